What follows belongs to an exercise in optimizing a design on an open flow for small area; a production flow would make more cautious choices.
Where RTL was checked, it was by simulation tests only, not by an equivalence proof against the original.
Order is by start time. A run may have started before the one above it ended, and the first run may already hold edits.
The series may have gaps, and a smaller design here may also do less where the tests do not look.
For run 8, only the layout was checked, not whether the RTL still works.
The clock cells of runs 8 to 18 come from the design's own scripts or RTL, not from TritonCTS.
The clock input has no modelled driver; a real chip could not lean on it and would need a root buffer or a full tree.
Power and IR drop assume default switching activity.

==> run.sh <==
#!/bin/bash
# synth_recipe.tcl (not shown) runs the flow's synth.tcl, then flattens the netlist and writes it again
# the make line also repeats each setting of config.mk as NAME=value (left out here)
make -C /OpenROAD-flow-scripts/flow DESIGN_CONFIG=/design/flow/config.mk WORK_HOME=/design/flow/orfs CLKGATE_MAP_FILE= SYNTH_SCRIPT=/design/flow/synth_recipe.tcl finish
==> config.mk <==
export PLATFORM = sky130hd
export DESIGN_NAME = stopwatch
export DESIGN_NICKNAME = stopwatch
export VERILOG_FILES = /design/flow/design.v
export SDC_FILE = /design/flow/constraint.sdc
export NUM_CORES = 4
export LEC_CHECK = 0
export CAP_MARGIN = 20
export CORE_MARGIN = 2
export CORE_UTILIZATION = 40
export SLEW_MARGIN = 20
==> constraint.sdc <==
create_clock -name core_clock -period 10.0 [get_ports {clk}]
set_input_delay 2.0000 -clock core_clock [delete_from_list [all_inputs] [get_ports {clk}]]
set_output_delay 2.0000 -clock core_clock [all_outputs]
set_load 0.01 [all_outputs]
==> design.v <==
`timescale 1ns / 1ps
module clock_div(
    input clk,
    input rst,
    output reg two_hz_clk,
    output reg one_hz_clk,
    output reg four_hundred_hz_clk,
    output reg four_hz_clk
);
integer two_hz_cnt, one_hz_cnt, four_hundred_hz_cnt, four_hz_cnt;
always @ (posedge clk) begin
    if (rst) begin
        two_hz_cnt  <= 0;
        one_hz_cnt  <= 0;
        four_hundred_hz_cnt <= 0;
        four_hz_cnt <= 0;
        two_hz_clk <= 0;
        one_hz_clk <= 0;
        four_hundred_hz_clk <= 0;
        four_hz_clk <= 0;
    end
    else begin
        two_hz_cnt <= two_hz_cnt + 1;
        one_hz_cnt <= one_hz_cnt + 1;
        four_hundred_hz_cnt <= four_hundred_hz_cnt + 1;
        four_hz_cnt <= four_hz_cnt + 1;   
        if (two_hz_cnt == 50000 - 1) begin
            two_hz_clk <= 1;
            two_hz_cnt <= 0;
        end
        else begin
            two_hz_clk <= 0;
        end
        if (one_hz_cnt == 100000 - 1) begin
            one_hz_clk <= 1;
            one_hz_cnt <= 0;
        end
        else begin
            one_hz_clk <= 0;
        end
        if (four_hundred_hz_cnt == 250 - 1) begin
            four_hundred_hz_clk <= 1;
            four_hundred_hz_cnt <= 0;
        end
        else begin
            four_hundred_hz_clk <= 0;
        end
        if (four_hz_cnt == 25000 - 1) begin
            four_hz_clk <= 1;
            four_hz_cnt <= 0;
        end
        else begin
            four_hz_clk <= 0;
        end
    end
 end
endmodule
`timescale 1ns / 1ps
module dec_counter(
    input wire       clk,
    input wire       rst,
    input wire       en,
    output reg [3:0] count,
    output wire      c_out
);
    assign c_out = en && (count == 4'b 1001);
    always @(posedge clk) begin
        if (rst) begin
            count <= 4'b0000;
        end
        else if (en) begin
            if (count == 4'b 1001) begin
                count <= 4'b 0000;
            end
            else begin
                count <= count + 1;
            end
        end
    end
endmodule
`timescale 1ns / 1ps
module counter(
    input clk,
    input rst,
    input en,
    output wire [3:0] count_ones,
    output wire [3:0] count_tens,
    output wire c_out
);
    wire c_out_ones;
    wire rst_tens;
    dec_counter ones_place (
        .clk(clk),
        .rst(rst),
        .en(en),
        .count(count_ones),
        .c_out(c_out_ones)
    );
    dec_counter tens_place (
        .clk(clk),
        .rst(rst_tens),
        .en(c_out_ones),
        .count(count_tens),
        .c_out()
    );
    assign c_out = en && count_tens == 5 && count_ones == 9;
    assign rst_tens = rst || c_out;
endmodule
`timescale 1ns / 1ps
module debouncer(
    input wire clk,
    input wire rst,
    input wire en,
    input wire btn_in,
    output reg btn_state
);
    reg [2:0] hist;
    always @(posedge clk) begin
        if (rst) begin
            hist <= 3'b000;
            btn_state <= 0;
        end
        else if (en) begin
            hist <= {hist[1:0], btn_in};
            if (hist == 3'b110)
                btn_state <= ~btn_state;
        end
    end
endmodule
`timescale 1ns / 1ps
module ssd_converter(
    input  wire [3:0] n,
    output reg  [7:0] ssd
);
    always @(n) begin
        case (n)           
            4'h0: ssd = ~8'b00111111;  
            4'h1: ssd = ~8'b00000110;  
            4'h2: ssd = ~8'b01011011;  
            4'h3: ssd = ~8'b01001111;  
            4'h4: ssd = ~8'b01100110;  
            4'h5: ssd = ~8'b01101101;  
            4'h6: ssd = ~8'b01111101;  
            4'h7: ssd = ~8'b00000111;  
            4'h8: ssd = ~8'b01111111;  
            4'h9: ssd = ~8'b01101111;  
            default: ssd = ~8'b00000000;  
        endcase
    end
endmodule
`timescale 1ns / 1ps
module blink(
    input wire clk,
    input wire rst,
    input wire en,
    input wire enable,
    input wire [7:0] digit1,
    input wire [7:0] digit2,
    output reg [7:0] digit1_out,
    output reg [7:0] digit2_out
);
    reg show;
    always @(posedge clk) begin
        if (rst) begin
            show <= 0;
            digit1_out <= ~8'b00000000;
            digit2_out <= ~8'b00000000;
        end
        else if (en) begin
            show <= ~show;
            if (enable && !show) begin
                digit1_out <= ~8'b00000000;
                digit2_out <= ~8'b00000000;
            end
            else begin
                digit1_out <= digit1;
                digit2_out <= digit2;
            end
        end
     end
endmodule
`timescale 1ns / 1ps
module ssd_driver(
    input wire clk,
    input wire rst,
    input wire en,
    input wire [7:0] digit1,  
    input wire [7:0] digit2,
    input wire [7:0] digit3,
    input wire [7:0] digit4,
    output reg [7:0] cathode,
    output reg [3:0] anode
);
    integer i;
    integer i_last;
    always @(posedge clk) begin
        if (rst) begin
            anode <= 4'b1111;
            cathode <= ~8'b00000000;
            i <= 0;
            i_last <= 3;
        end
        else if (en) begin
            anode[i_last] <= 1;
            anode[i] <= 0;
            case (i)
                'd 0: cathode <= digit1;
                'd 1: cathode <= digit2;
                'd 2: cathode <= digit3;
                'd 3: cathode <= digit4;
            endcase
            i_last <= i;
            i <= (i + 1) % 4;
        end
    end
endmodule
`timescale 1ns / 1ps
module stopwatch(
    input           clk,
    input   [1:0]   sw,      
    input           btnS,    
    input           btnR,    
    output  [7:0]   seg,     
    output  [3:0]   an       
    );
    wire one_hz, two_hz, four_hz, four_hundred_hz;
    wire rst, pause;
    assign rst = btnR;
    wire adj = sw[0];
    wire sel = sw[1];
    clock_div cdiv(
        .clk(clk),
        .rst(rst),
        .one_hz_clk(one_hz),
        .two_hz_clk(two_hz),
        .four_hz_clk(four_hz),
        .four_hundred_hz_clk(four_hundred_hz)
    );
    debouncer pause_db(
        .clk(clk),
        .rst(rst),
        .en(four_hundred_hz),
        .btn_in(btnS),
        .btn_state(pause)
    );
    wire [3:0] ones_sec, tens_sec, ones_min, tens_min;
    wire counter_en, seconds_en, minutes_en, sec_overflow;
    assign counter_en = (adj) ? two_hz : (pause ? 1'b0 : one_hz);
    assign seconds_en = (adj && !sel) ? 1'b0 : counter_en;
    assign minutes_en = (adj && !sel) ? counter_en : (adj ? 1'b0 : sec_overflow);
    counter seconds(
        .clk(clk),
        .rst(rst),
        .en(seconds_en),
        .count_ones(ones_sec),
        .count_tens(tens_sec),
        .c_out(sec_overflow)
    );
    counter minutes(
        .clk(clk),
        .rst(rst),
        .en(minutes_en),
        .count_ones(ones_min),
        .count_tens(tens_min),
        .c_out()
    );
    wire [7:0] digit1, digit2, digit3, digit4;
    ssd_converter sec_ones_convert(
        .n(ones_sec),
        .ssd(digit1)
    );
    ssd_converter sec_tens_convert(
        .n(tens_sec),
        .ssd(digit2)
    );
    ssd_converter min_ones_convert(
        .n(ones_min),
        .ssd(digit3)
    );
    ssd_converter min_tens_convert(
        .n(tens_min),
        .ssd(digit4)
    );
    wire [7:0] digit1_blink, digit2_blink, digit3_blink, digit4_blink;
    blink secBlink(
        .clk(clk),
        .rst(rst),
        .en(four_hz),
        .enable(adj && sel),
        .digit1(digit1),
        .digit2(digit2),
        .digit1_out(digit1_blink),
        .digit2_out(digit2_blink)
    );
    blink minBlink(
        .clk(clk),
        .rst(rst),
        .en(four_hz),
        .enable(adj && !sel),
        .digit1(digit3),
        .digit2(digit4),
        .digit1_out(digit3_blink),
        .digit2_out(digit4_blink)
    );
    ssd_driver driver(
        .clk(clk),
        .rst(rst),
        .en(four_hundred_hz),
        .digit1(digit1_blink),
        .digit2(digit2_blink),
        .digit3(digit3_blink),
        .digit4(digit4_blink),
        .cathode(seg),
        .anode(an)
    );
endmodule
==> metrics.cfg, run 1 <==
[placement]
dp_hpwl_mm = 13.9
placed_area_mm2 = 0.0109
pre_cts_ws_ns = 4.74
gp_congestion = 0.807
portBuffers = 15

[synthesis]
synth_nets = 1263
synthTopCellsByArea = dfxtp_1, nor2_1, xor2_1
synth_cells = 1221
synth-edff-count = 0
async_flop_share_pct = 0
ys_warn_count = 6
seq_area_frac_synth_pct = 43.3
synth_area_mm2 = 0.0105
yosysUniqueCellTypes = 75
yosysTopAreaCell = dfxtp_1
ys.flop_type = dfxtp_1
ys_ff_latch = 227
syn_avg_cell_area_um2 = 8.59
synth_top_area_share_pct = 43.3

[timing]
setup_viol = 0
fin_worst_skew_ns = 0.0149
drv_slew = 0
finalHoldViolations = 0
relSlewSlack_pct = 44.1
fmaxAchievable_ghz = 0.210
period_share_pct = 47.6
final.setup.tns_ns = 0
rsz0062_at_grt = false
fin_ws_ns = 5.24
period_needed_ns = 4.76
worstMarginPinSlew_ns = 0.835
whs_ns = 0.444

[critical_path]
r2r_slack_ns = 6.87
cp_max_fo = 13
reg2reg_from = seconds.tens_place.count[1]$_SDFFE_PP0P_
critPathLaunch = sw[0]
reg2reg_to = minBlink.digit2[4]$_DFF_P_
required_ns = 10.44
arrival_ns = 5.19
crit_end = minBlink.digit2[4]$_DFF_P_
reg2reg_depth = 11
startpoint_type = input pin
end_kind = flop
worstSetupPathType = in -> reg

[cts]
cts_resized = 0
clk_latency_ns = 0.52
clockBufferDepth = 3
clkTransAtPathRegs_ns = 0.06
cts_sinks = 227
cts_tree = built
cts_setup_buffers = 0
cts-hold-fix-buffers = 0
cts_buffers = 25
cts_max_level = 1
cts-root-buf = clkbuf_16

[run]
drv_cap = 0

[final_layout]
utilization_pct = 45.1
nFillCells = 2524
stdcell_area_mm2 = 0.0117
syn2layout_area_growth_pct = 11.5
drive_gt1_share_pct = 6.65
nets = 1259
antenna_cells = 0

[power]
irDropWorstVdd_mv = 0.147
p_leak_nw = 4.22
power_density_mw_per_mm2 = 158

[routing]
firstDrtPassIters = 4
wl_per_cell_um = 13.1
vias = 8080
final_antenna_net_count = 0
drtIter0Drc = 476
routed_wl_mm = 20.5
drcViolationCount = 0
vias_per_cell = 5.15

[global_route]
grt_overflow_total = 0
grt_max_degree = 55
grt_antenna_before_repair = 0
grt_pass1_wl_mm = 36.1
first_global_vias = 7529
grt_usage_pct = 14.9

[die]
die_w_um = 166
rows = 59
io_pins = 17
die_h_um = 166
start_util_pct = 40.5
fp.dieArea_mm2 = 0.0275
core_area_mm2 = 0.0259

[outcome]
outcome = timing/DRC/antenna clean

[worst_hold_path]
min_path_type = reg -> reg

-- critical path: stages --
cell and delay (ns):
clkdlybuf4s50_1 0.55, nor3b_2 0.48, o2111ai_4 0.25, a21o_1 0.40
nor3_1 0.23, a21oi_1 0.09, or2_2 0.34, ha_1 0.25
o21ai_0 0.16, a221o_1 0.16, o21ai_0 0.07, o32ai_1 0.21
-- state kept, by name, summed over array words and instances (netlist names), 32 cells and up --
register and flops:
cdiv.four_hz_cnt 32, cdiv.one_hz_cnt 32, cdiv.two_hz_cnt 32, cdiv.four_hundred_hz_cnt 32
-- final cells by class --
type	instances	area, µm²	area share (%)
clock buffers	33	696	5.95
clock inverters	10	111	0.952
repair buffers	22	198	1.69
multi-input cells	894	5550	47.5
flip-flops and latches	227	4540	38.9
inverters	47	176	1.51
well taps	335	419	3.58
-- cell families after synthesis --
| logic type | after synthesis | synth area share, % |
|---|---|---|
| AOI/OAI and AO/OA | 182 | 11.7 |
| xor gates and xnor gates | 123 | 10.3 |
| adders and majority gates | 37 | 4.42 |
| buffers and inverters | 100 | 3.76 |
| DFF | 227 | 43.3 |
| muxes | 14 | 1.35 |
| other | 1 | 0.0358 |
| and+or+nand+nor | 537 | 25.1 |
-- layer usage --
metal  up-vias  track usage, %  wire length (µm)
li1       4217               -                 -
met1      3741            21.5             10600
met2        87            23.0              8820
met3        35            2.26               609
met4         0            4.50               535
met5         -               0                 0
-- through the flow --
stage,cells,power (mW)
finish,1568,1.85
global route,1568,1.92
CTS,1568,1.88
detailed placement,1525,0.970
global placement,1525,0.970
floorplan,1221,0.960
-- where the power goes --
| part | leakage, nW | switching [mW] | internal (mW) |
|---|---|---|---|
| sequential | 1.83 | 0.00507 | 0.911 |
| combinational | 2.00 | 0.0236 | 0.0101 |
| clock | 0.390 | 0.360 | 0.538 |
| total | 4.22 | 0.389 | 1.46 |
-- how the worst min path moves through the flow --
stage | start | endpoint | depth (start not counted)
6_report | cdiv.one_hz_cnt[0]$_SDFF_PP0_ | cdiv.one_hz_cnt[0]$_SDFF_PP0_ | 1
5_1_grt | cdiv.one_hz_cnt[0]$_SDFF_PP0_ | cdiv.one_hz_cnt[0]$_SDFF_PP0_ | 1
4_1_cts | cdiv.one_hz_cnt[0]$_SDFF_PP0_ | cdiv.one_hz_cnt[0]$_SDFF_PP0_ | 1
3_5_place_dp | cdiv.one_hz_cnt[0]$_SDFF_PP0_ | cdiv.one_hz_cnt[0]$_SDFF_PP0_ | 1
3_3_place_gp | cdiv.one_hz_cnt[0]$_SDFF_PP0_ | cdiv.one_hz_cnt[0]$_SDFF_PP0_ | 1
2_1_floorplan | cdiv.one_hz_cnt[0]$_SDFF_PP0_ | cdiv.one_hz_cnt[0]$_SDFF_PP0_ | 1
-- cells in the final DEF (no fill, tap or decap), types with 28 or more instances in the layout --
master / count
nor2_1: 178
o21ai_0: 31
inv_1: 44
o22ai_1: 32
xnor2_1: 52
nand2_1: 120
nand3_1: 45
nor4_1: 28
a21oi_1: 43
ha_1: 37
nand4_1: 30
xor2_1: 71
dfxtp_1: 227
-- synth_stat cells (6+ instances only) --
cell      instances
nand4_1          30
nor4b_1           6
nor4_1           28
and3_1           26
nand2_1         120
or2_2             8
o21ai_0          31
nand2b_1          9
a22oi_1           7
or3_1            13
a21oi_1          43
o211ai_1         13
o21ai_1           7
a31oi_1           7
xnor2_1          52
mux2i_1          13
inv_1            45
dfxtp_1         227
and4_1           13
clkbuf_1         44
nor2b_1          10
nor2_1          178
nor3_1           21
and2_1           10
ha_1             37
o22ai_1          32
xor2_1           71
nand3_1          45
==> inputs of run 2 (changes only) <==
==> design.v (replaced) <==
`timescale 1ns / 1ps
module stopwatch(
    input           clk,
    input   [1:0]   sw,      
    input           btnS,    
    input           btnR,    
    output  [7:0]   seg,     
    output  [3:0]   an       
    );
    wire rst = btnR;
    wire adj = sw[0];
    wire sel = sw[1];
    reg [7:0] c1;
    reg [6:0] c2;
    reg [1:0] c3;
    wire [16:0] inc = {c3, c2, c1} + 17'd1;
    wire t400 = &c1;
    wire t4   = t400 & (&c2);
    always @(posedge clk) begin
        if (rst) begin
            c1 <= 8'd5;
            c2 <= 7'd28;
            c3 <= 2'd0;
        end
        else begin
            c1 <= inc[7:0] | {5'b0, t400, t400, 1'b0};
            c2 <= inc[14:8] | {2'b0, t4, t4, t4, 2'b0};
            c3 <= inc[16:15];
        end
    end
    reg [2:0] hist;
    reg pause;
    always @(posedge clk) begin
        if (t400)
            hist[2] <= hist[1];
        if (rst) begin
            hist[1:0] <= 2'b00;
            pause <= 1'b0;
        end
        else if (t400) begin
            hist[1:0] <= {hist[0], btnS};
            if (hist == 3'b110)
                pause <= ~pause;
        end
    end
    reg [3:0] so, mo;
    reg [2:0] st, mt;
    reg ps, pm, bs, bm;
    wire so9 = so == 4'd9;
    wire mo9 = mo == 4'd9;
    wire [3:0] so_n = ps ? (so9 ? 4'd0 : so + 4'd1) : so;
    wire [2:0] st_n = (ps & so9) ? ((st == 3'd5) ? 3'd0 : st + 3'd1) : st;
    wire [3:0] mo_n = pm ? (mo9 ? 4'd0 : mo + 4'd1) : mo;
    wire [2:0] mt_n = (pm & mo9) ? ((mt == 3'd5) ? 3'd0 : mt + 3'd1) : mt;
    wire hz1 = &c3;
    wire hz2 = c3[0];
    wire sec_en = adj ? (sel & hz2) : (~pause & hz1);
    wire min_en = adj ? (~sel & hz2) : (sec_en & so_n == 4'd9 & st_n == 3'd5);
    wire noshow = ~c3[0];
    always @(posedge clk) begin
        if (rst) begin
            so <= 4'd0; st <= 3'd0; mo <= 4'd0; mt <= 3'd0;
            ps <= 1'b0; pm <= 1'b0;
            bs <= 1'b1; bm <= 1'b1;
        end
        else if (t4) begin
            so <= so_n; st <= st_n; mo <= mo_n; mt <= mt_n;
            ps <= sec_en;
            pm <= min_en;
            bs <= adj & sel & noshow;
            bm <= adj & ~sel & noshow;
        end
    end
    reg [3:0] code;
    reg started;
    wire [1:0] pos = c2[1:0] - 2'd1;
    always @(posedge clk) begin
        if (rst) begin
            code <= 4'hf;
            started <= 1'b0;
        end
        else if (t400) begin
            started <= 1'b1;
            case (c2[1:0])
                2'd0: code <= bs ? 4'hf : so;
                2'd1: code <= bs ? 4'hf : {1'b0, st};
                2'd2: code <= bm ? 4'hf : mo;
                2'd3: code <= bm ? 4'hf : {1'b0, mt};
            endcase
        end
    end
    assign an[0] = ~(started & pos == 2'd0);
    assign an[1] = ~(started & pos == 2'd1);
    assign an[2] = ~(started & pos == 2'd2);
    assign an[3] = ~(started & pos == 2'd3);
    wire [6:0] seg_l =          
        (code == 4'h0) ? ~7'b0111111 :
        (code == 4'h1) ? ~7'b0000110 :
        (code == 4'h2) ? ~7'b1011011 :
        (code == 4'h3) ? ~7'b1001111 :
        (code == 4'h4) ? ~7'b1100110 :
        (code == 4'h5) ? ~7'b1101101 :
        (code == 4'h6) ? ~7'b1111101 :
        (code == 4'h7) ? ~7'b0000111 :
        (code == 4'h8) ? ~7'b1111111 :
        (code == 4'h9) ? ~7'b1101111 :
                         ~7'b0000000;
    assign seg = {1'b1, seg_l};
endmodule
==> run 2 against run 1 <==
Net effect:
- still clean
- die area is 77% lower
- setup slack improved by 0.80 ns
- total power decreased by 82%
- critical endpoint is now seg[3]
- largest cell class unchanged
==> metrics.cfg, run 2 <==
[critical_path]
critical_path.cell_chain = or3_1 -> and3_1 -> o21ai_0 -> clkdlybuf4s50_1
cp_max_fo = 11
critical_path_buf_inv_count = 1
critical-path-top-delay-family = simple AND/OR/NAND/NOR gates
arrival_ns = 1.96
end_kind = output pin
max_stage_delay_ns = 0.55
startpoint_type = flop
worstSetupPathType = reg -> out
crit_path_top_delay_cell = clkdlybuf4s50_1
required_ns = 8.00
r2r_slack_ns = 7.46

[cts]
clockBufferDepth = 2
cts-root-buf = clkbuf_8
clkTransAtPathRegs_ns = 0.09
cts_sinks = 44
cts_setup_buffers = 0
clk_latency_ns = 0.30
cts_max_level = 2
cts_resized = 0
cts_buffers = 5
cts-hold-fix-buffers = 0
cts_tree = built

[global_route]
grt_pass1_wl_mm = 7.96
grt_max_degree = 42
grt_usage_pct = 15.9
grt_antenna_before_repair = 0
first_global_vias = 1704
grt_overflow_total = 0

[routing]
vias = 1829
final_antenna_net_count = 0
wl_per_cell_um = 13.1
drtIter0Drc = 102
vias_per_cell = 5.27
drcViolationCount = 0
routed_wl_mm = 4.54
firstDrtPassIters = 4

[die]
fp.dieArea_mm2 = 0.00621
rows = 27
die_w_um = 78.8
die_h_um = 78.8
io_pins = 17
core_area_mm2 = 0.00544
start_util_pct = 41.2

[synthesis]
synth_area_mm2 = 0.00224
synth_nets = 273
yosysUniqueCellTypes = 49
ys_warn_count = 1
async_flop_share_pct = 0
yosysTopAreaCell = dfxtp_1
synth_cells = 267
post-synth-top-count-cell = dfxtp_1
synth_top_area_share_pct = 38.5
netlist_top_cells_count = dfxtp_1, nor2_1, nand2_1
syn_avg_cell_area_um2 = 8.38
seq_area_frac_synth_pct = 39.8
synth-edff-count = 1
ys.flop_type = dfxtp_1
synthTopCellsByArea = dfxtp_1, a21oi_1, nor2_1
ys_ff_latch = 44

[power]
p_clk_share_pct = 41.1
irDropWorstVdd_mv = 0.0703
power.internal_mw = 0.257
p_leak_nw = 0.813
power_density_mw_per_mm2 = 130
power_frac_seq_pct = 55.4
swShare_pct = 21.3
p_switching_mw = 0.0698
comb_power_share_pct = 3.5

[final_layout]
largest_register = c1
nFillCells = 548
utilization_pct = 46.4
largest_reg_flops = 8
reg.largest.list = c1 x8, c2 x7
syn2layout_area_growth_pct = 12.6
nets = 280
final_common_cell = dfxtp_1
mostFrequentLayoutCells = dfxtp_1, nor2_1, nand2_1
drive_gt1_share_pct = 5.82
antenna_cells = 0

[timing]
period_needed_ns = 3.96
setup_viol = 0
drv_slew = 0
period_share_pct = 39.6
fmaxAchievable_ghz = 0.253
finalHoldViolations = 0
relSlewSlack_pct = 54.7
rsz0062_at_grt = false
fin_worst_skew_ns = 0.0134
worstMarginPinSlew_ns = 0.679
final.setup.tns_ns = 0

[worst_hold_path]
min_path_type = reg -> reg

[placement]
gp_congestion = 0.772
portBuffers = 15
dp_hpwl_mm = 3.09

[run]
drv_cap = 0

[outcome]
outcome = timing/DRC/antenna clean

==> run 2: routing by layer <==
layer  vias up  share of wire [%]  wire, µm  track usage [%]
met3         5                2.8       128             3.86
met4         0               0.97        44             4.91
li1        977                  -         -                -
met1       826                 52      2380             21.1
met5         -                  0         0                0
met2        21                 44      1990             25.6
==> run 2: metrics by stage <==
stage               power (mW)  area [µm²]  hold WS, ns  setup slack [ns]  std cells
global placement         0.197        2410        0.432              6.33        339
finish                   0.327        2520        0.451              6.04        347
CTS                      0.332        2520        0.455              6.03        347
global route             0.341        2520        0.472              5.94        347
floorplan                0.193        2240        0.408              6.85        267
detailed placement       0.197        2410        0.433              6.26        339
==> run 2: worst reg2reg max path: stages (launching register included) <==
cell and delay (ns):
dfxtp_1 0.77, nand4_1 0.29, or4_4 0.71, or4b_1 0.55
a21oi_1 0.16
==> run 2: power by group through the flow <==
stage          clock network (mW)  logic, mW  registers, mW
3_3_place_gp                    0     0.0116          0.185
2_1_floorplan                   0    0.00833          0.185
3_5_place_dp                    0     0.0116          0.185
6_report                    0.134     0.0116          0.181
4_1_cts                     0.139     0.0117          0.181
5_1_grt                     0.146     0.0133          0.182
==> run 2: cell type report <==
cell class | count | area, µm² | area share [%]
timing repair buffer | 17 | 165 | 6.55
sequential | 44 | 891 | 35.3
clock inverter | 2 | 35.0 | 1.39
clock buffer | 6 | 72.6 | 2.88
multi-input combinational | 197 | 1230 | 48.9
inverter | 9 | 33.8 | 1.34
tap | 72 | 90.1 | 3.57
==> run 2: cell families (layout without fill, tap and decap cells) <==
| family | Yosys count | count (layout) | synth area share [%] |
|---|---|---|---|
| compound gates | 56 | 56 | 15.9 |
| xor+xnor | 16 | 16 | 6.26 |
| fa+ha+maj | 1 | 1 | 0.559 |
| buf+inv | 26 | 34 | 5.09 |
| flops | 44 | 44 | 39.8 |
| mux | 8 | 8 | 3.58 |
| other cells | 1 | 1 | 0.168 |
| simple gates | 115 | 115 | 28.6 |
==> run 2: worst paths after layout <==
path	start	endpoint	depth (start not counted)
worst min-delay path	c1[0]$_SDFF_PP1_	c1[0]$_SDFF_PP1_	1
worst max-delay path	code[1]$_SDFFE_PP1P_	seg[3]	4
worst max register to register	c2[0]$_SDFF_PP0_	mt[0]$_SDFFE_PP0P_	4
worst min register to register	c1[0]$_SDFF_PP1_	c1[0]$_SDFF_PP1_	1
==> inputs of run 3 (changes only) <==
==> flow/run.sh (new file) <==
#!/bin/bash
# Standard ORFS layout (standard.sh) with two changes:
#  - port buffers are buf_1 instead of the default choice,
#  - CTS inserts no dummy load cells and uses small clock buffers.
set -euo pipefail
export BUFFER_PORTS_ARGS="-buffer_cell sky130_fd_sc_hd__buf_1"
export CTS_ARGS="-sink_clustering_enable -repair_clock_nets -dont_use_dummy_load -buf_list sky130_fd_sc_hd__clkbuf_4"
bash standard.sh > standard_make.log 2>&1
==> standard.sh (new file) <==
#!/bin/bash
# synth_recipe.tcl (not shown) runs the flow's synth.tcl, then flattens the netlist and writes it again
# the make line also repeats each setting of config.mk as NAME=value (left out here)
make -C /OpenROAD-flow-scripts/flow DESIGN_CONFIG=/design/flow/config.mk WORK_HOME=/design/flow/orfs CLKGATE_MAP_FILE= SYNTH_SCRIPT=/design/flow/synth_recipe.tcl "${@:-finish}"
removed: run.sh
==> run 3 against run 2 <==
Net effect:
- wire length down 3.4%
- cell count is 0.86% lower
- sequential power barely moved
- count of clock-buffer cells in the layout is 1 lower
- synthesized cell count is the same
- area after synthesis did not move
- critical path depth did not move
- still clean on timing, DRC and antenna
- register-to-register slack about the same
- maximum frequency grew 8.6%
- sequential share of layout area increased by 2.5 points
==> metrics.cfg, run 3 <==
[critical_path]
required_ns = 8.00
startpoint_type = flop
arrival_ns = 1.64
end_kind = output pin
worstSetupPathType = reg -> out
r2r_slack_ns = 7.47
cp_max_fo = 11

[power]
power_mw = 0.269
p_switching_mw = 0.0633
p_clk_share_pct = 28.7
power_frac_seq_pct = 67.3
power.internal_mw = 0.206
power_density_mw_per_mm2 = 114
swShare_pct = 23.5
irDropWorstVdd_mv = 0.0892
p_leak_nw = 0.734
comb_power_share_pct = 3.9

[timing]
relSlewSlack_pct = 54.0
final.setup.tns_ns = 0
rsz0062_at_grt = false
fmaxAchievable_ghz = 0.275
fin_worst_skew_ns = 0.00657
drv_slew = 0
setup_viol = 0
period_needed_ns = 3.64
finalHoldViolations = 0
worstMarginPinSlew_ns = 0.689
period_share_pct = 36.4
fin_ws_ns = 6.36

[global_route]
grt_overflow_total = 0
first_global_vias = 1661
grt_usage_pct = 15.3
grt_pass1_wl_mm = 7.57
grt_antenna_before_repair = 0
grt_max_degree = 42

[die]
die_w_um = 78.8
core_area_mm2 = 0.00544
rows = 27
start_util_pct = 41.2
fp.dieArea_mm2 = 0.00621
die_h_um = 78.8
io_pins = 17

[synthesis]
synth-edff-count = 1
syn_avg_cell_area_um2 = 8.38
ys_ff_latch = 44
synth_nets = 273
post-synth-top-count-cell = dfxtp_1
synth_cells = 267
synth_area_mm2 = 0.00224
async_flop_share_pct = 0
yosysUniqueCellTypes = 49
synth_top_area_share_pct = 38.5
netlist_top_cells_count = dfxtp_1, nor2_1, nand2_1
seq_area_frac_synth_pct = 39.8
synthTopCellsByArea = dfxtp_1, a21oi_1, nor2_1
yosysTopAreaCell = dfxtp_1
ys.flop_type = dfxtp_1
ys_warn_count = 1

[worst_hold_path]
min_path_type = reg -> reg

[run]
drv_cap = 0

[routing]
firstDrtPassIters = 4
vias = 1878
final_antenna_net_count = 0
drcViolationCount = 0
drtIter0Drc = 150
vias_per_cell = 5.46
routed_wl_mm = 4.39
wl_per_cell_um = 12.8

[cts]
cts_resized = 0
clockBufferDepth = 2
cts_sinks = 44
cts-root-buf = clkbuf_4
cts_max_level = 2
cts_setup_buffers = 0
cts-hold-fix-buffers = 0
clk_latency_ns = 0.35
cts_buffers = 5
cts_tree = built
clkTransAtPathRegs_ns = 0.12

[final_layout]
drive_gt1_share_pct = 5.15
largest_reg_flops = 8
syn2layout_area_growth_pct = 5.31
mostFrequentLayoutCells = dfxtp_1, nor2_1, nand2_1
reg.largest.list = c1 x8, c2 x7
nets = 280
final_common_cell = dfxtp_1
largest_register = c1
stdcell_area_mm2 = 0.00236
fin_cells = 344
antenna_cells = 0

[placement]
placed_area_mm2 = 0.00232
pre_cts_ws_ns = 6.63
portBuffers = 15
gp_congestion = 0.786
dp_hpwl_mm = 3.00
dp.cells = 339

[outcome]
outcome = timing/DRC/antenna clean

## run 3: cell counts after synthesis
No cell type changed its count.
## run 3: cell families (layout without fill, tap and decap cells)
logic type	Yosys count	after routing	synth area share, %
AOI/OAI and AO/OA	56	56	15.9
adders and majority gates	1	1	0.559
buffers and inverters	26	31	5.09
and+or+nand+nor	115	115	28.6
DFF	44	44	39.8
other	1	1	0.168
xor gates and xnor gates	16	16	6.26
muxes	8	8	3.58
## run 3: power by group through the flow
stage                     sequential (mW)  clock (mW)  combinational [mW]
after floorplan                     0.185           0             0.00833
after global placement              0.185           0              0.0105
after detailed placement            0.185           0              0.0105
after CTS                           0.181      0.0813              0.0106
after global routing                0.182      0.0869              0.0124
final                               0.181      0.0774              0.0105
## run 3: final timing paths
check,start,end,cells after the start
max,code[1]$_SDFFE_PP1P_,seg[3],4
min,c1[0]$_SDFF_PP1_,c1[0]$_SDFF_PP1_,1
max reg2reg,c2[0]$_SDFF_PP0_,mo[3]$_SDFFE_PP0P_,4
min reg2reg,c1[0]$_SDFF_PP1_,c1[0]$_SDFF_PP1_,1
## run 3: layout make-up
cell class	count	area [µm²]
sequential	44	891
fill	566	3080
multi-input combinational	197	1230
tap	72	90.1
clock buffer	5	37.5
inverter	9	33.8
timing repair buffer	17	71.3
## run 3: critical path, cell delays in order (launching register included)
cell     delay [ns]
dfxtp_1        0.43
or3_1          0.40
and3_1         0.17
o21ai_0        0.14
buf_1          0.16
## run 3: through the flow
stage               hold slack, ns  utilization (%)
floorplan                    0.408                -
global placement             0.432             42.7
detailed placement           0.437             42.7
CTS                          0.467             43.3
global route                 0.494             43.3
finish                       0.461             43.3
## run 3: per-layer routing
layer / vias up / GRT usage, % / share of wire (%)
li1: 973 / - / -
met1: 881 / 20.6 / 52
met2: 19 / 24.0 / 44
met3: 5 / 3.18 / 2.9
met4: 0 / 5.79 / 1.1
met5: - / 0 / 0
==> inputs of run 4 (changes only) <==
--- a/design.v
+++ b/design.v
@@ -47,4 +47,5 @@
     reg [2:0] st, mt;
     reg ps, pm, bs, bm;
+    reg mtp, bmp;    
     wire so9 = so == 4'd9;
     wire mo9 = mo == 4'd9;
@@ -52,5 +53,4 @@
     wire [2:0] st_n = (ps & so9) ? ((st == 3'd5) ? 3'd0 : st + 3'd1) : st;
     wire [3:0] mo_n = pm ? (mo9 ? 4'd0 : mo + 4'd1) : mo;
-    wire [2:0] mt_n = (pm & mo9) ? ((mt == 3'd5) ? 3'd0 : mt + 3'd1) : mt;
     wire hz1 = &c3;
     wire hz2 = c3[0];
@@ -60,34 +60,41 @@
     always @(posedge clk) begin
         if (rst) begin
-            so <= 4'd0; st <= 3'd0; mo <= 4'd0; mt <= 3'd0;
+            so <= 4'd0; st <= 3'd0; mo <= 4'd0;
             ps <= 1'b0; pm <= 1'b0;
-            bs <= 1'b1; bm <= 1'b1;
+            bs <= 1'b1; bmp <= 1'b1;
         end
         else if (t4) begin
-            so <= so_n; st <= st_n; mo <= mo_n; mt <= mt_n;
+            so <= so_n; st <= st_n; mo <= mo_n;
             ps <= sec_en;
             pm <= min_en;
             bs <= adj & sel & noshow;
-            bm <= adj & ~sel & noshow;
+            bmp <= adj & ~sel & noshow;
         end
     end
-    reg [3:0] code;
-    reg started;
-    wire [1:0] pos = c2[1:0] - 2'd1;
     always @(posedge clk) begin
         if (rst) begin
-            code <= 4'hf;
-            started <= 1'b0;
+            mt <= 3'd0;
+            mtp <= 1'b0;
+            bm <= 1'b1;
         end
         else if (t400) begin
-            started <= 1'b1;
-            case (c2[1:0])
-                2'd0: code <= bs ? 4'hf : so;
-                2'd1: code <= bs ? 4'hf : {1'b0, st};
-                2'd2: code <= bm ? 4'hf : mo;
-                2'd3: code <= bm ? 4'hf : {1'b0, mt};
-            endcase
+            if (mtp)
+                mt <= (mt == 3'd5) ? 3'd0 : mt + 3'd1;
+            mtp <= t4 & pm & mo9;
+            bm <= bmp;
         end
     end
+    reg started;
+    always @(posedge clk) begin
+        if (rst)
+            started <= 1'b0;
+        else if (t400)
+            started <= 1'b1;
+    end
+    wire [1:0] pos = c2[1:0] - 2'd1;
+    wire [3:0] code = (pos == 2'd0) ? (bs ? 4'hf : so) :
+                      (pos == 2'd1) ? (bs ? 4'hf : {1'b0, st}) :
+                      (pos == 2'd2) ? (bm ? 4'hf : mo) :
+                                      (bm ? 4'hf : {1'b0, mt});
     assign an[0] = ~(started & pos == 2'd0);
     assign an[1] = ~(started & pos == 2'd1);
==> flow/run.sh (replaced) <==
#!/bin/bash
# Layout flow: the standard ORFS flow (standard.sh) with three changes.
#  1. Synthesis is the standard one, but ABC maps the logic with the
#     area-oriented script flow/abc_area.script (registers are mapped before
#     ABC runs, so they are the standard synthesis's, with the same names).
#  2. Port buffers are buf_1 (buffer_ports -buffer_cell).
#  3. CTS inserts no dummy loads and uses the buffers given in flow/cts_args.
# Each step's output goes to a log file of its own in this folder.
set -euo pipefail
W=$(pwd)
rm -rf "$W/scripts_area"
cp -r "$FLOW_HOME/scripts" "$W/scripts_area"
cp "$W/flow/abc_area.script" "$W/scripts_area/abc_area.script"
SCRIPTS_DIR="$W/scripts_area" ABC_AREA=1 bash standard.sh synth > "$W/synth.log" 2>&1
export BUFFER_PORTS_ARGS="-buffer_cell sky130_fd_sc_hd__buf_1"
export CTS_ARGS="$(cat "$W/flow/cts_args")"
bash standard.sh > "$W/layout.log" 2>&1
==> flow/abc_area.script (new file) <==
strash
dc2
dch -f
amap
strash
dc2
dch -f
amap
topo
==> flow/cts_args (new file) <==
-sink_clustering_enable -repair_clock_nets -dont_use_dummy_load -buf_list {sky130_fd_sc_hd__clkbuf_2 sky130_fd_sc_hd__clkbuf_4 sky130_fd_sc_hd__clkbuf_8}
==> run 4 against run 3 <==
Net effect:
- clock skew rose by 0.0096 ns
- setup slack worse by 1.0 ns
- die area is 15% lower
- cell count is 6.1% lower
- utilization grew 1.7 points
- flip-flop and latch count shrank 2
- critical endpoint is now seg[6]
- count of clock-buffer cells in the layout unchanged
==> metrics.cfg, run 4 <==
[die]
die_h_um = 72.8
fp.dieArea_mm2 = 0.00529
core_area_mm2 = 0.00463
rows = 25
start_util_pct = 40.8
io_pins = 17
die_w_um = 72.8

[routing]
drcViolationCount = 0
met3_length_um = 137
vias_per_cell = 5.24
vias = 1692
wl_per_cell_um = 12.1
drtIter0Drc = 104
final_antenna_net_count = 0
wl_met1_mm = 2.01
routed_wl_mm = 3.90
top_layer_used = met4
firstDrtPassIters = 4
wl_met2_mm = 1.65

[timing]
period_needed_ns = 4.66
fmaxAchievable_ghz = 0.214
final.setup.tns_ns = 0
period_share_pct = 46.6
drv_slew = 0
setup_viol = 0
fin_worst_skew_ns = 0.0161
finalHoldViolations = 0
rsz0062_at_grt = false

[global_route]
grt_overflow_total = 0
grt_max_degree = 28
grt_usage_pct = 16.0
first_global_vias = 1449
grt_pass1_wl_mm = 6.52
grt_antenna_before_repair = 0

[critical_path]
worstSetupPathType = reg -> out
required_ns = 8.00
startpoint_type = flop
end_kind = output pin
arrival_ns = 2.66
cp_max_fo = 6

[final_layout]
drive_gt1_share_pct = 2.23
syn2layout_area_growth_pct = 10.2
nets = 277
antenna_cells = 0
final_common_cell = nor2_1
stdcell_area_mm2 = 0.00208
mostFrequentLayoutCells = nor2_1, dfxtp_1, clkinv_1
largest_register = c1
reg.largest.list = c1 x8, c2 x7
largest_reg_flops = 8

[power]
swShare_pct = 21.2
power_frac_seq_pct = 61.8
p_switching_mw = 0.0585
p_leak_nw = 0.686
power_density_mw_per_mm2 = 133
comb_power_share_pct = 3.4
irDropWorstVdd_mv = 0.0535
power_mw = 0.276
p_clk_share_pct = 34.9
power.internal_mw = 0.218

[synthesis]
netlist_top_cells_count = nor2_1, dfxtp_1, clkinv_1
synth_area_mm2 = 0.00189
seq_area_frac_synth_pct = 45.0
ys_warn_count = 1
synth_top_area_share_pct = 43.4
synth_nets = 255
syn_avg_cell_area_um2 = 7.59
synthTopCellsByArea = dfxtp_1, nor2_1, clkinv_1
yosysUniqueCellTypes = 32
synth-edff-count = 1
ys.flop_type = dfxtp_1
ys_ff_latch = 42
post-synth-top-count-cell = nor2_1
synth_cells = 249
async_flop_share_pct = 0
yosysTopAreaCell = dfxtp_1

[placement]
portBuffers = 15
gp_congestion = 0.852
placed_area_mm2 = 0.00201
dp_hpwl_mm = 2.86

[cts]
clkTransAtPathRegs_ns = 0.08
cts_buffers = 5
clockBufferDepth = 2
cts_tree = built
cts_max_level = 2
cts-root-buf = clkbuf_8
cts_sinks = 42
clk_latency_ns = 0.30
cts-hold-fix-buffers = 0
cts_resized = 0
cts_setup_buffers = 0

[worst_hold_path]
min_path_type = reg -> reg

[outcome]
outcome = timing/DRC/antenna clean

[run]
drv_cap = 0

## run 4: power groups by stage
stage | combinational [mW] | sequential [mW] | clock, mW
floorplan | 0.00575 | 0.174 | 0
CTS | 0.00953 | 0.171 | 0.101
detailed placement | 0.00942 | 0.174 | 0
global route | 0.0108 | 0.171 | 0.108
finish | 0.00935 | 0.171 | 0.0963
global placement | 0.00949 | 0.174 | 0
## run 4: cell families (layout without fill, tap and decap cells)
kind of cell	count (synthesis)	in the layout	share of synthesized area (%)
compound gates	70	70	24.1
fa+ha+maj	1	1	0.662
flops	42	42	45.0
simple gates	104	104	23.7
buf+inv	31	51	6.35
other cells	1	1	0.198
## run 4: worst max-delay path, stage by stage (launching register included)
cell,delay [ns]
dfxtp_1,0.40
clkinv_1,0.14
nor2_1,0.36
nand2_1,0.17
o22ai_1,0.28
clkinv_1,0.19
nor2_1,0.23
nor2_1,0.10
nor2_1,0.14
o221a_1,0.20
buf_1,0.15
## run 4: final timing paths
path                         to             start  slack [ns]  depth (start not counted)
max                      seg[6]  c2[0]$_SDFF_PP0_        5.34                         10
min            c1[0]$_SDFF_PP1_  c1[0]$_SDFF_PP1_        0.41                          1
max reg2reg  mo[3]$_SDFFE_PP0P_  c1[0]$_SDFF_PP1_        6.26                         15
min reg2reg    c1[0]$_SDFF_PP1_  c1[0]$_SDFF_PP1_        0.41                          1
## run 4: cell type report
type / count / area [µm²]
Fill cell: 484 / 2550
Timing Repair Buffer: 16 / 63.8
Tap cell: 54 / 67.6
Clock buffer: 5 / 68.8
Multi-Input combinational cell: 176 / 920
Sequential cell: 42 / 851
Inverter: 30 / 113
## run 4: per-stage QoR
stage / utilization (%) / hold WS, ns / setup WS [ns] / instances
final: 45.0 / 0.406 / 5.34 / 323
after global placement: 43.5 / 0.388 / 5.70 / 318
after floorplan: - / 0.376 / 6.01 / 249
after CTS: 45.0 / 0.411 / 5.32 / 323
after global routing: 45.0 / 0.442 / 4.95 / 323
after detailed placement: 43.5 / 0.391 / 5.67 / 318
## run 4: routing by layer
metal / vias up / global-route usage, %
li1: 924 / -
met1: 731 / 21.3
met2: 26 / 24.1
met3: 11 / 3.87
met4: 0 / 7.82
met5: - / 0
==> inputs of run 5 (changes only) <==
==> flow/cts_args (replaced) <==
-sink_clustering_enable -repair_clock_nets -dont_use_dummy_load -buf_list sky130_fd_sc_hd__clkbuf_8 -sink_clustering_size 50 -sink_clustering_max_diameter 200
==> run 5 against run 4 <==
Net effect:
- wire length is the same
- critical path type unchanged
- area after synthesis is the same
- clock power is essentially flat
- global-route usage is the same
- register-to-register slack is essentially flat
- worst hold slack is the same
- first-iteration DRC count is the same
- largest cell class unchanged
- highest routed layer unchanged
- utilization is the same
- design area is the same
- setup slack is the same
- die area is the same
- synthesized cell count is the same
- still clean
==> metrics.cfg, run 5 <==
[cts]
clockBufferDepth = 2
clk_latency_ns = 0.30
cts-root-buf = clkbuf_8
clkTransAtPathRegs_ns = 0.08
cts_resized = 0
cts_max_level = 2
cts-hold-fix-buffers = 0
cts_buffers = 5
cts_setup_buffers = 0
cts_tree = built
cts_sinks = 42

[worst_hold_path]
min_path_type = reg -> reg
hold_depth = 1

[die]
start_util_pct = 40.8
die_h_um = 72.8
core_area_mm2 = 0.00463
io_pins = 17
die_w_um = 72.8
fp.dieArea_mm2 = 0.00529
rows = 25

[final_layout]
utilization_pct = 45.0
antenna_cells = 0
mostFrequentLayoutCells = nor2_1, dfxtp_1, clkinv_1
syn2layout_area_growth_pct = 10.2
stdcell_area_mm2 = 0.00208
nFillCells = 484
largest_reg_flops = 8
drive_gt1_share_pct = 2.23
multi_input_area_um2 = 920
reg.largest.list = c1 x8, c2 x7
seqCellArea_um2 = 851
final_common_cell = nor2_1
largest_register = c1
nets = 277

[synthesis]
post-synth-top-count-cell = nor2_1
syn_avg_cell_area_um2 = 7.59
synthTopCellsByArea = dfxtp_1, nor2_1, clkinv_1
yosysUniqueCellTypes = 32
netlist_top_cells_count = nor2_1, dfxtp_1, clkinv_1
ys.flop_type = dfxtp_1
yosysTopAreaCell = dfxtp_1
synth_nets = 255
seq_area_frac_synth_pct = 45.0
synth-edff-count = 1
async_flop_share_pct = 0
synth_area_mm2 = 0.00189
synth_cells = 249
ys_warn_count = 1
synth_top_area_share_pct = 43.4
ys_ff_latch = 42

[critical_path]
cp_max_fo = 6
worstSetupPathType = reg -> out
startpoint_type = flop
required_ns = 8.00
end_kind = output pin
reg2reg_depth = 15
arrival_ns = 2.66

[routing]
routed_wl_mm = 3.90
final_antenna_net_count = 0
drtIter0Drc = 104
vias_per_cell = 5.24
drcViolationCount = 0
vias = 1692
firstDrtPassIters = 4
wl_per_cell_um = 12.1

[placement]
dp_hpwl_mm = 2.86
portBuffers = 15
gp_congestion = 0.852
placed_area_mm2 = 0.00201

[global_route]
grt_usage_pct = 16.0
met3_usage_pct = 3.87
grt_pass1_wl_mm = 6.52
grt-busiest-layer = met2
grt_antenna_before_repair = 0
grt_use_met1_pct = 21.3
grt_max_degree = 28
first_global_vias = 1449
grt_overflow_total = 0
use_met2_pct = 24.1

[outcome]
outcome = timing/DRC/antenna clean

[power]
power_mw = 0.276
irDropWorstVdd_mv = 0.0535
p_leak_nw = 0.686
power_density_mw_per_mm2 = 133

[timing]
fmaxAchievable_ghz = 0.214
final.setup.tns_ns = 0
drv_slew = 0
fin_worst_skew_ns = 0.0161
whs_ns = 0.406
rsz0062_at_grt = false
period_needed_ns = 4.66
period_share_pct = 46.6
setup_viol = 0
finalHoldViolations = 0

[run]
drv_cap = 0

-- run 5: cell counts after synthesis --
No cell type changed its count.
-- run 5: final timing paths --
check,endpoint,slack [ns],start
min,c1[0]$_SDFF_PP1_,0.41,c1[0]$_SDFF_PP1_
max reg2reg,mo[3]$_SDFFE_PP0P_,6.26,c1[0]$_SDFF_PP1_
min reg2reg,c1[0]$_SDFF_PP1_,0.41,c1[0]$_SDFF_PP1_
max,seg[6],5.34,c2[0]$_SDFF_PP0_
-- run 5: cells by family after synthesis --
family | count (synthesis) | share of synthesized area [%]
AO/OA/AOI/OAI | 70 | 24.1
adder cells (fa/ha/maj) | 1 | 0.662
buffers and inverters | 31 | 6.35
flip-flops | 42 | 45.0
other | 1 | 0.198
AND/OR/NAND/NOR | 104 | 23.7
-- run 5: metrics by stage --
step / std cells / worst slack, ns
2_1_floorplan: 249 / 6.01
3_3_place_gp: 318 / 5.70
3_5_place_dp: 318 / 5.67
4_1_cts: 323 / 5.32
5_1_grt: 323 / 4.95
6_report: 323 / 5.34
-- run 5: final cells by class --
type	count	share of cell area, %
Tap cell	54	3.24
Multi-Input combinational cell	176	44.1
Sequential cell	42	40.8
Inverter	30	5.41
Clock buffer	5	3.30
Timing Repair Buffer	16	3.06
-- run 5: critical path, stage by stage, from the launching register on --
cell      delay [ns]
dfxtp_1         0.40
clkinv_1        0.14
nor2_1          0.36
nand2_1         0.17
o22ai_1         0.28
clkinv_1        0.19
nor2_1          0.23
nor2_1          0.10
nor2_1          0.14
o221a_1         0.20
buf_1           0.15
-- run 5: report_power, final --
group	total, mW	switching, mW	internal (mW)
Clock	0.0963	0.0513	0.0450
Combinational	0.00935	0.00617	0.00318
Sequential	0.171	0.00101	0.170
Total	0.276	0.0585	0.218
-- run 5: routing by layer --
layer | wire [µm] | vias up
met4 | 107 | 0
li1 | - | 924
met5 | 0 | -
met1 | 2010 | 731
met3 | 137 | 11
met2 | 1650 | 26
==> inputs of run 6 (changes only) <==
==> flow/cts_args (replaced) <==
-sink_clustering_enable -repair_clock_nets -dont_use_dummy_load -buf_list sky130_fd_sc_hd__clkbuf_8
==> run 6 against run 5 <==
Net effect:
- sequential power hardly changed
- sequential share of layout area stayed put
- combinational power hardly changed
- die area stayed put
- wire length stayed put
- register-to-register slack hardly changed
- worst hold slack stayed put
- clock power hardly changed
- utilization stayed put
- total power stayed put
- flip-flop and latch count stayed put
- clock skew stayed put
- critical path type unchanged
- largest cell class unchanged
==> metrics.cfg, run 6 <==
[final_layout]
largest_register = c1
drive_gt1_share_pct = 2.23
multi_input_area_um2 = 920
largest_reg_flops = 8
nFillCells = 484
reg.largest.list = c1 x8, c2 x7
antenna_cells = 0
syn2layout_area_growth_pct = 10.2
utilization_pct = 45.0
stdcell_area_mm2 = 0.00208
nets = 277
mostFrequentLayoutCells = nor2_1, dfxtp_1, clkinv_1
final_common_cell = nor2_1
seqCellArea_um2 = 851

[die]
rows = 25
core_area_mm2 = 0.00463
io_pins = 17
die_h_um = 72.8
start_util_pct = 40.8
die_w_um = 72.8
fp.dieArea_mm2 = 0.00529

[synthesis]
synth_xor_area_share_pct = 0
yosysTopAreaCell = dfxtp_1
ys.flop_type = dfxtp_1
synth_nets = 255
synth_area_mm2 = 0.00189
synth_top_area_share_pct = 43.4
synthTopCellsByArea = dfxtp_1, nor2_1, clkinv_1
synth-simple-area-share_pct = 23.7
syn_avg_cell_area_um2 = 7.59
synth_cells = 249
ys_ff_latch = 42
synth-adder-area-share_pct = 0.662
async_flop_share_pct = 0
synth_compound_area_share_pct = 24.1
ys_warn_count = 1
synthMuxAreaShare_pct = 0
synth_top_family_by_area = compound AO/OA/AOI/OAI gates
netlist_top_cells_count = nor2_1, dfxtp_1, clkinv_1
seq_area_frac_synth_pct = 45.0
yosysUniqueCellTypes = 32
post-synth-top-count-cell = nor2_1
synth-edff-count = 1

[routing]
vias_per_cell = 5.24
vias = 1692
final_antenna_net_count = 0
firstDrtPassIters = 4
drcViolationCount = 0
routed_wl_mm = 3.90
wl_per_cell_um = 12.1
drtIter0Drc = 104

[critical_path]
end_kind = output pin
arrival_ns = 2.66
required_ns = 8.00
cp_max_fo = 6
startpoint_type = flop
worstSetupPathType = reg -> out

[placement]
dp_hpwl_mm = 2.86
portBuffers = 15
placed_area_mm2 = 0.00201
gp_congestion = 0.852

[cts]
cts_tree = built
clk_latency_ns = 0.30
cts_sinks = 42
clkTransAtPathRegs_ns = 0.08
cts_buffers = 5
cts-hold-fix-buffers = 0
cts-root-buf = clkbuf_8
cts_max_level = 2
clockBufferDepth = 2
cts_resized = 0
cts_setup_buffers = 0

[timing]
fin_worst_skew_ns = 0.0161
period_needed_ns = 4.66
drv_slew = 0
period_share_pct = 46.6
whs_ns = 0.406
rsz0062_at_grt = false
fmaxAchievable_ghz = 0.214
setup_viol = 0
final.setup.tns_ns = 0
finalHoldViolations = 0

[power]
comb_power_share_pct = 3.4
power_frac_seq_pct = 61.8
p_leak_nw = 0.686
power.internal_mw = 0.218
power_mw = 0.276
irDropWorstVdd_mv = 0.0535
p_clk_share_pct = 34.9
power_density_mw_per_mm2 = 133
swShare_pct = 21.2
p_switching_mw = 0.0585

[global_route]
grt_antenna_before_repair = 0
first_global_vias = 1449
grt_usage_pct = 16.0
grt_pass1_wl_mm = 6.52
grt_overflow_total = 0
grt_max_degree = 28

[outcome]
outcome = timing/DRC/antenna clean

[worst_hold_path]
min_path_type = reg -> reg

[run]
drv_cap = 0

==> run 6: cell counts after synthesis <==
Identical to the previous run, type by type.
==> run 6: critical path: stages (launching register included) <==
cell and delay (ns):
dfxtp_1 0.40, clkinv_1 0.14, nor2_1 0.36, nand2_1 0.17, o22ai_1 0.28, clkinv_1 0.19
nor2_1 0.23, nor2_1 0.10, nor2_1 0.14, o221a_1 0.20, buf_1 0.15
==> run 6: logic make-up after synthesis <==
family | after synthesis
compound gates | 70
fa+ha+maj | 1
buf+inv | 31
flops | 42
other cells | 1
simple gates | 104
==> run 6: path summary, 6_finish.rpt <==
path	from	end	slack (ns)	cells after the start
setup / recovery	c2[0]$_SDFF_PP0_	seg[6]	5.34	10
setup reg to reg	c1[0]$_SDFF_PP1_	mo[3]$_SDFFE_PP0P_	6.26	15
hold / removal	c1[0]$_SDFF_PP1_	c1[0]$_SDFF_PP1_	0.41	1
hold reg to reg	c1[0]$_SDFF_PP1_	c1[0]$_SDFF_PP1_	0.41	1
==> run 6: final cells by class <==
class | count | area share [%]
clock buffer | 5 | 3.30
sequential | 42 | 40.8
timing repair buffer | 16 | 3.06
inverter | 30 | 5.41
multi-input combinational | 176 | 44.1
tap | 54 | 3.24
==> run 6: per-stage QoR <==
step	worst slack [ns]	std cells
CTS	5.32	323
global route	4.95	323
finish	5.34	323
floorplan	6.01	249
global placement	5.70	318
detailed placement	5.67	318
==> run 6: metal layers <==
metal	wire [µm]	vias up	GRT usage (%)
li1	-	924	-
met1	2010	731	21.3
met2	1650	26	24.1
met3	137	11	3.87
met4	107	0	7.82
met5	0	-	0
==> run 6: power by group through the flow <==
stage,sequential [mW],clock (mW),combinational [mW]
6_report,0.171,0.0963,0.00935
5_1_grt,0.171,0.108,0.0108
4_1_cts,0.171,0.101,0.00953
3_5_place_dp,0.174,0,0.00942
3_3_place_gp,0.174,0,0.00949
2_1_floorplan,0.174,0,0.00575
==> inputs of run 7 (changes only) <==
--- a/design.v
+++ b/design.v
@@ -85,11 +85,5 @@
         end
     end
-    reg started;
-    always @(posedge clk) begin
-        if (rst)
-            started <= 1'b0;
-        else if (t400)
-            started <= 1'b1;
-    end
+    wire started = ~((c2 == 7'd28) & bs & bmp);
     wire [1:0] pos = c2[1:0] - 2'd1;
     wire [3:0] code = (pos == 2'd0) ? (bs ? 4'hf : so) :
==> flow/abc_area.script (replaced) <==
strash
&get -n
&deepsyn -T 30
&put
dch -f
amap
topo
==> run 7 against run 6 <==
Net effect:
- still clean
- via count fell by 7.0%
- utilization rose by 0.54 points
- count of clock-buffer cells in the layout did not move
- sequential power barely moved
- sequential share of layout area rose by 1.3 points
- flip-flop and latch count fell by 1
- critical path type unchanged
- critical endpoint is now seg[1]
- largest cell class is now sequential cells
- largest power group unchanged
==> metrics.cfg, run 7 <==
[outcome]
outcome = timing/DRC/antenna clean

[synthesis]
ys_warn_count = 1
synth-edff-count = 1
async_flop_share_pct = 0
synthTopCellsByArea = dfxtp_1, nor2_1, clkinv_1
syn_avg_cell_area_um2 = 7.57
yosysTopAreaCell = dfxtp_1
synth_top_area_share_pct = 44.8
seq_area_frac_synth_pct = 46.5
synth_cells = 236
ys_ff_latch = 41
post-synth-top-count-cell = nor2_1
yosysUniqueCellTypes = 31
netlist_top_cells_count = nor2_1, dfxtp_1, clkinv_1
synth_area_mm2 = 0.00179
synth_nets = 242
ys.flop_type = dfxtp_1

[cts]
cts_tree = built
cts_buffers = 5
clkTransAtPathRegs_ns = 0.09
cts_resized = 0
cts_setup_buffers = 0
cts_max_level = 2
cts-root-buf = clkbuf_8
cts-hold-fix-buffers = 0
cts_sinks = 41
clk_latency_ns = 0.30
clockBufferDepth = 2

[die]
core_area_mm2 = 0.00432
io_pins = 17
start_util_pct = 41.3
die_w_um = 70.8
rows = 24
fp.dieArea_mm2 = 0.00502
die_h_um = 70.8

[timing]
worstMarginPinSlew_ns = 0.900
fmaxAchievable_ghz = 0.215
drv_slew = 0
relSlewSlack_pct = 40.0
final.setup.tns_ns = 0
period_needed_ns = 4.64
whs_ns = 0.404
finalHoldViolations = 0
fin_worst_skew_ns = 0.0231
rsz0062_at_grt = false
setup_viol = 0
period_share_pct = 46.4

[power]
p_switching_mw = 0.0606
power_density_mw_per_mm2 = 140
p_leak_nw = 0.656
power.internal_mw = 0.215
swShare_pct = 22.0
p_clk_share_pct = 35.2
irDropWorstVdd_mv = 0.0695
comb_power_share_pct = 3.9
power_frac_seq_pct = 60.8

[placement]
dp_hpwl_mm = 2.76
gp_congestion = 0.874
portBuffers = 15

[global_route]
first_global_vias = 1406
grt_max_degree = 20
grt_overflow_total = 0
grt_antenna_before_repair = 0
grt_pass1_wl_mm = 6.21
grt_usage_pct = 15.7

[critical_path]
reg2reg_depth = 14
worstSetupPathType = reg -> out
cp_max_fo = 7
startpoint_type = flop
required_ns = 8.00
arrival_ns = 2.64
end_kind = output pin

[final_layout]
mostFrequentLayoutCells = nor2_1, dfxtp_1, clkinv_1
nets = 263
antenna_cells = 0
largest_reg_flops = 8
drive_gt1_share_pct = 1.96
syn2layout_area_growth_pct = 10.2
reg.largest.list = c1 x8, c2 x7
utilization_pct = 45.5
final_common_cell = nor2_1
largest_register = c1

[routing]
wl_per_cell_um = 12.0
vias_per_cell = 5.13
drtIter0Drc = 101
vias = 1574
final_antenna_net_count = 0
routed_wl_mm = 3.67
firstDrtPassIters = 4
drcViolationCount = 0

[worst_hold_path]
min_path_type = reg -> reg
hold_depth = 1

[run]
drv_cap = 0

[run 7: cell count changes in the layout (fill, tap and decap cells not counted), sizes merged, moves of 4 or more]
cell and delta:
o21ai +6, clkinv +7, a22oi -4, a21oi -6
nor2 -6, a221oi -5
[run 7: final timing paths]
check	to	slack [ns]	start
min reg2reg	c1[0]$_SDFF_PP1_	0.40	c1[0]$_SDFF_PP1_
max reg2reg	mtp$_SDFFE_PP0P_	6.46	c1[0]$_SDFF_PP1_
max	seg[1]	5.36	c2[0]$_SDFF_PP0_
min	c1[0]$_SDFF_PP1_	0.40	c1[0]$_SDFF_PP1_
[run 7: layout make-up]
class                      count  area (µm²)
fill                         467        2350
sequential                    41         831
multi-input combinational    157         810
inverter                      37         139
clock buffer                   5        68.8
tap                           52        65.1
timing repair buffer          15        56.3
[run 7: routing by layer]
layer  GRT usage [%]  vias up  share of wire (%)
li1                -      843                  -
met2            24.6       32                 44
met3            4.42        6                5.2
met4            5.03        0                1.5
met1            21.0      693                 50
met5               0        -                  0
[run 7: cell families (layout without fill, tap and decap cells)]
kind of cell	count (synthesis)	count (layout)	share of synthesized area (%)
adder cells (fa/ha/maj)	1	1	0.700
flip-flops	41	41	46.5
buffers and inverters	38	57	8.19
other	1	1	0.210
AO/OA/AOI/OAI	62	62	22.0
AND/OR/NAND/NOR	93	93	22.4
[run 7: per-stage QoR]
stage                     setup slack (ns)  power [mW]  instances  cell area, µm²
after floorplan                       5.78       0.179        236            1790
after detailed placement              5.71       0.182        302            1900
final                                 5.36       0.275        307            1970
after CTS                             5.37       0.279        307            1970
after global routing                  4.98       0.286        307            1970
after global placement                5.80       0.182        302            1900
[run 7: critical path: stages (launching register included)]
cell	delay [ns]
dfxtp_1	0.45
nand2_1	0.19
o22a_1	0.20
o221ai_1	0.34
nand2_1	0.14
nand2_1	0.11
o21ai_0	0.10
o21ai_0	0.12
o31ai_1	0.14
or2_0	0.25
o21ai_0	0.14
buf_1	0.17
[run 7: power by group through the flow]
stage	Sequential [mW]	Combinational, mW	Clock, mW
after floorplan	0.171	0.00759	0
after global placement	0.171	0.0109	0
after detailed placement	0.171	0.0108	0
after CTS	0.168	0.0109	0.100
after global routing	0.168	0.0126	0.106
final	0.168	0.0109	0.0970
==> inputs of run 8 (changes only) <==
--- a/design.v
+++ b/design.v
@@ -51,10 +51,10 @@
     wire mo9 = mo == 4'd9;
     wire [3:0] so_n = ps ? (so9 ? 4'd0 : so + 4'd1) : so;
-    wire [2:0] st_n = (ps & so9) ? ((st == 3'd5) ? 3'd0 : st + 3'd1) : st;
+    wire [2:0] st_n = (ps & so9) ? {st[1:0], ~st[2]} : st;
     wire [3:0] mo_n = pm ? (mo9 ? 4'd0 : mo + 4'd1) : mo;
     wire hz1 = &c3;
     wire hz2 = c3[0];
     wire sec_en = adj ? (sel & hz2) : (~pause & hz1);
-    wire min_en = adj ? (~sel & hz2) : (sec_en & so_n == 4'd9 & st_n == 3'd5);
+    wire min_en = adj ? (~sel & hz2) : (sec_en & so_n == 4'd9 & st_n[2] & ~st_n[1]);
     wire noshow = ~c3[0];
     always @(posedge clk) begin
@@ -80,5 +80,5 @@
         else if (t400) begin
             if (mtp)
-                mt <= (mt == 3'd5) ? 3'd0 : mt + 3'd1;
+                mt <= {mt[1:0], ~mt[2]};
             mtp <= t4 & pm & mo9;
             bm <= bmp;
@@ -87,8 +87,10 @@
     wire started = ~((c2 == 7'd28) & bs & bmp);
     wire [1:0] pos = c2[1:0] - 2'd1;
+    wire [2:0] stb = {st[2] & ~st[0], st[1] & st[0], st[0] & ~st[1] | st[2] & st[0] | st[2] & ~st[1]};
+    wire [2:0] mtb = {mt[2] & ~mt[0], mt[1] & mt[0], mt[0] & ~mt[1] | mt[2] & mt[0] | mt[2] & ~mt[1]};
     wire [3:0] code = (pos == 2'd0) ? (bs ? 4'hf : so) :
-                      (pos == 2'd1) ? (bs ? 4'hf : {1'b0, st}) :
+                      (pos == 2'd1) ? (bs ? 4'hf : {1'b0, stb}) :
                       (pos == 2'd2) ? (bm ? 4'hf : mo) :
-                                      (bm ? 4'hf : {1'b0, mt});
+                                      (bm ? 4'hf : {1'b0, mtb});
     assign an[0] = ~(started & pos == 2'd0);
     assign an[1] = ~(started & pos == 2'd1);
==> flow/run.sh (replaced) <==
#!/bin/bash
# Layout flow: the standard ORFS flow (standard.sh) with these changes.
#  1. Synthesis is the standard one, but ABC maps the logic with the
#     area-oriented script flow/abc_area.script (registers are mapped before
#     ABC runs, so they are the standard synthesis's, with the same names).
#  2. Port buffers are buf_1 (buffer_ports -buffer_cell).
#  3. Clock distribution: instead of clock_tree_synthesis, the clock port
#     drives four clkbuf_8 leaf buffers, one per region of the die
#     (flow/leafcts.tcl); the rest of the CTS step (timing repair, detailed
#     placement) is unchanged.
# The ORFS scripts are copied to scripts_area/ and only those two points are
# changed there. Each step's output goes to a log file in this folder.
set -euo pipefail
W=$(pwd)
rm -rf "$W/scripts_area"
cp -r "$FLOW_HOME/scripts" "$W/scripts_area"
cp "$W/flow/abc_area.script" "$W/scripts_area/abc_area.script"
sed -i "s|^log_cmd clock_tree_synthesis {\*}\$cts_args\$|source $W/flow/leafcts.tcl; my_cts|" "$W/scripts_area/cts.tcl"
grep -q "my_cts" "$W/scripts_area/cts.tcl"
export SCRIPTS_DIR="$W/scripts_area"
ABC_AREA=1 bash standard.sh synth > "$W/synth.log" 2>&1
export BUFFER_PORTS_ARGS="-buffer_cell sky130_fd_sc_hd__buf_1"
bash standard.sh > "$W/layout.log" 2>&1
==> flow/leafcts.tcl (new file) <==
# Clock distribution: the clock port drives N leaf buffers directly, each
# feeding the flip-flops of one region of the die (regions split at the
# median x, then at the median y of each half).
proc my_leaf_cts { buf n } {
  set block [ord::get_db_block]
  set sinks {}
  foreach p [get_pins -hierarchical */CLK] {
    set inst [sta::sta_to_db_inst [get_cells -of_objects $p]]
    set bb [$inst getBBox]
    lappend sinks [list $p [expr {([$bb xMin] + [$bb xMax]) / 2}] [expr {([$bb yMin] + [$bb yMax]) / 2}]]
  }
  set groups [list $sinks]
  while { [llength $groups] < $n } {
    # split the largest group along its longer side
    set gi 0; set best -1
    for {set i 0} {$i < [llength $groups]} {incr i} {
      if { [llength [lindex $groups $i]] > $best } { set best [llength [lindex $groups $i]]; set gi $i }
    }
    set g [lindex $groups $gi]
    set xs [lmap s $g {lindex $s 1}]; set ys [lmap s $g {lindex $s 2}]
    set dx [expr {[tcl::mathfunc::max {*}$xs] - [tcl::mathfunc::min {*}$xs]}]
    set dy [expr {[tcl::mathfunc::max {*}$ys] - [tcl::mathfunc::min {*}$ys]}]
    set k [expr {$dx >= $dy ? 1 : 2}]
    set g [lsort -integer -index $k $g]
    set h [expr {[llength $g] / 2}]
    set groups [lreplace $groups $gi $gi [lrange $g 0 [expr {$h - 1}]] [lrange $g $h end]]
  }
  set i 0
  foreach g $groups {
    set pins [lmap s $g {lindex $s 0}]
    set cx 0; set cy 0
    foreach s $g { set cx [expr {$cx + [lindex $s 1]}]; set cy [expr {$cy + [lindex $s 2]}] }
    set cx [expr {$cx / [llength $g] / 1000.0}]; set cy [expr {$cy / [llength $g] / 1000.0}]
    insert_buffer -buffer_cell $buf -net clk -load_pins $pins -location [list $cx $cy] -buffer_name clkbuf_leaf_$i -net_name clk_leaf_$i
    incr i
  }
}

# Used in place of clock_tree_synthesis in cts.tcl (see run.sh).
proc my_cts { } {
  my_leaf_cts sky130_fd_sc_hd__clkbuf_8 4
  global_connect
  set_propagated_clock [all_clocks]
}
removed: flow/cts_args
==> run 8 against run 7 <==
Net effect:
- largest power group unchanged
- first-iteration DRC count decreased by 53%
- highest routed layer unchanged
- total power fell by 5.3%
- clock skew down 0.014 ns
- via count rose by 2.1%
- sequential share of layout area is 0.49 points higher
- synthesized cell count decreased by 1.7%
- design area shrank 1.1%
- maximum frequency up 5.9%
- critical path depth decreased by 1
- global-route usage fell by 0.69 points
==> metrics.cfg, run 8 <==
[power]
power_density_mw_per_mm2 = 134
p_leak_nw = 0.676
irDropWorstVdd_mv = 0.0785

[routing]
final_antenna_net_count = 0
routed_wl_mm = 3.69
drcViolationCount = 0
vias = 1607
wl_per_cell_um = 12.2
drtIter0Drc = 47
firstDrtPassIters = 4
vias_per_cell = 5.30

[synthesis]
ys.flop_type = dfxtp_1
synth-edff-count = 1
ys_ff_latch = 41
yosysTopAreaCell = dfxtp_1
ys_warn_count = 1
synth_area_mm2 = 0.00177
seq_area_frac_synth_pct = 46.9
post-synth-top-count-cell = dfxtp_1
syn_avg_cell_area_um2 = 7.63
async_flop_share_pct = 0
yosysUniqueCellTypes = 32
synthTopCellsByArea = dfxtp_1, clkinv_1, nor2_1
netlist_top_cells_count = dfxtp_1, clkinv_1, nor2_1
synth_top_area_share_pct = 45.2
synth_cells = 232
synth_nets = 238

[final_layout]
largest_reg_flops = 8
mostFrequentLayoutCells = dfxtp_1, clkinv_1, nor2_1
reg.largest.list = c1 x8, c2 x7
final_common_cell = dfxtp_1
drive_gt1_share_pct = 1.99
largest_register = c1
antenna_cells = 0
nets = 259
syn2layout_area_growth_pct = 9.96

[timing]
setup_viol = 0
finalHoldViolations = 0
period_needed_ns = 4.38
worstMarginPinSlew_ns = 0.566
fmaxAchievable_ghz = 0.228
period_share_pct = 43.8
drv_slew = 0
rsz0062_at_grt = false
relSlewSlack_pct = 62.1
fin_ws_ns = 5.62
fin_worst_skew_ns = 0.00909
final.setup.tns_ns = 0

[critical_path]
startpoint_type = flop
arrival_ns = 2.38
critical-path-top-delay-family = compound AO/OA/AOI/OAI gates
critical_path.cell_chain = clkinv_1 -> nand2_1 -> o22ai_1 -> a211oi_1 -> nand2_1 -> o221ai_1 -> nand2_1 -> o31ai_1 -> nor2b_1 -> buf_1
reg2reg_from = c1[0]$_SDFF_PP1_
reg2reg_to = mo[3]$_SDFFE_PP0P_
cp_max_fo = 8
cpMostUsedCell = nand2_1
reg2reg_depth = 16
end_kind = output pin
crit_path_top_delay_cell = a211oi_1
max_stage_delay_ns = 0.47
required_ns = 8.00
worstSetupPathType = reg -> out
r2r_slack_ns = 6.64
critical_path_buf_inv_count = 2

[cts]
cts_setup_buffers = 0
clk_latency_ns = 0.14
clkTransAtPathRegs_ns = 0.08
cts_resized = 0
cts-hold-fix-buffers = 0

[global_route]
grt_pass1_wl_mm = 6.40
grt_antenna_before_repair = 0
grt_usage_pct = 15.0
grt_overflow_total = 0
grt_max_degree = 19
first_global_vias = 1443

[die]
die_w_um = 70.5
fp.dieArea_mm2 = 0.00497
io_pins = 17
rows = 24
core_area_mm2 = 0.00429
start_util_pct = 41.2
die_h_um = 70.5

[placement]
portBuffers = 15
dp_hpwl_mm = 2.78
gp_congestion = 0.785
pre_cts_ws_ns = 5.77

[worst_hold_path]
min_to = c1[0]$_SDFF_PP1_
hold_depth = 1
min_path_type = reg -> reg
hp-start = c1[0]$_SDFF_PP1_

[run]
drv_cap = 0

[outcome]
outcome = timing/DRC/antenna clean

==> run 8: per-stage QoR <==
stage / utilization, % / std cells / total power, mW / hold WS (ns) / instance area, µm²
detailed placement: 44.1 / 299 / 0.187 / 0.396 / 1890
global route: 45.3 / 303 / 0.270 / 0.421 / 1950
floorplan: - / 232 / 0.181 / 0.376 / 1770
CTS: 45.3 / 303 / 0.263 / 0.412 / 1950
finish: 45.3 / 303 / 0.261 / 0.409 / 1950
global placement: 44.1 / 299 / 0.186 / 0.388 / 1890
==> run 8: layout make-up, without the clock buffers <==
cell class | count | area [µm²]
flip-flops and latches | 41 | 831
fillers | 448 | 2350
inverters | 38 | 143
well taps | 52 | 65.1
multi-input cells | 152 | 790
repair buffers | 16 | 63.8
==> run 8: worst max-delay path by stage <==
stage | to | slack (ns) | startpoint | cells after the start
2_1_floorplan | seg[0] | 5.88 | c2[1]$_SDFF_PP0_ | 11
3_3_place_gp | seg[0] | 5.83 | c2[0]$_SDFF_PP0_ | 10
3_5_place_dp | seg[0] | 5.77 | c2[0]$_SDFF_PP0_ | 10
4_1_cts | seg[0] | 5.61 | c2[0]$_SDFF_PP0_ | 10
5_1_grt | seg[0] | 5.25 | c2[1]$_SDFF_PP0_ | 12
6_report | seg[0] | 5.62 | c2[0]$_SDFF_PP0_ | 10
==> run 8: routing by layer <==
| layer | share of wire, % | GRT usage [%] |
|---|---|---|
| met1 | 49 | 21.4 |
| met2 | 46 | 25.8 |
| met3 | 3.2 | 1.85 |
| met4 | 0.98 | 1.05 |
| met5 | 0 | 0 |
==> run 8: cells by family (layout without fill, tap and decap cells) <==
| logic type | count (synthesis) | count (layout) | synth area share [%] |
|---|---|---|---|
| AND/OR/NAND/NOR | 81 | 81 | 19.3 |
| buffers and inverters | 39 | 58 | 8.48 |
| other | 1 | 1 | 0.212 |
| AO/OA/AOI/OAI | 69 | 69 | 24.4 |
| flip-flops | 41 | 41 | 46.9 |
| adder cells (fa/ha/maj) | 1 | 1 | 0.707 |
==> run 8: power breakdown <==
part	total [mW]	switching [mW]	internal, mW
combinational	0.0150	0.00994	0.00509
sequential	0.168	0.00183	0.166
clock	0.0781	0.0416	0.0365
==> inputs of run 9 (changes only) <==
--- a/design.v
+++ b/design.v
@@ -29,26 +29,43 @@
         end
     end
-    reg [2:0] hist;
-    reg pause;
+    reg [2:0] hist_i;    
+    wire [2:0] hist = ~hist_i;
+    reg pause_i;    
+    wire pause = ~pause_i;
     always @(posedge clk) begin
         if (t400)
-            hist[2] <= hist[1];
+            hist_i[2] <= ~(hist[1]);
         if (rst) begin
-            hist[1:0] <= 2'b00;
-            pause <= 1'b0;
+            hist_i[1:0] <= ~(2'b00);
+            pause_i <= ~(1'b0);
         end
         else if (t400) begin
-            hist[1:0] <= {hist[0], btnS};
+            hist_i[1:0] <= ~({hist[0], btnS});
             if (hist == 3'b110)
-                pause <= ~pause;
+                pause_i <= ~(~pause);
         end
     end
-    reg [3:0] so, mo;
-    reg [2:0] st, mt;
-    reg ps, pm, bs, bm;
-    reg mtp, bmp;    
-    wire so9 = so == 4'd9;
-    wire mo9 = mo == 4'd9;
-    wire [3:0] so_n = ps ? (so9 ? 4'd0 : so + 4'd1) : so;
+    reg [3:0] so;
+    reg [3:0] mo;
+    reg [2:0] st;
+    reg [2:0] mt;
+    reg bm;
+    reg x;
+    reg y;
+    reg z;
+    wire ps  = x & ~z;
+    wire pm  = y & ~z;
+    wire bs  = x & z;
+    wire bmp = y & z;
+    reg mtp;    
+    wire so9 = so[3] & so[0];
+    wire mo9 = mo[3] & mo[0];
+    function [3:0] bcd_inc(input [3:0] d);
+        bcd_inc = {(d[3] & ~d[0]) | (d[2] & d[1] & d[0]),
+                   d[2] ^ (d[1] & d[0]),
+                   d[1] ^ (d[0] & ~d[3]),
+                   ~d[0]};
+    endfunction
+    wire [3:0] so_n = ps ? bcd_inc(so) : so;
     wire [2:0] st_n = (ps & so9) ? {st[1:0], ~st[2]} : st;
     wire [3:0] mo_n = pm ? (mo9 ? 4'd0 : mo + 4'd1) : mo;
@@ -56,18 +73,22 @@
     wire hz2 = c3[0];
     wire sec_en = adj ? (sel & hz2) : (~pause & hz1);
-    wire min_en = adj ? (~sel & hz2) : (sec_en & so_n == 4'd9 & st_n[2] & ~st_n[1]);
+    wire min_en = adj ? (~sel & hz2) : (sec_en & so_n[3] & so_n[0] & st_n[2] & ~st_n[1]);
     wire noshow = ~c3[0];
     always @(posedge clk) begin
         if (rst) begin
-            so <= 4'd0; st <= 3'd0; mo <= 4'd0;
-            ps <= 1'b0; pm <= 1'b0;
-            bs <= 1'b1; bmp <= 1'b1;
+            so <= 4'd0;
+            st <= 3'd0;
+            mo <= 4'd0;
+            x <= 1'b1;
+            y <= 1'b1;
+            z <= 1'b1;
         end
         else if (t4) begin
-            so <= so_n; st <= st_n; mo <= mo_n;
-            ps <= sec_en;
-            pm <= min_en;
-            bs <= adj & sel & noshow;
-            bmp <= adj & ~sel & noshow;
+            so <= so_n;
+            st <= st_n;
+            mo <= mo_n;
+            x <= sec_en | (adj & sel & noshow);
+            y <= min_en | (adj & ~sel & noshow);
+            z <= noshow;
         end
     end
@@ -85,5 +106,5 @@
         end
     end
-    wire started = ~((c2 == 7'd28) & bs & bmp);
+    wire started = ~(~c2[6] & ~c2[5] & ~c2[1] & ~c2[0] & x & y & z);
     wire [1:0] pos = c2[1:0] - 2'd1;
     wire [2:0] stb = {st[2] & ~st[0], st[1] & st[0], st[0] & ~st[1] | st[2] & st[0] | st[2] & ~st[1]};
==> run 9 against run 8 <==
Net effect:
- clock skew fell by 0.0050 ns
- combinational power fell by 13%
- worst hold slack got worse by 0.0041 ns
- global-route usage fell by 0.58 points
- die area fell by 1.5%
- setup slack got worse by 0.29 ns
- area after synthesis fell by 1.6%
- highest routed layer unchanged
- utilization fell by 0.50 points
- critical path type unchanged
- sequential share of layout area fell by 0.26 points
- still clean on timing, DRC and antenna
==> metrics.cfg, run 9 <==
[global_route]
use_met2_pct = 24.4
first_global_vias = 1382
grt_usage_pct = 14.4
grt_antenna_before_repair = 0
met3_usage_pct = 1.59
grt_pass1_wl_mm = 6.02
grt_use_met1_pct = 20.8
grt-busiest-layer = met2
grt_max_degree = 18
grt_overflow_total = 0

[synthesis]
yosysUniqueCellTypes = 28
synthTopCellsByArea = dfxtp_1, nor2_1, clkinv_1
ys_warn_count = 1
synth_top_area_share_pct = 44.8
ys_ff_latch = 40
async_flop_share_pct = 0
netlist_top_cells_count = dfxtp_1, nor2_1, clkinv_1
seq_area_frac_synth_pct = 46.5
synth_cells = 229
synth_area_mm2 = 0.00174
ys.flop_type = dfxtp_1
post-synth-top-count-cell = dfxtp_1
yosysTopAreaCell = dfxtp_1
syn_avg_cell_area_um2 = 7.61
synth_nets = 236
synth-edff-count = 1

[cts]
cts_setup_buffers = 0
cts-hold-fix-buffers = 0
cts_resized = 0
clkTransAtPathRegs_ns = 0.07
clk_latency_ns = 0.13

[critical_path]
r2r_slack_ns = 6.33
required_ns = 8.00
startpoint_type = flop
cp_max_fo = 7
reg2reg_from = c1[0]$_SDFF_PP1_
arrival_ns = 2.67
reg2reg_depth = 12
worstSetupPathType = reg -> out
end_kind = output pin
reg2reg_to = mo[2]$_SDFFE_PP0P_

[routing]
drtIter0Drc = 74
routed_wl_mm = 3.59
vias = 1556
final_antenna_net_count = 0
firstDrtPassIters = 4
drcViolationCount = 0
wl_per_cell_um = 12.0
vias_per_cell = 5.20

[final_layout]
largest_register = c1
drive_gt1_share_pct = 1.62
syn2layout_area_growth_pct = 9.69
reg.largest.list = c1 x8, c2 x7
largest_reg_flops = 8
mostFrequentLayoutCells = dfxtp_1, nor2_1, clkinv_1
fin_cells = 299
final_common_cell = dfxtp_1
nets = 256
antenna_cells = 0

[die]
fp.dieArea_mm2 = 0.00490
io_pins = 17
core_area_mm2 = 0.00426
die_w_um = 70.0
start_util_pct = 40.9
rows = 24
die_h_um = 70.0

[timing]
period_share_pct = 46.7
finalHoldViolations = 0
setup_viol = 0
fmaxAchievable_ghz = 0.214
worstMarginPinSlew_ns = 0.851
period_needed_ns = 4.67
relSlewSlack_pct = 43.3
rsz0062_at_grt = false
fin_ws_ns = 5.33
final.setup.tns_ns = 0
fin_worst_skew_ns = 0.00409
whs_ns = 0.405
drv_slew = 0

[power]
p_leak_nw = 0.667
power_mw = 0.253
irDropWorstVdd_mv = 0.0990
power_density_mw_per_mm2 = 132

[placement]
pre_cts_ws_ns = 5.50
gp_congestion = 0.819
dp_hpwl_mm = 2.75
portBuffers = 15
dp.cells = 295

[worst_hold_path]
hp-start = c1[0]$_SDFF_PP1_
hold_depth = 1
min_path_type = reg -> reg
min_to = c1[0]$_SDFF_PP1_

[run]
drv_cap = 0

[outcome]
outcome = timing/DRC/antenna clean

-- run 9: cell count changes after synthesis, sizes merged, moves of 3 or more --
cell	before	now
nand2	23	15
nor3	8	12
o22ai	9	13
a21oi	16	19
-- run 9: final cells by class, without the clock buffers --
class	instances	area, µm²
inverters	36	135
fillers	467	2350
repair buffers	15	56.3
well taps	52	65.1
flip-flops and latches	40	811
multi-input cells	152	790
-- run 9: through the flow --
stage,area [µm²],utilization (%)
floorplan,1740,-
global placement,1860,43.5
detailed placement,1860,43.5
CTS,1910,44.8
global route,1910,44.8
finish,1910,44.8
-- run 9: how the worst max path moves through the flow --
stage,startpoint,endpoint,slack (ns),cells past startpoint
after floorplan,c2[0]$_SDFF_PP0_,seg[0],5.36,11
after global placement,c2[0]$_SDFF_PP0_,seg[1],5.58,13
after detailed placement,c2[0]$_SDFF_PP0_,seg[1],5.50,13
after CTS,c2[0]$_SDFF_PP0_,seg[1],5.34,13
after global routing,c2[0]$_SDFF_PP0_,seg[1],5.05,13
final,c2[0]$_SDFF_PP0_,seg[1],5.33,13
-- run 9: cell families (layout without fill, tap and decap cells) --
family | Yosys count | in the layout | synth area share, %
flip-flops | 40 | 40 | 46.5
AND/OR/NAND/NOR | 82 | 82 | 20.6
buffers and inverters | 37 | 55 | 8.18
adder cells (fa/ha/maj) | 2 | 2 | 1.44
other | 1 | 1 | 0.215
AO/OA/AOI/OAI | 67 | 67 | 23.0
-- run 9: per-layer routing --
| layer | wire length (µm) | part of all wire [%] |
|---|---|---|
| met2 | 1530 | 43 |
| met4 | 25 | 0.70 |
| met1 | 1930 | 54 |
| met3 | 102 | 2.8 |
| met5 | 0 | 0 |
-- run 9: power by group --
| group | internal [mW] | total (mW) | switching [mW] |
|---|---|---|---|
| clock | 0.0364 | 0.0765 | 0.0401 |
| sequential | 0.162 | 0.164 | 0.00162 |
| combinational | 0.00427 | 0.0130 | 0.00871 |
| total | 0.203 | 0.253 | 0.0504 |
-- run 9: worst max-delay path, cell delays in order (launching register included) --
cell	delay (ns)
dfxtp_1	0.43
clkinv_1	0.11
or2_0	0.30
o21a_1	0.19
o22a_1	0.25
nor2_1	0.16
a21oi_1	0.08
o31ai_1	0.29
clkinv_1	0.11
o22ai_1	0.18
o21ai_0	0.16
nor2_1	0.11
nor2_1	0.04
buf_1	0.12
==> inputs of run 10 (changes only) <==
--- a/design.v
+++ b/design.v
@@ -11,8 +11,16 @@
     wire adj = sw[0];
     wire sel = sw[1];
+    reg x;
+    reg y;
+    reg z;
+    wire ps  = x & ~z;
+    wire pm  = y & ~z;
+    wire bs  = x & z;
+    wire bmp = y & z;
     reg [7:0] c1;
     reg [6:0] c2;
-    reg [1:0] c3;
-    wire [16:0] inc = {c3, c2, c1} + 17'd1;
+    reg c3h;
+    wire c3l = z & ~(x & y);
+    wire [14:0] inc = {c2, c1} + 15'd1;
     wire t400 = &c1;
     wire t4   = t400 & (&c2);
@@ -21,10 +29,11 @@
             c1 <= 8'd5;
             c2 <= 7'd28;
-            c3 <= 2'd0;
+            c3h <= 1'b0;
         end
         else begin
             c1 <= inc[7:0] | {5'b0, t400, t400, 1'b0};
             c2 <= inc[14:8] | {2'b0, t4, t4, t4, 2'b0};
-            c3 <= inc[16:15];
+            if (t4 & c3l)
+                c3h <= ~c3h;
         end
     end
@@ -51,11 +60,4 @@
     reg [2:0] mt;
     reg bm;
-    reg x;
-    reg y;
-    reg z;
-    wire ps  = x & ~z;
-    wire pm  = y & ~z;
-    wire bs  = x & z;
-    wire bmp = y & z;
     reg mtp;    
     wire so9 = so[3] & so[0];
@@ -70,9 +72,9 @@
     wire [2:0] st_n = (ps & so9) ? {st[1:0], ~st[2]} : st;
     wire [3:0] mo_n = pm ? (mo9 ? 4'd0 : mo + 4'd1) : mo;
-    wire hz1 = &c3;
-    wire hz2 = c3[0];
+    wire hz1 = c3h & c3l;
+    wire hz2 = c3l;
     wire sec_en = adj ? (sel & hz2) : (~pause & hz1);
     wire min_en = adj ? (~sel & hz2) : (sec_en & so_n[3] & so_n[0] & st_n[2] & ~st_n[1]);
-    wire noshow = ~c3[0];
+    wire noshow = ~c3l;
     always @(posedge clk) begin
         if (rst) begin
==> run 10 against run 9 <==
Net effect:
- still clean
- first-iteration DRC count increased by 39%
- die area decreased by 2.2%
- register-to-register slack improved by 0.45 ns
- clock power about the same
- area after synthesis decreased by 2.4%
- critical path depth decreased by 1
- largest power group unchanged
- sequential power decreased by 3%
- clock skew increased by 0.0042 ns
- cell count decreased by 5.4%
- worst hold slack got worse by 0.0011 ns
- critical path type unchanged
- highest routed layer unchanged
==> metrics.cfg, run 10 <==
[outcome]
outcome = timing/DRC/antenna clean

[die]
fp.dieArea_mm2 = 0.00479
start_util_pct = 41.9
rows = 23
die_w_um = 69.2
io_pins = 17
core_area_mm2 = 0.00406
die_h_um = 69.2

[timing]
period_needed_ns = 4.93
setup_viol = 0
relSlewSlack_pct = 47.5
final.setup.tns_ns = 0
finalHoldViolations = 0
fmaxAchievable_ghz = 0.203
rsz0062_at_grt = false
fin_worst_skew_ns = 0.00833
period_share_pct = 49.3
drv_slew = 0
worstMarginPinSlew_ns = 0.787

[global_route]
grt_overflow_total = 0
grt_antenna_before_repair = 0
first_global_vias = 1369
grt_pass1_wl_mm = 6.28
grt_usage_pct = 15.1
grt_max_degree = 17

[critical_path]
worstSetupPathType = reg -> out
required_ns = 8.00
end_kind = output pin
arrival_ns = 2.93
cp_max_fo = 6
startpoint_type = flop

[cts]
cts_resized = 0
cts-hold-fix-buffers = 0
clk_latency_ns = 0.13
clkTransAtPathRegs_ns = 0.07
cts_setup_buffers = 0

[power]
power_density_mw_per_mm2 = 130
comb_power_share_pct = 3.5
power_mw = 0.244
p_switching_mw = 0.0468
swShare_pct = 19.2
irDropWorstVdd_mv = 0.0434
power.internal_mw = 0.197
power_frac_seq_pct = 65.2
p_clk_share_pct = 31.4
p_leak_nw = 0.648

[synthesis]
async_flop_share_pct = 0
synthMuxAreaShare_pct = 0
synth_nets = 222
synth-edff-count = 1
synthTopCellsByArea = dfxtp_1, clkinv_1, nor2_1
synth-adder-area-share_pct = 1.47
ys_warn_count = 1
synth_top_family_by_area = compound AO/OA/AOI/OAI gates
synth-simple-area-share_pct = 20.1
netlist_top_cells_count = dfxtp_1, clkinv_1, nor2_1
seq_area_frac_synth_pct = 46.5
ys_ff_latch = 39
synth_compound_area_share_pct = 24.6
synth_cells = 215
yosysTopAreaCell = dfxtp_1
post-synth-top-count-cell = dfxtp_1
yosysUniqueCellTypes = 34
synth_area_mm2 = 0.00170
synth_xor_area_share_pct = 0
synth_top_area_share_pct = 44.7
syn_avg_cell_area_um2 = 7.91
ys.flop_type = dfxtp_1

[routing]
vias_per_cell = 5.30
vias = 1499
routed_wl_mm = 3.63
final_antenna_net_count = 0
firstDrtPassIters = 4
drcViolationCount = 0
wl_per_cell_um = 12.8
drtIter0Drc = 103

[final_layout]
reg.largest.list = c1 x8, c2 x7
drive_gt1_share_pct = 1.72
antenna_cells = 0
seqCellArea_um2 = 791
nFillCells = 421
syn2layout_area_growth_pct = 9.78
fin_cells = 283
nets = 242
multi_input_area_um2 = 791
largest_reg_flops = 8
mostFrequentLayoutCells = dfxtp_1, clkinv_1, nor2_1
final_common_cell = dfxtp_1
largest_register = c1

[run]
drv_cap = 0

[placement]
dp_hpwl_mm = 2.70
portBuffers = 15
gp_congestion = 0.823
dp.cells = 279

[worst_hold_path]
min_path_type = reg -> reg

-- run 10: cell count changes in the layout (fill, tap and decap cells not counted), moves of 2 or more --
| cell | before | now |
|---|---|---|
| nor2_1 | 38 | 29 |
| clkinv_1 | 36 | 30 |
| o22ai_1 | 13 | 8 |
| a21oi_1 | 19 | 15 |
| a211oi_1 | 8 | 5 |
| nand2b_1 | 0 | 3 |
| nor3_1 | 12 | 9 |
| o32ai_1 | 0 | 3 |
| a22oi_1 | 1 | 3 |
| nand2_1 | 15 | 17 |
| o22a_1 | 2 | 4 |
-- run 10: through the flow --
step / utilization (%) / hold slack [ns] / setup slack, ns / instance area, µm²
4_1_cts: 46.0 / 0.405 / 5.11 / 1870
5_1_grt: 46.0 / 0.429 / 4.76 / 1870
6_report: 46.0 / 0.404 / 5.07 / 1870
3_5_place_dp: 44.7 / 0.389 / 5.30 / 1810
2_1_floorplan: - / 0.376 / 5.46 / 1700
3_3_place_gp: 44.7 / 0.390 / 5.40 / 1810
-- run 10: cell type report, without the clock buffers --
| cell class | instances | area share [%] |
|---|---|---|
| multi-input cells | 145 | 42.3 |
| flip-flops and latches | 39 | 42.3 |
| inverters | 30 | 6.03 |
| well taps | 50 | 3.35 |
| repair buffers | 15 | 3.01 |
-- run 10: worst paths after layout --
path	startpoint	end	slack, ns	cells after the start
max	c2[0]$_SDFF_PP0_	seg[1]	5.07	12
min	c1[0]$_SDFF_PP1_	c1[0]$_SDFF_PP1_	0.40	1
max reg2reg	c1[0]$_SDFF_PP1_	mo[2]$_SDFFE_PP0P_	6.78	13
min reg2reg	c1[0]$_SDFF_PP1_	c1[0]$_SDFF_PP1_	0.40	1
-- run 10: critical path, cell delays in order, from the launching register on --
cell and delay (ns):
dfxtp_1 0.43, clkinv_1 0.20, nor2_1 0.22, clkinv_1 0.17, o22a_1 0.18, o21ai_0 0.41, nand2b_1 0.16, nand2_1 0.11
o21ai_0 0.09, nor2b_1 0.15, or3_1 0.36, o21ai_0 0.15, buf_1 0.17
-- run 10: kinds of logic after synthesis --
logic type               after synthesis
AND/OR/NAND/NOR                       76
AO/OA/AOI/OAI                         66
flip-flops                            39
buffers and inverters                 31
adder cells (fa/ha/maj)                2
other                                  1
-- run 10: layer usage --
| layer | vias to the layer above | track usage (%) | part of all wire (%) |
|---|---|---|---|
| met3 | 6 | 2.03 | 4.9 |
| met2 | 28 | 22.9 | 41 |
| met4 | 0 | 2.61 | 1.6 |
| met1 | 671 | 23.2 | 52 |
| li1 | 794 | - | - |
| met5 | - | 0 | 0 |
-- run 10: power groups by stage --
stage | logic (mW) | registers [mW] | clock network [mW]
detailed placement | 0.00843 | 0.162 | 0
CTS | 0.00844 | 0.159 | 0.0773
global route | 0.00979 | 0.159 | 0.0850
floorplan | 0.00564 | 0.162 | 0
finish | 0.00845 | 0.159 | 0.0764
global placement | 0.00831 | 0.162 | 0
==> inputs of run 11 (changes only) <==
--- a/flow/run.sh
+++ b/flow/run.sh
@@ -6,5 +6,5 @@
 #  2. Port buffers are buf_1 (buffer_ports -buffer_cell).
 #  3. Clock distribution: instead of clock_tree_synthesis, the clock port
-#     drives four clkbuf_8 leaf buffers, one per region of the die
+#     drives three buf_6 leaf buffers, one per strip of the die
 #     (flow/leafcts.tcl); the rest of the CTS step (timing repair, detailed
 #     placement) is unchanged.
==> flow/leafcts.tcl (replaced) <==
# Clock distribution: the clock port drives n leaf buffers directly, each
# feeding the flip-flops of one strip of the die: the flip-flops are sorted
# along the longer side of their bounding box and cut into n groups of equal
# size; each buffer sits at the centroid of its group.
proc my_leaf_cts { buf n } {
  set block [ord::get_db_block]
  set sinks {}
  foreach p [get_pins -hierarchical */CLK] {
    set inst [sta::sta_to_db_inst [get_cells -of_objects $p]]
    set bb [$inst getBBox]
    lappend sinks [list $p [expr {([$bb xMin] + [$bb xMax]) / 2}] [expr {([$bb yMin] + [$bb yMax]) / 2}]]
  }
  # cut the sinks into n strips of equal count along the longer side
  set xs [lmap s $sinks {lindex $s 1}]; set ys [lmap s $sinks {lindex $s 2}]
  set dx [expr {[tcl::mathfunc::max {*}$xs] - [tcl::mathfunc::min {*}$xs]}]
  set dy [expr {[tcl::mathfunc::max {*}$ys] - [tcl::mathfunc::min {*}$ys]}]
  set k [expr {$dx >= $dy ? 1 : 2}]
  set sorted [lsort -integer -index $k $sinks]
  set groups {}
  set m [llength $sorted]
  for {set j 0} {$j < $n} {incr j} {
    lappend groups [lrange $sorted [expr {$j * $m / $n}] [expr {($j + 1) * $m / $n - 1}]]
  }
  set i 0
  foreach g $groups {
    set pins [lmap s $g {lindex $s 0}]
    set cx 0; set cy 0
    foreach s $g { set cx [expr {$cx + [lindex $s 1]}]; set cy [expr {$cy + [lindex $s 2]}] }
    set cx [expr {$cx / [llength $g] / 1000.0}]; set cy [expr {$cy / [llength $g] / 1000.0}]
    insert_buffer -buffer_cell $buf -net clk -load_pins $pins -location [list $cx $cy] -buffer_name clkbuf_leaf_$i -net_name clk_leaf_$i
    incr i
  }
}

# Used in place of clock_tree_synthesis in cts.tcl (see run.sh).
proc my_cts { } {
  my_leaf_cts sky130_fd_sc_hd__buf_6 3
  global_connect
  set_propagated_clock [all_clocks]
}
==> run 11 against run 10 <==
Net effect:
- total power down 5.8%
- die area is the same
- worst hold slack improved by 0.0052 ns
- critical endpoint unchanged
==> metrics.cfg, run 11 <==
[global_route]
first_global_vias = 1350
grt_max_degree = 17
grt_usage_pct = 14.9
grt_antenna_before_repair = 0
grt_overflow_total = 0
grt_pass1_wl_mm = 6.20

[routing]
vias = 1510
routed_wl_mm = 3.58
drtIter0Drc = 94
firstDrtPassIters = 4
vias_per_cell = 5.35
final_antenna_net_count = 0
wl_per_cell_um = 12.7
drcViolationCount = 0

[final_layout]
reg.largest.list = c1 x8, c2 x7
syn2layout_area_growth_pct = 8.53
stdcell_area_mm2 = 0.00185
largest_reg_flops = 8
nets = 241
mostFrequentLayoutCells = dfxtp_1, clkinv_1, nor2_1
drive_gt1_share_pct = 1.29
final_common_cell = dfxtp_1
utilization_pct = 45.5
fin_cells = 282
antenna_cells = 0
largest_register = c1

[timing]
relSlewSlack_pct = 47.0
rsz0062_at_grt = false
whs_ns = 0.409
finalHoldViolations = 0
fmaxAchievable_ghz = 0.205
worstMarginPinSlew_ns = 0.794
period_share_pct = 48.8
final.setup.tns_ns = 0
setup_viol = 0
period_needed_ns = 4.88
drv_slew = 0
fin_ws_ns = 5.12
fin_worst_skew_ns = 0.00182

[critical_path]
arrival_ns = 2.88
cpMostUsedCell = o21ai_0
startpoint_type = flop
worstSetupPathType = reg -> out
critical_path.cell_chain = clkinv_1 -> nor2_1 -> clkinv_1 -> o22a_1 -> o21ai_0 -> nand2b_1 -> nand2_1 -> o21ai_0 -> nor2b_1 -> or3_1 -> o21ai_0 -> buf_1
critical-path-top-delay-family = simple AND/OR/NAND/NOR gates
critical_path_buf_inv_count = 3
reg2reg_to = mo[2]$_SDFFE_PP0P_
cp_max_fo = 6
reg2reg_depth = 13
max_stage_delay_ns = 0.43
r2r_slack_ns = 6.76
crit_path_top_delay_cell = dfxtp_1
end_kind = output pin
crit_cells = 12
reg2reg_from = c1[0]$_SDFF_PP1_
required_ns = 8.00

[power]
comb_power_share_pct = 3.7
irDropWorstVdd_mv = 0.0486
p_clk_share_pct = 27.1
power_frac_seq_pct = 69.2
power.internal_mw = 0.184
power_mw = 0.229
p_switching_mw = 0.0449
swShare_pct = 19.6
p_leak_nw = 0.637
power_density_mw_per_mm2 = 124

[outcome]
outcome = timing/DRC/antenna clean

[synthesis]
netlist_top_cells_count = dfxtp_1, clkinv_1, nor2_1
yosysUniqueCellTypes = 34
synth_nets = 222
ys_warn_count = 1
yosysTopAreaCell = dfxtp_1
synth-edff-count = 1
synth_area_mm2 = 0.00170
syn_avg_cell_area_um2 = 7.91
post-synth-top-count-cell = dfxtp_1
synth_cells = 215
ys.flop_type = dfxtp_1
synthTopCellsByArea = dfxtp_1, clkinv_1, nor2_1
seq_area_frac_synth_pct = 46.5
ys_ff_latch = 39
async_flop_share_pct = 0
synth_top_area_share_pct = 44.7

[die]
core_area_mm2 = 0.00406
start_util_pct = 41.9
die_w_um = 69.2
die_h_um = 69.2
fp.dieArea_mm2 = 0.00479
rows = 23
io_pins = 17

[cts]
clk_latency_ns = 0.12
clkTransAtPathRegs_ns = 0.09
cts_resized = 0
cts_setup_buffers = 0
cts-hold-fix-buffers = 0

[placement]
dp_hpwl_mm = 2.70
placed_area_mm2 = 0.00181
gp_congestion = 0.823
dp.cells = 279
pre_cts_ws_ns = 5.30
portBuffers = 15

[worst_hold_path]
min_to = c1[0]$_SDFF_PP1_
min_path_type = reg -> reg
hp-start = c1[0]$_SDFF_PP1_
hold_depth = 1

[run]
drv_cap = 0

==> run 11: cell counts after synthesis <==
No cell type changed its count.
==> run 11: cells by family after synthesis <==
family	count (synthesis)	synth area share (%)
AOI/OAI and AO/OA	66	24.6
buffers and inverters	31	7.06
other	1	0.220
adders and majority gates	2	1.47
DFF	39	46.5
and+or+nand+nor	76	20.1
==> run 11: how the worst max path moves through the flow <==
stage | from | to | slack, ns
floorplan | c2[0]$_SDFF_PP0_ | seg[1] | 5.46
global placement | c2[0]$_SDFF_PP0_ | seg[1] | 5.40
detailed placement | c2[0]$_SDFF_PP0_ | seg[1] | 5.30
CTS | c2[0]$_SDFF_PP0_ | seg[1] | 5.13
global route | c2[0]$_SDFF_PP0_ | seg[1] | 4.76
finish | c2[0]$_SDFF_PP0_ | seg[1] | 5.12
==> run 11: final cells by class, without the clock buffers <==
class	count	area (µm²)
inverter	30	113
sequential	39	791
fill	423	2210
timing repair buffer	15	56.3
tap	50	62.6
multi-input combinational	145	791
==> run 11: power groups by stage <==
stage          logic, mW  clock network [mW]  registers (mW)
2_1_floorplan    0.00564                   0           0.162
5_1_grt          0.00977              0.0714           0.159
6_report         0.00840              0.0622           0.159
3_5_place_dp     0.00843                   0           0.162
4_1_cts          0.00845              0.0640           0.159
3_3_place_gp     0.00831                   0           0.162
==> run 11: worst reg2reg max path: cells and delay by family, from the launching register on <==
kind                       cells  cell delay [ns]
AOI/OAI and AO/OA              1             0.41
adders and majority gates      1             0.19
buffers and inverters          2             0.15
DFF                            1             0.36
and+or+nand+nor                9             2.03
==> run 11: layer usage <==
| layer | vias to the layer above | track usage [%] | share of wire [%] |
|---|---|---|---|
| met5 | - | 0 | 0 |
| met4 | 0 | 1.96 | 1.8 |
| met3 | 5 | 1.31 | 3.9 |
| met2 | 27 | 22.5 | 41 |
| met1 | 684 | 23.4 | 53 |
| li1 | 794 | - | - |
==> inputs of run 12 (changes only) <==
==> flow/abc_area.script (replaced) <==
strash
&get -n
&deepsyn -T 30
&put
dch -f
amap -A 20 -F 4 -C 2000
mfs3 -aez -H 6
mfs3 -ae -H 6
mfs3 -aer -H 6
topo
==> run 12 against run 11 <==
Net effect:
- via count is 4.2% lower
- largest cell class is now multi-input combinational cells
- sequential power hardly changed
- critical path depth is the same
- setup slack better by 0.23 ns
- still clean on timing, DRC and antenna
- sequential share of layout area grew 0.38 points
- first-iteration DRC count fell by 27%
- flip-flop and latch count unchanged
- worst hold slack improved by 0.0035 ns
==> metrics.cfg, run 12 <==
[routing]
final_antenna_net_count = 0
vias = 1447
drtIter0Drc = 69
firstDrtPassIters = 4
drcViolationCount = 0
vias_per_cell = 5.21
wl_per_cell_um = 12.1
routed_wl_mm = 3.37

[synthesis]
synth_area_mm2 = 0.00168
yosysTopAreaCell = dfxtp_1
ys_warn_count = 1
synth_cells = 210
yosysUniqueCellTypes = 32
async_flop_share_pct = 0
ys.flop_type = dfxtp_1
synth-edff-count = 1
synth_nets = 217
syn_avg_cell_area_um2 = 7.99
ys_ff_latch = 39
netlist_top_cells_count = dfxtp_1, nor2_1, clkinv_1
synthTopCellsByArea = dfxtp_1, nor2_1, o21ai_0
post-synth-top-count-cell = dfxtp_1
synth_top_area_share_pct = 45.3
seq_area_frac_synth_pct = 47.1

[timing]
fin_worst_skew_ns = 0.00364
rsz0062_at_grt = false
worstMarginPinSlew_ns = 0.572
period_share_pct = 46.5
drv_slew = 0
relSlewSlack_pct = 61.8
finalHoldViolations = 0
period_needed_ns = 4.65
final.setup.tns_ns = 0
setup_viol = 0
fin_ws_ns = 5.35
fmaxAchievable_ghz = 0.215

[cts]
cts-hold-fix-buffers = 0
cts_resized = 0
clk_latency_ns = 0.12
clkTransAtPathRegs_ns = 0.09
cts_setup_buffers = 0

[critical_path]
r2r_slack_ns = 6.72
required_ns = 8.00
end_kind = output pin
cp_max_fo = 6
reg2reg_depth = 17
reg2reg_to = st[0]$_SDFFE_PP0P_
startpoint_type = flop
reg2reg_from = c1[0]$_SDFF_PP1_
worstSetupPathType = reg -> out
arrival_ns = 2.65

[placement]
pre_cts_ws_ns = 5.50
dp_hpwl_mm = 2.60
gp_congestion = 0.861
portBuffers = 15

[final_layout]
antenna_cells = 0
largest_reg_flops = 8
final_common_cell = dfxtp_1
drive_gt1_share_pct = 1.75
mostFrequentLayoutCells = dfxtp_1, nor2_1, clkinv_1
reg.largest.list = c1 x8, c2 x7
syn2layout_area_growth_pct = 9.10
largest_register = c1
nets = 237
nFillCells = 432

[worst_hold_path]
hp-start = c1[0]$_SDFF_PP1_
min_to = c1[0]$_SDFF_PP1_
min_path_type = reg -> reg
hold_depth = 1

[power]
power_mw = 0.231
power_density_mw_per_mm2 = 126
p_leak_nw = 0.662
irDropWorstVdd_mv = 0.0754

[global_route]
grt_antenna_before_repair = 0
grt_overflow_total = 0
grt_max_degree = 19
first_global_vias = 1352
grt_usage_pct = 15.2
grt_pass1_wl_mm = 5.67

[die]
fp.dieArea_mm2 = 0.00473
die_h_um = 68.8
io_pins = 17
rows = 23
die_w_um = 68.8
start_util_pct = 41.6
core_area_mm2 = 0.00403

[run]
drv_cap = 0

[outcome]
outcome = timing/DRC/antenna clean

==> run 12: changes by cell type after synthesis, moves of 3 or more <==
cell,change
a21oi_1,+3
o21bai_1,+4
and2_0,+3
a211oi_1,-3
clkinv_1,-7
nor3_1,-3
nor2_1,+4
==> run 12: stage by stage <==
stage | utilization [%] | hold slack (ns) | cell area (µm²) | std cells
6_report | 45.4 | 0.413 | 1830 | 278
5_1_grt | 45.4 | 0.440 | 1830 | 278
4_1_cts | 45.4 | 0.417 | 1830 | 278
3_5_place_dp | 44.6 | 0.396 | 1800 | 275
3_3_place_gp | 44.6 | 0.390 | 1800 | 275
2_1_floorplan | - | 0.376 | 1680 | 210
==> run 12: worst max path at each step <==
stage                                 from     end
final                     c2[0]$_SDFF_PP0_  seg[1]
after global placement    c2[0]$_SDFF_PP0_  seg[1]
after floorplan           c2[0]$_SDFF_PP0_  seg[1]
after global routing      c2[0]$_SDFF_PP0_  seg[1]
after detailed placement  c2[0]$_SDFF_PP0_  seg[1]
after CTS                 c2[0]$_SDFF_PP0_  seg[1]
==> run 12: kinds of logic (layout without fill, tap and decap cells) <==
group | Yosys count | after routing | synth area share [%]
xor gates and xnor gates | 3 | 3 | 1.57
buffers and inverters | 24 | 42 | 5.59
adders and majority gates | 2 | 2 | 1.49
DFF | 39 | 39 | 47.1
other | 1 | 1 | 0.223
and+or+nand+nor | 73 | 73 | 19.2
AOI/OAI and AO/OA | 68 | 68 | 24.8
==> run 12: cell type report, without the clock buffers <==
type	instances	area, µm²	share of cell area (%)
Tap cell	50	62.6	3.42
Sequential cell	39	791	43.2
Timing Repair Buffer	16	63.8	3.49
Inverter	23	86.3	4.72
Multi-Input combinational cell	147	793	43.3
==> run 12: report_power, final <==
| part | leakage [nW] | internal (mW) | switching (mW) |
|---|---|---|---|
| registers | 0.319 | 0.158 | 0.00120 |
| logic | 0.325 | 0.00324 | 0.00577 |
| clock network | 0.0182 | 0.0241 | 0.0393 |
| total | 0.662 | 0.185 | 0.0462 |
==> run 12: critical path, stage by stage, from the launching register on <==
cell	delay, ns
dfxtp_1	0.38
clkinv_1	0.14
nor2_1	0.18
clkinv_1	0.15
o22a_1	0.18
o221ai_1	0.38
nor2b_1	0.22
nor2_1	0.10
a21oi_1	0.19
o21bai_1	0.11
o21bai_1	0.17
o21bai_1	0.14
buf_1	0.16
==> run 12: per-layer routing <==
layer	share of wire, %	global-route usage, %
met1	52	20.5
met2	42	27.0
met3	3.6	0.812
met4	2.2	2.70
met5	0	0
==> inputs of run 13 (changes only) <==
--- a/design.v
+++ b/design.v
@@ -22,16 +22,17 @@
     reg c3h;
     wire c3l = z & ~(x & y);
-    wire [14:0] inc = {c2, c1} + 15'd1;
-    wire t400 = &c1;
+    wire t400 = c1 == 8'h28;
     wire t4   = t400 & (&c2);
+    wire fb = c1[7] ^ c1[4] ^ c1[2] ^ c1[0];
+    wire [6:0] c2_inc = c2 + {6'd0, t400};
     always @(posedge clk) begin
         if (rst) begin
-            c1 <= 8'd5;
+            c1 <= 8'h08;
             c2 <= 7'd28;
             c3h <= 1'b0;
         end
         else begin
-            c1 <= inc[7:0] | {5'b0, t400, t400, 1'b0};
-            c2 <= inc[14:8] | {2'b0, t4, t4, t4, 2'b0};
+            c1 <= {c1[6], c1[5] & ~t400, c1[4:0], fb};
+            c2 <= c2_inc | {2'b0, t4, t4, t4, 2'b0};
             if (t4 & c3l)
                 c3h <= ~c3h;
==> run 13 against run 12 <==
Net effect:
- still clean
- via count fell by 1.8%
- flip-flop and latch count unchanged
- design area fell by 1.2%
- global-route usage increased by 0.73 points
- sequential share of layout area grew 0.51 points
- largest power group unchanged
==> metrics.cfg, run 13 <==
[global_route]
first_global_vias = 1295
grt_antenna_before_repair = 0
met3_usage_pct = 1.62
use_met2_pct = 26.0
grt_usage_pct = 15.9
grt_pass1_wl_mm = 5.91
grt_use_met1_pct = 23.2
grt_max_degree = 20
grt-busiest-layer = met2
grt_overflow_total = 0

[cts]
clk_latency_ns = 0.12
clkTransAtPathRegs_ns = 0.09
cts-hold-fix-buffers = 0
cts_setup_buffers = 0
cts_resized = 0

[timing]
period_share_pct = 45.5
drv_slew = 0
worstMarginPinSlew_ns = 0.826
relSlewSlack_pct = 44.9
rsz0062_at_grt = false
period_needed_ns = 4.55
final.setup.tns_ns = 0
setup_viol = 0
finalHoldViolations = 0
fin_worst_skew_ns = 0.00594
fmaxAchievable_ghz = 0.220

[routing]
wl_per_cell_um = 12.4
drcViolationCount = 0
final_antenna_net_count = 0
routed_wl_mm = 3.37
vias = 1421
drtIter0Drc = 64
firstDrtPassIters = 4
vias_per_cell = 5.22

[synthesis]
synth_top_area_share_pct = 45.7
synth_nets = 213
synth-edff-count = 1
async_flop_share_pct = 0
ys_warn_count = 1
synth_area_mm2 = 0.00166
post-synth-top-count-cell = dfxtp_1
yosysTopAreaCell = dfxtp_1
yosysUniqueCellTypes = 34
ys_ff_latch = 39
netlist_top_cells_count = dfxtp_1, clkinv_1, nor2_1
ys.flop_type = dfxtp_1
synth_cells = 205
syn_avg_cell_area_um2 = 8.12
seq_area_frac_synth_pct = 47.5
synthTopCellsByArea = dfxtp_1, clkinv_1, nor2_1

[die]
die_h_um = 68.5
core_area_mm2 = 0.00400
rows = 23
fp.dieArea_mm2 = 0.00469
die_w_um = 68.5
start_util_pct = 41.6
io_pins = 17

[final_layout]
antenna_cells = 0
stdcell_area_mm2 = 0.00181
final_common_cell = dfxtp_1
largest_register = c1
nets = 232
syn2layout_area_growth_pct = 8.72
mostFrequentLayoutCells = dfxtp_1, clkinv_1, nor2_1
drive_gt1_share_pct = 1.35
largest_reg_flops = 8
reg.largest.list = c1 x8, c2 x7

[placement]
placed_area_mm2 = 0.00178
portBuffers = 15
gp_congestion = 0.795
dp_hpwl_mm = 2.60

[worst_hold_path]
hold_depth = 2
min_to = c1[2]$_SDFF_PP0_
min_path_type = reg -> reg
hp-start = c1[1]$_SDFF_PP0_

[critical_path]
reg2reg_depth = 9
r2r_slack_ns = 6.81
worstSetupPathType = reg -> out
cp_max_fo = 8
required_ns = 8.00
end_kind = output pin
arrival_ns = 2.55
reg2reg_from = c1[6]$_SDFF_PP0_
reg2reg_to = mo[1]$_SDFFE_PP0P_
startpoint_type = flop

[power]
irDropWorstVdd_mv = 0.0688
power_mw = 0.233
p_leak_nw = 0.626
power_density_mw_per_mm2 = 129

[outcome]
outcome = timing/DRC/antenna clean

[run]
drv_cap = 0

run 13: final cells by class, without the clock buffers:
cell class              count  area [µm²]
fillers                   409        2190
inverters                  27         101
multi-input cells         138         764
flip-flops and latches     39         791
well taps                  50        62.6
repair buffers             15        56.3
run 13: report_power, final:
group | leakage, nW | switching (mW) | total [mW] | internal, mW
combinational | 0.290 | 0.00613 | 0.00911 | 0.00298
clock | 0.0182 | 0.0404 | 0.0645 | 0.0241
sequential | 0.317 | 0.00120 | 0.159 | 0.158
total | 0.626 | 0.0478 | 0.233 | 0.185
run 13: through the flow:
step | hold WS [ns] | util (%) | std cells | worst slack, ns
6_report | 0.425 | 45.2 | 272 | 5.45
5_1_grt | 0.467 | 45.2 | 272 | 5.11
4_1_cts | 0.429 | 45.2 | 272 | 5.46
3_5_place_dp | 0.416 | 44.4 | 269 | 5.63
3_3_place_gp | 0.419 | 44.4 | 269 | 5.74
2_1_floorplan | 0.401 | - | 205 | 5.61
run 13: layer usage:
layer / wire (µm) / up-vias
li1: - / 753
met1: 1690 / 653
met2: 1560 / 12
met3: 82 / 3
met4: 41 / 0
met5: 0 / -
run 13: worst max path at each step:
stage	from	end	cells past startpoint
final	c2[1]$_SDFF_PP0_	seg[0]	12
after global routing	c2[1]$_SDFF_PP0_	seg[0]	12
after CTS	c2[1]$_SDFF_PP0_	seg[0]	12
after detailed placement	c2[1]$_SDFF_PP0_	seg[0]	12
after global placement	c2[1]$_SDFF_PP0_	seg[0]	12
after floorplan	c2[1]$_SDFF_PP0_	seg[0]	11
run 13: cell families after synthesis:
family,count (synthesis),share of synthesized area [%]
flops,39,47.5
compound gates,63,23.2
fa+ha+maj,3,2.26
other cells,1,0.225
buf+inv,28,6.54
xor+xnor,3,1.58
simple gates,68,18.7
run 13: critical path: stages (launching register included):
cell and delay, ns:
dfxtp_1 0.45, nor2b_1 0.25, clkinv_1 0.13, a21oi_1 0.13, a21oi_1 0.06, o22ai_1 0.32, nand2_1 0.17, o31a_1 0.14
o21ai_0 0.22, a21oi_1 0.10, nor2_1 0.15, o21a_1 0.14, buf_1 0.15
==> inputs of run 14 (changes only) <==
--- a/design.v
+++ b/design.v
@@ -39,19 +39,17 @@
         end
     end
-    reg [2:0] hist_i;    
-    wire [2:0] hist = ~hist_i;
-    reg pause_i;    
-    wire pause = ~pause_i;
+    reg [2:0] hist;
+    reg pause;
     always @(posedge clk) begin
         if (t400)
-            hist_i[2] <= ~(hist[1]);
+            hist[2] <= hist[1];
         if (rst) begin
-            hist_i[1:0] <= ~(2'b00);
-            pause_i <= ~(1'b0);
+            hist[1:0] <= 2'b00;
+            pause <= 1'b0;
         end
         else if (t400) begin
-            hist_i[1:0] <= ~({hist[0], btnS});
+            hist[1:0] <= {hist[0], btnS};
             if (hist == 3'b110)
-                pause_i <= ~(~pause);
+                pause <= ~pause;
         end
     end
--- a/flow/run.sh
+++ b/flow/run.sh
@@ -1,7 +1,9 @@
 #!/bin/bash
 # Layout flow: the standard ORFS flow (standard.sh) with these changes.
-#  1. Synthesis is the standard one, but ABC maps the logic with the
-#     area-oriented script flow/abc_area.script (registers are mapped before
-#     ABC runs, so they are the standard synthesis's, with the same names).
+#  1. Synthesis is the standard one, except that Yosys does not extract
+#     half/full adders into adder cells (ADDER_MAP_FILE empty), and ABC maps
+#     the logic with the area-oriented script flow/abc_area.script.
+#     Registers are mapped before ABC runs, so they are the standard
+#     synthesis's, with the same names and cell types.
 #  2. Port buffers are buf_1 (buffer_ports -buffer_cell).
 #  3. Clock distribution: instead of clock_tree_synthesis, the clock port
@@ -19,5 +21,5 @@
 grep -q "my_cts" "$W/scripts_area/cts.tcl"
 export SCRIPTS_DIR="$W/scripts_area"
-ABC_AREA=1 bash standard.sh synth > "$W/synth.log" 2>&1
+ADDER_MAP_FILE= ABC_AREA=1 bash standard.sh synth > "$W/synth.log" 2>&1
 export BUFFER_PORTS_ARGS="-buffer_cell sky130_fd_sc_hd__buf_1"
 bash standard.sh > "$W/layout.log" 2>&1
==> run 14 against run 13 <==
Net effect:
- critical path type unchanged
- synthesized cell count is 0.49% higher
- sequential share of layout area is 1.2 points higher
- setup slack better by 0.31 ns
- flip-flop and latch count stayed put
- design area is 2.7% lower
- sequential power hardly changed
- register-to-register slack worse by 0.10 ns
- largest power group unchanged
- clock skew is 0.00081 ns higher
- utilization is 0.58 points lower
- area after synthesis is 3.4% lower
- still clean
- first-iteration DRC count is 84% higher
- global-route usage is 1.4 points lower
==> metrics.cfg, run 14 <==
[outcome]
outcome = timing/DRC/antenna clean

[timing]
final.setup.tns_ns = 0
rsz0062_at_grt = false
fmaxAchievable_ghz = 0.236
fin_ws_ns = 5.76
finalHoldViolations = 0
drv_slew = 0
setup_viol = 0
whs_ns = 0.420
period_needed_ns = 4.24
worstMarginPinSlew_ns = 0.559
relSlewSlack_pct = 62.4
period_share_pct = 42.4
fin_worst_skew_ns = 0.00675

[power]
power_density_mw_per_mm2 = 132
irDropWorstVdd_mv = 0.0794
p_leak_nw = 0.597

[global_route]
grt_overflow_total = 0
grt_antenna_before_repair = 0
grt_pass1_wl_mm = 5.22
first_global_vias = 1206
grt_max_degree = 17
grt_usage_pct = 14.5

[worst_hold_path]
min_path_type = reg -> reg
hold_depth = 2
hp-start = c1[1]$_SDFF_PP0_
min_to = c1[2]$_SDFF_PP0_

[synthesis]
seq_area_frac_synth_pct = 49.2
ys.flop_type = dfxtp_1
syn_avg_cell_area_um2 = 7.80
ys_ff_latch = 39
async_flop_share_pct = 0
synth_area_mm2 = 0.00161
synth-edff-count = 1
synthTopCellsByArea = dfxtp_1, clkinv_1, nor2_1
ys_warn_count = 1
yosysUniqueCellTypes = 32
post-synth-top-count-cell = clkinv_1
netlist_top_cells_count = clkinv_1, dfxtp_1, nor2_1
synth_cells = 206
synth_nets = 211
synth_top_area_share_pct = 47.3
yosysTopAreaCell = dfxtp_1

[cts]
clkTransAtPathRegs_ns = 0.09
clk_latency_ns = 0.12
cts-hold-fix-buffers = 0
cts_resized = 0
cts_setup_buffers = 0

[placement]
gp_congestion = 0.788
pre_cts_ws_ns = 5.93
dp_hpwl_mm = 2.42
portBuffers = 15

[critical_path]
worstSetupPathType = reg -> out
reg2reg_to = st[1]$_SDFFE_PP0P_
reg2reg_from = c1[0]$_SDFF_PP0_
required_ns = 8.00
critPathLaunch = c2[1]$_SDFF_PP0_
r2r_slack_ns = 6.71
cp_max_fo = 4
arrival_ns = 2.24
reg2reg_depth = 14
end_kind = output pin
startpoint_type = flop

[routing]
drcViolationCount = 0
firstDrtPassIters = 4
vias_per_cell = 5.06
drtIter0Drc = 118
final_antenna_net_count = 0
routed_wl_mm = 3.13
vias = 1386
wl_per_cell_um = 11.4

[final_layout]
syn2layout_area_growth_pct = 9.49
reg.largest.list = c1 x8, c2 x7
nets = 231
largest_reg_flops = 8
largest_register = c1
mostFrequentLayoutCells = clkinv_1, dfxtp_1, nor2_1
drive_gt1_share_pct = 1.79
antenna_cells = 0
utilization_pct = 44.7
final_common_cell = clkinv_1

[die]
die_w_um = 67.4
start_util_pct = 40.8
die_h_um = 67.4
io_pins = 17
rows = 23
core_area_mm2 = 0.00394
fp.dieArea_mm2 = 0.00454

[run]
drv_cap = 0

run 14: cell types whose count changed after synthesis, sizes merged, moves of 2 or more:
cell    change
nor4        -2
a221oi      -2
o22ai       +2
ha          -3
clkinv     +12
a21oi       -2
o21ai       +3
nor2b       -7
run 14: through the flow:
| step | area (µm²) | std cells | total power, mW |
|---|---|---|---|
| final | 1760 | 274 | 0.232 |
| after global routing | 1760 | 274 | 0.241 |
| after CTS | 1760 | 274 | 0.234 |
| after detailed placement | 1730 | 271 | 0.172 |
| after global placement | 1730 | 271 | 0.172 |
| after floorplan | 1610 | 206 | 0.168 |
run 14: how the worst max path moves through the flow:
| stage | end | cells after the start |
|---|---|---|
| global placement | seg[2] | 12 |
| global route | seg[2] | 13 |
| floorplan | seg[2] | 11 |
| CTS | seg[2] | 13 |
| detailed placement | seg[2] | 13 |
| finish | seg[2] | 13 |
run 14: critical path: stages (launching register included):
cell	delay [ns]
dfxtp_1	0.36
clkinv_1	0.10
nor2_1	0.14
clkinv_1	0.15
a21oi_1	0.14
a21oi_1	0.06
o22a_1	0.25
nor2_1	0.15
clkinv_1	0.09
nand2_1	0.10
o211ai_1	0.10
o21ai_0	0.23
o21ai_0	0.10
buf_1	0.14
run 14: metal layers:
metal | track usage, % | up-vias | part of all wire [%]
li1 | - | 743 | -
met1 | 20.4 | 627 | 51
met2 | 25.2 | 13 | 44
met3 | 1.17 | 3 | 3.0
met4 | 1.53 | 0 | 1.2
met5 | 0 | - | 0
run 14: logic make-up (layout without fill, tap and decap cells):
group / after synthesis / count (layout) / synth area share [%]
AOI/OAI and AO/OA: 64 / 64 / 24.0
and+or+nand+nor: 61 / 61 / 16.5
buffers and inverters: 40 / 58 / 9.57
DFF: 39 / 39 / 49.2
other: 1 / 1 / 0.233
xor gates and xnor gates: 1 / 1 / 0.545
run 14: final cells by class, without the clock buffers:
cell class	count	area, µm²
fill	399	2180
sequential	39	791
multi-input combinational	127	663
inverter	39	146
timing repair buffer	16	63.8
tap	50	62.6
run 14: where the power goes:
| part | switching, mW | internal (mW) |
|---|---|---|
| sequential | 0.00102 | 0.158 |
| combinational | 0.00655 | 0.00292 |
| clock | 0.0394 | 0.0241 |
| total | 0.0469 | 0.185 |
==> inputs of run 15 (changes only) <==
--- a/design.v
+++ b/design.v
@@ -11,5 +11,6 @@
     wire adj = sw[0];
     wire sel = sw[1];
-    reg x;
+    reg x_i;    
+    wire x = ~x_i;
     reg y;
     reg z;
@@ -18,6 +19,8 @@
     wire bs  = x & z;
     wire bmp = y & z;
-    reg [7:0] c1;
-    reg [6:0] c2;
+    reg [7:0] c1_s;    
+    wire [7:0] c1 = c1_s ^ 8'hc3;
+    reg [6:0] c2_s;    
+    wire [6:0] c2 = c2_s ^ 7'h20;
     reg c3h;
     wire c3l = z & ~(x & y);
@@ -28,11 +31,11 @@
     always @(posedge clk) begin
         if (rst) begin
-            c1 <= 8'h08;
-            c2 <= 7'd28;
+            c1_s <= 8'h08 ^ 8'hc3;
+            c2_s <= 7'd28 ^ 7'h20;
             c3h <= 1'b0;
         end
         else begin
-            c1 <= {c1[6], c1[5] & ~t400, c1[4:0], fb};
-            c2 <= c2_inc | {2'b0, t4, t4, t4, 2'b0};
+            c1_s <= {c1[6], c1[5] & ~t400, c1[4:0], fb} ^ 8'hc3;
+            c2_s <= (c2_inc | {2'b0, t4, t4, t4, 2'b0}) ^ 7'h20;
             if (t4 & c3l)
                 c3h <= ~c3h;
@@ -81,5 +84,5 @@
             st <= 3'd0;
             mo <= 4'd0;
-            x <= 1'b1;
+            x_i <= 1'b0;
             y <= 1'b1;
             z <= 1'b1;
@@ -89,5 +92,5 @@
             st <= st_n;
             mo <= mo_n;
-            x <= sec_en | (adj & sel & noshow);
+            x_i <= ~(sec_en | (adj & sel & noshow));
             y <= min_en | (adj & ~sel & noshow);
             z <= noshow;
==> run 15 against run 14 <==
Net effect:
- still clean
- sequential share of layout area is 0.29 points higher
- design area is 0.64% lower
- area after synthesis is 0.54% lower
- first-iteration DRC count is 30% lower
- wire length is 1.8% lower
- maximum frequency is 8.4% lower
- synthesized cell count is 0.97% lower
- critical path type unchanged
- largest cell class unchanged
==> metrics.cfg, run 15 <==
[critical_path]
r2r_slack_ns = 6.10
end_kind = output pin
startpoint_type = flop
required_ns = 8.00
reg2reg_from = c1_s[4]$_SDFF_PP0_
arrival_ns = 2.63
cp_max_fo = 5
reg2reg_depth = 18
worstSetupPathType = reg -> out
reg2reg_to = mo[3]$_SDFFE_PP0P_

[cts]
cts-hold-fix-buffers = 0
cts_setup_buffers = 0
clk_latency_ns = 0.12
clkTransAtPathRegs_ns = 0.09
cts_resized = 0

[synthesis]
ys_ff_latch = 39
synth_top_area_share_pct = 47.6
synth_area_mm2 = 0.00160
ys_warn_count = 1
yosysTopAreaCell = dfxtp_1
seq_area_frac_synth_pct = 49.5
post-synth-top-count-cell = dfxtp_1
netlist_top_cells_count = dfxtp_1, nor2_1, clkinv_1
syn_avg_cell_area_um2 = 7.84
async_flop_share_pct = 0
synthTopCellsByArea = dfxtp_1, nor2_1, o21ai_0
synth_nets = 209
ys.flop_type = dfxtp_1
synth-edff-count = 1
yosysUniqueCellTypes = 27
synth_cells = 204

[final_layout]
antenna_cells = 0
syn2layout_area_growth_pct = 9.39
utilization_pct = 46.7
nets = 229
final_common_cell = dfxtp_1
drive_gt1_share_pct = 1.80
reg.largest.list = c1_s x8, c2_s x7
largest_register = c1_s
mostFrequentLayoutCells = dfxtp_1, nor2_1, clkinv_1
largest_reg_flops = 8
stdcell_area_mm2 = 0.00175

[routing]
final_antenna_net_count = 0
drcViolationCount = 0
vias_per_cell = 5.04
drtIter0Drc = 83
routed_wl_mm = 3.08
firstDrtPassIters = 4
wl_per_cell_um = 11.4
vias = 1360

[worst_hold_path]
hp-start = c1_s[5]$_SDFF_PP0_
min_to = c1_s[6]$_SDFF_PP1_
hold_depth = 1
min_path_type = reg -> reg

[timing]
rsz0062_at_grt = false
period_share_pct = 46.3
period_needed_ns = 4.63
whs_ns = 0.416
drv_slew = 0
fmaxAchievable_ghz = 0.216
worstMarginPinSlew_ns = 0.802
fin_worst_skew_ns = 0.0110
finalHoldViolations = 0
setup_viol = 0
relSlewSlack_pct = 45.1
final.setup.tns_ns = 0

[die]
io_pins = 17
rows = 22
die_w_um = 67.2
start_util_pct = 42.7
core_area_mm2 = 0.00374
die_h_um = 67.2
fp.dieArea_mm2 = 0.00452

[global_route]
grt_usage_pct = 14.1
grt_pass1_wl_mm = 5.13
first_global_vias = 1162
grt_antenna_before_repair = 0
grt_overflow_total = 0
grt_max_degree = 20

[run]
drv_cap = 0

[power]
power_density_mw_per_mm2 = 134
irDropWorstVdd_mv = 0.0760
p_leak_nw = 0.594

[placement]
placed_area_mm2 = 0.00172
portBuffers = 15
gp_congestion = 0.790
dp_hpwl_mm = 2.36

[outcome]
outcome = timing/DRC/antenna clean

-- run 15: layer usage --
layer | routed length [µm] | up-vias | part of all wire, % | global-route usage (%)
met2 | 1340 | 22 | 44 | 24.3
li1 | - | 733 | - | -
met1 | 1550 | 600 | 50 | 19.6
met5 | 0 | - | 0 | 0
met4 | 36 | 0 | 1.2 | 1.53
met3 | 149 | 5 | 4.8 | 1.50
-- run 15: layout make-up, without the clock buffers --
cell class	count	area, µm²
fillers	406	1990
inverters	23	86.3
multi-input cells	141	714
flip-flops and latches	39	791
well taps	48	60.1
repair buffers	16	63.8
-- run 15: kinds of logic (layout without fill, tap and decap cells) --
kind of cell / Yosys count / count (layout) / synth area share [%]
buf+inv: 24 / 42 / 5.87
simple gates: 80 / 80 / 22.3
other cells: 1 / 1 / 0.235
flops: 39 / 39 / 49.5
compound gates: 60 / 60 / 22.1
-- run 15: worst max path at each step --
stage | startpoint | to | slack [ns]
floorplan | c2_s[0]$_SDFF_PP0_ | seg[1] | 5.68
global placement | c2_s[0]$_SDFF_PP0_ | seg[1] | 5.62
detailed placement | c2_s[0]$_SDFF_PP0_ | seg[1] | 5.56
CTS | c2_s[0]$_SDFF_PP0_ | seg[1] | 5.41
global route | c2_s[0]$_SDFF_PP0_ | seg[1] | 5.13
finish | c2_s[0]$_SDFF_PP0_ | seg[1] | 5.37
-- run 15: worst max-delay path: stages, from the launching register on --
cell,delay (ns)
dfxtp_1,0.37
nand2b_1,0.21
nor3_1,0.07
a2111oi_0,0.68
and2_0,0.25
nor2_1,0.07
o21bai_1,0.20
o21ai_0,0.24
clkinv_1,0.12
o21bai_1,0.13
buf_1,0.16
-- run 15: power breakdown --
group | total (mW) | leakage, nW | switching (mW) | internal (mW)
Combinational | 0.0106 | 0.257 | 0.00687 | 0.00375
Sequential | 0.160 | 0.319 | 0.00143 | 0.159
Clock | 0.0631 | 0.0182 | 0.0391 | 0.0241
Total | 0.234 | 0.594 | 0.0474 | 0.186
-- run 15: metrics by stage --
step                      cells  power (mW)  setup WS [ns]
after floorplan             204       0.170           5.68
after global placement      267       0.174           5.62
after detailed placement    267       0.174           5.56
after CTS                   270       0.236           5.41
after global routing        270       0.243           5.13
final                       270       0.234           5.37
==> inputs of run 16 (changes only) <==
--- a/design.v
+++ b/design.v
@@ -11,6 +11,5 @@
     wire adj = sw[0];
     wire sel = sw[1];
-    reg x_i;    
-    wire x = ~x_i;
+    reg x;
     reg y;
     reg z;
@@ -19,8 +18,6 @@
     wire bs  = x & z;
     wire bmp = y & z;
-    reg [7:0] c1_s;    
-    wire [7:0] c1 = c1_s ^ 8'hc3;
-    reg [6:0] c2_s;    
-    wire [6:0] c2 = c2_s ^ 7'h20;
+    reg [7:0] c1;
+    reg [6:0] c2;
     reg c3h;
     wire c3l = z & ~(x & y);
@@ -31,11 +28,11 @@
     always @(posedge clk) begin
         if (rst) begin
-            c1_s <= 8'h08 ^ 8'hc3;
-            c2_s <= 7'd28 ^ 7'h20;
+            c1 <= 8'h08;
+            c2 <= 7'd28;
             c3h <= 1'b0;
         end
         else begin
-            c1_s <= {c1[6], c1[5] & ~t400, c1[4:0], fb} ^ 8'hc3;
-            c2_s <= (c2_inc | {2'b0, t4, t4, t4, 2'b0}) ^ 7'h20;
+            c1 <= {c1[6], c1[5] & ~t400, c1[4:0], fb};
+            c2 <= c2_inc | {2'b0, t4, t4, t4, 2'b0};
             if (t4 & c3l)
                 c3h <= ~c3h;
@@ -84,5 +81,5 @@
             st <= 3'd0;
             mo <= 4'd0;
-            x_i <= 1'b0;
+            x <= 1'b1;
             y <= 1'b1;
             z <= 1'b1;
@@ -92,5 +89,5 @@
             st <= st_n;
             mo <= mo_n;
-            x_i <= ~(sec_en | (adj & sel & noshow));
+            x <= sec_en | (adj & sel & noshow);
             y <= min_en | (adj & ~sel & noshow);
             z <= noshow;
--- a/config.mk
+++ b/config.mk
@@ -6,6 +6,6 @@
 export NUM_CORES = 4
 export LEC_CHECK = 0
-export CAP_MARGIN = 20
+export CAP_MARGIN = 0
 export CORE_MARGIN = 2
 export CORE_UTILIZATION = 40
-export SLEW_MARGIN = 20
+export SLEW_MARGIN = 0
==> run 16 against run 15 <==
Net effect:
- largest cell class unchanged
- worst hold slack improved by 0.0040 ns
- critical endpoint is now seg[2]
- critical path depth increased by 3
- largest power group unchanged
- die area rose by 0.52%
- global-route usage increased by 0.46 points
- sequential power hardly changed
- utilization decreased by 2.1 points
- synthesized cell count is 0.98% higher
- cell count increased by 1.5%
- first-iteration DRC count increased by 42%
- still clean
- setup slack better by 0.39 ns
- wire length is 1.8% higher
==> metrics.cfg, run 16 <==
[outcome]
outcome = timing/DRC/antenna clean

[critical_path]
critPathLaunch = c2[1]$_SDFF_PP0_
reg2reg_from = c1[0]$_SDFF_PP0_
crit_path_top_delay_cell = dfxtp_1
arrival_ns = 2.24
cp_max_fo = 4
critical-path-top-delay-family = compound AO/OA/AOI/OAI gates
r2r_slack_ns = 6.71
end_kind = output pin
critical_path_buf_inv_count = 4
worstSetupPathType = reg -> out
critical_path.cell_chain = clkinv_1 -> nor2_1 -> clkinv_1 -> a21oi_1 -> a21oi_1 -> o22a_1 -> nor2_1 -> clkinv_1 -> nand2_1 -> o211ai_1 -> o21ai_0 -> o21ai_0 -> buf_1
cpMostUsedCell = clkinv_1
max_stage_delay_ns = 0.36
required_ns = 8.00
startpoint_type = flop

[synthesis]
ys.flop_type = dfxtp_1
ys_warn_count = 1
syn_avg_cell_area_um2 = 7.80
yosysTopAreaCell = dfxtp_1
yosysUniqueCellTypes = 32
ys_ff_latch = 39
netlist_top_cells_count = clkinv_1, dfxtp_1, nor2_1
seq_area_frac_synth_pct = 49.2
async_flop_share_pct = 0
synthTopCellsByArea = dfxtp_1, clkinv_1, nor2_1
synth_area_mm2 = 0.00161
synth_cells = 206
synth_top_area_share_pct = 47.3
synth_nets = 211
post-synth-top-count-cell = clkinv_1
synth-edff-count = 1

[routing]
drtIter0Drc = 118
drcViolationCount = 0
final_antenna_net_count = 0
vias = 1386
vias_per_cell = 5.06
firstDrtPassIters = 4
wl_per_cell_um = 11.4
routed_wl_mm = 3.13

[die]
core_area_mm2 = 0.00394
fp.dieArea_mm2 = 0.00454
die_h_um = 67.4
rows = 23
start_util_pct = 40.8
io_pins = 17
die_w_um = 67.4

[final_layout]
largest_register = c1
seqCellArea_um2 = 791
stdcell_area_mm2 = 0.00176
drive_gt1_share_pct = 1.79
largest_reg_flops = 8
mostFrequentLayoutCells = clkinv_1, dfxtp_1, nor2_1
final_common_cell = clkinv_1
fin_cells = 274
nets = 231
multi_input_area_um2 = 663
reg.largest.list = c1 x8, c2 x7
syn2layout_area_growth_pct = 9.49
antenna_cells = 0
nFillCells = 399

[worst_hold_path]
min_path_type = reg -> reg
hp-start = c1[1]$_SDFF_PP0_

[timing]
period_needed_ns = 4.24
fin_ws_ns = 5.76
fin_worst_skew_ns = 0.00675
drv_slew = 0
period_share_pct = 42.4
final.setup.tns_ns = 0
relSlewSlack_pct = 62.4
setup_viol = 0
rsz0062_at_grt = false
whs_ns = 0.420
finalHoldViolations = 0
fmaxAchievable_ghz = 0.236
worstMarginPinSlew_ns = 0.559

[power]
power_density_mw_per_mm2 = 132
irDropWorstVdd_mv = 0.0794
p_leak_nw = 0.597

[run]
drv_cap = 0

[cts]
cts_setup_buffers = 0
clk_latency_ns = 0.12
clkTransAtPathRegs_ns = 0.09
cts_resized = 0
cts-hold-fix-buffers = 0

[placement]
gp_congestion = 0.788
dp.cells = 271
placed_area_mm2 = 0.00173
dp_hpwl_mm = 2.42
pre_cts_ws_ns = 5.93
portBuffers = 15

[global_route]
grt_usage_pct = 14.5
grt_pass1_wl_mm = 5.22
grt_max_degree = 17
grt_antenna_before_repair = 0
first_global_vias = 1206
grt_overflow_total = 0

run 16: cell count changes in the layout (fill, tap and decap cells not counted), moves of 2 or more:
cell,delta
nor2_1,-8
o21bai_1,-2
nand2_1,-2
nor2b_1,-3
and2_0,-3
clkinv_1,+16
a222oi_1,+2
nor3_1,-5
and3_1,+2
run 16: logic make-up after synthesis:
family	Yosys count	share of synthesized area, %
AOI/OAI and AO/OA	64	24.0
xor gates and xnor gates	1	0.545
buffers and inverters	40	9.57
DFF	39	49.2
other	1	0.233
and+or+nand+nor	61	16.5
run 16: through the flow:
step	utilization (%)	power, mW
2_1_floorplan	-	0.168
3_3_place_gp	43.8	0.172
3_5_place_dp	43.8	0.172
4_1_cts	44.7	0.234
5_1_grt	44.7	0.241
6_report	44.7	0.232
run 16: worst paths after layout:
check,to,cells past startpoint
hold reg to reg,c1[2]$_SDFF_PP0_,2
setup reg to reg,st[1]$_SDFFE_PP0P_,14
setup / recovery,seg[2],13
hold / removal,c1[2]$_SDFF_PP0_,2
run 16: final cells by class, without the clock buffers:
cell class,instances,share of cell area [%]
multi-input combinational,127,37.7
tap,50,3.55
sequential,39,44.9
inverter,39,8.32
timing repair buffer,16,3.62
run 16: per-layer routing:
layer / up-vias / wire (µm) / GRT usage [%]
met3: 3 / 93 / 1.17
li1: 743 / - / -
met5: - / 0 / 0
met4: 0 / 37 / 1.53
met1: 627 / 1610 / 20.4
met2: 13 / 1390 / 25.2
run 16: where the power goes:
part	total, mW	leakage (nW)	internal, mW	switching (mW)
logic	0.00947	0.261	0.00292	0.00655
clock network	0.0634	0.0182	0.0241	0.0394
registers	0.159	0.319	0.158	0.00102
run 16: worst reg2reg max path, delay by kind of cell (launching register included):
family                 cells  cell delay [ns]
AND/OR/NAND/NOR           11             2.44
flip-flops                 1             0.31
buffers and inverters      2             0.34
AO/OA/AOI/OAI              1             0.10
==> inputs of run 17 (changes only) <==
--- a/design.v
+++ b/design.v
@@ -11,5 +11,6 @@
     wire adj = sw[0];
     wire sel = sw[1];
-    reg x;
+    reg x_i;    
+    wire x = ~x_i;
     reg y;
     reg z;
@@ -18,6 +19,8 @@
     wire bs  = x & z;
     wire bmp = y & z;
-    reg [7:0] c1;
-    reg [6:0] c2;
+    reg [7:0] c1_s;    
+    wire [7:0] c1 = c1_s ^ 8'hc3;
+    reg [6:0] c2_s;    
+    wire [6:0] c2 = c2_s ^ 7'h20;
     reg c3h;
     wire c3l = z & ~(x & y);
@@ -28,11 +31,11 @@
     always @(posedge clk) begin
         if (rst) begin
-            c1 <= 8'h08;
-            c2 <= 7'd28;
+            c1_s <= 8'h08 ^ 8'hc3;
+            c2_s <= 7'd28 ^ 7'h20;
             c3h <= 1'b0;
         end
         else begin
-            c1 <= {c1[6], c1[5] & ~t400, c1[4:0], fb};
-            c2 <= c2_inc | {2'b0, t4, t4, t4, 2'b0};
+            c1_s <= {c1[6], c1[5] & ~t400, c1[4:0], fb} ^ 8'hc3;
+            c2_s <= (c2_inc | {2'b0, t4, t4, t4, 2'b0}) ^ 7'h20;
             if (t4 & c3l)
                 c3h <= ~c3h;
@@ -81,5 +84,5 @@
             st <= 3'd0;
             mo <= 4'd0;
-            x <= 1'b1;
+            x_i <= 1'b0;
             y <= 1'b1;
             z <= 1'b1;
@@ -89,5 +92,5 @@
             st <= st_n;
             mo <= mo_n;
-            x <= sec_en | (adj & sel & noshow);
+            x_i <= ~(sec_en | (adj & sel & noshow));
             y <= min_en | (adj & ~sel & noshow);
             z <= noshow;
--- a/flow/run.sh
+++ b/flow/run.sh
@@ -21,5 +21,5 @@
 grep -q "my_cts" "$W/scripts_area/cts.tcl"
 export SCRIPTS_DIR="$W/scripts_area"
-ADDER_MAP_FILE= ABC_AREA=1 bash standard.sh synth > "$W/synth.log" 2>&1
+SYNTH_INSBUF=0 ADDER_MAP_FILE= ABC_AREA=1 bash standard.sh synth > "$W/synth.log" 2>&1
 export BUFFER_PORTS_ARGS="-buffer_cell sky130_fd_sc_hd__buf_1"
 bash standard.sh > "$W/layout.log" 2>&1
--- a/config.mk
+++ b/config.mk
@@ -9,3 +9,4 @@
 export CORE_MARGIN = 2
 export CORE_UTILIZATION = 40
+export GPL_TIMING_DRIVEN = 0
 export SLEW_MARGIN = 0
==> run 17 against run 16 <==
Net effect:
- maximum frequency is 8.3% lower
- setup slack worse by 0.38 ns
- area after synthesis is 1.0% lower
- register-to-register slack worse by 0.70 ns
- sequential share of layout area is 0.48 points higher
- first-iteration DRC count is 65% lower
- combinational power is 8% higher
- total power is 0.47% higher
- cell count is 1.8% lower
- die area is 0.96% lower
- via count is 4.3% lower
- critical endpoint is now seg[1]
- largest power group unchanged
- highest routed layer unchanged
==> metrics.cfg, run 17 <==
[placement]
portBuffers = 15
dp_hpwl_mm = 2.30
gp_congestion = 0.734

[worst_hold_path]
min_path_type = reg -> reg

[power]
irDropWorstVdd_mv = 0.0539
p_leak_nw = 0.590
power_density_mw_per_mm2 = 134

[critical_path]
max_stage_delay_ns = 0.72
cp_max_fo = 5
required_ns = 8.00
end_kind = output pin
arrival_ns = 2.62
critical-path-top-delay-family = compound AO/OA/AOI/OAI gates
critical_path.cell_chain = nand2b_1 -> nor3_1 -> a2111oi_0 -> and2_0 -> nor2_1 -> o21bai_1 -> o21ai_0 -> clkinv_1 -> o21bai_1 -> buf_1
critical_path_buf_inv_count = 2
worstSetupPathType = reg -> out
startpoint_type = flop
crit_path_top_delay_cell = a2111oi_0
cpMostUsedCell = o21bai_1

[final_layout]
largest_reg_flops = 8
seqCellArea_um2 = 791
final_common_cell = dfxtp_1
antenna_cells = 0
syn2layout_area_growth_pct = 9.43
nFillCells = 396
largest_register = c1_s
mostFrequentLayoutCells = dfxtp_1, nor2_1, clkinv_1
drive_gt1_share_pct = 1.36
reg.largest.list = c1_s x8, c2_s x7
nets = 228
multi_input_area_um2 = 714
utilization_pct = 46.5

[timing]
fin_worst_skew_ns = 0.00631
rsz0062_at_grt = false
worstMarginPinSlew_ns = 0.848
finalHoldViolations = 0
period_share_pct = 46.2
relSlewSlack_pct = 42.0
setup_viol = 0
period_needed_ns = 4.62
drv_slew = 0
whs_ns = 0.412
fmaxAchievable_ghz = 0.217
final.setup.tns_ns = 0

[synthesis]
netlist_top_cells_count = dfxtp_1, nor2_1, clkinv_1
ys_ff_latch = 39
synth_area_mm2 = 0.00159
yosysTopAreaCell = dfxtp_1
synth-edff-count = 1
synth_nets = 208
syn_avg_cell_area_um2 = 7.84
yosysUniqueCellTypes = 26
seq_area_frac_synth_pct = 49.7
ys_warn_count = 1
ys.flop_type = dfxtp_1
synthTopCellsByArea = dfxtp_1, nor2_1, o21ai_0
synth_top_area_share_pct = 47.8
post-synth-top-count-cell = dfxtp_1
async_flop_share_pct = 0
synth_cells = 203

[global_route]
grt_antenna_before_repair = 0
grt_overflow_total = 0
grt_pass1_wl_mm = 5.02
grt_usage_pct = 13.9
grt_max_degree = 20
first_global_vias = 1132

[routing]
final_antenna_net_count = 0
drtIter0Drc = 41
vias = 1326
vias_per_cell = 4.93
drcViolationCount = 0
wl_per_cell_um = 11.1
routed_wl_mm = 3.00
firstDrtPassIters = 4

[cts]
cts-hold-fix-buffers = 0
clkTransAtPathRegs_ns = 0.09
cts_setup_buffers = 0
clk_latency_ns = 0.12
cts_resized = 0

[run]
drv_cap = 0

[die]
fp.dieArea_mm2 = 0.00450
die_h_um = 67.1
rows = 22
io_pins = 17
start_util_pct = 42.5
die_w_um = 67.1
core_area_mm2 = 0.00374

[outcome]
outcome = timing/DRC/antenna clean

## run 17: final timing paths
kind,from,end,slack [ns],cells past startpoint
hold / removal,c1_s[5]$_SDFF_PP0_,c1_s[6]$_SDFF_PP1_,0.41,1
setup reg to reg,c1_s[0]$_SDFF_PP1_,mo[3]$_SDFFE_PP0P_,6.01,18
hold reg to reg,c1_s[5]$_SDFF_PP0_,c1_s[6]$_SDFF_PP1_,0.41,1
setup / recovery,c2_s[0]$_SDFF_PP0_,seg[1],5.38,10
## run 17: cell type report, without the clock buffers
class                           instances  share of cell area [%]
Tap cell                               48                    3.45
Timing Repair Buffer                   15                    3.23
Inverter                               23                    4.96
Sequential cell                        39                    45.4
Multi-Input combinational cell        141                    41.0
## run 17: cells by family (layout without fill, tap and decap cells)
family | after synthesis | in the layout | share of synthesized area (%)
and+or+nand+nor | 80 | 80 | 22.4
DFF | 39 | 39 | 49.7
other | 1 | 1 | 0.236
buffers and inverters | 23 | 41 | 5.42
AOI/OAI and AO/OA | 60 | 60 | 22.2
## run 17: per-stage QoR
step | instance area, µm² | setup WS, ns | cells | power (mW)
2_1_floorplan | 1590 | 5.68 | 203 | 0.170
3_3_place_gp | 1710 | 5.54 | 266 | 0.174
3_5_place_dp | 1710 | 5.54 | 266 | 0.174
4_1_cts | 1740 | 5.37 | 269 | 0.236
5_1_grt | 1740 | 5.07 | 269 | 0.244
6_report | 1740 | 5.38 | 269 | 0.233
## run 17: layer usage
layer	up-vias	wire [µm]	part of all wire [%]	track usage [%]
met4	0	47	1.6	1.79
met5	-	0	0	0
met1	560	1610	54	20.5
met3	4	119	4.0	1.18
li1	743	-	-	-
met2	19	1220	41	22.6
## run 17: power breakdown
part           switching (mW)  internal (mW)
sequential            0.00143          0.159
combinational         0.00673        0.00348
clock                  0.0387         0.0240
total                  0.0469          0.186
==> inputs of run 18 (changes only) <==
==> flow/run.sh (replaced) <==
#!/bin/bash
# Layout flow: the standard ORFS flow (standard.sh) with these changes.
#  1. Synthesis is the standard one, except that Yosys does not extract
#     half/full adders into adder cells (ADDER_MAP_FILE empty) nor buffer
#     pass-through outputs (SYNTH_INSBUF=0), and ABC maps the logic with the
#     area-oriented script flow/abc_area.script.
#     Registers are mapped before ABC runs, so they are the standard
#     synthesis's, with the same names and cell types.
#  2. Port buffers are buf_1 (buffer_ports -buffer_cell).
set -euo pipefail
W=$(pwd)
rm -rf "$W/scripts_area"
cp -r "$FLOW_HOME/scripts" "$W/scripts_area"
cp "$W/flow/abc_area.script" "$W/scripts_area/abc_area.script"
sed -i "s|^log_cmd clock_tree_synthesis {\*}\$cts_args\$|source $W/flow/leafcts.tcl; my_cts|" "$W/scripts_area/cts.tcl"
grep -q "my_cts" "$W/scripts_area/cts.tcl"
export SCRIPTS_DIR="$W/scripts_area"
SYNTH_INSBUF=0 ADDER_MAP_FILE= ABC_AREA=1 bash standard.sh synth > "$W/synth.log" 2>&1
export BUFFER_PORTS_ARGS="-buffer_cell sky130_fd_sc_hd__buf_1"
bash standard.sh > "$W/layout.log" 2>&1
==> run 18 against run 17 <==
Net effect:
- still clean on timing, DRC and antenna
- design area stayed put
- register-to-register slack hardly changed
- area after synthesis stayed put
- critical endpoint unchanged
- largest cell class unchanged
==> metrics.cfg, run 18 <==
[outcome]
outcome = timing/DRC/antenna clean

[power]
power_density_mw_per_mm2 = 134
swShare_pct = 20.1
irDropWorstVdd_mv = 0.0539
power.internal_mw = 0.186
power_mw = 0.233
power_frac_seq_pct = 68.7
p_leak_nw = 0.590
p_switching_mw = 0.0469
comb_power_share_pct = 4.4
p_clk_share_pct = 26.9

[final_layout]
largest_register = c1_s
syn2layout_area_growth_pct = 9.43
antenna_cells = 0
final_common_cell = dfxtp_1
reg.largest.list = c1_s x8, c2_s x7
drive_gt1_share_pct = 1.36
nFillCells = 396
utilization_pct = 46.5
nets = 228
largest_reg_flops = 8
mostFrequentLayoutCells = dfxtp_1, nor2_1, clkinv_1
fin_cells = 269

[global_route]
grt_max_degree = 20
grt_pass1_wl_mm = 5.02
first_global_vias = 1132
grt_overflow_total = 0
grt_antenna_before_repair = 0
grt_usage_pct = 13.9

[synthesis]
synth-edff-count = 1
synth_top_area_share_pct = 47.8
synth_cells = 203
post-synth-top-count-cell = dfxtp_1
async_flop_share_pct = 0
ys_warn_count = 1
synthTopCellsByArea = dfxtp_1, nor2_1, o21ai_0
syn_avg_cell_area_um2 = 7.84
yosysUniqueCellTypes = 26
seq_area_frac_synth_pct = 49.7
ys_ff_latch = 39
yosysTopAreaCell = dfxtp_1
netlist_top_cells_count = dfxtp_1, nor2_1, clkinv_1
synth_nets = 208
synth_area_mm2 = 0.00159
ys.flop_type = dfxtp_1

[timing]
fin_ws_ns = 5.38
period_needed_ns = 4.62
worstMarginPinSlew_ns = 0.848
drv_slew = 0
relSlewSlack_pct = 42.0
rsz0062_at_grt = false
setup_viol = 0
fin_worst_skew_ns = 0.00631
finalHoldViolations = 0
period_share_pct = 46.2
final.setup.tns_ns = 0
fmaxAchievable_ghz = 0.217

[cts]
cts-hold-fix-buffers = 0
clk_latency_ns = 0.12
clkTransAtPathRegs_ns = 0.09
cts_setup_buffers = 0
cts_resized = 0

[routing]
wl_per_cell_um = 11.1
vias = 1326
drtIter0Drc = 41
firstDrtPassIters = 4
vias_per_cell = 4.93
drcViolationCount = 0
routed_wl_mm = 3.00
final_antenna_net_count = 0

[critical_path]
reg2reg_from = c1_s[0]$_SDFF_PP1_
startpoint_type = flop
crit_path_top_delay_cell = a2111oi_0
cp_max_fo = 5
cpMostUsedCell = o21bai_1
max_stage_delay_ns = 0.72
arrival_ns = 2.62
critPathLaunch = c2_s[0]$_SDFF_PP0_
end_kind = output pin
critical_path.cell_chain = nand2b_1 -> nor3_1 -> a2111oi_0 -> and2_0 -> nor2_1 -> o21bai_1 -> o21ai_0 -> clkinv_1 -> o21bai_1 -> buf_1
worstSetupPathType = reg -> out
required_ns = 8.00

[placement]
pre_cts_ws_ns = 5.54
gp_congestion = 0.734
dp.cells = 266
portBuffers = 15
dp_hpwl_mm = 2.30

[die]
io_pins = 17
die_h_um = 67.1
rows = 22
fp.dieArea_mm2 = 0.00450
die_w_um = 67.1
core_area_mm2 = 0.00374
start_util_pct = 42.5

[worst_hold_path]
hp-start = c1_s[5]$_SDFF_PP0_
min_path_type = reg -> reg

[run]
drv_cap = 0

-- run 18: cell counts after synthesis --
Identical to the previous run, type by type.
-- run 18: stage by stage --
stage / area, µm² / hold slack [ns]
floorplan: 1590 / 0.384
global placement: 1710 / 0.399
detailed placement: 1710 / 0.399
CTS: 1740 / 0.417
global route: 1740 / 0.439
finish: 1740 / 0.412
-- run 18: worst max-delay path, delay by kind of cell (launching register included) --
family          cells  cell delay [ns]
compound gates      4             1.27
buf+inv             2             0.28
simple gates        4             0.58
flops               1             0.37
-- run 18: per-layer routing --
layer / part of all wire (%) / vias up / GRT usage (%)
met5: 0 / - / 0
met4: 1.6 / 0 / 1.79
met3: 4.0 / 4 / 1.18
met2: 41 / 19 / 22.6
met1: 54 / 560 / 20.5
li1: - / 743 / -
-- run 18: power groups by stage --
stage	logic (mW)	registers [mW]	clock network, mW
detailed placement	0.0104	0.163	0
CTS	0.0104	0.160	0.0660
finish	0.0102	0.160	0.0628
global route	0.0117	0.160	0.0719
floorplan	0.00691	0.163	0
global placement	0.0103	0.163	0
-- run 18: area by class of cell, without the clock buffers --
type                    count  area, µm²  share of cell area (%)
flip-flops and latches     39        791                    45.4
repair buffers             15       56.3                    3.23
inverters                  23       86.3                    4.96
multi-input cells         141        714                    41.0
well taps                  48       60.1                    3.45
-- run 18: path summary, 6_finish.rpt --
path                             end  slack [ns]  cells past startpoint
setup / recovery              seg[1]        5.38                     10
hold / removal    c1_s[6]$_SDFF_PP1_        0.41                      1
setup reg to reg  mo[3]$_SDFFE_PP0P_        6.01                     18
hold reg to reg   c1_s[6]$_SDFF_PP1_        0.41                      1
-- run 18: cell families (layout without fill, tap and decap cells) --
group / Yosys count / after routing / share of synthesized area [%]
AO/OA/AOI/OAI: 60 / 60 / 22.2
buffers and inverters: 23 / 41 / 5.42
flip-flops: 39 / 39 / 49.7
other: 1 / 1 / 0.236
AND/OR/NAND/NOR: 80 / 80 / 22.4

==> re-timing with driven ports <==
In the flow no input, the clock included, has a driving cell. The finished layouts below were timed again as built, in two steps.
Step 1, drivers: a clkbuf_16 drives clk and a buf_2 each remaining input, both assumed.
Step 2, shift: input delay + t, output delay - t, t = (earliest + latest rising clock arrival at the registers) / 2. This alone moves slack from input paths to output paths.
a / b / c = no drivers / after step 1 / after step 2; a / b = the first two.
run | t, ns | setup WS [ns] | slew at the worst register clock pin (ns) | worst data-port slew with drivers (ns) | pins driven straight from the clock port
run 1 | 0.565 | 5.242 / 5.270 / 4.705 | 0.06 / 0.06 | 0.03 | 1
run 2 | 0.321 | 6.045 / 6.016 / 6.250 | 0.09 / 0.09 | 0.03 | 1
run 3 | 0.370 | 6.358 / 6.332 / 6.639 | 0.12 / 0.12 | 0.03 | 1
run 4 | 0.315 | 5.336 / 5.309 / 5.623 | 0.08 / 0.08 | 0.03 | 1
run 5 | 0.315 | 5.336 / 5.309 / 5.623 | 0.08 / 0.08 | 0.03 | 1
run 6 | 0.315 | 5.336 / 5.309 / 5.623 | 0.08 / 0.08 | 0.03 | 1
run 7 | 0.309 | 5.356 / 5.331 / 5.641 | 0.09 / 0.09 | 0.03 | 1
run 8 | 0.186 | 5.616 / 5.562 / 5.748 | 0.08 / 0.08 | 0.03 | 4
run 9 | 0.184 | 5.328 / 5.275 / 5.459 | 0.07 / 0.07 | 0.03 | 4
run 10 | 0.182 | 5.074 / 5.022 / 5.204 | 0.07 / 0.07 | 0.03 | 4
run 11 | 0.165 | 5.120 / 5.072 / 5.237 | 0.09 / 0.09 | 0.03 | 3
run 12 | 0.163 | 5.354 / 5.310 / 5.473 | 0.09 / 0.09 | 0.03 | 3
run 13 | 0.163 | 5.454 / 5.411 / 5.574 | 0.09 / 0.09 | 0.03 | 3
run 14 | 0.163 | 5.764 / 5.720 / 5.882 | 0.09 / 0.09 | 0.03 | 3
run 15 | 0.165 | 5.374 / 5.327 / 5.492 | 0.10 / 0.10 | 0.03 | 3
run 16 | 0.163 | 5.764 / 5.720 / 5.882 | 0.09 / 0.09 | 0.03 | 3
run 17 | 0.165 | 5.382 / 5.336 / 5.500 | 0.09 / 0.09 | 0.03 | 3
run 18 | 0.165 | 5.382 / 5.336 / 5.500 | 0.09 / 0.09 | 0.03 | 3
After both steps every run listed still meets setup and hold. For run 1, which loses most, drivers alone change the setup slack by +0.028 ns; drivers and shift together by -0.537 ns.
